What follows belongs to an exercise in optimizing a design on an open flow for small area; a production flow would make more cautious choices.
RTL that was checked went through simulation tests only; none was proved equivalent to the original.
Order is by start time. A run may have started before the one above it ended, and the first run may already hold edits.
Not every run is shown, and edits may drop behaviour that the tests do not exercise.
For run 2, only the layout was checked, not whether the RTL still works.
Power is estimated from default activity; no workload was simulated. No driver is modelled on the clock port, so clocking that relies on it looks cheaper here than on a real chip.

**flow/config.mk**
```make
export PLATFORM = sky130hd
export DESIGN_NAME = convolutor3x3
export DESIGN_NICKNAME = convolutor3x3
export VERILOG_FILES = /design/flow/design.v
export SDC_FILE = /design/flow/constraint.sdc
export NUM_CORES = 4
export LEC_CHECK = 0
export CAP_MARGIN = 30
export CORE_MARGIN = 2
export CORE_UTILIZATION = 35
export SLEW_MARGIN = 20
```
**flow/constraint.sdc**
```tcl
create_clock -name core_clock -period 34.0 [get_ports {clk}]
set_input_delay 6.8000 -clock core_clock [delete_from_list [all_inputs] [get_ports {clk}]]
set_output_delay 6.8000 -clock core_clock [all_outputs]
set_load 0.01 [all_outputs]
```
**flow/design.v**
```verilog
module collector3x3 #(
		parameter IMAGE_WIDTH = 128,
		parameter IMAGE_HEIGHT = 128
	)(
		input  clk, rst_n,
		input  [7:0] pixel_in,
		input  [7:0] stage_width,   
		output [7:0] out1, out2, out3, out4, out5, out6, out7, out8, out9
	);
   reg [7:0] linebuf1_array [0:IMAGE_WIDTH-1];
   reg [7:0] linebuf2_array [0:IMAGE_WIDTH-1];
   reg [7:0] buffer[6:0];
   integer i;
   always @(posedge clk or negedge rst_n) begin
		if (!rst_n) begin
			for (i = 0; i < IMAGE_WIDTH; i = i + 1) begin
				linebuf1_array[i] <= 8'd0;
				linebuf2_array[i] <= 8'd0;
			end
			for (i = 0; i < 7; i = i+1) begin
				buffer[i] <= 0;
			end
		end else begin
			for (i = IMAGE_WIDTH - 1; i > 0; i = i - 1) begin
				linebuf1_array[i] <= linebuf1_array[i - 1];
			end
			linebuf1_array[0] <= buffer[6];
			for (i = IMAGE_WIDTH - 1; i > 0; i = i - 1) begin
				linebuf2_array[i] <= linebuf2_array[i - 1];
			end
			linebuf2_array[0] <= linebuf1_array[stage_width-1];
			buffer[6] <= pixel_in;
			buffer[5] <= buffer[6];
			buffer[4] <= buffer[5];
			buffer[3] <= linebuf1_array[stage_width-1];
			buffer[2] <= buffer[3];
			buffer[1] <= linebuf2_array[stage_width-1];
			buffer[0] <= buffer[1];
		end
	end
	assign out9 = buffer[6];
	assign out8 = buffer[5];
	assign out7 = buffer[4];
	assign out6 = linebuf1_array[stage_width-1];
	assign out5 = buffer[3];
	assign out4 = buffer[2];
	assign out3 = linebuf2_array[stage_width-1];
	assign out2 = buffer[1];
	assign out1 = buffer[0];
endmodule
module convolutor3x3 #(
		parameter IMAGE_WIDTH = 128,
		parameter IMAGE_HEIGHT = 128
	)(
		input signed [7:0]  pixel_in,
		input signed [7:0]  w9, w8, w7, w6, w5, w4, w3, w2, w1,
		input signed [31:0] bias,
		input [7:0]  width,
		input clk, rst_n, paddingl, paddingr, relu,
		output reg signed [31:0] pixel_out
	);
	wire signed [7:0] convout9, convout8, convout7, convout6, convout5, convout4, convout3, convout2, convout1;
	collector3x3 #(.IMAGE_WIDTH(IMAGE_WIDTH), .IMAGE_HEIGHT(IMAGE_HEIGHT)) collector0 (
		.pixel_in(pixel_in),
		.clk(clk), .rst_n(rst_n), .stage_width(width),
		.out9(convout9), .out8(convout8), .out7(convout7),
		.out6(convout6), .out5(convout5), .out4(convout4),
		.out3(convout3), .out2(convout2), .out1(convout1)
	);
	parameter conv3x3 = 2'd0,
	          idle    = 2'd1;
	reg signed [31:0] result;
	always@(*) begin
		result <= ((paddingl) ? 32'sd0 : (convout9 * w9)) + (convout8 * w8) + ((paddingr) ? 32'sd0 : (convout7 * w7)) +
					 ((paddingl) ? 32'sd0 : (convout6 * w6)) + (convout5 * w5) + ((paddingr) ? 32'sd0 : (convout4 * w4)) +
					 ((paddingl) ? 32'sd0 : (convout3 * w3)) + (convout2 * w2) + ((paddingr) ? 32'sd0 : (convout1 * w1)) +
					 bias;
		if (relu) begin
			if (result < 32'sd0)
				pixel_out <= 32'sd0;
			else
				pixel_out <= result;
		end else begin
			pixel_out <= result;
		end
	end
endmodule
```
**flow/run.sh**
```bash
#!/bin/bash
# synth_recipe.tcl (not shown) runs the flow's synth.tcl, then flattens the netlist and writes it again
# the make line also repeats each setting of config.mk as NAME=value (left out here)
make -C /OpenROAD-flow-scripts/flow DESIGN_CONFIG=/design/flow/config.mk WORK_HOME=/design/flow/orfs CLKGATE_MAP_FILE= SYNTH_SCRIPT=/design/flow/synth_recipe.tcl finish
```
==> results of run 1 <==
[path summary, 6_finish.rpt]
check	from	to	slack, ns
setup / recovery	width[0]	pixel_out[8]	2.19
hold / removal	collector0.linebuf2_array[35][5]	collector0.linebuf2_array[36][5]	0.29
setup reg to reg	collector0.linebuf1_array[90][4]	collector0.buffer[3][4]	29.78
hold reg to reg	collector0.linebuf2_array[35][5]	collector0.linebuf2_array[36][5]	0.29
max in group asynchronous	rst_n	collector0.linebuf2_array[51][6]	24.67
min in group asynchronous	rst_n	collector0.linebuf1_array[91][1]	5.83
[per-layer routing]
metal / global-route usage [%] / vias up / wire (um)
met5: 0.766 / - / 785
met4: 21.9 / 72 / 38100
met3: 13.7 / 1670 / 62900
met2: 45.1 / 5750 / 191000
met1: 40.4 / 38817 / 171000
li1: - / 27729 / -
[per-stage QoR]
| step | setup slack (ns) | cell area [um2] | utilization, % |
|---|---|---|---|
| finish | 2.19 | 115000 | 40.8 |
| global route | 2.01 | 115000 | 40.8 |
| CTS | 2.79 | 115000 | 40.6 |
| detailed placement | 2.86 | 108000 | 38.1 |
| global placement | 2.96 | 107000 | 38.0 |
| floorplan | 6.75 | 99100 | - |
[layout by cell type (no fill, tap or decap), types with 83 or more instances in the layout]
| master | synthesis | final |
|---|---|---|
| xnor2_1 | 98 | 98 |
| fa_1 | 790 | 790 |
| diode_2 | 0 | 83 |
| nor2_1 | 241 | 206 |
| a22o_1 | 110 | 110 |
| clkbuf_16 | 0 | 210 |
| ha_1 | 301 | 301 |
| dfrtp_1 | 2072 | 2072 |
| nand2_1 | 401 | 401 |
| nand2b_1 | 89 | 88 |
| inv_1 | 1044 | 1043 |
| buf_4 | 21 | 312 |
| a21oi_1 | 164 | 150 |
| o21ai_0 | 123 | 122 |
| clkdlybuf4s50_1 | 0 | 146 |
| mux2i_1 | 105 | 104 |
| a22oi_1 | 395 | 395 |
| nand3_1 | 119 | 118 |
| and2_1 | 284 | 283 |
| nand4_1 | 94 | 94 |
[state kept, by name (all words and copies together), names as in the netlist]
register,count
collector0.linebuf2_array,1016
collector0.linebuf1_array,1024
collector0.buffer,32
[critical path, delay by kind of cell]
kind,cells,cell delay (ns)
buf+inv,14,3.94
fa+ha+maj,14,6.66
compound gates,14,4.16
xor+xnor,1,0.32
simple gates,8,2.97
[cell type report]
type | instances | share of cell area (%)
multi-input combinational | 4406 | 37.1
sequential | 2072 | 45.0
inverter | 1049 | 3.42
antenna | 83 | 0.180
clock inverter | 95 | 0.894
tap | 3743 | 4.07
clock buffer | 284 | 5.19
timing repair buffer | 510 | 4.12
[kinds of logic (layout without fill, tap and decap cells)]
family	after synthesis	in the layout	synth area share, %
and+or+nand+nor	1606	1606	8.64
muxes	162	162	1.74
AOI/OAI and AO/OA	1414	1414	10.9
DFF	2072	2072	52.3
adders and majority gates	1091	1091	19.8
xor gates and xnor gates	133	133	1.19
buffers and inverters	1382	1938	5.47
other	0	83	0
==> flow_summary.yaml, run 1 <==
clock_tree:
  cts_setup_buffers: 0
  cts_hold_buf: 0
  tritoncts: "yes"
  clock_sinks: 2072
  clockBufferDepth: 4
  clkTransAtPathRegs_ns: 0.06
  cts_buffers: 210
  cts_resized: 0
  htree_levels: 4
  clockRootBuffer: "clkbuf_16"
  clk_latency_ns: 0.96
grt:
  grt_max_degree: 181
  grt_antenna_before_repair: 94
  grt_pass1_vias: 74612
  gr-total-overflow: 0
  grtUsageTotal_pct: 32.3
  grt_pass1_wl_um: 632000
hold_path:
  hold_path_class: "reg -> reg"
  timing.hold.worst_path_depth: 0
timing:
  fin_crit_sh_pct: 93.6
  rsz0062_at_grt: "false"
  hold_violations: 0
  fin_setup_tns_ns: 0
  fin_crit_ns: 31.81
  setup_viol: 0
  worst_slew_pin_slew_ns: 1.36
  max_freq_mhz: 31.4
  maxSlewViolCount: 0
  hold_ws_ns: 0.293
  slew_headroom_pct: 9.65
  finClkSkew_ns: 0.123
placement:
  numPortBuffers: 155
  place.gp.congestion: 1.06
  dp_cells: 11761
  hpwl_um: 333000
synth:
  synth.cell_area_um2: 99100
  yosysWarnings: 5
  synth_common_cells: "2072 x dfrtp_1, 1044 x inv_1, 790 x fa_1"
  synth_area_leader_cell: "dfrtp_1"
  ys_ff_latch: 2072
  synth_ff_type: "dfrtp_1"
  ys_seq_area_share_pct: 52.3
  synth.avg_cell_area_um2: 12.6
  ys_types: 108
  synthTopCellsByArea: "dfrtp_1 52%, fa_1 16%, inv_1 4.0%"
  synth_top_area_share_pct: 52.3
  synth.most_common_cell: "dfrtp_1"
  synth_edf_count: 0
  synthArstFlopShare_pct: 100
  netlist_instances: 7860
worst_setup_path:
  crit_fanout: 49
  path_class: "in -> out"
  slowest_delay_ns: 0.85
  worst-r2r-cell-count: 9
  crit_path_end_kind: "primary output"
  crit_path_top_delay_cell: "clkinv_1"
  arrival_ns: 25.01
  start_kind: "primary input"
  required_ns: 27.20
  crit_path_frequent_cell: "fa_1"
floorplanning:
  row_count: 195
  io_pins: 157
  die_h_um: 536
  core_um2: 282000
  fp.dieArea_um2: 287000
  initial_core_util_pct: 35.1
  die_w_um: 536
detailed_routing:
  routed_via_density: 6.05
  drtIter0Drc: 10535
  postRouteAntennaNets: 0
  finalWirelength_um: 464000
  dr.pass1.iters: 9
  vias: 74038
  drc: 0
  wire_per_inst_um: 37.9
status:
  status: "finished clean"
final_layout:
  seq_area_um2: 51800
  nets: 9465
  multiInputGateArea_um2: 42700
  fill_cells: 26633
  finalNonFillerCells: 12242
  layout-drive-gt1-share_pct: 11.5
  area_growth_pct: 16.2
run:
  maxCapViolations: 0
Power of run 1 is left out: the tool's default activity adds up to more than one toggle a clock period on the data nets, which glitch-free logic cannot reach.
## Run 2: large edit since run 1, in outline
flow/design.v: 87 -> 2192 lines; modules unchanged: 0
  conv_fa: new, 4 lines
  conv_ha: new, 4 lines
  conv_aoi222: new, 3 lines
  conv_aoi22: new, 3 lines
  conv_nor2: new, 3 lines
  convolutor3x3: edited, 37 -> 2175 lines, shown in part
  removed: collector3x3
==> module conv_fa as of run 2 <==
module conv_fa (input a, b, c, output s, co);
	assign s  = a ^ b ^ c;
	assign co = (a & b) | (a & c) | (b & c);
endmodule
==> module conv_ha as of run 2 <==
module conv_ha (input a, b, output s, co);
	assign s  = a ^ b;
	assign co = a & b;
endmodule
==> module conv_aoi222 as of run 2 <==
module conv_aoi222 (input a1, a2, b1, b2, c1, c2, output y);
	assign y = ~((a1 & a2) | (b1 & b2) | (c1 & c2));
endmodule
==> module conv_aoi22 as of run 2 <==
module conv_aoi22 (input a1, a2, b1, b2, output y);
	assign y = ~((a1 & a2) | (b1 & b2));
endmodule
==> module conv_nor2 as of run 2 <==
module conv_nor2 (input a, b, output y);
	assign y = ~(a | b);
endmodule
==> module convolutor3x3, changes in run 2, first 52 of 2193 lines <==
@@ -7,31 +7,2169 @@
 		input signed [31:0] bias,
 		input [7:0]  width,
 		input clk, rst_n, paddingl, paddingr, relu,
-		output reg signed [31:0] pixel_out
+		output signed [31:0] pixel_out
 	);
-	wire signed [7:0] convout9, convout8, convout7, convout6, convout5, convout4, convout3, convout2, convout1;
-	collector3x3 #(.IMAGE_WIDTH(IMAGE_WIDTH), .IMAGE_HEIGHT(IMAGE_HEIGHT)) collector0 (
-		.pixel_in(pixel_in),
-		.clk(clk), .rst_n(rst_n), .stage_width(width),
-		.out9(convout9), .out8(convout8), .out7(convout7),
-		.out6(convout6), .out5(convout5), .out4(convout4),
-		.out3(convout3), .out2(convout2), .out1(convout1)
-	);
-	parameter conv3x3 = 2'd0,
-	          idle    = 2'd1;
-	reg signed [31:0] result;
-	always@(*) begin
-		result <= ((paddingl) ? 32'sd0 : (convout9 * w9)) + (convout8 * w8) + ((paddingr) ? 32'sd0 : (convout7 * w7)) +
-					 ((paddingl) ? 32'sd0 : (convout6 * w6)) + (convout5 * w5) + ((paddingr) ? 32'sd0 : (convout4 * w4)) +
-					 ((paddingl) ? 32'sd0 : (convout3 * w3)) + (convout2 * w2) + ((paddingr) ? 32'sd0 : (convout1 * w1)) +
-					 bias;
-		if (relu) begin
-			if (result < 32'sd0)
-				pixel_out <= 32'sd0;
-			else
-				pixel_out <= result;
+	reg  [1023:0] lb1, lb2;    
+	reg  [7:0] b6;             
+	reg  [7:0] d1, d0;         
+	reg  [7:0] n;              
+	wire [7:0] t6, t3;         
+	wire m  = (n >= width);
+	wire v1 = (n != 8'd0);
+	wire v2 = (n[7:1] != 7'd0);
+	always @(posedge clk or negedge rst_n) begin
+		if (!rst_n) begin
+			b6 <= 8'd0;
+			n  <= 8'd0;
 		end else begin
-			pixel_out <= result;
+			b6 <= pixel_in;
+			if (!n[7]) n <= n + 8'd1;
 		end
 	end
+	always @(posedge clk) begin
+		lb1 <= {lb1[1015:0], b6};
+		lb2 <= {lb2[1015:0], t6};
+		d1  <= t3;
+		d0  <= d1;
+	end
--- a/flow/config.mk
+++ b/flow/config.mk
@@ -7,5 +7,7 @@
 export LEC_CHECK = 0
 export CAP_MARGIN = 30
 export CORE_MARGIN = 2
-export CORE_UTILIZATION = 35
+export CORE_UTILIZATION = 60
 export SLEW_MARGIN = 20
+export SYNTH_HIERARCHICAL = 1
+export SYNTH_MINIMUM_KEEP_SIZE = 0
==> run 2 against run 1 <==
  * Still clean on timing, DRC and antenna
  * Utilization rose by 33 points
  * Via count decreased by 39%
  * Global-route usage is 2.7 points higher
  * Die area down 60%
  * Cell count down 42%
  * Non-clock buffer count up 250
==> flow_summary.yaml, run 2 <==
floorplanning:
  die_h_um: 339
  row_count: 122
  fp.dieArea_um2: 115000
  core_um2: 111000
  initial_core_util_pct: 60.6
  io_pins: 157
  die_w_um: 339
timing:
  finClkSkew_ns: 0.0810
  rsz0062_at_grt: "false"
  slew_headroom_pct: 35.3
  fin_crit_ns: 33.43
  maxSlewViolCount: 0
  fin_setup_tns_ns: 0
  setup_viol: 0
  worst_slew_pin_slew_ns: 0.968
  fin_crit_sh_pct: 98.3
  max_freq_mhz: 29.9
  hold_violations: 0
synth:
  ys_seq_area_share_pct: 62.1
  synthArstFlopShare_pct: 0.769
  synth_top_area_share_pct: 61.5
  ys_ff_latch: 2080
  synth_ff_type: "dfxtp_1"
  synth.avg_cell_area_um2: 14.4
  synth_area_leader_cell: "dfxtp_1"
  synth.cell_area_um2: 67200
  synth_edf_count: 0
  yosysWarnings: 7
  netlist_instances: 4667
  ys_types: 34
  synth_common_cells: "2064 x dfxtp_1, 672 x a222oi_1, 589 x fa_1"
  synth.most_common_cell: "dfxtp_1"
  synthTopCellsByArea: "dfxtp_1 61%, fa_1 18%, a222oi_1 10%"
worst_setup_path:
  crit_path_top_delay_cell: "fa_2"
  crit_path_frequent_cell: "fa_1"
  path_class: "in -> out"
  rrSetupSlack_ns: 29.42
  r2r-start: "n[0]"
  start_kind: "primary input"
  rr_endpoint: "d1[7]"
  slowest_delay_ns: 0.63
  worst-path-buf-inv: 9
  required_ns: 27.20
  worst-r2r-cell-count: 20
  crit_fanout: 15
  crit_path_end_kind: "primary output"
  arrival_ns: 26.63
  cp_top_family: "adder cells"
clock_tree:
  cts_buffers: 185
  clock_sinks: 2080
  clkTransAtPathRegs_ns: 0.06
  htree_levels: 4
  tritoncts: "yes"
  clockBufferDepth: 3
  clockRootBuffer: "clkbuf_16"
  clk_latency_ns: 0.81
detailed_routing:
  vias: 45265
  wire_per_inst_um: 28.3
  finalWirelength_um: 202000
  drtIter0Drc: 6847
  routed_via_density: 6.35
  drc: 0
  dr.pass1.iters: 13
  postRouteAntennaNets: 0
grt:
  grt_pass1_wl_um: 300000
  grtUsageTotal_pct: 35.0
  grt_antenna_before_repair: 6
  gr-total-overflow: 0
  grt_max_degree: 68
  grt_pass1_vias: 46443
final_layout:
  layout-drive-gt1-share_pct: 16.7
  fill_cells: 7427
  nets: 6246
  most-common-layout-cells: "2064 x dfxtp_1, 672 x a222oi_1, 581 x fa_1, 565 x buf_4, 321 x nand3_1"
  area_growth_pct: 21.5
  layout_commonest_cell: "dfxtp_1"
  top_regs: "lb1 (1024), lb2 (1024)"
run:
  maxCapViolations: 0
hold_path:
  hold_end: "lb1[788]"
  min-delay-start: "lb1[780]"
  timing.hold.worst_path_depth: 0
  hold_path_class: "reg -> reg"
power:
  p_leak_uw: 0.0308
  finalPower_uw: 6710
  power_density_nw_per_um2: 82.2
  ir_drop_mv: 0.765
placement:
  place.gp.congestion: 1.01
  numPortBuffers: 156
  hpwl_um: 154000
status:
  status: "finished clean"
==> run 2: kinds of logic after synthesis <==
| kind of cell | synth area share (%) |
|---|---|
| fa+ha+maj | 18.2 |
| buf+inv | 1.25 |
| xor+xnor | 0.0782 |
| flops | 62.1 |
| compound gates | 10.5 |
| simple gates | 7.84 |
| mux | 0.0168 |
==> run 2: area by class of cell <==
class	count	area (um2)	share of cell area [%]
Tap cell	1488	1860	2.28
Clock inverter	64	892	1.09
Multi-Input combinational cell	2377	24800	30.4
Timing Repair Buffer	760	6630	8.12
Inverter	91	342	0.418
Clock buffer	270	5350	6.55
Antenna cell	3	7.51	0.00920
Sequential cell	2080	41700	51.1
==> run 2: modules after synthesis (local to each module, per instance) <==
module         cells inside  copies in the design  flip-flops and latches
conv_aoi22                1                    16                       0
conv_aoi222               1                   672                       0
conv_fa                   1                   589                       0
conv_ha                   1                     3                       0
conv_nor2                 1                   128                       0
convolutor3x3          3259                     1                    2080
==> run 2: worst max-delay path by stage <==
stage                  start       endpoint  slack [ns]  depth (start not counted)
floorplan           width[2]  pixel_out[10]        1.76                         52
global placement    width[3]   pixel_out[0]       -0.54                         55
detailed placement  width[3]   pixel_out[0]       -0.82                         53
CTS                 width[0]   pixel_out[0]       0.004                         56
global route        width[1]  pixel_out[27]        0.05                         57
finish              width[7]  pixel_out[27]        0.57                         58
==> run 2: stage by stage <==
stage | cells | cell area [um2] | utilization (%) | hold WS (ns) | setup slack [ns]
after floorplan | 4667 | 67200 | - | 0.329 | 1.76
after global placement | 6784 | 75000 | 67.7 | 0.331 | -0.536
after detailed placement | 6785 | 75000 | 67.7 | 0.335 | -0.817
after CTS | 7121 | 81400 | 73.4 | 0.293 | 0.00384
after global routing | 7131 | 81600 | 73.7 | 0.301 | 0.0479
final | 7133 | 81600 | 73.7 | 0.283 | 0.567
==> run 2: layer usage <==
layer  up-vias  global-route usage [%]  wire length [um]
met2      2501                    53.1             90300
met4         0                    13.4              7700
met3       443                    8.99             20200
li1      19409                       -                 -
met1     22912                    48.7             83900
met5         -                   0.125                 0
==> run 2: where the power goes <==
group          total [uW]  leakage (uW)  switching [uW]  internal (uW)
Combinational        2110        0.0108            1060           1060
Clock                2100       0.00305             912           1190
Sequential           2490        0.0170            25.9           2470
Total                6710        0.0308            2000           4710
==> run 2: what timing repair did <==
item,in CTS,in global routing
pin swaps,5,16
buffers inserted,1,9
gates resized for setup,18,46
setup endpoints to repair,32,32
cloned,1,0
hold buffers,0,0
--- run 3: outline of the changes from run 2 ---
flow/design.v: 2192 -> 2176 lines; modules unchanged: 5
  convolutor3x3: edited, 2175 -> 2159 lines, shown in part
==> module convolutor3x3, changes in run 3, first 4 of 1312 lines <==
@@ -905,7 +905,7 @@
 	wire [7:0] b3 = w3 & {8{~kl}};
 	wire [7:0] b2 = w2 & {8{~k0}};
 	wire [7:0] b1 = w1 & {8{~kr}};
--- a/flow/config.mk
+++ b/flow/config.mk
@@ -8,6 +8,7 @@
 export CAP_MARGIN = 30
 export CORE_MARGIN = 2
 export CORE_UTILIZATION = 60
+export GPL_TIMING_DRIVEN = 0
 export SLEW_MARGIN = 20
 export SYNTH_HIERARCHICAL = 1
 export SYNTH_MINIMUM_KEEP_SIZE = 0
==> run 3 against run 2 <==
  * Still clean
  * Highest routed layer is now met5
  * Utilization decreased by 3.1 points
  * Largest cell class unchanged
  * First-iteration DRC count is 10% higher
  * Critical endpoint is now pixel_out[0]
  * Die area is 0.20% higher
  * Synthesized cell count increased by 0.66%
  * Register-to-register slack got worse by 1.1 ns
==> flow_summary.yaml, run 3 <==
grt:
  grt_pass1_vias: 44432
  grt_max_degree: 17
  gr-total-overflow: 0
  grt_pass1_wl_um: 291000
  grtUsageTotal_pct: 34.1
  grt_antenna_before_repair: 6
final_layout:
  most-common-layout-cells: "2064 x dfxtp_1, 672 x a222oi_1, 574 x fa_1, 336 x nand3_1, 188 x clkbuf_16"
  area_growth_pct: 16.3
  seq_area_um2: 41700
  fill_cells: 7631
  multiInputGateArea_um2: 25200
  layout_commonest_cell: "dfxtp_1"
  nets: 5842
  top_regs: "lb1 (1024), lb2 (1024)"
  layout-drive-gt1-share_pct: 11.3
clock_tree:
  clock_sinks: 2080
  clkTransAtPathRegs_ns: 0.06
  cts_setup_buffers: 0
  clk_latency_ns: 0.81
  tritoncts: "yes"
  cts_resized: 0
  cts_buffers: 187
  clockBufferDepth: 3
  clockRootBuffer: "clkbuf_16"
  cts_hold_buf: 0
  htree_levels: 4
timing:
  rsz0062_at_grt: "false"
  worst_slew_pin_slew_ns: 1.02
  slew_headroom_pct: 31.3
  maxSlewViolCount: 0
  fin_setup_tns_ns: 0
  max_freq_mhz: 33.7
  finClkSkew_ns: 0.0601
  hold_violations: 0
  setup_viol: 0
  fin_crit_sh_pct: 87.1
  fin_crit_ns: 29.63
placement:
  place.gp.congestion: 0.993
  hpwl_um: 149000
  numPortBuffers: 114
floorplanning:
  row_count: 122
  core_um2: 111000
  fp.dieArea_um2: 115000
  die_w_um: 339
  initial_core_util_pct: 60.7
  io_pins: 157
  die_h_um: 339
detailed_routing:
  dr.pass1.iters: 14
  wire_per_inst_um: 29.1
  vias: 43918
  drc: 0
  finalWirelength_um: 196000
  postRouteAntennaNets: 0
  drtIter0Drc: 7549
  routed_via_density: 6.51
worst_setup_path:
  worst-path-buf-inv: 13
  slowest_delay_ns: 0.97
  required_ns: 27.20
  crit_fanout: 12
  crit_path_end_kind: "primary output"
  arrival_ns: 22.83
  cp_top_family: "adder cells"
  start_kind: "primary input"
  crit_path_top_delay_cell: "nor4_2"
  crit_path_frequent_cell: "fa_1"
  path_class: "in -> out"
status:
  status: "finished clean"
hold_path:
  hold_path_class: "reg -> reg"
synth:
  synth_edf_count: 0
  netlist_instances: 4698
  synth_ff_type: "dfxtp_1"
  synthArstFlopShare_pct: 0.769
  synth_top_area_share_pct: 61.4
  yosysWarnings: 7
  synth.cell_area_um2: 67300
  synth.most_common_cell: "dfxtp_1"
  ys_ff_latch: 2080
  synth_area_leader_cell: "dfxtp_1"
  synth_common_cells: "2064 x dfxtp_1, 672 x a222oi_1, 574 x fa_1"
  synth.avg_cell_area_um2: 14.3
  ys_types: 47
  synthTopCellsByArea: "dfxtp_1 61%, fa_1 17%, a222oi_1 10%"
  ys_seq_area_share_pct: 62.0
run:
  maxCapViolations: 0
-- run 3: changes by cell type after synthesis, moves of 15 or more --
cell,delta
fa_1,-15
clkbuf_1,+32
buf_1,+40
and3_1,-18
nand2_1,+16
nand3_1,+15
inv_1,-27
nor2_1,-29
buf_2,-31
-- run 3: worst reg2reg max path, delay by kind of cell, from the launching register on --
kind / cells / cell delay, ns
AO/OA/AOI/OAI: 3 / 1.16
AND/OR/NAND/NOR: 6 / 2.07
flip-flops: 1 / 0.47
adder cells (fa/ha/maj): 1 / 0.32
buffers and inverters: 5 / 1.48
-- run 3: per-layer routing --
layer,up-vias,part of all wire [%],global-route usage (%)
met5,-,0.012,0
met2,2420,45,52.3
met4,4,5.0,15.7
met1,22364,41,47.1
met3,400,9.3,6.57
li1,18730,-,-
-- run 3: worst paths after layout --
check,start,to,slack (ns),cells after the start
min in group asynchronous,rst_n,b6[2],6.03,1
max,width[4],pixel_out[0],4.37,47
min reg2reg,lb2[790],lb2[798],0.30,0
max in group asynchronous,rst_n,b6[1],27.51,1
min,lb2[790],lb2[798],0.30,0
max reg2reg,n[7],lb2[7],28.33,15
-- run 3: area by class of cell --
| cell class | count | area share (%) |
|---|---|---|
| multi-input combinational | 2387 | 32.1 |
| buffer | 167 | 0.878 |
| clock buffer | 277 | 7.05 |
| antenna | 4 | 0.0128 |
| timing repair buffer | 216 | 2.88 |
| inverter | 64 | 0.307 |
| clock inverter | 63 | 1.13 |
| sequential | 2080 | 53.3 |
| tap | 1488 | 2.38 |
-- run 3: logic make-up (layout without fill, tap and decap cells) --
| logic type | count (synthesis) | after routing | synth area share (%) |
|---|---|---|---|
| AO/OA/AOI/OAI | 717 | 717 | 10.6 |
| flip-flops | 2080 | 2080 | 62.0 |
| adder cells (fa/ha/maj) | 614 | 614 | 17.8 |
| other | 0 | 4 | 0 |
| buffers and inverters | 231 | 787 | 1.38 |
| multiplexers | 1 | 1 | 0.0167 |
| XOR/XNOR | 12 | 12 | 0.156 |
| AND/OR/NAND/NOR | 1043 | 1043 | 8.10 |
-- run 3: stage by stage --
step | setup slack, ns | utilization, % | cells | cell area (um2) | hold slack, ns
global route | 4.07 | 70.6 | 6744 | 78300 | 0.298
global placement | 2.83 | 63.4 | 6300 | 70300 | 0.331
detailed placement | 4.69 | 64.8 | 6402 | 71900 | 0.335
CTS | 4.70 | 70.6 | 6742 | 78300 | 0.297
floorplan | 8.14 | - | 4698 | 67300 | 0.329
finish | 4.37 | 70.6 | 6746 | 78300 | 0.301
-- run 3: modules after synthesis, one instance, submodules excluded --
module	flops+latches	cells inside	cell area, um2
conv_ha	0	1	12.5
conv_fa	0	1	20.0
conv_aoi222	0	1	10.0
convolutor3x3	2080	3290	48200
conv_nor2	0	1	3.75
conv_aoi22	0	1	12.5
Power of run 3 is not shown: the default activity estimate is doubtful for this run.
==> inputs of run 4 (changes only) <==
==> flow/flow/run.sh (new file) <==
#!/bin/bash
# Standard layout (standard.sh) with these changes to how it is made:
#  - clock tree: larger sink clusters and no dummy loads (fewer clock buffers);
#  - port buffers: buf_2 instead of the default delay cell;
#  - the buffers abc put in the netlist are removed at floorplan (repair adds
#    back what is needed).
set -euo pipefail
export CTS_ARGS="-sink_clustering_enable -repair_clock_nets -dont_use_dummy_load -sink_clustering_size 30 -sink_clustering_max_diameter 80"
export BUFFER_PORTS_ARGS="-buffer_cell sky130_fd_sc_hd__buf_2"
export REMOVE_ABC_BUFFERS=1
bash standard.sh > standard.log 2>&1
==> flow/standard.sh (new file) <==
#!/bin/bash
# synth_recipe.tcl (not shown) runs the flow's synth.tcl, then flattens the netlist and writes it again
# the make line also repeats each setting of config.mk as NAME=value (left out here)
make -C /OpenROAD-flow-scripts/flow DESIGN_CONFIG=/design/flow/config.mk WORK_HOME=/design/flow/orfs CLKGATE_MAP_FILE= SYNTH_SCRIPT=/design/flow/synth_recipe.tcl "${@:-finish}"
--- a/flow/config.mk
+++ b/flow/config.mk
@@ -7,7 +7,7 @@
 export LEC_CHECK = 0
 export CAP_MARGIN = 30
 export CORE_MARGIN = 2
-export CORE_UTILIZATION = 60
+export CORE_UTILIZATION = 64
 export GPL_TIMING_DRIVEN = 0
 export SLEW_MARGIN = 20
 export SYNTH_HIERARCHICAL = 1
removed: flow/run.sh
==> run 4 against run 3 <==
  * Global-route usage is 0.28 points lower
  * Final area is 6.8% lower
  * Via count is 3.5% lower
  * Utilization is 0.34 points lower
  * Synthesized cell count stayed put
  * Routed wire length is 6.9% lower
  * Synthesized area stayed put
  * Still clean
  * Critical path depth is 1 lower
  * Worst hold slack better by 0.0029 ns
==> flow_summary.yaml, run 4 <==
synth:
  synth.cell_area_um2: 67300
  synthArstFlopShare_pct: 0.769
  netlist_instances: 4698
  synth.most_common_cell: "dfxtp_1"
  ys_seq_area_share_pct: 62.0
  ys_ff_latch: 2080
  yosysWarnings: 7
  synth.avg_cell_area_um2: 14.3
  synth_common_cells: "2064 x dfxtp_1, 672 x a222oi_1, 574 x fa_1"
  synthTopCellsByArea: "dfxtp_1 61%, fa_1 17%, a222oi_1 10%"
  synth_ff_type: "dfxtp_1"
  synth_top_area_share_pct: 61.4
  synth_area_leader_cell: "dfxtp_1"
  synth_edf_count: 0
  ys_types: 47
floorplanning:
  row_count: 118
  core_um2: 104000
  die_w_um: 328
  io_pins: 157
  fp.dieArea_um2: 108000
  die_h_um: 328
  initial_core_util_pct: 64.8
worst_setup_path:
  arrival_ns: 21.22
  start_kind: "primary input"
  r2r-start: "n[6]"
  crit_path_frequent_cell: "fa_1"
  rr_endpoint: "lb2[3]"
  crit_path_top_delay_cell: "nor4_2"
  rrSetupSlack_ns: 28.63
  required_ns: 27.20
  path_class: "in -> out"
  crit_fanout: 28
  crit_path_end_kind: "primary output"
  slowest_delay_ns: 0.73
  worst-r2r-cell-count: 13
final_layout:
  area_growth_pct: 8.42
  multiInputGateArea_um2: 25100
  layout-drive-gt1-share_pct: 10.8
  layout_commonest_cell: "dfxtp_1"
  most-common-layout-cells: "2064 x dfxtp_1, 672 x a222oi_1, 574 x fa_1, 336 x nand3_1, 169 x nand4_1"
  fill_cells: 7275
  top_regs: "lb1 (1024), lb2 (1024)"
  seq_area_um2: 41700
  nets: 5621
  fin_area_um2: 73000
timing:
  rsz0062_at_grt: "false"
  fin_crit_ns: 28.02
  setup_viol: 0
  slew_headroom_pct: 22.3
  finClkSkew_ns: 0.0939
  max_freq_mhz: 35.7
  maxSlewViolCount: 0
  fin_crit_sh_pct: 82.4
  hold_violations: 0
  setup_ws_ns: 5.98
  worst_slew_pin_slew_ns: 1.15
grt:
  grt_pass1_wl_um: 270000
  grtUsageTotal_pct: 33.8
  grt_max_degree: 85
  grtUsageMet3_pct: 5.54
  grt_pass1_vias: 42347
  gr-usage-met2_pct: 51.4
  grt_busiest_layer: "met2"
  use_met1_pct: 47.3
  gr-total-overflow: 0
  grt_antenna_before_repair: 6
hold_path:
  hold_end: "lb1[94]"
  hold_path_class: "reg -> reg"
  min-delay-start: "lb1[86]"
  timing.hold.worst_path_depth: 0
clock_tree:
  tritoncts: "yes"
  cts_buffers: 81
  clock_sinks: 2080
  clockBufferDepth: 3
  cts_hold_buf: 0
  htree_levels: 3
  cts_resized: 0
  clockRootBuffer: "clkbuf_16"
  clk_latency_ns: 0.70
  clkTransAtPathRegs_ns: 0.11
  cts_setup_buffers: 0
detailed_routing:
  postRouteAntennaNets: 0
  dr.pass1.iters: 11
  drtIter0Drc: 7086
  wire_per_inst_um: 29.2
  drc: 0
  finalWirelength_um: 183000
  routed_via_density: 6.77
  vias: 42378
run:
  maxCapViolations: 0
placement:
  numPortBuffers: 156
  dpl_cell_area_um2: 71000
  hpwl_um: 138000
  place.gp.congestion: 0.957
  dp_slack_ns: 6.04
status:
  status: "finished clean"
run 4: through the flow:
step	hold slack (ns)	util (%)	std cells	TNS, ns
3_3_place_gp	0.330	66.5	6067	-82.44
5_1_grt	0.294	70.2	6262	0
3_5_place_dp	0.335	68.3	6176	0
2_1_floorplan	0.330	-	4531	0
6_report	0.304	70.2	6264	0
4_1_cts	0.298	70.2	6257	0
run 4: layout make-up:
class                   instances  area share [%]
clock buffers                  81            2.78
flip-flops and latches       2080            57.1
diodes                          4          0.0137
inverters                      64           0.329
repair buffers                268            2.94
well taps                    1380            2.36
multi-input cells            2387            34.4
run 4: how the worst max path moves through the flow:
stage                  start      endpoint  depth (start not counted)
finish              width[6]  pixel_out[5]                         46
global route        width[6]  pixel_out[7]                         46
CTS                 width[6]  pixel_out[7]                         46
detailed placement  width[6]  pixel_out[7]                         46
global placement    paddingr  pixel_out[5]                         39
floorplan           paddingr  pixel_out[0]                         37
run 4: cell families (layout without fill, tap and decap cells):
logic type,Yosys count,count (layout),synth area share (%)
flip-flops,2080,2080,62.0
adder cells (fa/ha/maj),614,614,17.8
multiplexers,1,1,0.0167
AO/OA/AOI/OAI,717,717,10.6
buffers and inverters,231,413,1.38
XOR/XNOR,12,12,0.156
other,0,4,0
AND/OR/NAND/NOR,1043,1043,8.10
run 4: worst max-delay path: cells and delay by family:
family,cells,cell delay (ns)
compound gates,4,1.53
fa+ha+maj,20,6.91
buf+inv,12,1.60
simple gates,10,4.35
run 4: per-module statistics from Yosys, one instance, submodules excluded:
module / copies in the design / cells / cell area [um2]
convolutor3x3: 1 / 3290 / 48200
conv_nor2: 128 / 1 / 3.75
conv_fa: 574 / 1 / 20.0
conv_aoi22: 16 / 1 / 12.5
conv_aoi222: 672 / 1 / 10.0
conv_ha: 18 / 1 / 12.5
run 4: metal layers:
layer | up-vias | wire length, um | part of all wire (%)
met4 | 4 | 10600 | 5.8
met1 | 21579 | 74100 | 41
met5 | - | 54 | 0.030
met3 | 406 | 15400 | 8.4
met2 | 2278 | 82400 | 45
li1 | 18111 | - | -
Power of run 4 is not shown: the default activity estimate is doubtful for this run.
==> inputs of run 5 (changes only) <==
==> flow/flow/run.sh (replaced) <==
#!/bin/bash
# Standard layout (standard.sh) with two changes to how it is made:
#  - clock tree: larger sink clusters and no dummy loads (fewer clock buffers);
#  - port buffers: buf_2 instead of the default delay cell.
set -euo pipefail
export CTS_ARGS="-sink_clustering_enable -repair_clock_nets -dont_use_dummy_load -sink_clustering_size 30 -sink_clustering_max_diameter 80"
export BUFFER_PORTS_ARGS="-buffer_cell sky130_fd_sc_hd__buf_2"
bash standard.sh > standard.log 2>&1
--- a/flow/config.mk
+++ b/flow/config.mk
@@ -7,8 +7,9 @@
 export LEC_CHECK = 0
 export CAP_MARGIN = 30
 export CORE_MARGIN = 2
-export CORE_UTILIZATION = 64
+export CORE_UTILIZATION = 72
 export GPL_TIMING_DRIVEN = 0
+export PLACE_DENSITY = 0.78
 export SLEW_MARGIN = 20
 export SYNTH_HIERARCHICAL = 1
 export SYNTH_MINIMUM_KEEP_SIZE = 0
==> run 5 against run 4 <==
  * Final area up 0.14%
  * Global-route usage up 7.4 points
  * Cell count about the same
  * Sequential cell count unchanged
  * Critical path depth down 2
  * Sequential share of layout area down 0.082 points
  * Maximum frequency down 3.3%
  * Clock skew up 0.029 ns
  * Largest cell class unchanged
==> flow_summary.yaml, run 5 <==
detailed_routing:
  postRouteAntennaNets: 0
  wire_per_inst_um: 31.5
  routed_via_density: 7.13
  drtIter0Drc: 8348
  drc: 0
  finalWirelength_um: 197000
  dr.pass1.iters: 14
  vias: 44672
synth:
  synthTopCellsByArea: "dfxtp_1 61%, fa_1 17%, a222oi_1 10%"
  ys_seq_area_share_pct: 62.0
  synth.most_common_cell: "dfxtp_1"
  synth_common_cells: "2064 x dfxtp_1, 672 x a222oi_1, 574 x fa_1"
  ys_ff_latch: 2080
  ys_types: 47
  synth_edf_count: 0
  synth_area_leader_cell: "dfxtp_1"
  synthArstFlopShare_pct: 0.769
  netlist_instances: 4698
  yosysWarnings: 7
  synth_top_area_share_pct: 61.4
  synth_ff_type: "dfxtp_1"
  synth.avg_cell_area_um2: 14.3
  synth.cell_area_um2: 67300
clock_tree:
  cts_setup_buffers: 0
  clkTransAtPathRegs_ns: 0.10
  cts_resized: 0
  htree_levels: 3
  cts_hold_buf: 0
  tritoncts: "yes"
  clk_latency_ns: 0.75
  cts_buffers: 84
  clockBufferDepth: 3
  clockRootBuffer: "clkbuf_16"
  clock_sinks: 2080
final_layout:
  most-common-layout-cells: "2064 x dfxtp_1, 672 x a222oi_1, 574 x fa_1, 336 x nand3_1, 169 x nand4_1"
  layout_commonest_cell: "dfxtp_1"
  top_regs: "lb1 (1024), lb2 (1024)"
  layout-drive-gt1-share_pct: 9.53
  area_growth_pct: 8.58
  nets: 5747
  fin_area_um2: 73100
worst_setup_path:
  arrival_ns: 22.17
  cp_top_family: "adder cells"
  required_ns: 27.20
  crit_fanout: 10
  start_kind: "primary input"
  path_class: "in -> out"
  r2r-start: "n[0]"
  slowest_delay_ns: 0.78
  worst-path-buf-inv: 13
  crit_path_frequent_cell: "fa_1"
  crit_path_top_delay_cell: "nor3b_1"
  crit_path_end_kind: "primary output"
  crit_start: "paddingr"
floorplanning:
  io_pins: 157
  initial_core_util_pct: 72.4
  fp.dieArea_um2: 96000
  die_h_um: 310
  die_w_um: 310
  core_um2: 93000
  row_count: 112
timing:
  setup_ws_ns: 5.03
  slew_headroom_pct: 26.2
  fin_setup_tns_ns: 0
  fin_crit_ns: 28.97
  maxSlewViolCount: 0
  setup_viol: 0
  rsz0062_at_grt: "false"
  max_freq_mhz: 34.5
  hold_violations: 0
  hold_ws_ns: 0.239
  finClkSkew_ns: 0.123
  fin_crit_sh_pct: 85.2
  worst_slew_pin_slew_ns: 1.10
hold_path:
  hold_path_class: "reg -> reg"
  min-delay-start: "lb1[20]"
placement:
  dpl_cell_area_um2: 70900
  hpwl_um: 147000
  numPortBuffers: 114
  place.gp.congestion: 1.04
  dp_slack_ns: 5.38
status:
  status: "finished clean"
grt:
  grt_pass1_vias: 44718
  grt_antenna_before_repair: 10
  grt_pass1_wl_um: 288000
  grt_max_degree: 31
  grtUsageTotal_pct: 41.2
  gr-total-overflow: 0
run:
  maxCapViolations: 0
-- run 5: cell count changes in the layout (fill, tap and decap cells not counted), moves of 3 or more --
cell and delta:
buf_4 +22, nor2_1 +16, clkbuf_1 +67, buf_2 -45, buf_6 -5, clkbuf_16 +3, buf_8 -4, nor2_2 -16
buf_16 -8, buf_1 +93
-- run 5: final timing paths --
check	end	slack, ns	cells past startpoint
max	pixel_out[1]	5.03	44
min	lb1[28]	0.24	0
max reg2reg	lb2[7]	28.27	15
min reg2reg	lb1[28]	0.24	0
max in group asynchronous	b6[4]	27.34	1
min in group asynchronous	b6[1]	6.12	1
-- run 5: cell families after synthesis --
kind of cell / synth area share (%)
buffers and inverters: 1.38
adders and majority gates: 17.8
muxes: 0.0167
DFF: 62.0
AOI/OAI and AO/OA: 10.6
xor gates and xnor gates: 0.156
and+or+nand+nor: 8.10
-- run 5: area by class of cell --
type / count / area [um2]
clock buffers: 84 / 2100
well taps: 1254 / 1570
inverters: 64 / 240
flip-flops and latches: 2080 / 41700
plain buffers: 167 / 688
multi-input cells: 2387 / 25100
fillers: 5648 / 19900
diodes: 6 / 15.0
repair buffers: 224 / 1700
-- run 5: modules after synthesis, one instance, submodules excluded --
module,times used,area (um2),flip-flops and latches,cells
convolutor3x3,1,48200,2080,3290
conv_ha,18,12.5,0,1
conv_aoi22,16,12.5,0,1
conv_nor2,128,3.75,0,1
conv_fa,574,20.0,0,1
conv_aoi222,672,10.0,0,1
-- run 5: through the flow --
stage | cells | util [%]
CTS | 6250 | 78.5
floorplan | 4698 | -
global route | 6263 | 78.6
detailed placement | 6166 | 76.2
global placement | 6066 | 74.7
finish | 6266 | 78.6
-- run 5: layer usage --
metal	global-route usage, %	wire length, um	share of wire, %
met1	55.4	72700	37
met2	62.0	87900	44
met3	9.29	22800	12
met4	24.2	14100	7.1
met5	0	53	0.027
Power of run 5 is not shown: the default activity estimate is doubtful for this run.
==> run 6: too many edits to list; what changed since run 5 <==
flow/design.v: 2176 -> 2304 lines; modules unchanged: 5
  convolutor3x3: edited, 2159 -> 2287 lines, shown in part
==> module convolutor3x3, changes in run 6, first 40 of 973 lines <==
@@ -51,7 +51,7 @@
 	wire [6:0] ws = width[6:0];
 	wire [7:0] nlo;    
 	wire [15:0] nhi;   
-	wire [127:0] sel;
+	wire [127:0] sel, sel2;
 	genvar gi;
 	generate
 		for (gi = 0; gi < 8; gi = gi + 1) begin : g_lo
@@ -62,133 +62,261 @@
 		end
 	endgenerate
 	conv_nor2 s0 (.a(nlo[1]), .b(nhi[0]), .y(sel[0]));
+	conv_nor2 r0 (.a(nlo[1]), .b(nhi[0]), .y(sel2[0]));
 	conv_nor2 s1 (.a(nlo[2]), .b(nhi[0]), .y(sel[1]));
+	conv_nor2 r1 (.a(nlo[2]), .b(nhi[0]), .y(sel2[1]));
 	conv_nor2 s2 (.a(nlo[3]), .b(nhi[0]), .y(sel[2]));
+	conv_nor2 r2 (.a(nlo[3]), .b(nhi[0]), .y(sel2[2]));
 	conv_nor2 s3 (.a(nlo[4]), .b(nhi[0]), .y(sel[3]));
+	conv_nor2 r3 (.a(nlo[4]), .b(nhi[0]), .y(sel2[3]));
 	conv_nor2 s4 (.a(nlo[5]), .b(nhi[0]), .y(sel[4]));
+	conv_nor2 r4 (.a(nlo[5]), .b(nhi[0]), .y(sel2[4]));
 	conv_nor2 s5 (.a(nlo[6]), .b(nhi[0]), .y(sel[5]));
+	conv_nor2 r5 (.a(nlo[6]), .b(nhi[0]), .y(sel2[5]));
 	conv_nor2 s6 (.a(nlo[7]), .b(nhi[0]), .y(sel[6]));
+	conv_nor2 r6 (.a(nlo[7]), .b(nhi[0]), .y(sel2[6]));
 	conv_nor2 s7 (.a(nlo[0]), .b(nhi[1]), .y(sel[7]));
+	conv_nor2 r7 (.a(nlo[0]), .b(nhi[1]), .y(sel2[7]));
 	conv_nor2 s8 (.a(nlo[1]), .b(nhi[1]), .y(sel[8]));
+	conv_nor2 r8 (.a(nlo[1]), .b(nhi[1]), .y(sel2[8]));
 	conv_nor2 s9 (.a(nlo[2]), .b(nhi[1]), .y(sel[9]));
+	conv_nor2 r9 (.a(nlo[2]), .b(nhi[1]), .y(sel2[9]));
 	conv_nor2 s10 (.a(nlo[3]), .b(nhi[1]), .y(sel[10]));
+	conv_nor2 r10 (.a(nlo[3]), .b(nhi[1]), .y(sel2[10]));
 	conv_nor2 s11 (.a(nlo[4]), .b(nhi[1]), .y(sel[11]));
+	conv_nor2 r11 (.a(nlo[4]), .b(nhi[1]), .y(sel2[11]));
 	conv_nor2 s12 (.a(nlo[5]), .b(nhi[1]), .y(sel[12]));
+	conv_nor2 r12 (.a(nlo[5]), .b(nhi[1]), .y(sel2[12]));
 	conv_nor2 s13 (.a(nlo[6]), .b(nhi[1]), .y(sel[13]));
+	conv_nor2 r13 (.a(nlo[6]), .b(nhi[1]), .y(sel2[13]));
==> flow/flow/run.sh (replaced) <==
#!/bin/bash
# Standard layout (standard.sh) with these changes to how it is made:
#  - clock tree: larger sink clusters and no dummy loads (fewer clock buffers);
#  - port buffers: buf_2 instead of the default delay cell;
#  - the buffers abc put in the netlist are removed at floorplan (repair adds
#    back what is needed).
set -euo pipefail
export CTS_ARGS="-sink_clustering_enable -repair_clock_nets -dont_use_dummy_load -sink_clustering_size 30 -sink_clustering_max_diameter 80"
export BUFFER_PORTS_ARGS="-buffer_cell sky130_fd_sc_hd__buf_2"
export REMOVE_ABC_BUFFERS=1
bash standard.sh > standard.log 2>&1
--- a/flow/config.mk
+++ b/flow/config.mk
@@ -7,9 +7,8 @@
 export LEC_CHECK = 0
 export CAP_MARGIN = 30
 export CORE_MARGIN = 2
-export CORE_UTILIZATION = 72
+export CORE_UTILIZATION = 64
 export GPL_TIMING_DRIVEN = 0
-export PLACE_DENSITY = 0.78
 export SLEW_MARGIN = 20
 export SYNTH_HIERARCHICAL = 1
 export SYNTH_MINIMUM_KEEP_SIZE = 0
==> run 6 against run 5 <==
  * Still clean on timing, DRC and antenna
  * Utilization fell by 9.6 points
  * Maximum frequency rose by 3.6%
  * Clock skew fell by 0.034 ns
==> flow_summary.yaml, run 6 <==
clock_tree:
  htree_levels: 3
  cts_hold_buf: 0
  cts_resized: 0
  tritoncts: "yes"
  cts_buffers: 83
  clkTransAtPathRegs_ns: 0.10
  clk_latency_ns: 0.70
  clockBufferDepth: 3
  cts_setup_buffers: 0
  clock_sinks: 2080
  clockRootBuffer: "clkbuf_16"
detailed_routing:
  drc: 0
  drtIter0Drc: 7537
  finalWirelength_um: 178000
  wire_per_inst_um: 28.1
  vias: 42838
  dr.pass1.iters: 13
  postRouteAntennaNets: 0
  routed_via_density: 6.75
hold_path:
  hold_path_class: "reg -> reg"
run:
  maxCapViolations: 0
final_layout:
  area_growth_pct: 6.94
  top_regs: "lb1 (1024), lb2 (1024)"
  finalNonFillerCells: 6347
  layout-drive-gt1-share_pct: 6.90
  layout_commonest_cell: "dfxtp_1"
  nets: 5696
  most-common-layout-cells: "2064 x dfxtp_1, 672 x a222oi_1, 574 x fa_1, 337 x nand3_1, 268 x nor2_1"
timing:
  fin_crit_ns: 27.97
  max_freq_mhz: 35.7
  worst_slew_pin_slew_ns: 1.10
  fin_crit_sh_pct: 82.3
  setup_viol: 0
  fin_setup_tns_ns: 0
  maxSlewViolCount: 0
  slew_headroom_pct: 25.8
  finClkSkew_ns: 0.0883
  hold_violations: 0
  rsz0062_at_grt: "false"
synth:
  netlist_instances: 4824
  synth.cell_area_um2: 67800
  synthTopCellsByArea: "dfxtp_1 61%, fa_1 17%, a222oi_1 9.9%"
  ys_ff_latch: 2080
  synth.most_common_cell: "dfxtp_1"
  synthArstFlopShare_pct: 0.769
  synth_edf_count: 0
  synth.avg_cell_area_um2: 14.1
  synthSimpleGateAreaFrac_pct: 8.75
  synth_area_leader_cell: "dfxtp_1"
  ys_seq_area_share_pct: 61.5
  synth_ff_type: "dfxtp_1"
  synth_top_family_by_area: "adder cells"
  yosysWarnings: 7
  synth-xor-area-share_pct: 0.155
  synth_common_cells: "2064 x dfxtp_1, 672 x a222oi_1, 574 x fa_1"
  muxShareOfSynthArea_pct: 0.0166
  synth_compound_gate_area_share_pct: 10.5
  ys_types: 47
  synth_fa_ha_area_share_pct: 17.7
  synth_top_area_share_pct: 60.9
floorplanning:
  initial_core_util_pct: 64.5
  io_pins: 157
  fp.dieArea_um2: 109000
  die_h_um: 330
  core_um2: 105000
  die_w_um: 330
  row_count: 119
worst_setup_path:
  crit_path_end_kind: "primary output"
  path_class: "in -> out"
  crit_path_top_delay_cell: "a222oi_1"
  crit_fanout: 18
  slowest_delay_ns: 0.85
  arrival_ns: 21.17
  start_kind: "primary input"
  crit_path_frequent_cell: "fa_1"
  required_ns: 27.20
status:
  status: "finished clean"
grt:
  use_met1_pct: 46.5
  gr-usage-met2_pct: 50.4
  grtUsageMet3_pct: 7.34
  grtUsageTotal_pct: 32.9
  grt_max_degree: 82
  grt_antenna_before_repair: 8
  grt_busiest_layer: "met2"
  grt_pass1_wl_um: 267000
  grt_pass1_vias: 43240
  gr-total-overflow: 0
placement:
  numPortBuffers: 156
  hpwl_um: 134000
  dp_cells: 6261
  place.gp.congestion: 0.936
[run 6: worst max-delay path, delay by kind of cell]
family                     cells  cell delay (ns)
adders and majority gates     20             7.03
and+or+nand+nor                9             4.06
AOI/OAI and AO/OA              5             1.85
buffers and inverters         11             1.41
[run 6: per-module statistics from Yosys (local to each module, per instance)]
module / flops+latches / times used / cell area (um2) / cells
convolutor3x3: 2080 / 1 / 48200 / 3288
conv_fa: 0 / 574 / 20.0 / 1
conv_aoi22: 0 / 16 / 12.5 / 1
conv_ha: 0 / 18 / 12.5 / 1
conv_aoi222: 0 / 672 / 10.0 / 1
conv_nor2: 0 / 256 / 3.75 / 1
[run 6: worst paths after layout]
kind	depth (start not counted)	from	to	slack, ns
worst min-delay path	0	lb2[488]	lb2[496]	0.31
max in group asynchronous	1	rst_n	b6[0]	27.55
worst max register to register	15	n[0]	lb2[6]	28.49
worst min register to register	0	lb2[488]	lb2[496]	0.31
worst max-delay path	45	width[4]	pixel_out[8]	6.03
min in group asynchronous	1	rst_n	n[1]	6.07
[run 6: layout make-up]
type	instances	area, um2
clock buffer	83	2080
timing repair buffer	214	1550
multi-input combinational	2515	25200
sequential	2080	41700
tap	1391	1740
antenna	1	2.50
fill	7595	32600
inverter	63	236
[run 6: cells by family after synthesis]
group / after synthesis
fa+ha+maj: 614
flops: 2080
simple gates: 1171
buf+inv: 229
compound gates: 717
xor+xnor: 12
mux: 1
[run 6: per-stage QoR]
step	setup WS (ns)	area (um2)	utilization (%)	hold WS, ns
final	6.03	72500	69.0	0.313
after floorplan	1.68	67100	-	0.330
after CTS	5.91	72500	69.0	0.314
after global placement	-3.16	69700	66.3	0.331
after global routing	5.46	72500	69.0	0.315
after detailed placement	5.92	70400	67.0	0.335
[run 6: metal layers]
metal  vias up  routed length [um]
li1      18412                   -
met1     21674               73100
met2      2338               80900
met3       404               17600
met4        10                6810
met5         -                  67
Power of run 6 is left out: the tool's default activity adds up to more than one toggle a clock period on the data nets, which glitch-free logic cannot reach.
==> inputs of run 7 (changes only) <==
--- a/flow/design.v
+++ b/flow/design.v
@@ -376,7 +376,7 @@
 	conv_aoi222 t6_m0_40 (.a1(sel[117]), .a2(lb1[936]), .b1(sel[118]), .b2(lb1[944]), .c1(sel[119]), .c2(lb1[952]), .y(t6_a0_39));
 	conv_aoi222 t6_m0_41 (.a1(sel[120]), .a2(lb1[960]), .b1(sel[121]), .b2(lb1[968]), .c1(sel[122]), .c2(lb1[976]), .y(t6_a0_40));
 	conv_aoi222 t6_m0_42 (.a1(sel[123]), .a2(lb1[984]), .b1(sel[124]), .b2(lb1[992]), .c1(sel[125]), .c2(lb1[1000]), .y(t6_a0_41));
-	conv_aoi22 t6_m0_43 (.a1(sel[126]), .a2(lb1[1008]), .b1(sel[127]), .b2(lb1[1016]), .y(t6_a0_42));
+	assign t6_a0_42 = ~((sel[126] & lb1[1008]) | (sel[127] & lb1[1016]));
 	assign t6[0] = ~(t6_a0_0 & t6_a0_1 & t6_a0_2 & t6_a0_3 & t6_a0_4 & t6_a0_5 & t6_a0_6 & t6_a0_7 & t6_a0_8 & t6_a0_9 & t6_a0_10 & t6_a0_11 & t6_a0_12 & t6_a0_13 & t6_a0_14 & t6_a0_15 & t6_a0_16 & t6_a0_17 & t6_a0_18 & t6_a0_19 & t6_a0_20 & t6_a0_21 & t6_a0_22 & t6_a0_23 & t6_a0_24 & t6_a0_25 & t6_a0_26 & t6_a0_27 & t6_a0_28 & t6_a0_29 & t6_a0_30 & t6_a0_31 & t6_a0_32 & t6_a0_33 & t6_a0_34 & t6_a0_35 & t6_a0_36 & t6_a0_37 & t6_a0_38 & t6_a0_39 & t6_a0_40 & t6_a0_41 & t6_a0_42);
 	conv_aoi222 t6_m1_1 (.a1(sel[0]), .a2(lb1[1]), .b1(sel[1]), .b2(lb1[9]), .c1(sel[2]), .c2(lb1[17]), .y(t6_a1_0));
 	conv_aoi222 t6_m1_2 (.a1(sel[3]), .a2(lb1[25]), .b1(sel[4]), .b2(lb1[33]), .c1(sel[5]), .c2(lb1[41]), .y(t6_a1_1));
@@ -420,7 +420,7 @@
 	conv_aoi222 t6_m1_40 (.a1(sel[117]), .a2(lb1[937]), .b1(sel[118]), .b2(lb1[945]), .c1(sel[119]), .c2(lb1[953]), .y(t6_a1_39));
 	conv_aoi222 t6_m1_41 (.a1(sel[120]), .a2(lb1[961]), .b1(sel[121]), .b2(lb1[969]), .c1(sel[122]), .c2(lb1[977]), .y(t6_a1_40));
 	conv_aoi222 t6_m1_42 (.a1(sel[123]), .a2(lb1[985]), .b1(sel[124]), .b2(lb1[993]), .c1(sel[125]), .c2(lb1[1001]), .y(t6_a1_41));
-	conv_aoi22 t6_m1_43 (.a1(sel[126]), .a2(lb1[1009]), .b1(sel[127]), .b2(lb1[1017]), .y(t6_a1_42));
+	assign t6_a1_42 = ~((sel[126] & lb1[1009]) | (sel[127] & lb1[1017]));
 	assign t6[1] = ~(t6_a1_0 & t6_a1_1 & t6_a1_2 & t6_a1_3 & t6_a1_4 & t6_a1_5 & t6_a1_6 & t6_a1_7 & t6_a1_8 & t6_a1_9 & t6_a1_10 & t6_a1_11 & t6_a1_12 & t6_a1_13 & t6_a1_14 & t6_a1_15 & t6_a1_16 & t6_a1_17 & t6_a1_18 & t6_a1_19 & t6_a1_20 & t6_a1_21 & t6_a1_22 & t6_a1_23 & t6_a1_24 & t6_a1_25 & t6_a1_26 & t6_a1_27 & t6_a1_28 & t6_a1_29 & t6_a1_30 & t6_a1_31 & t6_a1_32 & t6_a1_33 & t6_a1_34 & t6_a1_35 & t6_a1_36 & t6_a1_37 & t6_a1_38 & t6_a1_39 & t6_a1_40 & t6_a1_41 & t6_a1_42);
 	conv_aoi222 t6_m2_1 (.a1(sel[0]), .a2(lb1[2]), .b1(sel[1]), .b2(lb1[10]), .c1(sel[2]), .c2(lb1[18]), .y(t6_a2_0));
 	conv_aoi222 t6_m2_2 (.a1(sel[3]), .a2(lb1[26]), .b1(sel[4]), .b2(lb1[34]), .c1(sel[5]), .c2(lb1[42]), .y(t6_a2_1));
@@ -464,7 +464,7 @@
 	conv_aoi222 t6_m2_40 (.a1(sel[117]), .a2(lb1[938]), .b1(sel[118]), .b2(lb1[946]), .c1(sel[119]), .c2(lb1[954]), .y(t6_a2_39));
 	conv_aoi222 t6_m2_41 (.a1(sel[120]), .a2(lb1[962]), .b1(sel[121]), .b2(lb1[970]), .c1(sel[122]), .c2(lb1[978]), .y(t6_a2_40));
 	conv_aoi222 t6_m2_42 (.a1(sel[123]), .a2(lb1[986]), .b1(sel[124]), .b2(lb1[994]), .c1(sel[125]), .c2(lb1[1002]), .y(t6_a2_41));
-	conv_aoi22 t6_m2_43 (.a1(sel[126]), .a2(lb1[1010]), .b1(sel[127]), .b2(lb1[1018]), .y(t6_a2_42));
+	assign t6_a2_42 = ~((sel[126] & lb1[1010]) | (sel[127] & lb1[1018]));
 	assign t6[2] = ~(t6_a2_0 & t6_a2_1 & t6_a2_2 & t6_a2_3 & t6_a2_4 & t6_a2_5 & t6_a2_6 & t6_a2_7 & t6_a2_8 & t6_a2_9 & t6_a2_10 & t6_a2_11 & t6_a2_12 & t6_a2_13 & t6_a2_14 & t6_a2_15 & t6_a2_16 & t6_a2_17 & t6_a2_18 & t6_a2_19 & t6_a2_20 & t6_a2_21 & t6_a2_22 & t6_a2_23 & t6_a2_24 & t6_a2_25 & t6_a2_26 & t6_a2_27 & t6_a2_28 & t6_a2_29 & t6_a2_30 & t6_a2_31 & t6_a2_32 & t6_a2_33 & t6_a2_34 & t6_a2_35 & t6_a2_36 & t6_a2_37 & t6_a2_38 & t6_a2_39 & t6_a2_40 & t6_a2_41 & t6_a2_42);
 	conv_aoi222 t6_m3_1 (.a1(sel[0]), .a2(lb1[3]), .b1(sel[1]), .b2(lb1[11]), .c1(sel[2]), .c2(lb1[19]), .y(t6_a3_0));
 	conv_aoi222 t6_m3_2 (.a1(sel[3]), .a2(lb1[27]), .b1(sel[4]), .b2(lb1[35]), .c1(sel[5]), .c2(lb1[43]), .y(t6_a3_1));
@@ -508,7 +508,7 @@
 	conv_aoi222 t6_m3_40 (.a1(sel[117]), .a2(lb1[939]), .b1(sel[118]), .b2(lb1[947]), .c1(sel[119]), .c2(lb1[955]), .y(t6_a3_39));
 	conv_aoi222 t6_m3_41 (.a1(sel[120]), .a2(lb1[963]), .b1(sel[121]), .b2(lb1[971]), .c1(sel[122]), .c2(lb1[979]), .y(t6_a3_40));
 	conv_aoi222 t6_m3_42 (.a1(sel[123]), .a2(lb1[987]), .b1(sel[124]), .b2(lb1[995]), .c1(sel[125]), .c2(lb1[1003]), .y(t6_a3_41));
-	conv_aoi22 t6_m3_43 (.a1(sel[126]), .a2(lb1[1011]), .b1(sel[127]), .b2(lb1[1019]), .y(t6_a3_42));
+	assign t6_a3_42 = ~((sel[126] & lb1[1011]) | (sel[127] & lb1[1019]));
 	assign t6[3] = ~(t6_a3_0 & t6_a3_1 & t6_a3_2 & t6_a3_3 & t6_a3_4 & t6_a3_5 & t6_a3_6 & t6_a3_7 & t6_a3_8 & t6_a3_9 & t6_a3_10 & t6_a3_11 & t6_a3_12 & t6_a3_13 & t6_a3_14 & t6_a3_15 & t6_a3_16 & t6_a3_17 & t6_a3_18 & t6_a3_19 & t6_a3_20 & t6_a3_21 & t6_a3_22 & t6_a3_23 & t6_a3_24 & t6_a3_25 & t6_a3_26 & t6_a3_27 & t6_a3_28 & t6_a3_29 & t6_a3_30 & t6_a3_31 & t6_a3_32 & t6_a3_33 & t6_a3_34 & t6_a3_35 & t6_a3_36 & t6_a3_37 & t6_a3_38 & t6_a3_39 & t6_a3_40 & t6_a3_41 & t6_a3_42);
 	conv_aoi222 t6_m4_1 (.a1(sel[0]), .a2(lb1[4]), .b1(sel[1]), .b2(lb1[12]), .c1(sel[2]), .c2(lb1[20]), .y(t6_a4_0));
 	conv_aoi222 t6_m4_2 (.a1(sel[3]), .a2(lb1[28]), .b1(sel[4]), .b2(lb1[36]), .c1(sel[5]), .c2(lb1[44]), .y(t6_a4_1));
@@ -552,7 +552,7 @@
 	conv_aoi222 t6_m4_40 (.a1(sel[117]), .a2(lb1[940]), .b1(sel[118]), .b2(lb1[948]), .c1(sel[119]), .c2(lb1[956]), .y(t6_a4_39));
 	conv_aoi222 t6_m4_41 (.a1(sel[120]), .a2(lb1[964]), .b1(sel[121]), .b2(lb1[972]), .c1(sel[122]), .c2(lb1[980]), .y(t6_a4_40));
 	conv_aoi222 t6_m4_42 (.a1(sel[123]), .a2(lb1[988]), .b1(sel[124]), .b2(lb1[996]), .c1(sel[125]), .c2(lb1[1004]), .y(t6_a4_41));
-	conv_aoi22 t6_m4_43 (.a1(sel[126]), .a2(lb1[1012]), .b1(sel[127]), .b2(lb1[1020]), .y(t6_a4_42));
+	assign t6_a4_42 = ~((sel[126] & lb1[1012]) | (sel[127] & lb1[1020]));
 	assign t6[4] = ~(t6_a4_0 & t6_a4_1 & t6_a4_2 & t6_a4_3 & t6_a4_4 & t6_a4_5 & t6_a4_6 & t6_a4_7 & t6_a4_8 & t6_a4_9 & t6_a4_10 & t6_a4_11 & t6_a4_12 & t6_a4_13 & t6_a4_14 & t6_a4_15 & t6_a4_16 & t6_a4_17 & t6_a4_18 & t6_a4_19 & t6_a4_20 & t6_a4_21 & t6_a4_22 & t6_a4_23 & t6_a4_24 & t6_a4_25 & t6_a4_26 & t6_a4_27 & t6_a4_28 & t6_a4_29 & t6_a4_30 & t6_a4_31 & t6_a4_32 & t6_a4_33 & t6_a4_34 & t6_a4_35 & t6_a4_36 & t6_a4_37 & t6_a4_38 & t6_a4_39 & t6_a4_40 & t6_a4_41 & t6_a4_42);
 	conv_aoi222 t6_m5_1 (.a1(sel[0]), .a2(lb1[5]), .b1(sel[1]), .b2(lb1[13]), .c1(sel[2]), .c2(lb1[21]), .y(t6_a5_0));
 	conv_aoi222 t6_m5_2 (.a1(sel[3]), .a2(lb1[29]), .b1(sel[4]), .b2(lb1[37]), .c1(sel[5]), .c2(lb1[45]), .y(t6_a5_1));
@@ -596,7 +596,7 @@
 	conv_aoi222 t6_m5_40 (.a1(sel[117]), .a2(lb1[941]), .b1(sel[118]), .b2(lb1[949]), .c1(sel[119]), .c2(lb1[957]), .y(t6_a5_39));
 	conv_aoi222 t6_m5_41 (.a1(sel[120]), .a2(lb1[965]), .b1(sel[121]), .b2(lb1[973]), .c1(sel[122]), .c2(lb1[981]), .y(t6_a5_40));
 	conv_aoi222 t6_m5_42 (.a1(sel[123]), .a2(lb1[989]), .b1(sel[124]), .b2(lb1[997]), .c1(sel[125]), .c2(lb1[1005]), .y(t6_a5_41));
-	conv_aoi22 t6_m5_43 (.a1(sel[126]), .a2(lb1[1013]), .b1(sel[127]), .b2(lb1[1021]), .y(t6_a5_42));
+	assign t6_a5_42 = ~((sel[126] & lb1[1013]) | (sel[127] & lb1[1021]));
 	assign t6[5] = ~(t6_a5_0 & t6_a5_1 & t6_a5_2 & t6_a5_3 & t6_a5_4 & t6_a5_5 & t6_a5_6 & t6_a5_7 & t6_a5_8 & t6_a5_9 & t6_a5_10 & t6_a5_11 & t6_a5_12 & t6_a5_13 & t6_a5_14 & t6_a5_15 & t6_a5_16 & t6_a5_17 & t6_a5_18 & t6_a5_19 & t6_a5_20 & t6_a5_21 & t6_a5_22 & t6_a5_23 & t6_a5_24 & t6_a5_25 & t6_a5_26 & t6_a5_27 & t6_a5_28 & t6_a5_29 & t6_a5_30 & t6_a5_31 & t6_a5_32 & t6_a5_33 & t6_a5_34 & t6_a5_35 & t6_a5_36 & t6_a5_37 & t6_a5_38 & t6_a5_39 & t6_a5_40 & t6_a5_41 & t6_a5_42);
 	conv_aoi222 t6_m6_1 (.a1(sel[0]), .a2(lb1[6]), .b1(sel[1]), .b2(lb1[14]), .c1(sel[2]), .c2(lb1[22]), .y(t6_a6_0));
 	conv_aoi222 t6_m6_2 (.a1(sel[3]), .a2(lb1[30]), .b1(sel[4]), .b2(lb1[38]), .c1(sel[5]), .c2(lb1[46]), .y(t6_a6_1));
@@ -640,7 +640,7 @@
 	conv_aoi222 t6_m6_40 (.a1(sel[117]), .a2(lb1[942]), .b1(sel[118]), .b2(lb1[950]), .c1(sel[119]), .c2(lb1[958]), .y(t6_a6_39));
 	conv_aoi222 t6_m6_41 (.a1(sel[120]), .a2(lb1[966]), .b1(sel[121]), .b2(lb1[974]), .c1(sel[122]), .c2(lb1[982]), .y(t6_a6_40));
 	conv_aoi222 t6_m6_42 (.a1(sel[123]), .a2(lb1[990]), .b1(sel[124]), .b2(lb1[998]), .c1(sel[125]), .c2(lb1[1006]), .y(t6_a6_41));
-	conv_aoi22 t6_m6_43 (.a1(sel[126]), .a2(lb1[1014]), .b1(sel[127]), .b2(lb1[1022]), .y(t6_a6_42));
+	assign t6_a6_42 = ~((sel[126] & lb1[1014]) | (sel[127] & lb1[1022]));
 	assign t6[6] = ~(t6_a6_0 & t6_a6_1 & t6_a6_2 & t6_a6_3 & t6_a6_4 & t6_a6_5 & t6_a6_6 & t6_a6_7 & t6_a6_8 & t6_a6_9 & t6_a6_10 & t6_a6_11 & t6_a6_12 & t6_a6_13 & t6_a6_14 & t6_a6_15 & t6_a6_16 & t6_a6_17 & t6_a6_18 & t6_a6_19 & t6_a6_20 & t6_a6_21 & t6_a6_22 & t6_a6_23 & t6_a6_24 & t6_a6_25 & t6_a6_26 & t6_a6_27 & t6_a6_28 & t6_a6_29 & t6_a6_30 & t6_a6_31 & t6_a6_32 & t6_a6_33 & t6_a6_34 & t6_a6_35 & t6_a6_36 & t6_a6_37 & t6_a6_38 & t6_a6_39 & t6_a6_40 & t6_a6_41 & t6_a6_42);
 	conv_aoi222 t6_m7_1 (.a1(sel[0]), .a2(lb1[7]), .b1(sel[1]), .b2(lb1[15]), .c1(sel[2]), .c2(lb1[23]), .y(t6_a7_0));
 	conv_aoi222 t6_m7_2 (.a1(sel[3]), .a2(lb1[31]), .b1(sel[4]), .b2(lb1[39]), .c1(sel[5]), .c2(lb1[47]), .y(t6_a7_1));
@@ -684,7 +684,7 @@
 	conv_aoi222 t6_m7_40 (.a1(sel[117]), .a2(lb1[943]), .b1(sel[118]), .b2(lb1[951]), .c1(sel[119]), .c2(lb1[959]), .y(t6_a7_39));
 	conv_aoi222 t6_m7_41 (.a1(sel[120]), .a2(lb1[967]), .b1(sel[121]), .b2(lb1[975]), .c1(sel[122]), .c2(lb1[983]), .y(t6_a7_40));
 	conv_aoi222 t6_m7_42 (.a1(sel[123]), .a2(lb1[991]), .b1(sel[124]), .b2(lb1[999]), .c1(sel[125]), .c2(lb1[1007]), .y(t6_a7_41));
-	conv_aoi22 t6_m7_43 (.a1(sel[126]), .a2(lb1[1015]), .b1(sel[127]), .b2(lb1[1023]), .y(t6_a7_42));
+	assign t6_a7_42 = ~((sel[126] & lb1[1015]) | (sel[127] & lb1[1023]));
 	assign t6[7] = ~(t6_a7_0 & t6_a7_1 & t6_a7_2 & t6_a7_3 & t6_a7_4 & t6_a7_5 & t6_a7_6 & t6_a7_7 & t6_a7_8 & t6_a7_9 & t6_a7_10 & t6_a7_11 & t6_a7_12 & t6_a7_13 & t6_a7_14 & t6_a7_15 & t6_a7_16 & t6_a7_17 & t6_a7_18 & t6_a7_19 & t6_a7_20 & t6_a7_21 & t6_a7_22 & t6_a7_23 & t6_a7_24 & t6_a7_25 & t6_a7_26 & t6_a7_27 & t6_a7_28 & t6_a7_29 & t6_a7_30 & t6_a7_31 & t6_a7_32 & t6_a7_33 & t6_a7_34 & t6_a7_35 & t6_a7_36 & t6_a7_37 & t6_a7_38 & t6_a7_39 & t6_a7_40 & t6_a7_41 & t6_a7_42);
 	conv_aoi222 t3_m0_1 (.a1(sel2[0]), .a2(lb2[0]), .b1(sel2[1]), .b2(lb2[8]), .c1(sel2[2]), .c2(lb2[16]), .y(t3_a0_0));
 	conv_aoi222 t3_m0_2 (.a1(sel2[3]), .a2(lb2[24]), .b1(sel2[4]), .b2(lb2[32]), .c1(sel2[5]), .c2(lb2[40]), .y(t3_a0_1));
@@ -728,7 +728,7 @@
 	conv_aoi222 t3_m0_40 (.a1(sel2[117]), .a2(lb2[936]), .b1(sel2[118]), .b2(lb2[944]), .c1(sel2[119]), .c2(lb2[952]), .y(t3_a0_39));
 	conv_aoi222 t3_m0_41 (.a1(sel2[120]), .a2(lb2[960]), .b1(sel2[121]), .b2(lb2[968]), .c1(sel2[122]), .c2(lb2[976]), .y(t3_a0_40));
 	conv_aoi222 t3_m0_42 (.a1(sel2[123]), .a2(lb2[984]), .b1(sel2[124]), .b2(lb2[992]), .c1(sel2[125]), .c2(lb2[1000]), .y(t3_a0_41));
-	conv_aoi22 t3_m0_43 (.a1(sel2[126]), .a2(lb2[1008]), .b1(sel2[127]), .b2(lb2[1016]), .y(t3_a0_42));
+	assign t3_a0_42 = ~((sel2[126] & lb2[1008]) | (sel2[127] & lb2[1016]));
 	assign t3[0] = ~(t3_a0_0 & t3_a0_1 & t3_a0_2 & t3_a0_3 & t3_a0_4 & t3_a0_5 & t3_a0_6 & t3_a0_7 & t3_a0_8 & t3_a0_9 & t3_a0_10 & t3_a0_11 & t3_a0_12 & t3_a0_13 & t3_a0_14 & t3_a0_15 & t3_a0_16 & t3_a0_17 & t3_a0_18 & t3_a0_19 & t3_a0_20 & t3_a0_21 & t3_a0_22 & t3_a0_23 & t3_a0_24 & t3_a0_25 & t3_a0_26 & t3_a0_27 & t3_a0_28 & t3_a0_29 & t3_a0_30 & t3_a0_31 & t3_a0_32 & t3_a0_33 & t3_a0_34 & t3_a0_35 & t3_a0_36 & t3_a0_37 & t3_a0_38 & t3_a0_39 & t3_a0_40 & t3_a0_41 & t3_a0_42);
 	conv_aoi222 t3_m1_1 (.a1(sel2[0]), .a2(lb2[1]), .b1(sel2[1]), .b2(lb2[9]), .c1(sel2[2]), .c2(lb2[17]), .y(t3_a1_0));
 	conv_aoi222 t3_m1_2 (.a1(sel2[3]), .a2(lb2[25]), .b1(sel2[4]), .b2(lb2[33]), .c1(sel2[5]), .c2(lb2[41]), .y(t3_a1_1));
@@ -772,7 +772,7 @@
 	conv_aoi222 t3_m1_40 (.a1(sel2[117]), .a2(lb2[937]), .b1(sel2[118]), .b2(lb2[945]), .c1(sel2[119]), .c2(lb2[953]), .y(t3_a1_39));
 	conv_aoi222 t3_m1_41 (.a1(sel2[120]), .a2(lb2[961]), .b1(sel2[121]), .b2(lb2[969]), .c1(sel2[122]), .c2(lb2[977]), .y(t3_a1_40));
 	conv_aoi222 t3_m1_42 (.a1(sel2[123]), .a2(lb2[985]), .b1(sel2[124]), .b2(lb2[993]), .c1(sel2[125]), .c2(lb2[1001]), .y(t3_a1_41));
-	conv_aoi22 t3_m1_43 (.a1(sel2[126]), .a2(lb2[1009]), .b1(sel2[127]), .b2(lb2[1017]), .y(t3_a1_42));
+	assign t3_a1_42 = ~((sel2[126] & lb2[1009]) | (sel2[127] & lb2[1017]));
 	assign t3[1] = ~(t3_a1_0 & t3_a1_1 & t3_a1_2 & t3_a1_3 & t3_a1_4 & t3_a1_5 & t3_a1_6 & t3_a1_7 & t3_a1_8 & t3_a1_9 & t3_a1_10 & t3_a1_11 & t3_a1_12 & t3_a1_13 & t3_a1_14 & t3_a1_15 & t3_a1_16 & t3_a1_17 & t3_a1_18 & t3_a1_19 & t3_a1_20 & t3_a1_21 & t3_a1_22 & t3_a1_23 & t3_a1_24 & t3_a1_25 & t3_a1_26 & t3_a1_27 & t3_a1_28 & t3_a1_29 & t3_a1_30 & t3_a1_31 & t3_a1_32 & t3_a1_33 & t3_a1_34 & t3_a1_35 & t3_a1_36 & t3_a1_37 & t3_a1_38 & t3_a1_39 & t3_a1_40 & t3_a1_41 & t3_a1_42);
 	conv_aoi222 t3_m2_1 (.a1(sel2[0]), .a2(lb2[2]), .b1(sel2[1]), .b2(lb2[10]), .c1(sel2[2]), .c2(lb2[18]), .y(t3_a2_0));
 	conv_aoi222 t3_m2_2 (.a1(sel2[3]), .a2(lb2[26]), .b1(sel2[4]), .b2(lb2[34]), .c1(sel2[5]), .c2(lb2[42]), .y(t3_a2_1));
@@ -816,7 +816,7 @@
 	conv_aoi222 t3_m2_40 (.a1(sel2[117]), .a2(lb2[938]), .b1(sel2[118]), .b2(lb2[946]), .c1(sel2[119]), .c2(lb2[954]), .y(t3_a2_39));
 	conv_aoi222 t3_m2_41 (.a1(sel2[120]), .a2(lb2[962]), .b1(sel2[121]), .b2(lb2[970]), .c1(sel2[122]), .c2(lb2[978]), .y(t3_a2_40));
 	conv_aoi222 t3_m2_42 (.a1(sel2[123]), .a2(lb2[986]), .b1(sel2[124]), .b2(lb2[994]), .c1(sel2[125]), .c2(lb2[1002]), .y(t3_a2_41));
-	conv_aoi22 t3_m2_43 (.a1(sel2[126]), .a2(lb2[1010]), .b1(sel2[127]), .b2(lb2[1018]), .y(t3_a2_42));
+	assign t3_a2_42 = ~((sel2[126] & lb2[1010]) | (sel2[127] & lb2[1018]));
 	assign t3[2] = ~(t3_a2_0 & t3_a2_1 & t3_a2_2 & t3_a2_3 & t3_a2_4 & t3_a2_5 & t3_a2_6 & t3_a2_7 & t3_a2_8 & t3_a2_9 & t3_a2_10 & t3_a2_11 & t3_a2_12 & t3_a2_13 & t3_a2_14 & t3_a2_15 & t3_a2_16 & t3_a2_17 & t3_a2_18 & t3_a2_19 & t3_a2_20 & t3_a2_21 & t3_a2_22 & t3_a2_23 & t3_a2_24 & t3_a2_25 & t3_a2_26 & t3_a2_27 & t3_a2_28 & t3_a2_29 & t3_a2_30 & t3_a2_31 & t3_a2_32 & t3_a2_33 & t3_a2_34 & t3_a2_35 & t3_a2_36 & t3_a2_37 & t3_a2_38 & t3_a2_39 & t3_a2_40 & t3_a2_41 & t3_a2_42);
 	conv_aoi222 t3_m3_1 (.a1(sel2[0]), .a2(lb2[3]), .b1(sel2[1]), .b2(lb2[11]), .c1(sel2[2]), .c2(lb2[19]), .y(t3_a3_0));
 	conv_aoi222 t3_m3_2 (.a1(sel2[3]), .a2(lb2[27]), .b1(sel2[4]), .b2(lb2[35]), .c1(sel2[5]), .c2(lb2[43]), .y(t3_a3_1));
@@ -860,7 +860,7 @@
 	conv_aoi222 t3_m3_40 (.a1(sel2[117]), .a2(lb2[939]), .b1(sel2[118]), .b2(lb2[947]), .c1(sel2[119]), .c2(lb2[955]), .y(t3_a3_39));
 	conv_aoi222 t3_m3_41 (.a1(sel2[120]), .a2(lb2[963]), .b1(sel2[121]), .b2(lb2[971]), .c1(sel2[122]), .c2(lb2[979]), .y(t3_a3_40));
 	conv_aoi222 t3_m3_42 (.a1(sel2[123]), .a2(lb2[987]), .b1(sel2[124]), .b2(lb2[995]), .c1(sel2[125]), .c2(lb2[1003]), .y(t3_a3_41));
-	conv_aoi22 t3_m3_43 (.a1(sel2[126]), .a2(lb2[1011]), .b1(sel2[127]), .b2(lb2[1019]), .y(t3_a3_42));
+	assign t3_a3_42 = ~((sel2[126] & lb2[1011]) | (sel2[127] & lb2[1019]));
 	assign t3[3] = ~(t3_a3_0 & t3_a3_1 & t3_a3_2 & t3_a3_3 & t3_a3_4 & t3_a3_5 & t3_a3_6 & t3_a3_7 & t3_a3_8 & t3_a3_9 & t3_a3_10 & t3_a3_11 & t3_a3_12 & t3_a3_13 & t3_a3_14 & t3_a3_15 & t3_a3_16 & t3_a3_17 & t3_a3_18 & t3_a3_19 & t3_a3_20 & t3_a3_21 & t3_a3_22 & t3_a3_23 & t3_a3_24 & t3_a3_25 & t3_a3_26 & t3_a3_27 & t3_a3_28 & t3_a3_29 & t3_a3_30 & t3_a3_31 & t3_a3_32 & t3_a3_33 & t3_a3_34 & t3_a3_35 & t3_a3_36 & t3_a3_37 & t3_a3_38 & t3_a3_39 & t3_a3_40 & t3_a3_41 & t3_a3_42);
 	conv_aoi222 t3_m4_1 (.a1(sel2[0]), .a2(lb2[4]), .b1(sel2[1]), .b2(lb2[12]), .c1(sel2[2]), .c2(lb2[20]), .y(t3_a4_0));
 	conv_aoi222 t3_m4_2 (.a1(sel2[3]), .a2(lb2[28]), .b1(sel2[4]), .b2(lb2[36]), .c1(sel2[5]), .c2(lb2[44]), .y(t3_a4_1));
@@ -904,7 +904,7 @@
 	conv_aoi222 t3_m4_40 (.a1(sel2[117]), .a2(lb2[940]), .b1(sel2[118]), .b2(lb2[948]), .c1(sel2[119]), .c2(lb2[956]), .y(t3_a4_39));
 	conv_aoi222 t3_m4_41 (.a1(sel2[120]), .a2(lb2[964]), .b1(sel2[121]), .b2(lb2[972]), .c1(sel2[122]), .c2(lb2[980]), .y(t3_a4_40));
 	conv_aoi222 t3_m4_42 (.a1(sel2[123]), .a2(lb2[988]), .b1(sel2[124]), .b2(lb2[996]), .c1(sel2[125]), .c2(lb2[1004]), .y(t3_a4_41));
-	conv_aoi22 t3_m4_43 (.a1(sel2[126]), .a2(lb2[1012]), .b1(sel2[127]), .b2(lb2[1020]), .y(t3_a4_42));
+	assign t3_a4_42 = ~((sel2[126] & lb2[1012]) | (sel2[127] & lb2[1020]));
 	assign t3[4] = ~(t3_a4_0 & t3_a4_1 & t3_a4_2 & t3_a4_3 & t3_a4_4 & t3_a4_5 & t3_a4_6 & t3_a4_7 & t3_a4_8 & t3_a4_9 & t3_a4_10 & t3_a4_11 & t3_a4_12 & t3_a4_13 & t3_a4_14 & t3_a4_15 & t3_a4_16 & t3_a4_17 & t3_a4_18 & t3_a4_19 & t3_a4_20 & t3_a4_21 & t3_a4_22 & t3_a4_23 & t3_a4_24 & t3_a4_25 & t3_a4_26 & t3_a4_27 & t3_a4_28 & t3_a4_29 & t3_a4_30 & t3_a4_31 & t3_a4_32 & t3_a4_33 & t3_a4_34 & t3_a4_35 & t3_a4_36 & t3_a4_37 & t3_a4_38 & t3_a4_39 & t3_a4_40 & t3_a4_41 & t3_a4_42);
 	conv_aoi222 t3_m5_1 (.a1(sel2[0]), .a2(lb2[5]), .b1(sel2[1]), .b2(lb2[13]), .c1(sel2[2]), .c2(lb2[21]), .y(t3_a5_0));
 	conv_aoi222 t3_m5_2 (.a1(sel2[3]), .a2(lb2[29]), .b1(sel2[4]), .b2(lb2[37]), .c1(sel2[5]), .c2(lb2[45]), .y(t3_a5_1));
@@ -948,7 +948,7 @@
 	conv_aoi222 t3_m5_40 (.a1(sel2[117]), .a2(lb2[941]), .b1(sel2[118]), .b2(lb2[949]), .c1(sel2[119]), .c2(lb2[957]), .y(t3_a5_39));
 	conv_aoi222 t3_m5_41 (.a1(sel2[120]), .a2(lb2[965]), .b1(sel2[121]), .b2(lb2[973]), .c1(sel2[122]), .c2(lb2[981]), .y(t3_a5_40));
 	conv_aoi222 t3_m5_42 (.a1(sel2[123]), .a2(lb2[989]), .b1(sel2[124]), .b2(lb2[997]), .c1(sel2[125]), .c2(lb2[1005]), .y(t3_a5_41));
-	conv_aoi22 t3_m5_43 (.a1(sel2[126]), .a2(lb2[1013]), .b1(sel2[127]), .b2(lb2[1021]), .y(t3_a5_42));
+	assign t3_a5_42 = ~((sel2[126] & lb2[1013]) | (sel2[127] & lb2[1021]));
 	assign t3[5] = ~(t3_a5_0 & t3_a5_1 & t3_a5_2 & t3_a5_3 & t3_a5_4 & t3_a5_5 & t3_a5_6 & t3_a5_7 & t3_a5_8 & t3_a5_9 & t3_a5_10 & t3_a5_11 & t3_a5_12 & t3_a5_13 & t3_a5_14 & t3_a5_15 & t3_a5_16 & t3_a5_17 & t3_a5_18 & t3_a5_19 & t3_a5_20 & t3_a5_21 & t3_a5_22 & t3_a5_23 & t3_a5_24 & t3_a5_25 & t3_a5_26 & t3_a5_27 & t3_a5_28 & t3_a5_29 & t3_a5_30 & t3_a5_31 & t3_a5_32 & t3_a5_33 & t3_a5_34 & t3_a5_35 & t3_a5_36 & t3_a5_37 & t3_a5_38 & t3_a5_39 & t3_a5_40 & t3_a5_41 & t3_a5_42);
 	conv_aoi222 t3_m6_1 (.a1(sel2[0]), .a2(lb2[6]), .b1(sel2[1]), .b2(lb2[14]), .c1(sel2[2]), .c2(lb2[22]), .y(t3_a6_0));
 	conv_aoi222 t3_m6_2 (.a1(sel2[3]), .a2(lb2[30]), .b1(sel2[4]), .b2(lb2[38]), .c1(sel2[5]), .c2(lb2[46]), .y(t3_a6_1));
@@ -992,7 +992,7 @@
 	conv_aoi222 t3_m6_40 (.a1(sel2[117]), .a2(lb2[942]), .b1(sel2[118]), .b2(lb2[950]), .c1(sel2[119]), .c2(lb2[958]), .y(t3_a6_39));
 	conv_aoi222 t3_m6_41 (.a1(sel2[120]), .a2(lb2[966]), .b1(sel2[121]), .b2(lb2[974]), .c1(sel2[122]), .c2(lb2[982]), .y(t3_a6_40));
 	conv_aoi222 t3_m6_42 (.a1(sel2[123]), .a2(lb2[990]), .b1(sel2[124]), .b2(lb2[998]), .c1(sel2[125]), .c2(lb2[1006]), .y(t3_a6_41));
-	conv_aoi22 t3_m6_43 (.a1(sel2[126]), .a2(lb2[1014]), .b1(sel2[127]), .b2(lb2[1022]), .y(t3_a6_42));
+	assign t3_a6_42 = ~((sel2[126] & lb2[1014]) | (sel2[127] & lb2[1022]));
 	assign t3[6] = ~(t3_a6_0 & t3_a6_1 & t3_a6_2 & t3_a6_3 & t3_a6_4 & t3_a6_5 & t3_a6_6 & t3_a6_7 & t3_a6_8 & t3_a6_9 & t3_a6_10 & t3_a6_11 & t3_a6_12 & t3_a6_13 & t3_a6_14 & t3_a6_15 & t3_a6_16 & t3_a6_17 & t3_a6_18 & t3_a6_19 & t3_a6_20 & t3_a6_21 & t3_a6_22 & t3_a6_23 & t3_a6_24 & t3_a6_25 & t3_a6_26 & t3_a6_27 & t3_a6_28 & t3_a6_29 & t3_a6_30 & t3_a6_31 & t3_a6_32 & t3_a6_33 & t3_a6_34 & t3_a6_35 & t3_a6_36 & t3_a6_37 & t3_a6_38 & t3_a6_39 & t3_a6_40 & t3_a6_41 & t3_a6_42);
 	conv_aoi222 t3_m7_1 (.a1(sel2[0]), .a2(lb2[7]), .b1(sel2[1]), .b2(lb2[15]), .c1(sel2[2]), .c2(lb2[23]), .y(t3_a7_0));
 	conv_aoi222 t3_m7_2 (.a1(sel2[3]), .a2(lb2[31]), .b1(sel2[4]), .b2(lb2[39]), .c1(sel2[5]), .c2(lb2[47]), .y(t3_a7_1));
@@ -1036,7 +1036,7 @@
 	conv_aoi222 t3_m7_40 (.a1(sel2[117]), .a2(lb2[943]), .b1(sel2[118]), .b2(lb2[951]), .c1(sel2[119]), .c2(lb2[959]), .y(t3_a7_39));
 	conv_aoi222 t3_m7_41 (.a1(sel2[120]), .a2(lb2[967]), .b1(sel2[121]), .b2(lb2[975]), .c1(sel2[122]), .c2(lb2[983]), .y(t3_a7_40));
 	conv_aoi222 t3_m7_42 (.a1(sel2[123]), .a2(lb2[991]), .b1(sel2[124]), .b2(lb2[999]), .c1(sel2[125]), .c2(lb2[1007]), .y(t3_a7_41));
-	conv_aoi22 t3_m7_43 (.a1(sel2[126]), .a2(lb2[1015]), .b1(sel2[127]), .b2(lb2[1023]), .y(t3_a7_42));
+	assign t3_a7_42 = ~((sel2[126] & lb2[1015]) | (sel2[127] & lb2[1023]));
 	assign t3[7] = ~(t3_a7_0 & t3_a7_1 & t3_a7_2 & t3_a7_3 & t3_a7_4 & t3_a7_5 & t3_a7_6 & t3_a7_7 & t3_a7_8 & t3_a7_9 & t3_a7_10 & t3_a7_11 & t3_a7_12 & t3_a7_13 & t3_a7_14 & t3_a7_15 & t3_a7_16 & t3_a7_17 & t3_a7_18 & t3_a7_19 & t3_a7_20 & t3_a7_21 & t3_a7_22 & t3_a7_23 & t3_a7_24 & t3_a7_25 & t3_a7_26 & t3_a7_27 & t3_a7_28 & t3_a7_29 & t3_a7_30 & t3_a7_31 & t3_a7_32 & t3_a7_33 & t3_a7_34 & t3_a7_35 & t3_a7_36 & t3_a7_37 & t3_a7_38 & t3_a7_39 & t3_a7_40 & t3_a7_41 & t3_a7_42);
 	wire [7:0] a9 = b6, a8 = lb1[7:0], a7 = lb1[15:8], a6 = t6, a5 = lb2[7:0],
 	           a4 = lb2[15:8], a3 = t3, a2 = d1, a1 = d0;
@@ -1050,7 +1050,7 @@
 	wire [7:0] b3 = w3 & {8{~kl}};
 	wire [7:0] b2 = w2 & {8{~k0}};
 	wire [7:0] b1 = w1 & {8{~kr}};
-	wire x1, x2, x3, x4, x5, x6, x7, x8, x9, x10, x11, x12, x13, x14, x15, x16, x17, x18, x19, x20, x21, x22, x23, x24, x25, x26, x27, x28, x29, x30, x31, x32, x33, x34, x35, x36, x37, x38, x39, x40, x41, x42, x43, x44, x45, x46, x47, x48, x49, x50, x51, x52, x53, x54, x55, x56, x57, x58, x59, x60, x61, x62, x63, x64, x65, x66, x67, x68, x69, x70, x71, x72, x73, x74, x75, x76, x77, x78, x79, x80, x81, x82, x83, x84, x85, x86, x87, x88, x89, x90, x91, x92, x93, x94, x95, x96, x97, x98, x99, x100, x101, x102, x103, x104, x105, x106, x107, x108, x109, x110, x111, x112, x113, x114, x115, x116, x117, x118, x119, x120, x121, x122, x123, x124, x125, x126, x127, x128, x129, x130, x131, x132, x133, x134, x135, x136, x137, x138, x139, x140, x141, x142, x143, x144, x145, x146, x147, x148, x149, x150, x151, x152, x153, x154, x155, x156, x157, x158, x159, x160, x161, x162, x163, x164, x165, x166, x167, x168, x169, x170, x171, x172, x173, x174, x175, x176, x177, x178, x179, x180, x181, x182, x183, x184, x185, x186, x187, x188, x189, x190, x191, x192, x193, x194, x195, x196, x197, x198, x199, x200, x201, x202, x203, x204, x205, x206, x207, x208, x209, x210, x211, x212, x213, x214, x215, x216, x217, x218, x219, x220, x221, x222, x223, x224, x225, x226, x227, x228, x229, x230, x231, x232, x233, x234, x235, x236, x237, x238, x239, x240, x241, x242, x243, x244, x245, x246, x247, x248, x249, x250, x251, x252, x253, x254, x255, x256, x257, x258, x259, x260, x261, x262, x263, x264, x265, x266, x267, x268, x269, x270, x271, x272, x273, x274, x275, x276, x277, x278, x279, x280, x281, x282, x283, x284, x285, x286, x287, x288, x289, x290, x291, x292, x293, x294, x295, x296, x297, x298, x299, x300, x301, x302, x303, x304, x305, x306, x307, x308, x309, x310, x311, x312, x313, x314, x315, x316, x317, x318, x319, x320, x321, x322, x323, x324, x325, x326, x327, x328, x329, x330, x331, x332, x333, x334, x335, x336, x337, x338, x339, x340, x341, x342, x343, x344, x345, x346, x347, x348, x349, x350, x351, x352, x353, x354, x355, x356, x357, x358, x359, x360, x361, x362, x363, x364, x365, x366, x367, x368, x369, x370, x371, x372, x373, x374, x375, x376, x377, x378, x379, x380, x381, x382, x383, x384, x385, x386, x387, x388, x389, x390, x391, x392, x393, x394, x395, x396, x397, x398, x399, x400, x401, x402, x403, x404, x405, x406, x407, x408, x409, x410, x411, x412, x413, x414, x415, x416, x417, x418, x419, x420, x421, x422, x423, x424, x425, x426, x427, x428, x429, x430, x431, x432, x433, x434, x435, x436, x437, x438, x439, x440, x441, x442, x443, x444, x445, x446, x447, x448, x449, x450, x451, x452, x453, x454, x455, x456, x457, x458, x459, x460, x461, x462, x463, x464, x465, x466, x467, x468, x469, x470, x471, x472, x473, x474, x475, x476, x477, x478, x479, x480, x481, x482, x483, x484, x485, x486, x487, x488, x489, x490, x491, x492, x493, x494, x495, x496, x497, x498, x499, x500, x501, x502, x503, x504, x505, x506, x507, x508, x509, x510, x511, x512, x513, x514, x515, x516, x517, x518, x519, x520, x521, x522, x523, x524, x525, x526, x527, x528, x529, x530, x531, x532, x533, x534, x535, x536, x537, x538, x539, x540, x541, x542, x543, x544, x545, x546, x547, x548, x549, x550, x551, x552, x553, x554, x555, x556, x557, x558, x559, x560, x561, x562, x563, x564, x565, x566, x567, x568, x569, x570, x571, x572, x573, x574, x575, x576, x577, x578, x579, x580, x581, x582, x583, x584, x585, x586, x587, x588, x589, x590, x591, x592, x593, x594, x595, x596, x597, x598, x599, x600, x601, x602, x603, x604, x605, x606, x607, x608, x609, x610, x611, x612, x613, x614, x615, x616, x617, x618, x619, x620, x621, x622, x623, x624, x625, x626, x627, x628, x629, x630, x631, x632, x633, x634, x635, x636, x637, x638, x639, x640, x641, x642, x643, x644, x645, x646, x647, x648, x649, x650, x651, x652, x653, x654, x655, x656, x657, x658, x659, x660, x661, x662, x663, x664, x665, x666, x667, x668, x669, x670, x671, x672, x673, x674, x675, x676, x677, x678, x679, x680, x681, x682, x683, x684, x685, x686, x687, x688, x689, x690, x691, x692, x693, x694, x695, x696, x697, x698, x699, x700, x701, x702, x703, x704, x705, x706, x707, x708, x709, x710, x711, x712, x713, x714, x715, x716, x717, x718, x719, x720, x721, x722, x723, x724, x725, x726, x727, x728, x729, x730, x731, x732, x733, x734, x735, x736, x737, x738, x739, x740, x741, x742, x743, x744, x745, x746, x747, x748, x749, x750, x751, x752, x753, x754, x755, x756, x757, x758, x759, x760, x761, x762, x763, x764, x765, x766, x767, x768, x769, x770, x771, x772, x773, x774, x775, x776, x777, x778, x779, x780, x781, x782, x783, x784, x785, x786, x787, x788, x789, x790, x791, x792, x793, x794, x795, x796, x797, x798, x799, x800, x801, x802, x803, x804, x805, x806, x807, x808, x809, x810, x811, x812, x813, x814, x815, x816, x817, x818, x819, x820, x821, x822, x823, x824, x825, x826, x827, x828, x829, x830, x831, x832, x833, x834, x835, x836, x837, x838, x839, x840, x841, x842, x843, x844, x845, x846, x847, x848, x849, x850, x851, x852, x853, x854, x855, x856, x857, x858, x859, x860, x861, x862, x863, x864, x865, x866, x867, x868, x869, x870, x871, x872, x873, x874, x875, x876, x877, x878, x879, x880, x881, x882, x883, x884, x885, x886, x887, x888, x889, x890, x891, x892, x893, x894, x895, x896, x897, x898, x899, x900, x901, x902, x903, x904, x905, x906, x907, x908, x909, x910, x911, x912, x913, x914, x915, x916, x917, x918, x919, x920, x921, x922, x923, x924, x925, x926, x927, x928, x929, x930, x931, x932, x933, x934, x935, x936, x937, x938, x939, x940, x941, x942, x943, x944, x945, x946, x947, x948, x949, x950, x951, x952, x953, x954, x955, x956, x957, x958, x959, x960, x961, x962, x963, x964, x965, x966, x967, x968, x969, x970, x971, x972, x973, x974, x975, x976, x977, x978, x979, x980, x981, x982, x983, x984, x985, x986, x987, x988, x989, x990, x991, x992, x993, x994, x995, x996, x997, x998, x999, x1000, x1001, x1002, x1003, x1004, x1005, x1006, x1007, x1008, x1009, x1010, x1011, x1012, x1013, x1014, x1015, x1016, x1017, x1018, x1019, x1020, x1021, x1022, x1023, x1024, x1025, x1026, x1027, x1028, x1029, x1030, x1031, x1032, x1033, x1034, x1035, x1036, x1037, x1038, x1039, x1040, x1041, x1042, x1043, x1044, x1045, x1046, x1047, x1048, x1049, x1050, x1051, x1052, x1053, x1054, x1055, x1056, x1057, x1058, x1059, x1060, x1061, x1062, x1063, x1064, x1065, x1066, x1067, x1068, x1069, x1070, x1071, x1072, x1073, x1074, x1075, x1076, x1077, x1078, x1079, x1080, x1081, x1082, x1083, x1084, x1085, x1086, x1087, x1088, x1089, x1090, x1091, x1092, x1093, x1094, x1095, x1096, x1097, x1098, x1099, x1100, x1101, x1102, x1103, x1104, x1105, x1106, x1107, x1108, x1109, x1110, x1111, x1112, x1113, x1114, x1115, x1116, x1117, x1118, x1119, x1120, x1121, x1122, x1123, x1124, x1125, x1126, x1127, x1128, x1129, x1130, x1131, x1132, x1133, x1134, x1135, x1136, x1137, x1138, x1139, x1140, x1141, x1142, x1143, x1144, x1145, x1146, x1147, x1148, x1149, x1150, x1151, x1152, x1153, x1154, x1155, x1156, x1157, x1158, x1159, x1160, x1161, x1162, x1163, x1164, x1165, x1166, x1167, x1168, x1169, x1170, x1171, x1172, x1173, x1174, x1175, x1176, x1177, x1178, x1179, x1180, x1181, x1182, x1183, x1184, x1185, x1186, x1187, x1188, x1189, x1190, x1191, x1192, x1193, x1194, x1195, x1196, x1197, x1198, x1199, x1200, x1201, x1202, x1203, x1204, x1205, x1206, x1207, x1208, x1209, x1210, x1211, x1212, x1213, x1214, x1215, x1216, x1217, x1218, x1219, x1220, x1221, x1222, x1223, x1224, x1225, x1226, x1227, x1228, x1229, x1230, x1231, x1232, x1233, x1234, x1235, x1236, x1237, x1238, x1239, x1240, x1241, x1242, x1243, x1244, x1245, x1246, x1247, x1248, x1249, x1250, x1251, x1252, x1253, x1254, x1255, x1256, x1257, x1258, x1259, x1260, x1261, x1262, x1263, x1264, x1265, x1266, x1267, x1268, x1269, x1270, x1271, x1272, x1273, x1274, x1275, x1276, x1277, x1278, x1279, x1280, x1281, x1282, x1283, x1284, x1285, x1286, x1287, x1288, x1289, x1290, x1291, x1292, x1293, x1294, x1295, x1296, x1297, x1298, x1299, x1300, x1301, x1302, x1303, x1304, x1305, x1306, x1307, x1308, x1309, x1310, x1311, x1312, x1313, x1314, x1315, x1316, x1317, x1318, x1319, x1320, x1321, x1322, x1323, x1324, x1325, x1326, x1327, x1328, x1329, x1330, x1331, x1332, x1333, x1334, x1335, x1336, x1337, x1338, x1339, x1340, x1341, x1342, x1343, x1344, x1345, x1346, x1347, x1348, x1349, x1350, x1351, x1352, x1353, x1354, x1355, x1356, x1357, x1358, x1359, x1360, x1361, x1362, x1363, x1364, x1365, x1366, x1367, x1368, x1369, x1370, x1371, x1372, x1373, x1374, x1375, x1376, x1377, x1378, x1379, x1380, x1381, x1382, x1383, x1384, x1385, x1386, x1387, x1388, x1389, x1390, x1391, x1392, x1393, x1394, x1395, x1396, x1397, x1398, x1399, x1400, x1401, x1402, x1403, x1404, x1405, x1406, x1407, x1408, x1409, x1410, x1411, x1412, x1413, x1414, x1415, x1416, x1417, x1418, x1419, x1420, x1421, x1422, x1423, x1424, x1425, x1426, x1427, x1428, x1429, x1430, x1431, x1432, x1433, x1434, x1435, x1436, x1437, x1438, x1439, x1440, x1441, x1442, x1443, x1444, x1445, x1446, x1447, x1448, x1449, x1450, x1451, x1452, x1453, x1454, x1455, x1456, x1457, x1458, x1459, x1460, x1461, x1462, x1463, x1464, x1465, x1466, x1467, x1468, x1469, x1470, x1471, x1472, x1473, x1474, x1475, x1476, x1477, x1478, x1479, x1480, x1481, x1482, x1483, x1484, x1485, x1486, x1487, x1488, x1489, x1490, x1491, x1492, x1493, x1494, x1495, x1496, x1497, x1498, x1499, x1500, x1501, x1502, x1503, x1504, x1505, x1506, x1507, x1508, x1509, x1510, x1511, x1512, x1513, x1514, x1515, x1516, x1517, x1518, x1519, x1520, x1521, x1522, x1523, x1524, x1525, x1526, x1527, x1528, x1529, x1530, x1531, x1532, x1533, x1534, x1535, x1536, x1537, x1538, x1539, x1540, x1541, x1542, x1543, x1544, x1545, x1546, x1547, x1548, x1549, x1550, x1551, x1552, x1553, x1554, x1555, x1556, x1557, x1558, x1559, x1560, x1561, x1562, x1563, x1564, x1565, x1566, x1567, x1568, x1569, x1570, x1571, x1572, x1573, x1574, x1575, x1576, x1577, x1578, x1579, x1580, x1581, x1582, x1583, x1584, x1585, x1586, x1587, x1588, x1589, x1590, x1591, x1592, x1593, x1594, x1595, x1596, x1597, x1598, x1599, x1600, x1601, x1602, x1603, x1604, x1605, x1606, x1607, x1608, x1609, x1610, x1611, x1612, x1613, x1614, x1615, x1616, x1617, x1618, x1619, x1620, x1621, x1622, x1623, x1624, x1625, x1626, x1627, x1628, x1629, x1630, x1631, x1632, x1633, x1634, x1635, x1636, x1637, x1638, x1639, x1640, x1641, x1642, x1643, x1644, x1645, x1646, x1647, x1648, x1649, x1650, x1651, x1652, x1653, x1654, x1655, x1656, x1657, x1658, x1659, x1660, x1661, x1662, x1663, x1664, x1665, x1666, x1667, x1668, x1669, x1670, x1671, x1672, x1673, x1674, x1675, x1676, x1677, x1678, x1679, x1680, x1681, x1682, x1683, x1684, x1685, x1686, x1687, x1688, x1689, x1690, x1691, x1692, x1693, x1694, x1695, x1696, x1697, x1698, x1699, x1700, x1701, x1702, x1703, x1704, x1705, x1706, x1707, x1708, x1709, x1710, x1711, x1712, x1713, x1714, x1715, x1716, x1717, x1718, x1719, x1720, x1721, x1722, x1723, x1724, x1725, x1726, x1727, x1728, x1729, x1730, x1731, x1732, x1733, x1734, x1735, x1736, x1737, x1738, x1739, x1740, x1741, x1742, x1743, x1744, x1745, x1746, x1747, x1748, x1749, x1750, x1751, x1752, x1753, x1754, x1755, x1756, x1757, x1758, x1759, x1760, x1761, x1762, x1763, x1764, x1765, x1766, x1767, x1768, x1769, x1770, x1771, x1772, x1773, x1774, x1775, x1776, x1777, x1778, x1779, x1780, x1781, x1782, x1783, x1784, x1785, x1786, x1787, x1788, x1789, x1790, x1791, x1792, x1793, x1794, x1795, x1796, x1797, x1798, x1799, x1800, x1801, x1802, x1803, x1804, x1805, x1806, x1807, x1808, x1809, x1810, x1811, x1812, x1813, x1814, x1815, x1816, x1817, x1818, x1819, x1820, x1821, x1822, x1823, x1824, x1825, x1826, x1827, x1828, x1829, x1830, x1831, x1832, x1833, x1834, x1835, x1836, x1837, x1838, x1839;
+	wire x1, x2, x3, x4, x5, x6, x7, x8, x9, x10, x11, x12, x13, x14, x15, x16, x17, x18, x19, x20, x21, x22, x23, x24, x25, x26, x27, x28, x29, x30, x31, x32, x33, x34, x35, x36, x37, x38, x39, x40, x41, x42, x43, x44, x45, x46, x47, x48, x49, x50, x51, x52, x53, x54, x55, x56, x57, x58, x59, x60, x61, x62, x63, x64, x65, x66, x67, x68, x69, x70, x71, x72, x73, x74, x75, x76, x77, x78, x79, x80, x81, x82, x83, x84, x85, x86, x87, x88, x89, x90, x91, x92, x93, x94, x95, x96, x97, x98, x99, x100, x101, x102, x103, x104, x105, x106, x107, x108, x109, x110, x111, x112, x113, x114, x115, x116, x117, x118, x119, x120, x121, x122, x123, x124, x125, x126, x127, x128, x129, x130, x131, x132, x133, x134, x135, x136, x137, x138, x139, x140, x141, x142, x143, x144, x145, x146, x147, x148, x149, x150, x151, x152, x153, x154, x155, x156, x157, x158, x159, x160, x161, x162, x163, x164, x165, x166, x167, x168, x169, x170, x171, x172, x173, x174, x175, x176, x177, x178, x179, x180, x181, x182, x183, x184, x185, x186, x187, x188, x189, x190, x191, x192, x193, x194, x195, x196, x197, x198, x199, x200, x201, x202, x203, x204, x205, x206, x207, x208, x209, x210, x211, x212, x213, x214, x215, x216, x217, x218, x219, x220, x221, x222, x223, x224, x225, x226, x227, x228, x229, x230, x231, x232, x233, x234, x235, x236, x237, x238, x239, x240, x241, x242, x243, x244, x245, x246, x247, x248, x249, x250, x251, x252, x253, x254, x255, x256, x257, x258, x259, x260, x261, x262, x263, x264, x265, x266, x267, x268, x269, x270, x271, x272, x273, x274, x275, x276, x277, x278, x279, x280, x281, x282, x283, x284, x285, x286, x287, x288, x289, x290, x291, x292, x293, x294, x295, x296, x297, x298, x299, x300, x301, x302, x303, x304, x305, x306, x307, x308, x309, x310, x311, x312, x313, x314, x315, x316, x317, x318, x319, x320, x321, x322, x323, x324, x325, x326, x327, x328, x329, x330, x331, x332, x333, x334, x335, x336, x337, x338, x339, x340, x341, x342, x343, x344, x345, x346, x347, x348, x349, x350, x351, x352, x353, x354, x355, x356, x357, x358, x359, x360, x361, x362, x363, x364, x365, x366, x367, x368, x369, x370, x371, x372, x373, x374, x375, x376, x377, x378, x379, x380, x381, x382, x383, x384, x385, x386, x387, x388, x389, x390, x391, x392, x393, x394, x395, x396, x397, x398, x399, x400, x401, x402, x403, x404, x405, x406, x407, x408, x409, x410, x411, x412, x413, x414, x415, x416, x417, x418, x419, x420, x421, x422, x423, x424, x425, x426, x427, x428, x429, x430, x431, x432, x433, x434, x435, x436, x437, x438, x439, x440, x441, x442, x443, x444, x445, x446, x447, x448, x449, x450, x451, x452, x453, x454, x455, x456, x457, x458, x459, x460, x461, x462, x463, x464, x465, x466, x467, x468, x469, x470, x471, x472, x473, x474, x475, x476, x477, x478, x479, x480, x481, x482, x483, x484, x485, x486, x487, x488, x489, x490, x491, x492, x493, x494, x495, x496, x497, x498, x499, x500, x501, x502, x503, x504, x505, x506, x507, x508, x509, x510, x511, x512, x513, x514, x515, x516, x517, x518, x519, x520, x521, x522, x523, x524, x525, x526, x527, x528, x529, x530, x531, x532, x533, x534, x535, x536, x537, x538, x539, x540, x541, x542, x543, x544, x545, x546, x547, x548, x549, x550, x551, x552, x553, x554, x555, x556, x557, x558, x559, x560, x561, x562, x563, x564, x565, x566, x567, x568, x569, x570, x571, x572, x573, x574, x575, x576, x577, x578, x579, x580, x581, x582, x583, x584, x585, x586, x587, x588, x589, x590, x591, x592, x593, x594, x595, x596, x597, x598, x599, x600, x601, x602, x603, x604, x605, x606, x607, x608, x609, x610, x611, x612, x613, x614, x615, x616, x617, x618, x619, x620, x621, x622, x623, x624, x625, x626, x627, x628, x629, x630, x631, x632, x633, x634, x635, x636, x637, x638, x639, x640, x641, x642, x643, x644, x645, x646, x647, x648, x649, x650, x651, x652, x653, x654, x655, x656, x657, x658, x659, x660, x661, x662, x663, x664, x665, x666, x667, x668, x669, x670, x671, x672, x673, x674, x675, x676, x677, x678, x679, x680, x681, x682, x683, x684, x685, x686, x687, x688, x689, x690, x691, x692, x693, x694, x695, x696, x697, x698, x699, x700, x701, x702, x703, x704, x705, x706, x707, x708, x709, x710, x711, x712, x713, x714, x715, x716, x717, x718, x719, x720, x721, x722, x723, x724, x725, x726, x727, x728, x729, x730, x731, x732, x733, x734, x735, x736, x737, x738, x739, x740, x741, x742, x743, x744, x745, x746, x747, x748, x749, x750, x751, x752, x753, x754, x755, x756, x757, x758, x759, x760, x761, x762, x763, x764, x765, x766, x767, x768, x769, x770, x771, x772, x773, x774, x775, x776, x777, x778, x779, x780, x781, x782, x783, x784, x785, x786, x787, x788, x789, x790, x791, x792, x793, x794, x795, x796, x797, x798, x799, x800, x801, x802, x803, x804, x805, x806, x807, x808, x809, x810, x811, x812, x813, x814, x815, x816, x817, x818, x819, x820, x821, x822, x823, x824, x825, x826, x827, x828, x829, x830, x831, x832, x833, x834, x835, x836, x837, x838, x839, x840, x841, x842, x843, x844, x845, x846, x847, x848, x849, x850, x851, x852, x853, x854, x855, x856, x857, x858, x859, x860, x861, x862, x863, x864, x865, x866, x867, x868, x869, x870, x871, x872, x873, x874, x875, x876, x877, x878, x879, x880, x881, x882, x883, x884, x885, x886, x887, x888, x889, x890, x891, x892, x893, x894, x895, x896, x897, x898, x899, x900, x901, x902, x903, x904, x905, x906, x907, x908, x909, x910, x911, x912, x913, x914, x915, x916, x917, x918, x919, x920, x921, x922, x923, x924, x925, x926, x927, x928, x929, x930, x931, x932, x933, x934, x935, x936, x937, x938, x939, x940, x941, x942, x943, x944, x945, x946, x947, x948, x949, x950, x951, x952, x953, x954, x955, x956, x957, x958, x959, x960, x961, x962, x963, x964, x965, x966, x967, x968, x969, x970, x971, x972, x973, x974, x975, x976, x977, x978, x979, x980, x981, x982, x983, x984, x985, x986, x987, x988, x989, x990, x991, x992, x993, x994, x995, x996, x997, x998, x999, x1000, x1001, x1002, x1003, x1004, x1005, x1006, x1007, x1008, x1009, x1010, x1011, x1012, x1013, x1014, x1015, x1016, x1017, x1018, x1019, x1020, x1021, x1022, x1023, x1024, x1025, x1026, x1027, x1028, x1029, x1030, x1031, x1032, x1033, x1034, x1035, x1036, x1037, x1038, x1039, x1040, x1041, x1042, x1043, x1044, x1045, x1046, x1047, x1048, x1049, x1050, x1051, x1052, x1053, x1054, x1055, x1056, x1057, x1058, x1059, x1060, x1061, x1062, x1063, x1064, x1065, x1066, x1067, x1068, x1069, x1070, x1071, x1072, x1073, x1074, x1075, x1076, x1077, x1078, x1079, x1080, x1081, x1082, x1083, x1084, x1085, x1086, x1087, x1088, x1089, x1090, x1091, x1092, x1093, x1094, x1095, x1096, x1097, x1098, x1099, x1100, x1101, x1102, x1103, x1104, x1105, x1106, x1107, x1108, x1109, x1110, x1111, x1112, x1113, x1114, x1115, x1116, x1117, x1118, x1119, x1120, x1121, x1122, x1123, x1124, x1125, x1126, x1127, x1128, x1129, x1130, x1131, x1132, x1133, x1134, x1135, x1136, x1137, x1138, x1139, x1140, x1141, x1142, x1143, x1144, x1145, x1146, x1147, x1148, x1149, x1150, x1151, x1152, x1153, x1154, x1155, x1156, x1157, x1158, x1159, x1160, x1161, x1162, x1163, x1164, x1165, x1166, x1167, x1168, x1169, x1170, x1171, x1172, x1173, x1174, x1175, x1176, x1177, x1178, x1179, x1180, x1181, x1182, x1183, x1184, x1185, x1186, x1187, x1188, x1189, x1190, x1191, x1192, x1193, x1194, x1195, x1196, x1197, x1198, x1199, x1200, x1201, x1202, x1203, x1204, x1205, x1206, x1207, x1208, x1209, x1210, x1211, x1212, x1213, x1214, x1215, x1216, x1217, x1218, x1219, x1220, x1221, x1222, x1223, x1224, x1225, x1226, x1227, x1228, x1229, x1230, x1231, x1232, x1233, x1234, x1235, x1236, x1237, x1238, x1239, x1240, x1241, x1242, x1243, x1244, x1245, x1246, x1247, x1248, x1249, x1250, x1251, x1252, x1253, x1254, x1255, x1256, x1257, x1258, x1259, x1260, x1261, x1262, x1263, x1264, x1265, x1266, x1267, x1268, x1269, x1270, x1271, x1272, x1273, x1274, x1275, x1276, x1277, x1278, x1279, x1280, x1281, x1282, x1283, x1284, x1285, x1286, x1287, x1288, x1289, x1290, x1291, x1292, x1293, x1294, x1295, x1296, x1297, x1298, x1299, x1300, x1301, x1302, x1303, x1304, x1305, x1306, x1307, x1308, x1309, x1310, x1311, x1312, x1313, x1314, x1315, x1316, x1317, x1318, x1319, x1320, x1321, x1322, x1323, x1324, x1325, x1326, x1327, x1328, x1329, x1330, x1331, x1332, x1333, x1334, x1335, x1336, x1337, x1338, x1339, x1340, x1341, x1342, x1343, x1344, x1345, x1346, x1347, x1348, x1349, x1350, x1351, x1352, x1353, x1354, x1355, x1356, x1357, x1358, x1359, x1360, x1361, x1362, x1363, x1364, x1365, x1366, x1367, x1368, x1369, x1370, x1371, x1372, x1373, x1374, x1375, x1376, x1377, x1378, x1379, x1380, x1381, x1382, x1383, x1384, x1385, x1386, x1387, x1388, x1389, x1390, x1391, x1392, x1393, x1394, x1395, x1396, x1397, x1398, x1399, x1400, x1401, x1402, x1403, x1404, x1405, x1406, x1407, x1408, x1409, x1410, x1411, x1412, x1413, x1414, x1415, x1416, x1417, x1418, x1419, x1420, x1421, x1422, x1423, x1424, x1425, x1426, x1427, x1428, x1429, x1430, x1431, x1432, x1433, x1434, x1435, x1436, x1437, x1438, x1439, x1440, x1441, x1442, x1443, x1444, x1445, x1446, x1447, x1448, x1449, x1450, x1451, x1452, x1453, x1454, x1455, x1456, x1457, x1458, x1459, x1460, x1461, x1462, x1463, x1464, x1465, x1466, x1467, x1468, x1469, x1470, x1471, x1472, x1473, x1474, x1475, x1476, x1477, x1478, x1479, x1480, x1481, x1482, x1483, x1484, x1485, x1486, x1487, x1488, x1489, x1490, x1491, x1492, x1493, x1494, x1495, x1496, x1497, x1498, x1499, x1500, x1501, x1502, x1503, x1504, x1505, x1506, x1507, x1508, x1509, x1510, x1511, x1512, x1513, x1514, x1515, x1516, x1517, x1518, x1519, x1520, x1521, x1522, x1523, x1524, x1525, x1526, x1527, x1528, x1529, x1530, x1531, x1532, x1533, x1534, x1535, x1536, x1537, x1538, x1539, x1540, x1541, x1542, x1543, x1544, x1545, x1546, x1547, x1548, x1549, x1550, x1551, x1552, x1553, x1554, x1555, x1556, x1557, x1558, x1559, x1560, x1561, x1562, x1563, x1564, x1565, x1566, x1567, x1568, x1569, x1570, x1571, x1572, x1573, x1574, x1575, x1576, x1577, x1578, x1579, x1580, x1581, x1582, x1583, x1584, x1585, x1586, x1587, x1588, x1589, x1590, x1591, x1592, x1593, x1594, x1595, x1596, x1597, x1598, x1599, x1600, x1601, x1602, x1603, x1604, x1605, x1606, x1607, x1608, x1609, x1610, x1611, x1612, x1613, x1614, x1615, x1616, x1617, x1618, x1619, x1620, x1621, x1622, x1623, x1624, x1625, x1626, x1627, x1628, x1629, x1630, x1631, x1632, x1633, x1634, x1635, x1636, x1637, x1638, x1639, x1640, x1641, x1642, x1643, x1644, x1645, x1646, x1647, x1648, x1649, x1650, x1651, x1652, x1653, x1654, x1655, x1656, x1657, x1658, x1659, x1660, x1661, x1662, x1663, x1664, x1665, x1666, x1667, x1668, x1669, x1670, x1671, x1672, x1673, x1674, x1675, x1676, x1677, x1678, x1679, x1680, x1681, x1682, x1683, x1684, x1685, x1686, x1687, x1688, x1689, x1690, x1691, x1692, x1693, x1694, x1695, x1696, x1697, x1698, x1699, x1700, x1701, x1702, x1703, x1704, x1705, x1706, x1707, x1708, x1709, x1710, x1711, x1712, x1713, x1714, x1715, x1716, x1717, x1718, x1719, x1720, x1721, x1722, x1723, x1724, x1725, x1726, x1727, x1728, x1729, x1730, x1731, x1732, x1733, x1734, x1735, x1736, x1737, x1738, x1739, x1740, x1741, x1742, x1743, x1744, x1745, x1746, x1747, x1748, x1749, x1750, x1751, x1752, x1753, x1754, x1755, x1756, x1757, x1758, x1759, x1760, x1761, x1762, x1763, x1764, x1765, x1766, x1767, x1768, x1769, x1770, x1771, x1772, x1773, x1774, x1775, x1776, x1777, x1778, x1779, x1780, x1781, x1782, x1783, x1784, x1785, x1786, x1787, x1788, x1789, x1790, x1791, x1792, x1793, x1794, x1795, x1796, x1797, x1798, x1799, x1800, x1801, x1802, x1803, x1804, x1805, x1806, x1807, x1808, x1809, x1810, x1811, x1812, x1813, x1814, x1815, x1816, x1817, x1818, x1819, x1820, x1821, x1822, x1823, x1824, x1825, x1826, x1827, x1828, x1829, x1830, x1831, x1832, x1833, x1834, x1835, x1836, x1837, x1838, x1839, x1840;
 	assign x1 = ~(a1[0] & b1[0]);
 	assign x2 = ~(a1[0] & b1[1]);
 	assign x3 = ~(a1[0] & b1[2]);
@@ -2261,44 +2261,45 @@
 	conv_fa u578 (.a(x595), .b(x1778), .c(x1780), .s(x1785), .co(x1786));
 	conv_fa u579 (.a(x1785), .b(x1782), .c(x1784), .s(x1787), .co(x1788));
 	conv_ha u580 (.a(x596), .b(x1786), .s(x1789), .co(x1790));
-	conv_ha u581 (.a(x597), .b(x1790), .s(x1791), .co(x1792));
-	conv_ha u582 (.a(x598), .b(x1792), .s(x1793), .co(x1794));
-	conv_ha u583 (.a(x599), .b(x1794), .s(x1795), .co(x1796));
-	conv_ha u584 (.a(x600), .b(x1796), .s(x1797), .co(x1798));
-	conv_ha u585 (.a(x601), .b(x1798), .s(x1799), .co(x1800));
-	conv_ha u586 (.a(x602), .b(x1800), .s(x1801), .co(x1802));
-	conv_ha u587 (.a(x603), .b(x1802), .s(x1803), .co(x1804));
-	conv_ha u588 (.a(x604), .b(x1804), .s(x1805), .co(x1806));
-	conv_ha u589 (.a(x605), .b(x1806), .s(x1807), .co(x1808));
-	conv_ha u590 (.a(x606), .b(x1808), .s(x1809), .co(x1810));
-	conv_ha u591 (.a(x607), .b(x1810), .s(x1811), .co(x1812));
-	conv_ha u592 (.a(x608), .b(x1812), .s(x1813), .co(x1814));
-	assign x1815 = ~(x1789 ^ x1788);
-	assign x1816 = x1791 ^ ~(x1788 | x1789);
-	assign x1817 = x1789 | x1791;
-	assign x1818 = x1793 ^ ~(x1788 | x1817);
-	assign x1819 = x1817 | x1793;
-	assign x1820 = x1795 ^ ~(x1788 | x1819);
-	assign x1821 = x1819 | x1795;
-	assign x1822 = x1797 ^ ~(x1788 | x1821);
-	assign x1823 = x1821 | x1797;
-	assign x1824 = x1799 ^ ~(x1788 | x1823);
-	assign x1825 = x1823 | x1799;
-	assign x1826 = x1801 ^ ~(x1788 | x1825);
-	assign x1827 = x1825 | x1801;
-	assign x1828 = x1803 ^ ~(x1788 | x1827);
-	assign x1829 = x1827 | x1803;
-	assign x1830 = x1805 ^ ~(x1788 | x1829);
-	assign x1831 = x1829 | x1805;
-	assign x1832 = x1807 ^ ~(x1788 | x1831);
-	assign x1833 = x1831 | x1807;
-	assign x1834 = x1809 ^ ~(x1788 | x1833);
-	assign x1835 = x1833 | x1809;
-	assign x1836 = x1811 ^ ~(x1788 | x1835);
-	assign x1837 = x1835 | x1811;
-	assign x1838 = x1813 ^ ~(x1788 | x1837);
-	assign x1839 = x1837 | x1813;
-	wire [31:0] nr = {x1838, x1836, x1834, x1832, x1830, x1828, x1826, x1824, x1822, x1820, x1818, x1816, x1815, x1787, x1783, x1775, x1763, x1743, x1707, x1653, x1581, x1491, x1387, x1269, x1141, x1013, x903, x811, x737, x681, x641, x617};    
+	assign x1791 = ~(x1789 ^ x1788);
+	assign x1792 = x1789 | x1788;
+	conv_ha u581 (.a(x597), .b(x1790), .s(x1793), .co(x1794));
+	assign x1795 = ~(x1793 ^ x1792);
+	assign x1796 = x1793 | x1792;
+	conv_ha u582 (.a(x598), .b(x1794), .s(x1797), .co(x1798));
+	assign x1799 = ~(x1797 ^ x1796);
+	assign x1800 = x1797 | x1796;
+	conv_ha u583 (.a(x599), .b(x1798), .s(x1801), .co(x1802));
+	assign x1803 = ~(x1801 ^ x1800);
+	assign x1804 = x1801 | x1800;
+	conv_ha u584 (.a(x600), .b(x1802), .s(x1805), .co(x1806));
+	assign x1807 = ~(x1805 ^ x1804);
+	assign x1808 = x1805 | x1804;
+	conv_ha u585 (.a(x601), .b(x1806), .s(x1809), .co(x1810));
+	assign x1811 = ~(x1809 ^ x1808);
+	assign x1812 = x1809 | x1808;
+	conv_ha u586 (.a(x602), .b(x1810), .s(x1813), .co(x1814));
+	assign x1815 = ~(x1813 ^ x1812);
+	assign x1816 = x1813 | x1812;
+	conv_ha u587 (.a(x603), .b(x1814), .s(x1817), .co(x1818));
+	assign x1819 = ~(x1817 ^ x1816);
+	assign x1820 = x1817 | x1816;
+	conv_ha u588 (.a(x604), .b(x1818), .s(x1821), .co(x1822));
+	assign x1823 = ~(x1821 ^ x1820);
+	assign x1824 = x1821 | x1820;
+	conv_ha u589 (.a(x605), .b(x1822), .s(x1825), .co(x1826));
+	assign x1827 = ~(x1825 ^ x1824);
+	assign x1828 = x1825 | x1824;
+	conv_ha u590 (.a(x606), .b(x1826), .s(x1829), .co(x1830));
+	assign x1831 = ~(x1829 ^ x1828);
+	assign x1832 = x1829 | x1828;
+	conv_ha u591 (.a(x607), .b(x1830), .s(x1833), .co(x1834));
+	assign x1835 = ~(x1833 ^ x1832);
+	assign x1836 = x1833 | x1832;
+	conv_ha u592 (.a(x608), .b(x1834), .s(x1837), .co(x1838));
+	assign x1839 = ~(x1837 ^ x1836);
+	assign x1840 = x1837 | x1836;
+	wire [31:0] nr = {x1839, x1835, x1831, x1827, x1823, x1819, x1815, x1811, x1807, x1803, x1799, x1795, x1791, x1787, x1783, x1775, x1763, x1743, x1707, x1653, x1581, x1491, x1387, x1269, x1141, x1013, x903, x811, x737, x681, x641, x617};    
 	wire kill = relu & ~nr[31];
 	assign pixel_out = ~(nr | {32{kill}});
 endmodule
==> flow/flow/run.sh (replaced) <==
#!/bin/bash
# Standard layout (standard.sh) with these changes to how it is made:
#  - clock tree: larger sink clusters and no dummy loads (fewer clock buffers);
#  - port buffers: buf_1 instead of the default delay cell;
#  - the buffers abc put in the netlist are removed at floorplan (repair adds
#    back what is needed).
set -euo pipefail
export CTS_ARGS="-sink_clustering_enable -repair_clock_nets -dont_use_dummy_load -sink_clustering_size 30 -sink_clustering_max_diameter 80"
export BUFFER_PORTS_ARGS="-buffer_cell sky130_fd_sc_hd__buf_1"
export REMOVE_ABC_BUFFERS=1
bash standard.sh > standard.log 2>&1
==> run 7 against run 6 <==
  * Routed wire length shrank 1.2%
  * Via count shrank 1.2%
  * First-iteration DRC count grew 5.1%
  * Cell count is the same
  * Worst hold slack lost 0.049 ns
  * Synthesized cell count is the same
  * Sequential cell count is the same
  * Maximum frequency shrank 4.0%
  * Non-clock buffer count shrank 4
  * Die area shrank 0.31%
  * Still clean on timing, DRC and antenna
==> flow_summary.yaml, run 7 <==
timing:
  worst_slew_pin_slew_ns: 1.07
  fin_crit_sh_pct: 85.7
  max_freq_mhz: 34.3
  rsz0062_at_grt: "false"
  slew_headroom_pct: 28.6
  fin_setup_tns_ns: 0
  fin_crit_ns: 29.15
  setup_viol: 0
  finClkSkew_ns: 0.0995
  hold_violations: 0
  maxSlewViolCount: 0
worst_setup_path:
  crit_path_end_kind: "primary output"
  rr_endpoint: "d1[5]"
  rrSetupSlack_ns: 28.21
  crit_path_frequent_cell: "ha_1"
  crit_fanout: 23
  arrival_ns: 22.35
  worst-r2r-cell-count: 14
  slowest_delay_ns: 0.85
  r2r-start: "n[0]"
  path_class: "in -> out"
  start_kind: "primary input"
  crit_start: "width[0]"
  required_ns: 27.20
  crit_path_top_delay_cell: "nor4_2"
synth:
  synth_common_cells: "2064 x dfxtp_1, 672 x a222oi_1, 574 x fa_1"
  synth.most_common_cell: "dfxtp_1"
  synth_top_area_share_pct: 61.1
  synthArstFlopShare_pct: 0.769
  synth_ff_type: "dfxtp_1"
  synthTopCellsByArea: "dfxtp_1 61%, fa_1 17%, a222oi_1 10%"
  ys_seq_area_share_pct: 61.7
  synth_area_leader_cell: "dfxtp_1"
  ys_ff_latch: 2080
  synth.avg_cell_area_um2: 14.0
  netlist_instances: 4824
  yosysWarnings: 7
  ys_types: 33
  synth.cell_area_um2: 67600
  synth_edf_count: 0
detailed_routing:
  dr.pass1.iters: 11
  wire_per_inst_um: 27.8
  drc: 0
  routed_via_density: 6.67
  vias: 42315
  postRouteAntennaNets: 0
  drtIter0Drc: 7919
  finalWirelength_um: 176000
final_layout:
  area_growth_pct: 6.64
  most-common-layout-cells: "2064 x dfxtp_1, 672 x a222oi_1, 574 x fa_1, 306 x nand3_1, 289 x nor2_1"
  final_util_pct: 68.7
  layout-drive-gt1-share_pct: 2.93
  fill_cells: 7529
  seq_area_um2: 41700
  top_regs: "lb1 (1024), lb2 (1024)"
  nets: 5703
  multiInputGateArea_um2: 25000
  layout_commonest_cell: "dfxtp_1"
clock_tree:
  cts_hold_buf: 0
  tritoncts: "yes"
  clock_sinks: 2080
  clkTransAtPathRegs_ns: 0.11
  clockRootBuffer: "clkbuf_16"
  cts_setup_buffers: 0
  cts_buffers: 82
  clockBufferDepth: 3
  clk_latency_ns: 0.72
  htree_levels: 3
  cts_resized: 0
hold_path:
  hold_end: "lb1[315]"
  timing.hold.worst_path_depth: 0
  min-delay-start: "lb1[307]"
  hold_path_class: "reg -> reg"
grt:
  grt_max_degree: 86
  grt_pass1_vias: 41625
  gr-total-overflow: 0
  grtUsageTotal_pct: 32.5
  grt_pass1_wl_um: 263000
  grt_antenna_before_repair: 6
run:
  maxCapViolations: 0
status:
  status: "finished clean"
placement:
  hpwl_um: 133000
  numPortBuffers: 156
  place.gp.congestion: 0.929
floorplanning:
  io_pins: 157
  core_um2: 105000
  fp.dieArea_um2: 108000
  row_count: 119
  die_w_um: 329
  initial_core_util_pct: 64.4
  die_h_um: 329
## run 7: logic make-up (layout without fill, tap and decap cells)
group           count (synthesis)  count (layout)  share of synthesized area [%]
compound gates                696             696                           10.2
xor+xnor                        7               7                         0.0907
fa+ha+maj                     625             625                           17.9
buf+inv                       240             367                           1.39
flops                        2080            2080                           61.7
mux                             1               1                         0.0167
other cells                     0               5                              0
simple gates                 1175            1175                           8.60
## run 7: cell type report
class,count,area share (%)
clock buffers,82,2.85
multi-input cells,2504,34.6
flip-flops and latches,2080,57.9
repair buffers,210,1.83
well taps,1391,2.41
diodes,5,0.0174
inverters,75,0.391
## run 7: metrics by stage
stage / setup slack, ns / cell area (um2) / std cells / hold WS [ns]
CTS: 4.92 / 72000 / 6337 / 0.249
global route: 4.02 / 72100 / 6344 / 0.251
detailed placement: 4.91 / 70000 / 6255 / 0.335
finish: 4.85 / 72100 / 6347 / 0.263
global placement: -3.39 / 69300 / 6206 / 0.331
floorplan: 1.52 / 66900 / 4659 / 0.330
## run 7: modules after synthesis (local to each module, per instance)
module         copies in the design  cell area [um2]  cells inside  flip-flops and latches
conv_aoi222                     672             10.0             1                       0
conv_fa                         574             20.0             1                       0
conv_ha                          18             12.5             1                       0
conv_nor2                       256             3.75             1                       0
convolutor3x3                     1            48200          3304                    2080
## run 7: worst max-delay path, delay by kind of cell
kind / cells / cell delay [ns]
AND/OR/NAND/NOR: 9 / 4.06
buffers and inverters: 12 / 1.48
XOR/XNOR: 1 / 0.15
AO/OA/AOI/OAI: 3 / 1.26
adder cells (fa/ha/maj): 32 / 8.54
## run 7: how the worst max path moves through the flow
stage / end / slack, ns / cells past startpoint
after floorplan: pixel_out[0] / 1.52 / 49
after global placement: pixel_out[6] / -3.39 / 51
after detailed placement: pixel_out[6] / 4.91 / 57
after CTS: pixel_out[6] / 4.92 / 57
after global routing: pixel_out[6] / 4.02 / 57
final: pixel_out[6] / 4.85 / 57
## run 7: layer usage
metal  part of all wire (%)  vias up  global-route usage [%]
li1                       -    18334                       -
met1                     43    21288                    48.5
met2                     45     2340                    48.8
met3                    8.8      351                    5.05
met4                    3.8        2                    11.0
met5                 0.0074        -                       0
Power of run 7 is not shown: the default activity estimate is doubtful for this run.
--- run 8: outline of the changes from run 7 ---
flow/design.v: 2305 -> 1969 lines; modules unchanged: 5
  conv_bsel: new, 3 lines
  convolutor3x3: edited, 2288 -> 1949 lines, shown in part
==> module conv_bsel as of run 8 <==
module conv_bsel (input o, a, t, b, n, output y);
	assign y = ~(((o & a) | (t & b)) ^ n);
endmodule
==> module convolutor3x3 as of run 8, first 36 of 1949 lines <==
module convolutor3x3 #(
		parameter IMAGE_WIDTH = 128,
		parameter IMAGE_HEIGHT = 128
	)(
		input signed [7:0]  pixel_in,
		input signed [7:0]  w9, w8, w7, w6, w5, w4, w3, w2, w1,
		input signed [31:0] bias,
		input [7:0]  width,
		input clk, rst_n, paddingl, paddingr, relu,
		output signed [31:0] pixel_out
	);
	reg  [1023:0] lb1, lb2;    
	reg  [7:0] b6;             
	reg  [7:0] d1, d0;         
	reg  [7:0] n;              
	wire [7:0] t6, t3;         
	wire m  = (n >= width);
	wire v1 = (n != 8'd0);
	wire v2 = (n[7:1] != 7'd0);
	always @(posedge clk or negedge rst_n) begin
		if (!rst_n) begin
			b6 <= 8'd0;
			n  <= 8'd0;
		end else begin
			b6 <= pixel_in;
			if (!n[7]) n <= n + 8'd1;
		end
	end
	always @(posedge clk) begin
		lb1 <= {lb1[1015:0], b6};
		lb2 <= {lb2[1015:0], t6};
		d1  <= t3;
		d0  <= d1;
	end
	wire t3_a7_0, t3_a7_1, t3_a7_2, t3_a7_3, t3_a7_4, t3_a7_5, t3_a7_6, t3_a7_7, t3_a7_8, t3_a7_9, t3_a7_10, t3_a7_11, t3_a7_12, t3_a7_13, t3_a7_14, t3_a7_15, t3_a7_16, t3_a7_17, t3_a7_18, t3_a7_19, t3_a7_20, t3_a7_21, t3_a7_22, t3_a7_23, t3_a7_24, t3_a7_25, t3_a7_26, t3_a7_27, t3_a7_28, t3_a7_29, t3_a7_30, t3_a7_31, t3_a7_32, t3_a7_33, t3_a7_34, t3_a7_35, t3_a7_36, t3_a7_37, t3_a7_38, t3_a7_39, t3_a7_40, t3_a7_41, t3_a7_42;
	wire t3_a6_0, t3_a6_1, t3_a6_2, t3_a6_3, t3_a6_4, t3_a6_5, t3_a6_6, t3_a6_7, t3_a6_8, t3_a6_9, t3_a6_10, t3_a6_11, t3_a6_12, t3_a6_13, t3_a6_14, t3_a6_15, t3_a6_16, t3_a6_17, t3_a6_18, t3_a6_19, t3_a6_20, t3_a6_21, t3_a6_22, t3_a6_23, t3_a6_24, t3_a6_25, t3_a6_26, t3_a6_27, t3_a6_28, t3_a6_29, t3_a6_30, t3_a6_31, t3_a6_32, t3_a6_33, t3_a6_34, t3_a6_35, t3_a6_36, t3_a6_37, t3_a6_38, t3_a6_39, t3_a6_40, t3_a6_41, t3_a6_42;
==> flow/flow/run.sh (replaced) <==
#!/bin/bash
# Standard layout (standard.sh) with these changes to how it is made:
#  - clock tree: larger sink clusters and no dummy loads (fewer clock buffers);
#  - port buffers: buf_1 instead of the default delay cell;
#  - the buffers abc put in the netlist are removed at floorplan (repair adds
#    back what is needed);
#  - after floorplan, combinational cells are set to the smallest drive
#    strength of their family (downsize.tcl); repair sizes up what needs it.
set -euo pipefail
here="$(cd "$(dirname "${BASH_SOURCE[0]}")" && pwd)"
export CTS_ARGS="-sink_clustering_enable -repair_clock_nets -dont_use_dummy_load -sink_clustering_size 30 -sink_clustering_max_diameter 80"
export BUFFER_PORTS_ARGS="-buffer_cell sky130_fd_sc_hd__buf_1"
export REMOVE_ABC_BUFFERS=1
export POST_FLOORPLAN_TCL="$here/downsize.tcl"
bash standard.sh > standard.log 2>&1
==> flow/flow/downsize.tcl (new file) <==
# Swap each combinational cell to the smallest cell of its family (same name
# up to the drive-strength suffix); repair_design and repair_timing later size
# up what needs it.  Registers, clock cells and physical cells are left alone.
set count 0
set saved 0.0
array set best {}
foreach inst [get_cells *] {
  set name [get_property $inst ref_name]
  if {![regexp {^(sky130_fd_sc_hd__[a-z0-9]+)_([0-9]+)$} $name -> base sz]} { continue }
  if {[regexp {__(df|dl|sdf|sedf|edf|conb|tap|fill|decap|clk|diode|probe|lpflow)} $base]} { continue }
  if {![info exists best($base)]} {
    set b ""
    set ba 1e9
    foreach lc [get_lib_cells ${base}_*] {
      set lcn [get_name $lc]
      if {![regexp "^${base}_\[0-9\]+\$" $lcn]} { continue }
      if {[get_property $lc dont_use]} { continue }
      set a [get_property $lc area]
      if {$a < $ba} { set ba $a; set b $lcn }
    }
    set best($base) [list $b $ba]
  }
  lassign $best($base) b ba
  if {$b ne "" && $b ne $name} {
    set a0 [get_property [get_lib_cells $name] area]
    if {$ba < $a0} {
      replace_cell $inst $b
      incr count
      set saved [expr {$saved + $a0 - $ba}]
    }
  }
}
puts "downsize: $count cells, [format %.1f $saved] um2"
==> run 8 against run 7 <==
  * Sequential share of layout area up 0.73 points
  * Setup slack worse by 0.41 ns
  * First-iteration DRC count down 12%
  * Critical path depth up 1
  * Synthesized area up 0.32%
  * Synthesized cell count up 1.1%
  * Count of clock-buffer cells in the layout down 1
  * Die area up 0.32%
  * Register-to-register slack worse by 0.03 ns
  * Sequential cell count unchanged
  * Via count about the same
  * Largest cell class unchanged
==> flow_summary.yaml, run 8 <==
status:
  status: "finished clean"
grt:
  grt_max_degree: 42
  gr-total-overflow: 0
  grt_antenna_before_repair: 5
  grtUsageTotal_pct: 32.0
  grt_pass1_vias: 40965
  grt_pass1_wl_um: 259000
detailed_routing:
  routed_via_density: 6.52
  drc: 0
  routed.top_layer: "met5"
  dr.pass1.iters: 11
  postRouteAntennaNets: 0
  m1WireLength_um: 76500
  drtIter0Drc: 7008
  wire_per_inst_um: 27.1
  finalWirelength_um: 176000
  wl_met2_um: 78600
  dr_wl_met3_um: 13700
  vias: 42328
clock_tree:
  cts_setup_buffers: 0
  clkTransAtPathRegs_ns: 0.10
  clk_latency_ns: 0.72
  cts_hold_buf: 0
  tritoncts: "yes"
  clockBufferDepth: 3
  cts_resized: 0
  htree_levels: 3
  clock_sinks: 2080
  cts_buffers: 81
  clockRootBuffer: "clkbuf_16"
final_layout:
  layout-drive-gt1-share_pct: 3.00
  final_util_pct: 67.6
  layout_commonest_cell: "dfxtp_1"
  fill_cells: 7719
  multiInputGateArea_um2: 24200
  area_growth_pct: 4.98
  seq_area_um2: 41700
  top_regs: "lb1 (1024), lb2 (1024)"
  most-common-layout-cells: "2064 x dfxtp_1, 672 x a222oi_1, 400 x nor2_1, 358 x fa_1, 265 x a22oi_1"
  nets: 5625
timing:
  fin_crit_ns: 29.56
  maxSlewViolCount: 0
  finClkSkew_ns: 0.0833
  hold_violations: 0
  fin_setup_tns_ns: 0
  max_freq_mhz: 33.8
  hold_ws_ns: 0.266
  setup_viol: 0
  rsz0062_at_grt: "false"
  worst_slew_pin_slew_ns: 1.05
  slew_headroom_pct: 29.2
  fin_crit_sh_pct: 86.9
placement:
  place.gp.congestion: 0.944
  numPortBuffers: 156
  hpwl_um: 134000
synth:
  ys_seq_area_share_pct: 61.5
  synth.avg_cell_area_um2: 13.9
  yosysWarnings: 7
  synth.most_common_cell: "dfxtp_1"
  synth_edf_count: 0
  synth.cell_area_um2: 67800
  synth_area_leader_cell: "dfxtp_1"
  ys_ff_latch: 2080
  synth_top_area_share_pct: 60.9
  ys_types: 51
  synth_common_cells: "2064 x dfxtp_1, 672 x a222oi_1, 400 x nor2_1"
  synthTopCellsByArea: "dfxtp_1 61%, fa_1 11%, a222oi_1 9.9%"
  synth_ff_type: "dfxtp_1"
  netlist_instances: 4877
  synthArstFlopShare_pct: 0.769
worst_setup_path:
  crit_path_end_kind: "primary output"
  slowest_delay_ns: 0.77
  arrival_ns: 22.76
  worst-r2r-cell-count: 12
  crit_path_frequent_cell: "ha_1"
  crit_fanout: 16
  crit_path_top_delay_cell: "and2_1"
  start_kind: "primary input"
  required_ns: 27.20
  path_class: "in -> out"
floorplanning:
  core_um2: 105000
  die_w_um: 330
  row_count: 119
  initial_core_util_pct: 64.4
  fp.dieArea_um2: 109000
  io_pins: 157
  die_h_um: 330
run:
  maxCapViolations: 0
hold_path:
  hold_path_class: "reg -> reg"
  timing.hold.worst_path_depth: 0
[run 8: cell count changes after synthesis, sizes merged, moves of 106 or more]
cell | previous run | this run
a22oi | 0 | 265
buf | 126 | 20
fa | 574 | 358
nand3 | 306 | 36
nor2 | 289 | 400
xor2 | 1 | 255
[run 8: area by class of cell]
class,count,share of cell area [%]
Sequential cell,2080,58.6
Multi-Input combinational cell,2641,34.1
Clock buffer,81,2.85
Tap cell,1391,2.44
Timing Repair Buffer,193,1.50
Inverter,102,0.538
Antenna cell,6,0.0211
[run 8: cell families after synthesis]
family	share of synthesized area (%)
AOI/OAI and AO/OA	15.4
buffers and inverters	0.900
adders and majority gates	11.4
xor gates and xnor gates	4.16
DFF	61.5
muxes	0.363
and+or+nand+nor	6.28
[run 8: worst paths after layout]
path / startpoint / to / slack (ns)
max: width[4] / pixel_out[6] / 4.44
min: lb2[910] / lb2[918] / 0.27
max reg2reg: n[7] / d1[7] / 28.18
min reg2reg: lb2[910] / lb2[918] / 0.27
max in group asynchronous: rst_n / b6[6] / 27.57
min in group asynchronous: rst_n / b6[3] / 6.02
[run 8: per-module statistics from Yosys, one instance, submodules excluded]
module,cell area (um2),flops+latches,cells
convolutor3x3,47400,2080,3070
conv_fa,20.0,0,1
conv_aoi222,10.0,0,1
conv_ha,12.5,0,1
conv_nor2,3.75,0,1
conv_bsel,21.3,0,2
[run 8: metrics by stage]
stage / instance area [um2] / worst slack [ns] / instances
6_report: 71200 / 4.44 / 6494
3_5_place_dp: 69100 / 4.44 / 6405
5_1_grt: 71200 / 3.67 / 6489
4_1_cts: 71200 / 4.46 / 6486
3_3_place_gp: 68600 / 2.32 / 6370
2_1_floorplan: 67600 / 7.65 / 4823
[run 8: worst max-delay path: cells and delay by family]
family | cells | cell delay (ns)
adders and majority gates | 32 | 8.77
and+or+nand+nor | 8 | 3.43
AOI/OAI and AO/OA | 5 | 1.67
buffers and inverters | 11 | 1.64
xor gates and xnor gates | 2 | 0.38
[run 8: routing by layer]
layer	track usage, %	up-vias
li1	-	19015
met1	46.2	21151
met2	49.4	1861
met3	4.73	295
met4	11.2	6
met5	0	-
Power of run 8 is not shown: default switching activity piles up to over one toggle a cycle in this logic, so the estimate is an artifact.
--- run 9: outline of the changes from run 8 ---
flow/design.v: 1969 -> 1972 lines; modules unchanged: 6
  conv_bselp: new, 3 lines
  convolutor3x3: edited, 1949 -> 1949 lines, shown in part
==> module conv_bselp as of run 9 <==
module conv_bselp (input o, a, t, b, n, output y);
	assign y = ((o & a) | (t & b)) ^ n;
endmodule
==> module convolutor3x3, changes in run 9, first 26 of 1533 lines <==
@@ -1045,462 +1045,462 @@
 	conv_bsel u5 (.o(bo1_0), .a(a1[5]), .t(bt1_0), .b(a1[4]), .n(b1[1]), .y(x6));
 	conv_bsel u6 (.o(bo1_0), .a(a1[6]), .t(bt1_0), .b(a1[5]), .n(b1[1]), .y(x7));
 	conv_bsel u7 (.o(bo1_0), .a(a1[7]), .t(bt1_0), .b(a1[6]), .n(b1[1]), .y(x8));
-	assign x9 = (bz1_0 & a1[7]) ^ b1[1];
+	conv_bselp u8 (.o(bo1_0), .a(a1[7]), .t(bt1_0), .b(a1[7]), .n(b1[1]), .y(x9));
 	assign x10 = ~b1[1];
 	assign bo1_1 = b1[2] ^ b1[1];
 	assign bt1_1 = (b1[3] ^ b1[2]) & ~(b1[2] ^ b1[1]);
 	assign bz1_1 = bo1_1 | bt1_1;
 	assign x11 = ~((bo1_1 & a1[0]) ^ b1[3]);
-	conv_bsel u8 (.o(bo1_1), .a(a1[1]), .t(bt1_1), .b(a1[0]), .n(b1[3]), .y(x12));
-	conv_bsel u9 (.o(bo1_1), .a(a1[2]), .t(bt1_1), .b(a1[1]), .n(b1[3]), .y(x13));
-	conv_bsel u10 (.o(bo1_1), .a(a1[3]), .t(bt1_1), .b(a1[2]), .n(b1[3]), .y(x14));
-	conv_bsel u11 (.o(bo1_1), .a(a1[4]), .t(bt1_1), .b(a1[3]), .n(b1[3]), .y(x15));
-	conv_bsel u12 (.o(bo1_1), .a(a1[5]), .t(bt1_1), .b(a1[4]), .n(b1[3]), .y(x16));
-	conv_bsel u13 (.o(bo1_1), .a(a1[6]), .t(bt1_1), .b(a1[5]), .n(b1[3]), .y(x17));
-	conv_bsel u14 (.o(bo1_1), .a(a1[7]), .t(bt1_1), .b(a1[6]), .n(b1[3]), .y(x18));
-	assign x19 = (bz1_1 & a1[7]) ^ b1[3];
+	conv_bsel u9 (.o(bo1_1), .a(a1[1]), .t(bt1_1), .b(a1[0]), .n(b1[3]), .y(x12));
+	conv_bsel u10 (.o(bo1_1), .a(a1[2]), .t(bt1_1), .b(a1[1]), .n(b1[3]), .y(x13));
+	conv_bsel u11 (.o(bo1_1), .a(a1[3]), .t(bt1_1), .b(a1[2]), .n(b1[3]), .y(x14));
+	conv_bsel u12 (.o(bo1_1), .a(a1[4]), .t(bt1_1), .b(a1[3]), .n(b1[3]), .y(x15));
+	conv_bsel u13 (.o(bo1_1), .a(a1[5]), .t(bt1_1), .b(a1[4]), .n(b1[3]), .y(x16));
+	conv_bsel u14 (.o(bo1_1), .a(a1[6]), .t(bt1_1), .b(a1[5]), .n(b1[3]), .y(x17));
+	conv_bsel u15 (.o(bo1_1), .a(a1[7]), .t(bt1_1), .b(a1[6]), .n(b1[3]), .y(x18));
--- a/flow/config.mk
+++ b/flow/config.mk
@@ -5,7 +5,7 @@
 export SDC_FILE = /design/flow/constraint.sdc
 export NUM_CORES = 4
 export LEC_CHECK = 0
-export CAP_MARGIN = 30
+export CAP_MARGIN = 20
 export CORE_MARGIN = 2
 export CORE_UTILIZATION = 64
 export GPL_TIMING_DRIVEN = 0
==> run 9 against run 8 <==
  * Register-to-register slack worse by 0.17 ns
  * Critical path type unchanged
  * Cell count is 1.1% lower
  * Final area shrank 0.39%
  * Critical path depth is the same
  * Routed wire length increased by 2.2%
  * Still clean on timing, DRC and antenna
  * Setup slack got worse by 0.41 ns
  * Count of clock-buffer cells in the layout is 1 higher
  * Die area decreased by 0.13%
==> flow_summary.yaml, run 9 <==
status:
  status: "finished clean"
detailed_routing:
  routed_via_density: 6.61
  postRouteAntennaNets: 0
  drtIter0Drc: 7180
  drc: 0
  vias: 42454
  dr.pass1.iters: 14
  finalWirelength_um: 180000
  wire_per_inst_um: 27.9
synth:
  ys_seq_area_share_pct: 61.6
  ys_types: 47
  synth_area_leader_cell: "dfxtp_1"
  synth-xor-area-share_pct: 4.60
  synth_top_area_share_pct: 61.0
  yosysWarnings: 7
  synthTopCellsByArea: "dfxtp_1 61%, fa_1 11%, a222oi_1 9.9%"
  synth_fa_ha_area_share_pct: 11.4
  netlist_instances: 4791
  synth_ff_type: "dfxtp_1"
  synthArstFlopShare_pct: 0.769
  synth.avg_cell_area_um2: 14.1
  synth.most_common_cell: "dfxtp_1"
  synth.cell_area_um2: 67700
  synth_edf_count: 0
  synthSimpleGateAreaFrac_pct: 5.84
  ys_ff_latch: 2080
  muxShareOfSynthArea_pct: 0.0166
  synth_top_family_by_area: "compound AO/OA/AOI/OAI gates"
  synth_common_cells: "2064 x dfxtp_1, 672 x a222oi_1, 365 x nor2_1"
  synth_compound_gate_area_share_pct: 15.8
hold_path:
  hold_path_class: "reg -> reg"
  timing.hold.worst_path_depth: 0
grt:
  grt_pass1_vias: 41064
  grt_pass1_wl_um: 264000
  use_met1_pct: 47.3
  grtUsageTotal_pct: 32.8
  grtUsageMet3_pct: 5.10
  gr-usage-met2_pct: 50.4
  grt_max_degree: 37
  gr-total-overflow: 0
  grt_antenna_before_repair: 11
  grt_busiest_layer: "met2"
floorplanning:
  row_count: 119
  die_w_um: 329
  initial_core_util_pct: 64.4
  io_pins: 157
  core_um2: 105000
  die_h_um: 329
  fp.dieArea_um2: 108000
clock_tree:
  tritoncts: "yes"
  cts_resized: 0
  clockBufferDepth: 3
  cts_hold_buf: 0
  clock_sinks: 2080
  htree_levels: 3
  cts_setup_buffers: 0
  clkTransAtPathRegs_ns: 0.11
  clockRootBuffer: "clkbuf_16"
  cts_buffers: 82
  clk_latency_ns: 0.72
worst_setup_path:
  required_ns: 27.20
  r2r-start: "n[0]"
  crit_path_frequent_cell: "ha_1"
  cp-endpoint: "pixel_out[0]"
  slowest_delay_ns: 0.95
  crit_path_top_delay_cell: "a222oi_1"
  arrival_ns: 23.17
  crit_path_end_kind: "primary output"
  rr_endpoint: "d1[4]"
  rrSetupSlack_ns: 28.01
  start_kind: "primary input"
  path_class: "in -> out"
  worst-r2r-cell-count: 16
  crit_fanout: 15
  crit_start: "width[3]"
timing:
  worst_slew_pin_slew_ns: 1.18
  hold_violations: 0
  max_freq_mhz: 33.4
  fin_crit_ns: 29.97
  finClkSkew_ns: 0.0991
  slew_headroom_pct: 20.3
  setup_ws_ns: 4.03
  setup_viol: 0
  maxSlewViolCount: 0
  fin_setup_tns_ns: 0
  rsz0062_at_grt: "false"
  fin_crit_sh_pct: 88.1
placement:
  place.gp.congestion: 0.983
  dp_slack_ns: 4.32
  hpwl_um: 137000
  numPortBuffers: 156
run:
  maxCapViolations: 0
final_layout:
  top_regs: "lb1 (1024), lb2 (1024)"
  area_growth_pct: 4.71
  final_util_pct: 67.5
  nets: 5557
  layout_commonest_cell: "dfxtp_1"
  most-common-layout-cells: "2064 x dfxtp_1, 672 x a222oi_1, 365 x nor2_1, 358 x fa_1, 302 x a22oi_1"
  layout-drive-gt1-share_pct: 2.76
## run 9: changes by cell type after synthesis, sizes merged, moves of 10 or more
cell	previous run	this run
nor2b	43	24
nor2	400	365
nand2	98	79
mux2	13	1
buf	20	8
a22oi	265	302
a21oi	40	28
xnor2	67	103
mux2i	10	0
clkbuf	34	23
a311oi	13	0
## run 9: area by class of cell
| cell class | count | area [um2] |
|---|---|---|
| fill | 7918 | 34200 |
| antenna | 5 | 12.5 |
| tap | 1391 | 1740 |
| inverter | 98 | 368 |
| multi-input combinational | 2582 | 24000 |
| timing repair buffer | 187 | 986 |
| clock buffer | 82 | 2050 |
| sequential | 2080 | 41700 |
## run 9: kinds of logic after synthesis
logic type / Yosys count
compound gates: 1016
xor+xnor: 356
fa+ha+maj: 401
buf+inv: 129
flops: 2080
mux: 1
simple gates: 808
## run 9: per-module statistics from Yosys (local to each module, per instance)
module	area (um2)	cells
conv_aoi222	10.0	1
conv_bsel	21.3	2
conv_bselp	21.3	2
conv_fa	20.0	1
conv_ha	12.5	1
conv_nor2	3.75	1
convolutor3x3	46500	2912
## run 9: critical path, delay by kind of cell
| family | cells | cell delay, ns |
|---|---|---|
| AND/OR/NAND/NOR | 7 | 3.05 |
| AO/OA/AOI/OAI | 5 | 1.84 |
| adder cells (fa/ha/maj) | 32 | 8.70 |
| buffers and inverters | 12 | 2.15 |
| XOR/XNOR | 2 | 0.53 |
## run 9: layer usage
metal	wire length (um)	part of all wire (%)
met1	76600	43
met2	80100	45
met3	15100	8.4
met4	7720	4.3
met5	51	0.028
## run 9: metrics by stage
step	area, um2	hold WS, ns	cells
5_1_grt	70900	0.292	6421
6_report	70900	0.276	6425
3_3_place_gp	68400	0.331	6307
3_5_place_dp	68900	0.335	6338
2_1_floorplan	67600	0.330	4760
4_1_cts	70900	0.277	6420
## run 9: how the worst min path moves through the flow
| stage | from | to | slack (ns) |
|---|---|---|---|
| floorplan | lb1[96] | lb1[104] | 0.33 |
| global placement | lb1[84] | lb1[92] | 0.33 |
| detailed placement | lb2[132] | lb2[140] | 0.33 |
| CTS | lb2[84] | lb2[92] | 0.28 |
| global route | lb2[107] | lb2[115] | 0.29 |
| finish | lb2[84] | lb2[92] | 0.28 |
Power of run 9 is left out for the same reason.
## Run 10: large edit since run 9, in outline
flow/design.v: 1972 -> 1937 lines; modules unchanged: 7
  convolutor3x3: edited, 1949 -> 1914 lines, shown in part
==> module convolutor3x3 as of run 10, first 36 of 1914 lines <==
module convolutor3x3 #(
		parameter IMAGE_WIDTH = 128,
		parameter IMAGE_HEIGHT = 128
	)(
		input signed [7:0]  pixel_in,
		input signed [7:0]  w9, w8, w7, w6, w5, w4, w3, w2, w1,
		input signed [31:0] bias,
		input [7:0]  width,
		input clk, rst_n, paddingl, paddingr, relu,
		output signed [31:0] pixel_out
	);
	reg  [1023:0] lb1, lb2;    
	reg  [7:0] b6;             
	reg  [7:0] d1, d0;         
	reg  [7:0] n;              
	wire [7:0] t6, t3;         
	wire m  = (n >= width);
	wire v1 = (n != 8'd0);
	wire v2 = (n[7:1] != 7'd0);
	always @(posedge clk or negedge rst_n) begin
		if (!rst_n) begin
			b6 <= 8'd0;
			n  <= 8'd0;
		end else begin
			b6 <= pixel_in;
			if (!n[7]) n <= n + 8'd1;
		end
	end
	always @(posedge clk) begin
		lb1 <= {lb1[1015:0], b6};
		lb2 <= {lb2[1015:0], t6};
		d1  <= t3;
		d0  <= d1;
	end
	wire t3_a7_0, t3_a7_1, t3_a7_2, t3_a7_3, t3_a7_4, t3_a7_5, t3_a7_6, t3_a7_7, t3_a7_8, t3_a7_9, t3_a7_10, t3_a7_11, t3_a7_12, t3_a7_13, t3_a7_14, t3_a7_15, t3_a7_16, t3_a7_17, t3_a7_18, t3_a7_19, t3_a7_20, t3_a7_21, t3_a7_22, t3_a7_23, t3_a7_24, t3_a7_25, t3_a7_26, t3_a7_27, t3_a7_28, t3_a7_29, t3_a7_30, t3_a7_31, t3_a7_32, t3_a7_33, t3_a7_34, t3_a7_35, t3_a7_36, t3_a7_37, t3_a7_38, t3_a7_39, t3_a7_40, t3_a7_41, t3_a7_42;
	wire t3_a6_0, t3_a6_1, t3_a6_2, t3_a6_3, t3_a6_4, t3_a6_5, t3_a6_6, t3_a6_7, t3_a6_8, t3_a6_9, t3_a6_10, t3_a6_11, t3_a6_12, t3_a6_13, t3_a6_14, t3_a6_15, t3_a6_16, t3_a6_17, t3_a6_18, t3_a6_19, t3_a6_20, t3_a6_21, t3_a6_22, t3_a6_23, t3_a6_24, t3_a6_25, t3_a6_26, t3_a6_27, t3_a6_28, t3_a6_29, t3_a6_30, t3_a6_31, t3_a6_32, t3_a6_33, t3_a6_34, t3_a6_35, t3_a6_36, t3_a6_37, t3_a6_38, t3_a6_39, t3_a6_40, t3_a6_41, t3_a6_42;
==> run 10 against run 9 <==
  * Die area down 0.28%
  * Register-to-register slack better by 0.15 ns
  * Utilization barely moved
  * Synthesized area is 0.28% lower
  * Final area about the same
  * Critical endpoint is now pixel_out[6]
  * First-iteration DRC count down 0.13%
  * Sequential share of layout area grew 0.053 points
  * Maximum frequency up 1.0%
  * Worst hold slack got worse by 0.040 ns
  * Via count down 1.3%
  * Count of clock-buffer cells in the layout is 1 lower
  * Critical path type unchanged
==> flow_summary.yaml, run 10 <==
clock_tree:
  htree_levels: 3
  clk_latency_ns: 0.71
  clockRootBuffer: "clkbuf_16"
  cts_hold_buf: 0
  clockBufferDepth: 3
  clock_sinks: 2080
  clkTransAtPathRegs_ns: 0.10
  cts_buffers: 81
  cts_resized: 0
  tritoncts: "yes"
  cts_setup_buffers: 0
timing:
  rsz0062_at_grt: "false"
  worst_slew_pin_slew_ns: 1.16
  fin_crit_ns: 29.66
  slew_headroom_pct: 22.4
  fin_setup_tns_ns: 0
  max_freq_mhz: 33.7
  setup_ws_ns: 4.34
  setup_viol: 0
  hold_violations: 0
  finClkSkew_ns: 0.101
  fin_crit_sh_pct: 87.2
  maxSlewViolCount: 0
final_layout:
  nets: 5532
  fill_cells: 7836
  most-common-layout-cells: "2064 x dfxtp_1, 672 x a222oi_1, 403 x nor2_1, 358 x fa_1, 312 x xnor2_1"
  layout_commonest_cell: "dfxtp_1"
  top_regs: "lb1 (1024), lb2 (1024)"
  area_growth_pct: 4.91
  layout-drive-gt1-share_pct: 2.84
  finalNonFillerCells: 6400
  fin_area_um2: 70900
worst_setup_path:
  path_class: "in -> out"
  crit_path_end_kind: "primary output"
  cp_top_family: "adder cells"
  worst-path-buf-inv: 4
  required_ns: 27.20
  crit_fanout: 31
  slowest_delay_ns: 0.73
  start_kind: "primary input"
  crit_path_frequent_cell: "ha_1"
  crit_path_top_delay_cell: "nand3_1"
  arrival_ns: 22.86
placement:
  dp_cells: 6314
  hpwl_um: 131000
  dpl_cell_area_um2: 68800
  numPortBuffers: 156
  dp_slack_ns: 3.89
  place.gp.congestion: 0.935
floorplanning:
  row_count: 119
  die_h_um: 329
  initial_core_util_pct: 64.3
  core_um2: 105000
  die_w_um: 329
  io_pins: 157
  fp.dieArea_um2: 108000
synth:
  ys_types: 35
  synthArstFlopShare_pct: 0.769
  synth_common_cells: "2064 x dfxtp_1, 672 x a222oi_1, 403 x nor2_1"
  ys_seq_area_share_pct: 61.8
  synth_edf_count: 0
  netlist_instances: 4765
  synth_top_area_share_pct: 61.2
  synth_ff_type: "dfxtp_1"
  yosysWarnings: 7
  synth.most_common_cell: "dfxtp_1"
  synth_area_leader_cell: "dfxtp_1"
  synth.cell_area_um2: 67500
  ys_ff_latch: 2080
  synth.avg_cell_area_um2: 14.2
  synthTopCellsByArea: "dfxtp_1 61%, fa_1 11%, a222oi_1 10%"
detailed_routing:
  finalWirelength_um: 174000
  drc: 0
  wire_per_inst_um: 27.1
  routed_via_density: 6.55
  drtIter0Drc: 7171
  dr.pass1.iters: 13
  vias: 41918
  postRouteAntennaNets: 0
grt:
  grt_pass1_wl_um: 256000
  grt_pass1_vias: 40421
  grt_antenna_before_repair: 9
  grtUsageTotal_pct: 31.7
  grt_max_degree: 36
  gr-total-overflow: 0
hold_path:
  hold_path_class: "reg -> reg"
status:
  status: "finished clean"
run:
  maxCapViolations: 0
## run 10: changes by cell type in the layout (fill, tap and decap cells not counted), moves of 13 or more
cell,before,now
nand2_1,78,58
nor2b_2,0,15
and2_1,23,48
nor2b_1,24,41
buf_8,2,15
inv_1,98,50
xnor2_1,103,312
nor2_1,365,403
xor2_1,253,46
nand2b_1,25,3
## run 10: cells by family (layout without fill, tap and decap cells)
group                    count (synthesis)  in the layout  synth area share (%)
flip-flops                            2080           2080                  61.8
other                                    0              5                     0
AND/OR/NAND/NOR                        830            830                  5.89
multiplexers                             1              1                0.0167
adder cells (fa/ha/maj)                401            401                  11.4
AO/OA/AOI/OAI                         1014           1014                  15.8
XOR/XNOR                               358            358                  4.64
buffers and inverters                   81            320                 0.484
## run 10: Yosys stat by module, one instance, submodules excluded
module,area (um2),flip-flops and latches,copies in the design
conv_bselp,21.3,0,252
conv_fa,20.0,0,358
conv_bsel,21.3,0,36
conv_aoi222,10.0,0,672
convolutor3x3,46300,2080,1
conv_ha,12.5,0,17
conv_nor2,3.75,0,256
## run 10: cell type report
cell class / instances / area [um2] / share of cell area (%)
Inverter: 50 / 188 / 0.265
Tap cell: 1391 / 1740 / 2.46
Multi-Input combinational cell: 2604 / 24100 / 34.0
Timing Repair Buffer: 189 / 1050 / 1.48
Antenna cell: 5 / 12.5 / 0.0177
Clock buffer: 81 / 2030 / 2.86
Sequential cell: 2080 / 41700 / 58.9
## run 10: final timing paths
path | from | to | slack [ns] | depth (start not counted)
min in group asynchronous | rst_n | b6[2] | 6.06 | 1
worst max register to register | n[0] | d1[7] | 28.16 | 14
max in group asynchronous | rst_n | n[1] | 27.47 | 1
worst min register to register | lb2[908] | lb2[916] | 0.24 | 0
worst max-delay path | width[0] | pixel_out[6] | 4.34 | 51
worst min-delay path | lb2[908] | lb2[916] | 0.24 | 0
## run 10: through the flow
step	util (%)	hold slack, ns
after floorplan	-	0.330
after global placement	65.0	0.332
after detailed placement	65.5	0.335
after CTS	67.5	0.236
after global routing	67.5	0.229
final	67.5	0.236
## run 10: layer usage
layer	share of wire, %	GRT usage, %	vias up	routed length (um)
met5	0.012	0	-	20
met4	4.0	11.6	4	6940
met3	7.6	4.03	319	13300
met2	45	48.4	1882	78100
met1	43	46.6	20956	75300
li1	-	-	18757	-
Power of run 10 is left out for the same reason.

## separate check: timing with driven ports
How much do the figures lean on ideal ports? The routed layouts below were timed once more, with nothing changed but the port constraints.
Step 1: set_driving_cell puts a clkbuf_16 on clk and a buf_2 on each other input, an assumption about the parent block.
Step 2 adds t to the input delays and takes it off the output delays; t is the mean of the earliest and latest rising clock arrival at the registers after step 1. Input paths then give back, and output paths get back, about the clock's delay inside the block.
Slacks: no drivers / after step 1 / after step 2; pairs: no drivers / after step 1.
run | shift t [ns] | slack for setup (ns) | hold WS [ns]
run 1 | 0.986 | 2.186 / 2.142 / 2.142 | 0.293 / 0.293 / 0.293
run 2 | 0.848 | 0.567 / 0.480 / 0.480 | 0.283 / 0.283 / 0.283
run 3 | 0.867 | 4.369 / 4.340 / 4.340 | 0.301 / 0.301 / 0.301
run 4 | 0.726 | 5.975 / 5.951 / 5.951 | 0.304 / 0.304 / 0.304
run 5 | 0.752 | 5.031 / 5.012 / 5.012 | 0.239 / 0.239 / 0.239
run 6 | 0.736 | 6.025 / 6.002 / 6.002 | 0.313 / 0.313 / 0.313
run 7 | 0.741 | 4.852 / 4.769 / 4.769 | 0.263 / 0.263 / 0.263
run 8 | 0.748 | 4.444 / 4.331 / 4.331 | 0.266 / 0.266 / 0.266
run 9 | 0.738 | 4.032 / 4.005 / 4.005 | 0.276 / 0.276 / 0.276
run 10 | 0.737 | 4.337 / 4.210 / 4.210 | 0.236 / 0.236 / 0.236
After both steps every run listed still meets setup and hold. The setup slack of run 10, which loses most, moves by -0.127 ns with the drivers and by -0.127 ns with both steps.
